This design comes from an exercise in tuning for small area on the open sky130 flow, not from production work.
At most, simulation tests tie the RTL to the original design; equivalence was not proved.
The runs stand in the order in which they began. Some may have run side by side, so a run need not build on the results above it, and the first need not be the original design.
Not every run is shown, and edits may drop behaviour that the tests do not exercise.
Only the layout flow was run in runs 2 to 4, 6 and 10; the RTL was not checked for function there.
No driver is modelled on the clock port, so clocking that relies on it looks cheaper here than on a real chip.

<file path="design/flow/design.v">
module clock_divider (
    input  wire clk,         
    input  wire rst,         
    output reg  en_1hz,      
    output reg  en_mux,      
    output reg  en_debounce  
);
    localparam CNT_1HZ_MAX     = 100_000 - 1;
    localparam CNT_MUX_MAX     = 200 - 1;
    localparam CNT_DEBOUNCE_MAX = 100 - 1;
    reg [16:0] cnt_1hz;
    reg [7:0]  cnt_mux;
    reg [6:0]  cnt_debounce;
    always @(posedge clk) begin
        if (rst) begin
            cnt_1hz <= 0;
            en_1hz  <= 0;
        end else if (cnt_1hz == CNT_1HZ_MAX) begin
            cnt_1hz <= 0;
            en_1hz  <= 1;
        end else begin
            cnt_1hz <= cnt_1hz + 1;
            en_1hz  <= 0;
        end
    end
    always @(posedge clk) begin
        if (rst) begin
            cnt_mux <= 0;
            en_mux  <= 0;
        end else if (cnt_mux == CNT_MUX_MAX) begin
            cnt_mux <= 0;
            en_mux  <= 1;
        end else begin
            cnt_mux <= cnt_mux + 1;
            en_mux  <= 0;
        end
    end
    always @(posedge clk) begin
        if (rst) begin
            cnt_debounce <= 0;
            en_debounce  <= 0;
        end else if (cnt_debounce == CNT_DEBOUNCE_MAX) begin
            cnt_debounce <= 0;
            en_debounce  <= 1;
        end else begin
            cnt_debounce <= cnt_debounce + 1;
            en_debounce  <= 0;
        end
    end
endmodule
module debouncer (
    input  wire clk,
    input  wire rst,
    input  wire en_sample,    
    input  wire raw_in,       
    output wire db_level,     
    output wire db_pulse      
);
    reg sync_0, sync_1;
    always @(posedge clk) begin
        if (rst) begin
            sync_0 <= 0;
            sync_1 <= 0;
        end else begin
            sync_0 <= raw_in;
            sync_1 <= sync_0;
        end
    end
    reg [3:0] count;
    reg       db_reg;
    always @(posedge clk) begin
        if (rst) begin
            count  <= 0;
            db_reg <= 0;
        end else if (en_sample) begin
            if (sync_1 != db_reg) begin
                count <= count + 1;
                if (count == 4'd10) begin
                    db_reg <= sync_1;
                    count  <= 0;
                end
            end else begin
                count <= 0;
            end
        end
    end
    assign db_level = db_reg;
    reg db_prev;
    always @(posedge clk) begin
        if (rst)
            db_prev <= 0;
        else
            db_prev <= db_reg;
    end
    assign db_pulse = db_reg & ~db_prev;
endmodule
module fsm_controller (
    input  wire       clk,
    input  wire       rst,
    input  wire       en_1hz,
    input  wire       btn_confirm,
    input  wire       btn_nickel,
    input  wire       btn_dime,
    input  wire       btn_quarter,
    input  wire [1:0] sw_item,
    input  wire       sw_restock,
    output reg  [3:0] digit3,
    output reg  [3:0] digit2,
    output reg  [3:0] digit1,
    output reg  [3:0] digit0,
    output reg  [3:0] item_leds
);
    localparam S_IDLE       = 3'd0;
    localparam S_SOLD_OUT   = 3'd1;
    localparam S_SHOW_PRICE = 3'd2;
    localparam S_INSERT     = 3'd3;
    localparam S_DISPENSE   = 3'd4;
    localparam S_SHOW_CHG   = 3'd5;
    reg [2:0] state, next_state;
    function [6:0] get_price;
        input [1:0] item;
        case (item)
            2'd0: get_price = 7'd25;
            2'd1: get_price = 7'd50;
            2'd2: get_price = 7'd75;
            2'd3: get_price = 7'd95;
        endcase
    endfunction
    reg [6:0] balance;
    reg [6:0] price;
    reg [1:0] sel_item;
    reg [6:0] change;
    reg [2:0] timer;
    reg [2:0] stock_0, stock_1, stock_2, stock_3;
    reg [2:0] cur_stock;
    always @(*) begin
        case (sw_item)
            2'd0: cur_stock = stock_0;
            2'd1: cur_stock = stock_1;
            2'd2: cur_stock = stock_2;
            2'd3: cur_stock = stock_3;
        endcase
    end
    reg [2:0] sel_stock;
    always @(*) begin
        case (sel_item)
            2'd0: sel_stock = stock_0;
            2'd1: sel_stock = stock_1;
            2'd2: sel_stock = stock_2;
            2'd3: sel_stock = stock_3;
        endcase
    end
    function [7:0] to_bcd;
        input [6:0] val;
        begin
            to_bcd[7:4] = val / 10;
            to_bcd[3:0] = val % 10;
        end
    endfunction
    always @(posedge clk) begin
        if (rst)
            state <= S_IDLE;
        else
            state <= next_state;
    end
    always @(*) begin
        next_state = state;
        case (state)
            S_IDLE: begin
                if (!sw_restock && btn_confirm) begin
                    if (cur_stock == 0)
                        next_state = S_SOLD_OUT;
                    else
                        next_state = S_SHOW_PRICE;
                end
            end
            S_SOLD_OUT: begin
                if (timer == 0)
                    next_state = S_IDLE;
            end
            S_SHOW_PRICE: begin
                if (timer == 0)
                    next_state = S_INSERT;
            end
            S_INSERT: begin
                if (balance >= price)
                    next_state = S_DISPENSE;
            end
            S_DISPENSE: begin
                if (timer == 0) begin
                    if (change > 0)
                        next_state = S_SHOW_CHG;
                    else
                        next_state = S_IDLE;
                end
            end
            S_SHOW_CHG: begin
                if (timer == 0)
                    next_state = S_IDLE;
            end
            default: next_state = S_IDLE;
        endcase
    end
    always @(posedge clk) begin
        if (rst) begin
            balance   <= 0;
            price     <= 0;
            sel_item  <= 0;
            change    <= 0;
            timer     <= 0;
            item_leds <= 4'b0000;
            stock_0   <= 3'd5;
            stock_1   <= 3'd5;
            stock_2   <= 3'd5;
            stock_3   <= 3'd5;
        end else begin
            case (state)
                S_IDLE: begin
                    balance   <= 0;
                    change    <= 0;
                    item_leds <= 4'b0000;
                    if (sw_restock) begin
                        if (btn_confirm && cur_stock < 3'd5) begin
                            case (sw_item)
                                2'd0: stock_0 <= stock_0 + 1;
                                2'd1: stock_1 <= stock_1 + 1;
                                2'd2: stock_2 <= stock_2 + 1;
                                2'd3: stock_3 <= stock_3 + 1;
                            endcase
                        end
                    end else if (btn_confirm) begin
                        sel_item <= sw_item;
                        price    <= get_price(sw_item);
                        timer    <= 3'd1;
                    end
                end
                S_SOLD_OUT: begin
                    if (en_1hz && timer > 0)
                        timer <= timer - 1;
                end
                S_SHOW_PRICE: begin
                    if (en_1hz && timer > 0)
                        timer <= timer - 1;
                end
                S_INSERT: begin
                    if (btn_nickel && balance <= 7'd94)
                        balance <= balance + 7'd5;
                    else if (btn_dime && balance <= 7'd89)
                        balance <= balance + 7'd10;
                    else if (btn_quarter && balance <= 7'd74)
                        balance <= balance + 7'd25;
                end
                S_DISPENSE: begin
                    item_leds <= (4'b0001 << sel_item);
                    if (en_1hz && timer > 0)
                        timer <= timer - 1;
                end
                S_SHOW_CHG: begin
                    item_leds <= 4'b0000;
                    if (en_1hz && timer > 0)
                        timer <= timer - 1;
                end
                default: ;
            endcase
            if (state == S_INSERT && next_state == S_DISPENSE) begin
                timer  <= 3'd2;
                change <= balance - price;
                case (sel_item)
                    2'd0: stock_0 <= stock_0 - 1;
                    2'd1: stock_1 <= stock_1 - 1;
                    2'd2: stock_2 <= stock_2 - 1;
                    2'd3: stock_3 <= stock_3 - 1;
                endcase
            end
            if (state == S_DISPENSE && next_state == S_SHOW_CHG)
                timer <= 3'd2;
        end
    end
    wire [7:0] bcd_balance = to_bcd(balance);
    wire [7:0] bcd_price   = to_bcd(price);
    wire [7:0] bcd_change  = to_bcd(change);
    wire [7:0] bcd_stock   = to_bcd({4'b0, cur_stock});
    always @(*) begin
        case (state)
            S_IDLE: begin
                if (sw_restock) begin
                    case (sw_item)
                        2'd0: digit3 = 4'hA;
                        2'd1: digit3 = 4'h8;
                        2'd2: digit3 = 4'hC;
                        2'd3: digit3 = 4'hD;
                    endcase
                    digit2 = 4'hE;
                    digit1 = 4'hF;
                    digit0 = bcd_stock[3:0];
                end else begin
                    digit3 = 4'h0;
                    digit2 = 4'h0;
                    digit1 = 4'h0;
                    digit0 = 4'h0;
                end
            end
            S_SOLD_OUT: begin
                digit3 = 4'hA;
                digit2 = 4'hB;
                digit1 = 4'hE;
                digit0 = 4'hE;
            end
            S_SHOW_PRICE: begin
                digit3 = 4'hF;
                digit2 = 4'hF;
                digit1 = bcd_price[7:4];
                digit0 = bcd_price[3:0];
            end
            S_INSERT: begin
                digit3 = 4'hF;
                digit2 = 4'hF;
                digit1 = bcd_balance[7:4];
                digit0 = bcd_balance[3:0];
            end
            S_DISPENSE: begin
                digit3 = 4'hE;
                digit2 = 4'hE;
                digit1 = 4'hE;
                digit0 = 4'hE;
            end
            S_SHOW_CHG: begin
                digit3 = 4'hC;
                digit2 = 4'hD;
                digit1 = bcd_change[7:4];
                digit0 = bcd_change[3:0];
            end
            default: begin
                digit3 = 4'hF;
                digit2 = 4'hF;
                digit1 = 4'hF;
                digit0 = 4'hF;
            end
        endcase
    end
endmodule
module seg_display (
    input  wire       clk,
    input  wire       rst,
    input  wire       en_mux,       
    input  wire [3:0] digit3,       
    input  wire [3:0] digit2,
    input  wire [3:0] digit1,
    input  wire [3:0] digit0,       
    input  wire       dp_en,        
    output reg  [6:0] seg,          
    output reg        dp,           
    output reg  [3:0] an            
);
    reg [1:0] sel;   
    always @(posedge clk) begin
        if (rst)
            sel <= 0;
        else if (en_mux)
            sel <= sel + 1;
    end
    reg [3:0] cur_digit;
    always @(*) begin
        case (sel)
            2'd0: begin cur_digit = digit0; an = 4'b1110; end
            2'd1: begin cur_digit = digit1; an = 4'b1101; end
            2'd2: begin cur_digit = digit2; an = 4'b1011; end
            2'd3: begin cur_digit = digit3; an = 4'b0111; end
            default: begin cur_digit = 4'hF; an = 4'b1111; end
        endcase
    end
    always @(*) begin
        if (dp_en && sel == 2'd2)
            dp = 1'b0;   
        else
            dp = 1'b1;
    end
    always @(*) begin
        case (cur_digit)
            4'h0: seg = 7'b1000000;  
            4'h1: seg = 7'b1111001;  
            4'h2: seg = 7'b0100100;  
            4'h3: seg = 7'b0110000;  
            4'h4: seg = 7'b0011001;  
            4'h5: seg = 7'b0010010;  
            4'h6: seg = 7'b0000010;  
            4'h7: seg = 7'b1111000;  
            4'h8: seg = 7'b0000000;  
            4'h9: seg = 7'b0010000;  
            4'hA: seg = 7'b0010010;  
            4'hB: seg = 7'b1000000;  
            4'hC: seg = 7'b1000110;  
            4'hD: seg = 7'b0001011;  
            4'hE: seg = 7'b0111111;  
            4'hF: seg = 7'b1111111;  
            default: seg = 7'b1111111;
        endcase
    end
endmodule
module vending_top (
    input  wire       clk,           
    input  wire       sys_rst,       
    input  wire       btn_reset,     
    input  wire       btn_confirm,   
    input  wire       btn_nickel,    
    input  wire       btn_dime,      
    input  wire       btn_quarter,   
    input  wire       sw_sel0,       
    input  wire       sw_sel1,       
    input  wire       sw_restock,    
    output wire [6:0] seg,           
    output wire       dp,            
    output wire [3:0] an,            
    output wire [3:0] led            
);
    wire en_1hz, en_mux, en_debounce;
    wire rst;
    wire db_confirm, db_nickel, db_dime, db_quarter;
    wire db_sel0, db_sel1, db_restock;
    wire pulse_confirm, pulse_nickel, pulse_dime, pulse_quarter;
    wire [3:0] digit3, digit2, digit1, digit0;
    wire rst_pulse;
    clock_divider u_clkdiv (
        .clk        (clk),
        .rst        (rst),
        .en_1hz     (en_1hz),
        .en_mux     (en_mux),
        .en_debounce(en_debounce)
    );
    debouncer u_db_reset (
        .clk(clk), .rst(sys_rst), .en_sample(en_debounce),
        .raw_in(btn_reset), .db_level(), .db_pulse(rst_pulse)
    );
    assign rst = rst_pulse | sys_rst;
    debouncer u_db_confirm (
        .clk(clk), .rst(rst), .en_sample(en_debounce),
        .raw_in(btn_confirm), .db_level(db_confirm), .db_pulse(pulse_confirm)
    );
    debouncer u_db_nickel (
        .clk(clk), .rst(rst), .en_sample(en_debounce),
        .raw_in(btn_nickel), .db_level(db_nickel), .db_pulse(pulse_nickel)
    );
    debouncer u_db_dime (
        .clk(clk), .rst(rst), .en_sample(en_debounce),
        .raw_in(btn_dime), .db_level(db_dime), .db_pulse(pulse_dime)
    );
    debouncer u_db_quarter (
        .clk(clk), .rst(rst), .en_sample(en_debounce),
        .raw_in(btn_quarter), .db_level(db_quarter), .db_pulse(pulse_quarter)
    );
    debouncer u_db_sel0 (
        .clk(clk), .rst(rst), .en_sample(en_debounce),
        .raw_in(sw_sel0), .db_level(db_sel0), .db_pulse()
    );
    debouncer u_db_sel1 (
        .clk(clk), .rst(rst), .en_sample(en_debounce),
        .raw_in(sw_sel1), .db_level(db_sel1), .db_pulse()
    );
    debouncer u_db_restock (
        .clk(clk), .rst(rst), .en_sample(en_debounce),
        .raw_in(sw_restock), .db_level(db_restock), .db_pulse()
    );
    fsm_controller u_fsm (
        .clk        (clk),
        .rst        (rst),
        .en_1hz     (en_1hz),
        .btn_confirm(pulse_confirm),
        .btn_nickel (pulse_nickel),
        .btn_dime   (pulse_dime),
        .btn_quarter(pulse_quarter),
        .sw_item    ({db_sel1, db_sel0}),
        .sw_restock (db_restock),
        .digit3     (digit3),
        .digit2     (digit2),
        .digit1     (digit1),
        .digit0     (digit0),
        .item_leds  (led)
    );
    seg_display u_seg (
        .clk    (clk),
        .rst    (rst),
        .en_mux (en_mux),
        .digit3 (digit3),
        .digit2 (digit2),
        .digit1 (digit1),
        .digit0 (digit0),
        .dp_en  (1'b0),
        .seg    (seg),
        .dp     (dp),
        .an     (an)
    );
endmodule
</file>
<file path="design/flow/run.sh">
#!/bin/bash
# synth_recipe.tcl (not shown) runs the flow's synth.tcl, then flattens the netlist and writes it again
# the make line also repeats each setting of config.mk as NAME=value (left out here)
make -C /OpenROAD-flow-scripts/flow DESIGN_CONFIG=/design/flow/config.mk WORK_HOME=/design/flow/orfs CLKGATE_MAP_FILE= SYNTH_SCRIPT=/design/flow/synth_recipe.tcl finish
</file>
<file path="design/flow/config.mk">
export PLATFORM = sky130hd
export DESIGN_NAME = vending_top
export DESIGN_NICKNAME = vending_top
export VERILOG_FILES = /design/flow/design.v
export SDC_FILE = /design/flow/constraint.sdc
export NUM_CORES = 4
export LEC_CHECK = 0
export CAP_MARGIN = 20
export CORE_MARGIN = 2
export CORE_UTILIZATION = 40
export SLEW_MARGIN = 20
</file>
<file path="design/flow/constraint.sdc">
create_clock -name core_clock -period 10.0 [get_ports {clk}]
set_input_delay 2.0000 -clock core_clock [delete_from_list [all_inputs] [get_ports {clk}]]
set_output_delay 2.0000 -clock core_clock [all_outputs]
set_load 0.01 [all_outputs]
</file>
==> results.txt, run 1 <==
fillers 1963; Final Hold Viols 0; start point of the worst min-delay path u_db_confirm.sync_0; flip-flop and latch area 0.00284 mm^2; antenna diode instance count 0; area inside the core boundary 0.0201 mm^2; critical path's slowest cell sky130_fd_sc_hd__o221ai_1; Reg clk slew, reported paths roughly 0.06 ns; largest registers u_clkdiv.cnt_1hz: 17 flops, u_clkdiv.cnt_mux: 8 flops; Synth area leader sky130_fd_sc_hd__dfxtp_1; via count of the first global-routing pass 6118; Top FF cell, synth sky130_fd_sc_hd__dfxtp_1; simple-gate share of the synthesized area 0.228; growth of design area from synthesis to finish 12.5%; instance count along the most critical hold path 1; maximum clock path buffer count 2; worst-skew pair later-pin latency 0.43 ns; number of top-level pins 26; post-CTS setup buffers 0; number of distinct library cells after synthesis 81; leading cell types by count after synthesis sky130_fd_sc_hd__dfxtp_1, sky130_fd_sc_hd__nor2_1, sky130_fd_sc_hd__nand2_1, sky130_fd_sc_hd__a21oi_1, sky130_fd_sc_hd__inv_1; Mapped Nets 1063; vias per cell 5.28; routed len/inst roughly 14 um; num rows 52; Total Routed Length roughly 18000 um; Worst Reg2Reg Path Length in Cells 13; Critical Path End Type output port; largest family of logic cells by synthesized area simple AND/OR/NAND/NOR gates; number of violations of the max-capacitance limit 0; number of storage elements in the synthesis netlist 142; Non-Filler Cell Area, Final about 0.0092 mm^2; x dimension of the die 147 um; number of flops mapped to enable cells by yosys 0; kind of critical path flop to output port; worst hold slack 0.425 ns; unrepaired setup endpoints after global routing no; Clock Root Buffer sky130_fd_sc_hd__clkbuf_16; most numerous cell in the Yosys netlist sky130_fd_sc_hd__dfxtp_1; final max-slew violation count 0; area share of the largest cell type after synthesis 0.349; Max FO, Critical Path 17; XOR/XNOR share of the synthesized area 0.0611; final count of negative-setup-slack endpoints 0; compound-gate portion of the synthesized area 0.191; proportion of synthesized area in mux cells 0.0252; slew at the pin closest to its max-slew limit 1.01 ns; type of origin of the critical path flop; HPWL after detailed placement about 12000 um; sequential area share after synthesis 0.349; routability cong. 0.891; grt ovf 0; final period demand of the worst path 8.47 ns; count of TritonRoute iterations in the first routing pass 5; remaining antenna violation count 0; total via count in the routed design 6761; CP required around 8 ns; global routing usage summed across all routing layers 0.165; antenna violations before repair 0; worst endpoint data arrival time 6.47 ns; Hold Path Sink u_db_confirm.sync_1; max_slew headroom 0.324; slack of the worst reg-to-reg path roughly 6.8 ns; post-route DRC violation count 0; count of warnings emitted by yosys 4; DRT iter0 DRCs between 400 and 500; wire length of the first global-routing pass 29400 um; delay of the slowest cell on the worst path 0.81 ns; classification of the worst-slack hold path flop to flop; Placement Cell Area 0.00856 mm^2; pin count of the biggest net entering global routing 64; largest register by flop count u_clkdiv.cnt_1hz; count of buffers inserted at the top-level ports 24; adder-cell area share of the yosys netlist 0.0897; layout cell share with drive strength beyond 1 0.0644; TritonCTS clock tree yes; CP cell instances nand2_1 > or2_1 > o221ai_1 > nand2_1 > xnor2_1 > a221oi_1 > ha_1 > inv_1 > a2111oi_4 > a21oi_1 > a221o_1 > o21ba_1 > o31ai_2 > and2_1 > nor3_2 > a221oi_2 > clkdlybuf4s50_1; synthesized instance count 996; multi-input gate area in the final layout slightly below 0.005 mm^2; Clock H-tree levels 4; post-route setup TNS 0 ns; max reg flops 17; launch point of the worst reg-to-reg path u_fsm.balance[1]; CP dominant cell by count sky130_fd_sc_hd__nand2_1; sink count of the clock tree 142; share of the cycle needed by the critical path after routing 0.847; peak clock frequency supported by timing 118 MHz; cell area after synthesis 0.00815 mm^2; dominant cells by area after synthesis sky130_fd_sc_hd__dfxtp_1, sky130_fd_sc_hd__ha_1, sky130_fd_sc_hd__nor2_1; die height 147 um; Net count, final 1064; outcome finished clean; worst clock skew 0.0103 ns; capture instance of the worst register-to-register path u_fsm.stock_3[2]; CTS Hold Buffers Added 0; proportion of register bits with asynchronous set or reset after synthesis 0; Avg Cell Area, Syn 8.18 um^2; clock buffer count from CTS 17; number of resized instances in the post-cts repair step 0; Die Area 0.0215 mm^2; initial core utilization 0.405
==> area by class of cell <==
cell class,instances,share of cell area
multi-input cells,746,0.531
flip-flops and latches,142,0.310
clock buffers,20,0.0498
well taps,270,0.0369
repair buffers,30,0.0311
inverters,60,0.0246
clock inverters,12,0.0160
==> how the worst max path moves through the flow <==
stage / from / end
after floorplan: u_fsm.state[2] / seg[4]
after global placement: u_fsm.state[0] / seg[6]
after detailed placement: u_fsm.state[2] / seg[6]
after CTS: u_fsm.state[2] / seg[6]
after global routing: u_fsm.state[2] / seg[6]
final: u_fsm.state[0] / seg[6]
==> cells in the final DEF (no fill, tap or decap), drive strengths merged, types with 9 or more instances in the layout <==
cell type / count
clkdlybuf4s50: 24
nor3b: 10
mux2i: 16
a21oi: 73
o211ai: 17
inv: 67
xnor2: 20
clkbuf: 20
a211oi: 14
a22oi: 9
nand3: 36
nand2: 77
o21ai: 45
and2: 24
nor3: 19
nor2: 140
dfxtp: 142
xor2: 36
and3: 18
nand2b: 9
ha: 56
==> through the flow <==
stage	setup slack, ns	instances	utilization
detailed placement	2.01	1248	0.426
finish	1.53	1280	0.456
CTS	1.57	1280	0.456
global route	1.04	1280	0.456
floorplan	3.61	996	-
global placement	2.10	1248	0.426
==> critical path, delay by kind of cell, from the launching register on <==
family / cells / cell delay (ns)
buffers and inverters: 2 / 0.68
adder cells (fa/ha/maj): 1 / 0.37
AO/OA/AOI/OAI: 8 / 3.02
XOR/XNOR: 1 / 0.20
AND/OR/NAND/NOR: 5 / 1.12
flip-flops: 1 / 0.65
==> routing by layer <==
layer | part of all wire | global-route usage | vias up
li1 | - | - | 3484
met1 | 0.50 | 0.222 | 3120
met2 | 0.44 | 0.258 | 123
met3 | 0.033 | 0.0304 | 34
met4 | 0.030 | 0.0762 | 0
met5 | 0 | 0 | -
==> kinds of logic after synthesis <==
kind of cell             Yosys count
AND/OR/NAND/NOR                  383
buffers and inverters            108
XOR/XNOR                          56
adder cells (fa/ha/maj)           58
multiplexers                      18
AO/OA/AOI/OAI                    230
other                              1
flip-flops                       142
Power of run 1 is not shown: the default activity estimate is doubtful for this run.
==> run 2, diff against run 1 <==
==> design/flow/design.v (replaced) <==
module clock_divider (
    input  wire       clk,
    input  wire       rst,
    output wire       en_1hz,
    output wire       en_mux,
    output wire       en_debounce,
    output wire       en_capture,   
    output wire       en_after,     
    output wire [1:0] mux_sel
);
    reg [6:0] c;
    reg [9:0] k;
    wire c_top = &c;
    always @(posedge clk) begin
        if (rst) begin
            c <= 7'd27;
            k <= 10'd24;
        end else begin
            c <= c_top ? 7'd28 : c + 7'd1;
            if (c_top)
                k <= (&k) ? 10'd24 : k + 10'd1;
        end
    end
    assign en_debounce = c_top;
    assign en_mux      = c_top & k[0];
    assign en_1hz      = c_top & (&k);
    assign en_capture  = (c == 7'd125);
    assign en_after    = (c == 7'd28);
    assign mux_sel     = k[2:1];
endmodule
module debouncer #(parameter PULSE = 1) (
    input  wire clk,
    input  wire rst,          
    input  wire rst_level,    
    input  wire en_capture,
    input  wire en_sample,
    input  wire en_after,
    input  wire raw_in,
    output wire db_level,
    output wire db_pulse
);
    localparam ROSE = 4'd15;
    reg samp;
    always @(posedge clk)
        if (en_capture)
            samp <= raw_in;
    reg [3:0] count;
    reg       db_reg;
    always @(posedge clk) begin
        if (rst)
            count <= 4'd0;
        else if (en_sample) begin
            if (samp != db_reg) begin
                if (count == 4'd10)
                    count <= (PULSE && samp) ? ROSE : 4'd0;
                else if (PULSE && count == ROSE)
                    count <= 4'd1;
                else
                    count <= count + 4'd1;
            end else
                count <= 4'd0;
        end
    end
    always @(posedge clk) begin
        if (rst_level)
            db_reg <= 1'b0;
        else if (en_sample && samp != db_reg && count == 4'd10)
            db_reg <= samp;
    end
    assign db_level = db_reg;
    assign db_pulse = PULSE ? (en_after & (count == ROSE)) : 1'b0;
endmodule
module fsm_controller (
    input  wire       clk,
    input  wire       rst,
    input  wire       en_1hz,
    input  wire       btn_confirm,
    input  wire       btn_nickel,
    input  wire       btn_dime,
    input  wire       btn_quarter,
    input  wire [1:0] sw_item,
    input  wire       sw_restock,
    output reg  [3:0] digit3,
    output reg  [3:0] digit2,
    output reg  [3:0] digit1,
    output reg  [3:0] digit0,
    output wire [3:0] item_leds
);
    localparam S_IDLE   = 4'd0;
    localparam S_IDLE_L = 4'd1;
    localparam S_SO1    = 4'd2;
    localparam S_SO0    = 4'd3;
    localparam S_SP1    = 4'd4;
    localparam S_SP0    = 4'd5;
    localparam S_INS    = 4'd6;
    localparam S_D2A    = 4'd7;
    localparam S_D2     = 4'd8;
    localparam S_D1     = 4'd9;
    localparam S_D0     = 4'd10;
    localparam S_C2L    = 4'd11;
    localparam S_C2     = 4'd12;
    localparam S_C1     = 4'd13;
    localparam S_C0     = 4'd14;
    reg [3:0] state;
    reg [1:0] sel_item;
    reg [4:0] val;
    reg [2:0] stock_0, stock_1, stock_2, stock_3;
    wire idle = (state == S_IDLE) || (state == S_IDLE_L);
    reg [2:0] cur_stock;
    always @(*) begin
        case (sw_item)
            2'd0: cur_stock = stock_0;
            2'd1: cur_stock = stock_1;
            2'd2: cur_stock = stock_2;
            default: cur_stock = stock_3;
        endcase
    end
    reg [4:0] price5;
    always @(*) begin
        case (sel_item)
            2'd0: price5 = 5'd5;
            2'd1: price5 = 5'd10;
            2'd2: price5 = 5'd15;
            default: price5 = 5'd19;
        endcase
    end
    wire paid = (val >= price5);
    wire restock_inc = idle && sw_restock && btn_confirm && (cur_stock != 3'b100);
    wire sale        = (state == S_INS) && paid;
    always @(posedge clk) begin
        if (rst) begin
            state    <= S_IDLE;
            sel_item <= 2'd0;
            val      <= 5'd0;
            stock_0  <= 3'b100;
            stock_1  <= 3'b100;
            stock_2  <= 3'b100;
            stock_3  <= 3'b100;
        end else begin
            case (state)
                S_IDLE, S_IDLE_L: begin
                    val   <= 5'd0;
                    state <= S_IDLE;
                    if (!sw_restock && btn_confirm) begin
                        sel_item <= sw_item;
                        state    <= (cur_stock == 3'b000) ? S_SO1 : S_SP1;
                    end
                end
                S_SO1: if (en_1hz) state <= S_SO0;
                S_SO0: state <= S_IDLE;
                S_SP1: if (en_1hz) state <= S_SP0;
                S_SP0: state <= S_INS;
                S_INS: begin
                    if (paid) begin
                        state <= S_D2A;
                        val   <= val - price5;
                    end else if (btn_nickel && val <= 5'd18)
                        val <= val + 5'd1;
                    else if (btn_dime && val <= 5'd17)
                        val <= val + 5'd2;
                    else if (btn_quarter && val <= 5'd14)
                        val <= val + 5'd5;
                end
                S_D2A: state <= en_1hz ? S_D1 : S_D2;
                S_D2:  if (en_1hz) state <= S_D1;
                S_D1:  if (en_1hz) state <= S_D0;
                S_D0:  state <= (val != 5'd0) ? S_C2L : S_IDLE_L;
                S_C2L: state <= en_1hz ? S_C1 : S_C2;
                S_C2:  if (en_1hz) state <= S_C1;
                S_C1:  if (en_1hz) state <= S_C0;
                S_C0:  state <= S_IDLE;
                default: state <= S_IDLE;
            endcase
            if (restock_inc) begin
                case (sw_item)
                    2'd0: stock_0 <= {stock_0[1:0], ~stock_0[2]};
                    2'd1: stock_1 <= {stock_1[1:0], ~stock_1[2]};
                    2'd2: stock_2 <= {stock_2[1:0], ~stock_2[2]};
                    2'd3: stock_3 <= {stock_3[1:0], ~stock_3[2]};
                endcase
            end
            if (sale) begin
                case (sel_item)
                    2'd0: stock_0 <= {~stock_0[0], stock_0[2:1]};
                    2'd1: stock_1 <= {~stock_1[0], stock_1[2:1]};
                    2'd2: stock_2 <= {~stock_2[0], stock_2[2:1]};
                    2'd3: stock_3 <= {~stock_3[0], stock_3[2:1]};
                endcase
            end
        end
    end
    wire led_on = (state == S_D2) || (state == S_D1) || (state == S_D0) ||
                  (state == S_C2L) || (state == S_IDLE_L);
    assign item_leds = led_on ? (4'b0001 << sel_item) : 4'b0000;
    reg [3:0] stock_digit;
    always @(*) begin
        case (cur_stock)
            3'b000: stock_digit = 4'd0;
            3'b001: stock_digit = 4'd1;
            3'b011: stock_digit = 4'd2;
            3'b111: stock_digit = 4'd3;
            3'b110: stock_digit = 4'd4;
            default: stock_digit = 4'd5;
        endcase
    end
    reg [3:0] price_tens;
    always @(*) begin
        case (sel_item)
            2'd0: price_tens = 4'd2;
            2'd1: price_tens = 4'd5;
            2'd2: price_tens = 4'd7;
            default: price_tens = 4'd9;
        endcase
    end
    wire [3:0] price_units = (sel_item == 2'd1) ? 4'd0 : 4'd5;
    wire [3:0] val_tens  = val[4:1];
    wire [3:0] val_units = val[0] ? 4'd5 : 4'd0;
    always @(*) begin
        digit3 = 4'hF;
        digit2 = 4'hF;
        digit1 = 4'hF;
        digit0 = 4'hF;
        case (state)
            S_IDLE, S_IDLE_L: begin
                if (sw_restock) begin
                    case (sw_item)
                        2'd0: digit3 = 4'hA;
                        2'd1: digit3 = 4'h8;
                        2'd2: digit3 = 4'hC;
                        default: digit3 = 4'hD;
                    endcase
                    digit2 = 4'hE;
                    digit1 = 4'hF;
                    digit0 = stock_digit;
                end else begin
                    digit3 = 4'h0;
                    digit2 = 4'h0;
                    digit1 = 4'h0;
                    digit0 = 4'h0;
                end
            end
            S_SO1, S_SO0: begin
                digit3 = 4'hA;
                digit2 = 4'hB;
                digit1 = 4'hE;
                digit0 = 4'hE;
            end
            S_SP1, S_SP0: begin
                digit1 = price_tens;
                digit0 = price_units;
            end
            S_INS: begin
                digit1 = val_tens;
                digit0 = val_units;
            end
            S_D2A, S_D2, S_D1, S_D0: begin
                digit3 = 4'hE;
                digit2 = 4'hE;
                digit1 = 4'hE;
                digit0 = 4'hE;
            end
            S_C2L, S_C2, S_C1, S_C0: begin
                digit3 = 4'hC;
                digit2 = 4'hD;
                digit1 = val_tens;
                digit0 = val_units;
            end
            default: ;
        endcase
    end
endmodule
module seg_display (
    input  wire [1:0] sel,
    input  wire [3:0] digit3,
    input  wire [3:0] digit2,
    input  wire [3:0] digit1,
    input  wire [3:0] digit0,
    output reg  [6:0] seg,
    output wire       dp,
    output reg  [3:0] an
);
    reg [3:0] cur_digit;
    always @(*) begin
        case (sel)
            2'd0: begin cur_digit = digit0; an = 4'b1110; end
            2'd1: begin cur_digit = digit1; an = 4'b1101; end
            2'd2: begin cur_digit = digit2; an = 4'b1011; end
            default: begin cur_digit = digit3; an = 4'b0111; end
        endcase
    end
    assign dp = 1'b1;
    always @(*) begin
        case (cur_digit)
            4'h0: seg = 7'b1000000;
            4'h1: seg = 7'b1111001;
            4'h2: seg = 7'b0100100;
            4'h3: seg = 7'b0110000;
            4'h4: seg = 7'b0011001;
            4'h5: seg = 7'b0010010;
            4'h6: seg = 7'b0000010;
            4'h7: seg = 7'b1111000;
            4'h8: seg = 7'b0000000;
            4'h9: seg = 7'b0010000;
            4'hA: seg = 7'b0010010;
            4'hB: seg = 7'b1000000;
            4'hC: seg = 7'b1000110;
            4'hD: seg = 7'b0001011;
            4'hE: seg = 7'b0111111;
            default: seg = 7'b1111111;
        endcase
    end
endmodule
module vending_top (
    input  wire       clk,
    input  wire       sys_rst,
    input  wire       btn_reset,
    input  wire       btn_confirm,
    input  wire       btn_nickel,
    input  wire       btn_dime,
    input  wire       btn_quarter,
    input  wire       sw_sel0,
    input  wire       sw_sel1,
    input  wire       sw_restock,
    output wire [6:0] seg,
    output wire       dp,
    output wire [3:0] an,
    output wire [3:0] led
);
    wire en_1hz, en_mux, en_debounce, en_capture, en_after;
    wire [1:0] mux_sel;
    wire rst, rst_pulse;
    wire db_sel0, db_sel1, db_restock;
    wire pulse_confirm, pulse_nickel, pulse_dime, pulse_quarter;
    wire [3:0] digit3, digit2, digit1, digit0;
    assign rst = rst_pulse | sys_rst;
    clock_divider u_clkdiv (
        .clk(clk), .rst(rst),
        .en_1hz(en_1hz), .en_mux(en_mux), .en_debounce(en_debounce),
        .en_capture(en_capture), .en_after(en_after), .mux_sel(mux_sel)
    );
    debouncer #(.PULSE(1)) u_db_reset (
        .clk(clk), .rst(rst), .rst_level(sys_rst),
        .en_capture(en_capture), .en_sample(en_debounce), .en_after(en_after),
        .raw_in(btn_reset), .db_level(), .db_pulse(rst_pulse)
    );
    debouncer #(.PULSE(1)) u_db_confirm (
        .clk(clk), .rst(rst), .rst_level(rst),
        .en_capture(en_capture), .en_sample(en_debounce), .en_after(en_after),
        .raw_in(btn_confirm), .db_level(), .db_pulse(pulse_confirm)
    );
    debouncer #(.PULSE(1)) u_db_nickel (
        .clk(clk), .rst(rst), .rst_level(rst),
        .en_capture(en_capture), .en_sample(en_debounce), .en_after(en_after),
        .raw_in(btn_nickel), .db_level(), .db_pulse(pulse_nickel)
    );
    debouncer #(.PULSE(1)) u_db_dime (
        .clk(clk), .rst(rst), .rst_level(rst),
        .en_capture(en_capture), .en_sample(en_debounce), .en_after(en_after),
        .raw_in(btn_dime), .db_level(), .db_pulse(pulse_dime)
    );
    debouncer #(.PULSE(1)) u_db_quarter (
        .clk(clk), .rst(rst), .rst_level(rst),
        .en_capture(en_capture), .en_sample(en_debounce), .en_after(en_after),
        .raw_in(btn_quarter), .db_level(), .db_pulse(pulse_quarter)
    );
    debouncer #(.PULSE(0)) u_db_sel0 (
        .clk(clk), .rst(rst), .rst_level(rst),
        .en_capture(en_capture), .en_sample(en_debounce), .en_after(en_after),
        .raw_in(sw_sel0), .db_level(db_sel0), .db_pulse()
    );
    debouncer #(.PULSE(0)) u_db_sel1 (
        .clk(clk), .rst(rst), .rst_level(rst),
        .en_capture(en_capture), .en_sample(en_debounce), .en_after(en_after),
        .raw_in(sw_sel1), .db_level(db_sel1), .db_pulse()
    );
    debouncer #(.PULSE(0)) u_db_restock (
        .clk(clk), .rst(rst), .rst_level(rst),
        .en_capture(en_capture), .en_sample(en_debounce), .en_after(en_after),
        .raw_in(sw_restock), .db_level(db_restock), .db_pulse()
    );
    fsm_controller u_fsm (
        .clk(clk), .rst(rst), .en_1hz(en_1hz),
        .btn_confirm(pulse_confirm), .btn_nickel(pulse_nickel),
        .btn_dime(pulse_dime), .btn_quarter(pulse_quarter),
        .sw_item({db_sel1, db_sel0}), .sw_restock(db_restock),
        .digit3(digit3), .digit2(digit2), .digit1(digit1), .digit0(digit0),
        .item_leds(led)
    );
    seg_display u_seg (
        .sel(mux_sel),
        .digit3(digit3), .digit2(digit2), .digit1(digit1), .digit0(digit0),
        .seg(seg), .dp(dp), .an(an)
    );
endmodule
--- a/design/flow/config.mk
+++ b/design/flow/config.mk
@@ -6,4 +6,5 @@
 export NUM_CORES = 4
 export LEC_CHECK = 0
+export ABC_AREA = 1
 export CAP_MARGIN = 20
 export CORE_MARGIN = 2
==> run 2 against run 1 <==
Still clean on timing, DRC and antenna. Sequential cell count decreased by 54. Register-to-register slack improved by 0.25 ns. Via count fell by 21%. Core utilization increased by 0.080 points. Count of clock-buffer cells in the layout down 7. Die area is 26% lower. Worst setup slack better by 3.3 ns. Clock skew is 0.0012 ns lower. Synthesized cell count fell by 15%. First-iteration DRC count fell by 22%. Wire length decreased by 23%. Sequential share of layout area is 3.3 points lower. Critical endpoint is now seg[4]. Largest cell class unchanged.
==> results.txt, run 2 <==
routability cong. 0.896 (was 0.891); via count of the first global-routing pass 4788 (was 6118); Max FO, Critical Path 9 (was 17); CP required 8.00 ns (about the same); largest register by flop count u_clkdiv.k (was u_clkdiv.cnt_1hz); wire length of the first global-routing pass 22900 um (was 29400 um); slew at the pin closest to its max-slew limit 1.08 ns (was 1.01 ns); max reg flops 10 (was 17); Mapped Nets 893 (was 1063); antenna diode instance count 0 (unchanged); worst clock skew 0.00916 ns (was 0.0103 ns); die height 126 um (was 147 um); area inside the core boundary 0.0145 mm^2 (was 0.0201 mm^2); worst-skew pair later-pin latency 0.35 ns (was 0.43 ns); leading cell types by count after synthesis sky130_fd_sc_hd__nand2_1, sky130_fd_sc_hd__inv_1, sky130_fd_sc_hd__nor2_1, sky130_fd_sc_hd__dfxtp_1, sky130_fd_sc_hd__o21ai_0 (was sky130_fd_sc_hd__dfxtp_1, sky130_fd_sc_hd__nor2_1, sky130_fd_sc_hd__nand2_1, sky130_fd_sc_hd__a21oi_1, sky130_fd_sc_hd__inv_1); most numerous cell in the Yosys netlist sky130_fd_sc_hd__nand2_1 (was sky130_fd_sc_hd__dfxtp_1); count of buffers inserted at the top-level ports 24 (unchanged); vias per cell 5.06 (was 5.28); CP dominant cell by count sky130_fd_sc_hd__nand2_1 (unchanged); area share of the largest cell type after synthesis 0.269 (was 0.349); peak clock frequency supported by timing 194 MHz (was 118 MHz); count of TritonRoute iterations in the first routing pass 5 (unchanged); initial core utilization 0.410 (was 0.405); Final Hold Viols 0 (unchanged); x dimension of the die 126 um (was 147 um); Total Routed Length 13500 um (was 17500 um); classification of the worst-slack hold path flop to flop (unchanged); share of the cycle needed by the critical path after routing 0.515 (was 0.847); Synth area leader sky130_fd_sc_hd__dfxtp_1 (unchanged); fillers 1487 (was 1963); number of storage elements in the synthesis netlist 88 (was 142); type of origin of the critical path flop (unchanged); remaining antenna violation count 0 (unchanged); worst hold slack 0.486 ns (was 0.425 ns); max_slew headroom 0.279 (was 0.324); largest registers u_clkdiv.k: 10 flops, u_clkdiv.c: 7 flops, u_fsm.val: 5 flops (was u_clkdiv.cnt_1hz: 17 flops, u_clkdiv.cnt_mux: 8 flops); number of distinct library cells after synthesis 59 (was 81); final max-slew violation count 0 (unchanged); Non-Filler Cell Area, Final 0.00664 mm^2 (was 0.00916 mm^2); synthesized instance count 844 (was 996); number of top-level pins 26 (unchanged); unrepaired setup endpoints after global routing no (unchanged); HPWL after detailed placement 9860 um (was 12300 um); growth of design area from synthesis to finish 11.5% (was 12.5%); layout cell share with drive strength beyond 1 0.0936 (was 0.0644); post-CTS setup buffers 0 (unchanged); number of violations of the max-capacitance limit 0 (unchanged); global routing usage summed across all routing layers 0.173 (was 0.165); number of resized instances in the post-cts repair step 0 (unchanged); num rows 44 (was 52); Clock H-tree levels 3 (was 4); total via count in the routed design 5313 (was 6761); critical path's slowest cell sky130_fd_sc_hd__dfxtp_1 (was sky130_fd_sc_hd__o221ai_1); routed len/inst 12.9 um (was 13.7 um); proportion of register bits with asynchronous set or reset after synthesis 0 (unchanged); Net count, final 909 (was 1064); sequential area share after synthesis 0.309 (was 0.349); Avg Cell Area, Syn 7.06 um^2 (was 8.18 um^2); final period demand of the worst path 5.15 ns (was 8.47 ns); grt ovf 0 (unchanged); DRT iter0 DRCs 321 (was 412); clock buffer count from CTS 9 (was 17); post-route DRC violation count 0 (unchanged); delay of the slowest cell on the worst path 0.59 ns (was 0.81 ns); antenna violations before repair 0 (unchanged); final count of negative-setup-slack endpoints 0 (unchanged); Clock Root Buffer sky130_fd_sc_hd__clkbuf_16 (unchanged); worst endpoint data arrival time 3.15 ns (was 6.47 ns); dominant cells by area after synthesis sky130_fd_sc_hd__dfxtp_1, sky130_fd_sc_hd__nand2_1, sky130_fd_sc_hd__ha_1 (was sky130_fd_sc_hd__dfxtp_1, sky130_fd_sc_hd__ha_1, sky130_fd_sc_hd__nor2_1); flip-flop and latch area 0.00184 mm^2 (was 0.00284 mm^2); outcome finished clean (unchanged); Die Area 0.0159 mm^2 (was 0.0215 mm^2); maximum clock path buffer count 2 (unchanged); Top FF cell, synth sky130_fd_sc_hd__dfxtp_1 (unchanged); CTS Hold Buffers Added 0 (unchanged); multi-input gate area in the final layout 0.00352 mm^2 (was 0.00487 mm^2); number of flops mapped to enable cells by yosys 8 (was 0); Reg clk slew, reported paths 0.06 ns (about the same); cell area after synthesis 0.00595 mm^2 (was 0.00815 mm^2); commonest non-fill, non-tap cells in the layout sky130_fd_sc_hd__nand2_1, sky130_fd_sc_hd__inv_1, sky130_fd_sc_hd__nor2_1 (was sky130_fd_sc_hd__dfxtp_1, sky130_fd_sc_hd__nor2_1, sky130_fd_sc_hd__nand2_1); count of warnings emitted by yosys 5 (was 4); TritonCTS clock tree yes (unchanged); Critical Path End Type output port (unchanged); CP cell instances inv_2 > nor2_1 > nand2_1 > nand4_4 > inv_2 > nand2_1 > nand3_1 > nand2_1 > nand2_1 > nand2_1 > nand3_2 > ha_1 > nand3b_1 > a21oi_1 > nor2_1 > clkdlybuf4s50_1 (was nand2_1 > or2_1 > o221ai_1 > nand2_1 > xnor2_1 > a221oi_1 > ha_1 > inv_1 > a2111oi_4 > a21oi_1 > a221o_1 > o21ba_1 > o31ai_2 > and2_1 > nor3_2 > a221oi_2 > clkdlybuf4s50_1); most frequent standard cell in the layout excluding fill and tap cells sky130_fd_sc_hd__nand2_1 (was sky130_fd_sc_hd__dfxtp_1); pin count of the biggest net entering global routing 35 (was 64); sink count of the clock tree 88 (was 142); Placement Cell Area 0.00632 mm^2 (was 0.00856 mm^2); post-route setup TNS 0 ns (unchanged); kind of critical path flop to output port (unchanged)
==> run 2: cell count changes after synthesis, moves of 16 or more <==
cell and change:
sky130_fd_sc_hd__nand2_1 +73, sky130_fd_sc_hd__dfxtp_1 -62, sky130_fd_sc_hd__nor2_1 -54, sky130_fd_sc_hd__inv_1 +47, sky130_fd_sc_hd__and2_1 -23, sky130_fd_sc_hd__a21oi_1 -20
sky130_fd_sc_hd__clkbuf_1 -20, sky130_fd_sc_hd__xor2_1 -20, sky130_fd_sc_hd__ha_1 -18, sky130_fd_sc_hd__nand3_1 +18, sky130_fd_sc_hd__and3_1 -17, sky130_fd_sc_hd__mux2i_1 -16
sky130_fd_sc_hd__o21ai_0 +16
==> run 2: per-layer routing <==
metal  wire length (um)  track usage
met5                  0            0
met4                251       0.0588
met3                494       0.0246
met2               5740        0.269
met1               7010        0.245
==> run 2: final cells by class <==
cell class / count / share of cell area
repair buffers: 26 / 0.0385
clock buffers: 13 / 0.0441
inverters: 126 / 0.0718
flip-flops and latches: 88 / 0.278
clock inverters: 3 / 0.00283
multi-input cells: 609 / 0.531
well taps: 184 / 0.0347
==> run 2: cell families after synthesis <==
family	after synthesis	synth area share
AOI/OAI and AO/OA	158	0.150
xor gates and xnor gates	27	0.0397
adders and majority gates	39	0.0832
buffers and inverters	147	0.0994
DFF	88	0.309
other	1	0.000630
and+or+nand+nor	384	0.317
==> run 2: critical path: cells and delay by family, from the launching register on <==
family | cells | cell delay, ns
compound gates | 1 | 0.15
buf+inv | 3 | 0.64
flops | 1 | 0.59
fa+ha+maj | 1 | 0.34
simple gates | 11 | 1.09
==> run 2: worst paths after layout <==
| check | from | end | slack, ns | cells past startpoint |
|---|---|---|---|---|
| worst max-delay path | u_db_sel1.db_reg | seg[4] | 4.85 | 16 |
| worst min-delay path | u_clkdiv.k[9] | u_clkdiv.k[9] | 0.49 | 1 |
| worst max register to register | u_clkdiv.c[0] | u_db_reset.count[1] | 7.02 | 9 |
| worst min register to register | u_clkdiv.k[9] | u_clkdiv.k[9] | 0.49 | 1 |
==> run 2: through the flow <==
step                      cells  setup WS [ns]  utilization
after global routing       1049           4.61        0.457
after CTS                  1049           4.84        0.457
final                      1049           4.85        0.457
after floorplan             844           5.91            -
after detailed placement   1033           5.22        0.435
after global placement     1033           5.28        0.435
Power of run 2 is not shown: the default activity estimate is doubtful for this run.
==> run 3, diff against run 2 <==
--- a/design/flow/design.v
+++ b/design/flow/design.v
@@ -9,25 +9,38 @@
     output wire [1:0] mux_sel
 );
+    localparam [6:0] C_PRE = 7'd78;
+    localparam [6:0] C_S0  = 7'd28;
+    localparam [6:0] C_S97 = 7'd99;
+    localparam [6:0] C_S99 = 7'd14;    
+    localparam [6:0] H_S0   = 7'd0;
+    localparam [6:0] H_S124 = 7'd80;   
     reg [6:0] c;
-    reg [9:0] k;
-    wire c_top = &c;
+    reg [2:0] lo;
+    reg [6:0] hi;
+    wire c_top  = (c == C_S99);
+    wire lo_top = (lo == 3'd7);
+    wire hi_top = (hi == H_S124);
     always @(posedge clk) begin
         if (rst) begin
-            c <= 7'd27;
-            k <= 10'd24;
+            c  <= C_PRE;
+            lo <= 3'd0;
+            hi <= H_S0;
         end else begin
-            c <= c_top ? 7'd28 : c + 7'd1;
-            if (c_top)
-                k <= (&k) ? 10'd24 : k + 10'd1;
+            c <= {c[5:0], ~(c[6] ^ c[5]) & ~c_top};
+            if (c_top) begin
+                lo <= lo + 3'd1;
+                if (lo_top)
+                    hi <= {hi[5], hi[4] & ~hi_top, hi[3:0], ~(hi[6] ^ hi[5])};
+            end
         end
     end
     assign en_debounce = c_top;
-    assign en_mux      = c_top & k[0];
-    assign en_1hz      = c_top & (&k);
-    assign en_capture  = (c == 7'd125);
-    assign en_after    = (c == 7'd28);
-    assign mux_sel     = k[2:1];
+    assign en_mux      = c_top & lo[0];
+    assign en_1hz      = c_top & lo_top & hi_top;
+    assign en_capture  = (c == C_S97);
+    assign en_after    = (c == C_S0);
+    assign mux_sel     = lo[2:1];
 endmodule
-module debouncer #(parameter PULSE = 1) (
+module debouncer #(parameter LEVEL = 1) (
     input  wire clk,
     input  wire rst,          
@@ -40,34 +53,25 @@
     output wire db_pulse
 );
-    localparam ROSE = 4'd15;
-    reg samp;
-    always @(posedge clk)
-        if (en_capture)
-            samp <= raw_in;
+    localparam [3:0] PEND = 4'd5;
     reg [3:0] count;
     reg       db_reg;
+    wire pend  = (count == PEND);
+    wire apply = pend & (LEVEL ? en_sample : en_after);
     always @(posedge clk) begin
         if (rst)
             count <= 4'd0;
-        else if (en_sample) begin
-            if (samp != db_reg) begin
-                if (count == 4'd10)
-                    count <= (PULSE && samp) ? ROSE : 4'd0;
-                else if (PULSE && count == ROSE)
-                    count <= 4'd1;
-                else
-                    count <= count + 4'd1;
-            end else
-                count <= 4'd0;
-        end
+        else if (en_capture)
+            count <= (raw_in != db_reg) ? {count[2:0], ~(count[3] ^ count[2])} : 4'd0;
+        else if (apply)
+            count <= 4'd0;
     end
     always @(posedge clk) begin
         if (rst_level)
             db_reg <= 1'b0;
-        else if (en_sample && samp != db_reg && count == 4'd10)
-            db_reg <= samp;
+        else if (apply)
+            db_reg <= ~db_reg;
     end
     assign db_level = db_reg;
-    assign db_pulse = PULSE ? (en_after & (count == ROSE)) : 1'b0;
+    assign db_pulse = en_after & pend & ~db_reg;
 endmodule
 module fsm_controller (
@@ -339,40 +343,40 @@
         .en_capture(en_capture), .en_after(en_after), .mux_sel(mux_sel)
     );
-    debouncer #(.PULSE(1)) u_db_reset (
+    debouncer #(.LEVEL(0)) u_db_reset (
         .clk(clk), .rst(rst), .rst_level(sys_rst),
         .en_capture(en_capture), .en_sample(en_debounce), .en_after(en_after),
         .raw_in(btn_reset), .db_level(), .db_pulse(rst_pulse)
     );
-    debouncer #(.PULSE(1)) u_db_confirm (
+    debouncer #(.LEVEL(0)) u_db_confirm (
         .clk(clk), .rst(rst), .rst_level(rst),
         .en_capture(en_capture), .en_sample(en_debounce), .en_after(en_after),
         .raw_in(btn_confirm), .db_level(), .db_pulse(pulse_confirm)
     );
-    debouncer #(.PULSE(1)) u_db_nickel (
+    debouncer #(.LEVEL(0)) u_db_nickel (
         .clk(clk), .rst(rst), .rst_level(rst),
         .en_capture(en_capture), .en_sample(en_debounce), .en_after(en_after),
         .raw_in(btn_nickel), .db_level(), .db_pulse(pulse_nickel)
     );
-    debouncer #(.PULSE(1)) u_db_dime (
+    debouncer #(.LEVEL(0)) u_db_dime (
         .clk(clk), .rst(rst), .rst_level(rst),
         .en_capture(en_capture), .en_sample(en_debounce), .en_after(en_after),
         .raw_in(btn_dime), .db_level(), .db_pulse(pulse_dime)
     );
-    debouncer #(.PULSE(1)) u_db_quarter (
+    debouncer #(.LEVEL(0)) u_db_quarter (
         .clk(clk), .rst(rst), .rst_level(rst),
         .en_capture(en_capture), .en_sample(en_debounce), .en_after(en_after),
         .raw_in(btn_quarter), .db_level(), .db_pulse(pulse_quarter)
     );
-    debouncer #(.PULSE(0)) u_db_sel0 (
+    debouncer #(.LEVEL(1)) u_db_sel0 (
         .clk(clk), .rst(rst), .rst_level(rst),
         .en_capture(en_capture), .en_sample(en_debounce), .en_after(en_after),
         .raw_in(sw_sel0), .db_level(db_sel0), .db_pulse()
     );
-    debouncer #(.PULSE(0)) u_db_sel1 (
+    debouncer #(.LEVEL(1)) u_db_sel1 (
         .clk(clk), .rst(rst), .rst_level(rst),
         .en_capture(en_capture), .en_sample(en_debounce), .en_after(en_after),
         .raw_in(sw_sel1), .db_level(db_sel1), .db_pulse()
     );
-    debouncer #(.PULSE(0)) u_db_restock (
+    debouncer #(.LEVEL(1)) u_db_restock (
         .clk(clk), .rst(rst), .rst_level(rst),
         .en_capture(en_capture), .en_sample(en_debounce), .en_after(en_after),
--- a/design/flow/config.mk
+++ b/design/flow/config.mk
@@ -10,3 +10,4 @@
 export CORE_MARGIN = 2
 export CORE_UTILIZATION = 40
+export CTS_BUF_LIST = sky130_fd_sc_hd__clkbuf_2 sky130_fd_sc_hd__clkbuf_4 sky130_fd_sc_hd__clkbuf_8
 export SLEW_MARGIN = 20
==> run 3 against run 2 <==
Cell count shrank 3.5%. Sequential share of layout area hardly changed. Fmax shrank 4.0%. Clock skew up 0.0058 ns. Highest routed layer unchanged. Cell area fell by 13%. Still clean on timing, DRC and antenna. Synthesized area is 12% lower. Critical path depth is 3 higher. Sequential cell count down 8.
==> results.txt, run 3 <==
outcome finished clean (unchanged); commonest non-fill, non-tap cells in the layout sky130_fd_sc_hd__nand2_1, sky130_fd_sc_hd__inv_1, sky130_fd_sc_hd__dfxtp_1 (was sky130_fd_sc_hd__nand2_1, sky130_fd_sc_hd__inv_1, sky130_fd_sc_hd__nor2_1); vias per cell 4.96 (was 5.06); number of violations of the max-capacitance limit 0 (unchanged); multi-input gate area in the final layout 0.00308 mm^2 (was 0.00352 mm^2); leading cell types by count after synthesis sky130_fd_sc_hd__nand2_1, sky130_fd_sc_hd__inv_1, sky130_fd_sc_hd__dfxtp_1, sky130_fd_sc_hd__nor2_1, sky130_fd_sc_hd__a21oi_1 (was sky130_fd_sc_hd__nand2_1, sky130_fd_sc_hd__inv_1, sky130_fd_sc_hd__nor2_1, sky130_fd_sc_hd__dfxtp_1, sky130_fd_sc_hd__o21ai_0); most numerous cell in the Yosys netlist sky130_fd_sc_hd__nand2_1 (unchanged); max_slew headroom 0.548 (was 0.279); Worst Reg2Reg Path Length in Cells 10 (was 9); kind of critical path flop to output port (unchanged); worst endpoint data arrival time 3.36 ns (was 3.15 ns); Mapped Nets 860 (was 893); classification of the worst-slack hold path flop to flop (unchanged); Layout Cells excl Fill 1012 (was 1049); cell area after synthesis 0.00523 mm^2 (was 0.00595 mm^2); area inside the core boundary 0.0127 mm^2 (was 0.0145 mm^2); largest registers u_clkdiv.c: 7 flops, u_clkdiv.hi: 7 flops, u_fsm.val: 5 flops (was u_clkdiv.k: 10 flops, u_clkdiv.c: 7 flops, u_fsm.val: 5 flops); launch point of the worst reg-to-reg path u_clkdiv.c[5] (was u_clkdiv.c[0]); routed len/inst 12.7 um (was 12.9 um); die height 118 um (was 126 um); number of top-level pins 26 (unchanged); antenna diode instance count 0 (unchanged); Total Routed Length 12900 um (was 13500 um); count of TritonRoute iterations in the first routing pass 5 (unchanged); num rows 41 (was 44); antenna violations before repair 0 (unchanged); DRT iter0 DRCs 317 (was 321); final max-slew violation count 0 (unchanged); start point of the worst min-delay path u_db_reset.count[3] (was u_clkdiv.k[9]); Clock Root Buffer sky130_fd_sc_hd__clkbuf_8 (was sky130_fd_sc_hd__clkbuf_16); post-route setup TNS 0 ns (unchanged); unrepaired setup endpoints after global routing no (unchanged); number of resized instances in the post-cts repair step 0 (unchanged); critical path's slowest cell sky130_fd_sc_hd__dfxtp_1 (unchanged); Avg Cell Area, Syn 6.40 um^2 (was 7.06 um^2); clock buffer count from CTS 9 (unchanged); initial core utilization 0.413 (was 0.410); Cells after DPL 996 (was 1033); count of warnings emitted by yosys 5 (unchanged); instance count along the most critical hold path 2 (was 1); count of buffers inserted at the top-level ports 24 (unchanged); sink count of the clock tree 80 (was 88); growth of design area from synthesis to finish 10.3% (was 11.5%); number of distinct library cells after synthesis 45 (was 59); fillers 1325 (was 1487); Synth area leader sky130_fd_sc_hd__dfxtp_1 (unchanged); buffers and inverters on the worst path 6 (was 3); HPWL after detailed placement 9690 um (was 9860 um); dominant cells by area after synthesis sky130_fd_sc_hd__dfxtp_1, sky130_fd_sc_hd__nand2_1, sky130_fd_sc_hd__inv_1 (was sky130_fd_sc_hd__dfxtp_1, sky130_fd_sc_hd__nand2_1, sky130_fd_sc_hd__ha_1); maximum clock path buffer count 2 (unchanged); Net count, final 878 (was 909); x dimension of the die 118 um (was 126 um); family with the most delay on the worst path buffers and inverters (was simple AND/OR/NAND/NOR gates); sequential area share after synthesis 0.306 (was 0.309); worst-skew pair later-pin latency 0.38 ns (was 0.35 ns); proportion of register bits with asynchronous set or reset after synthesis 0 (unchanged); TritonCTS clock tree yes (unchanged); most frequent standard cell in the layout excluding fill and tap cells sky130_fd_sc_hd__nand2_1 (unchanged); Top FF cell, synth sky130_fd_sc_hd__dfxtp_1 (unchanged); Hold Path Sink u_db_reset.count[3] (was u_clkdiv.k[9]); flip-flop and latch area 0.00160 mm^2 (was 0.00184 mm^2); delay of the slowest cell on the worst path 0.56 ns (was 0.59 ns); type of origin of the critical path flop (unchanged); capture instance of the worst register-to-register path u_fsm.stock_2[0] (was u_db_reset.count[1]); Critical Path End Type output port (unchanged); pin count of the biggest net entering global routing 63 (was 35); number of storage elements in the synthesis netlist 80 (was 88); wire length of the first global-routing pass 21800 um (was 22900 um); synthesized instance count 817 (was 844); post-CTS setup buffers 0 (unchanged); Die Area 0.0140 mm^2 (was 0.0159 mm^2); global routing usage summed across all routing layers 0.191 (was 0.173); post-route DRC violation count 0 (unchanged); layout cell share with drive strength beyond 1 0.0607 (was 0.0936); Clock H-tree levels 3 (unchanged); final count of negative-setup-slack endpoints 0 (unchanged); peak clock frequency supported by timing 187 MHz (was 194 MHz); slack of the worst reg-to-reg path 7.22 ns (was 7.02 ns); Reg clk slew, reported paths 0.09 ns (was 0.06 ns); worst clock skew 0.0150 ns (was 0.00916 ns); CTS Hold Buffers Added 0 (unchanged); total via count in the routed design 5024 (was 5313); CP required 8.00 ns (about the same); final period demand of the worst path 5.36 ns (was 5.15 ns); share of the cycle needed by the critical path after routing 0.536 (was 0.515); Final Hold Viols 0 (unchanged); CP cell instances inv_1 > nand3_1 > nand2_1 > inv_1 > nand2_1 > nand2_1 > nand3_1 > nand2_1 > inv_1 > nand2_1 > nand2_1 > nand2_1 > nand3_1 > inv_1 > ha_1 > inv_1 > nand2_1 > a21oi_1 > clkdlybuf4s50_1 (was inv_2 > nor2_1 > nand2_1 > nand4_4 > inv_2 > nand2_1 > nand3_1 > nand2_1 > nand2_1 > nand2_1 > nand3_2 > ha_1 > nand3b_1 > a21oi_1 > nor2_1 > clkdlybuf4s50_1); number of flops mapped to enable cells by yosys 0 (was 8); CP dominant cell by count sky130_fd_sc_hd__nand2_1 (unchanged); via count of the first global-routing pass 4784 (was 4788); grt ovf 0 (unchanged); routability cong. 0.889 (was 0.896); area share of the largest cell type after synthesis 0.306 (was 0.269); Max FO, Critical Path 11 (was 9); slew at the pin closest to its max-slew limit 0.677 ns (was 1.08 ns); remaining antenna violation count 0 (unchanged)
run 3: cell types whose count changed after synthesis, sizes merged, moves of 5 or more:
| cell | delta |
|---|---|
| nand4 | -10 |
| o32ai | -6 |
| nor2 | -13 |
| and2 | +5 |
| clkbuf | -7 |
| nor3 | -20 |
| xnor2 | -9 |
| nand2 | +77 |
| o21ai | -32 |
| edfxtp | -8 |
| nand3 | -12 |
| ha | -6 |
| a21oi | +20 |
run 3: cells by family (layout without fill, tap and decap cells):
group | Yosys count | count (layout) | synth area share
xor+xnor | 15 | 15 | 0.0251
fa+ha+maj | 33 | 33 | 0.0804
flops | 80 | 80 | 0.306
compound gates | 131 | 131 | 0.135
simple gates | 417 | 417 | 0.347
other cells | 1 | 1 | 0.000717
buf+inv | 140 | 163 | 0.106
run 3: worst min-delay path, delay by kind of cell, from the launching register on:
| family | cells | cell delay [ns] |
|---|---|---|
| flops | 1 | 0.31 |
| simple gates | 1 | 0.06 |
| compound gates | 1 | 0.05 |
run 3: worst max-delay path by stage:
stage	start	endpoint	slack, ns	cells past startpoint
finish	u_db_sel1.db_reg	seg[1]	4.64	19
global route	u_db_sel0.db_reg	seg[1]	4.34	16
CTS	u_db_sel1.db_reg	seg[1]	4.64	19
detailed placement	u_db_sel1.db_reg	seg[1]	5.09	19
global placement	u_db_sel0.db_reg	seg[1]	5.14	18
floorplan	u_db_sel1.db_reg	seg[1]	5.94	19
run 3: layout make-up:
cell class,instances,area share
sequential,80,0.278
clock inverter,7,0.00781
inverter,123,0.0805
multi-input combinational,597,0.534
clock buffer,9,0.0215
timing repair buffer,24,0.0417
tap,172,0.0373
run 3: per-layer routing:
metal  GRT usage  up-vias  part of all wire
li1            -     2637                 -
met1       0.243     2272              0.50
met2       0.317       88              0.45
met3      0.0319       27             0.029
met4      0.0821        0             0.025
met5           0        -                 0
run 3: through the flow:
stage | instance area, um^2 | hold WS [ns] | util | setup slack, ns
2_1_floorplan | 5230 | 0.423 | - | 5.94
3_3_place_gp | 5600 | 0.447 | 0.442 | 5.14
3_5_place_dp | 5600 | 0.451 | 0.442 | 5.09
4_1_cts | 5770 | 0.464 | 0.455 | 4.64
5_1_grt | 5770 | 0.482 | 0.455 | 4.34
6_report | 5770 | 0.462 | 0.455 | 4.64
Power of run 3 is not shown: the default activity estimate is doubtful for this run.
==> run 4, diff against run 3 <==
--- a/design/flow/config.mk
+++ b/design/flow/config.mk
@@ -9,5 +9,7 @@
 export CAP_MARGIN = 20
 export CORE_MARGIN = 2
-export CORE_UTILIZATION = 40
+export CORE_UTILIZATION = 60
 export CTS_BUF_LIST = sky130_fd_sc_hd__clkbuf_2 sky130_fd_sc_hd__clkbuf_4 sky130_fd_sc_hd__clkbuf_8
+export CTS_CLUSTER_DIAMETER = 200
+export CTS_CLUSTER_SIZE = 40
 export SLEW_MARGIN = 20
==> run 4 against run 3 <==
Still clean. Register-to-register slack got worse by 0.05 ns. First-iteration DRC count fell by 0.32%. Sequential share of layout area grew 0.18 points. Non-clock buffer count did not move. Sequential cell count is the same. Cell count shrank 6.3%. Cell area fell by 0.65%. Critical path depth unchanged. Worst hold slack worse by 0.0012 ns. Synthesized cell count did not move. Highest routed layer unchanged.
==> results.txt, run 4 <==
Die Area 0.00948 mm^2 (was 0.0140 mm^2); start point of the worst min-delay path u_clkdiv.hi[5] (was u_db_reset.count[3]); Max FO, Critical Path 11 (unchanged); Final Hold Viols 0 (unchanged); share of the cycle needed by the critical path after routing 0.534 (was 0.536); TritonCTS clock tree yes (unchanged); peak clock frequency supported by timing 187 MHz (about the same); total via count in the routed design 5125 (was 5024); final max-slew violation count 0 (unchanged); Layout Cells excl Fill 948 (was 1012); via count of the first global-routing pass 4937 (was 4784); Clock H-tree levels 3 (unchanged); worst clock skew 0.0135 ns (was 0.0150 ns); buffers and inverters on the worst path 6 (unchanged); sequential area share after synthesis 0.306 (unchanged); Avg Cell Area, Syn 6.40 um^2 (unchanged); CP dominant cell by count sky130_fd_sc_hd__nand2_1 (unchanged); max_slew headroom 0.558 (was 0.548); area share of the largest cell type after synthesis 0.306 (unchanged); growth of design area from synthesis to finish 9.55% (was 10.3%); count of TritonRoute iterations in the first routing pass 4 (was 5); delay of the slowest cell on the worst path 0.57 ns (was 0.56 ns); number of resized instances in the post-cts repair step 0 (unchanged); Total Routed Length 12200 um (was 12900 um); routed len/inst 12.9 um (was 12.7 um); post-CTS setup buffers 0 (unchanged); pin count of the biggest net entering global routing 63 (unchanged); classification of the worst-slack hold path flop to flop (unchanged); antenna violations before repair 0 (unchanged); multi-input gate area in the final layout 0.00308 mm^2 (unchanged); met2 layer wire length in the routed design 5950 um (was 5800 um); Clock Root Buffer sky130_fd_sc_hd__clkbuf_8 (unchanged); most frequent standard cell in the layout excluding fill and tap cells sky130_fd_sc_hd__nand2_1 (unchanged); slew at the pin closest to its max-slew limit 0.663 ns (was 0.677 ns); die height 97.4 um (was 118 um); final period demand of the worst path 5.34 ns (was 5.36 ns); Cells after DPL 932 (was 996); type of origin of the critical path flop (unchanged); maximum clock path buffer count 2 (unchanged); x dimension of the die 97.4 um (was 118 um); count of warnings emitted by yosys 5 (unchanged); proportion of register bits with asynchronous set or reset after synthesis 0 (unchanged); worst endpoint data arrival time 3.34 ns (was 3.36 ns); family with the most delay on the worst path buffers and inverters (unchanged); Top FF cell, synth sky130_fd_sc_hd__dfxtp_1 (unchanged); initial core utilization 0.609 (was 0.413); commonest non-fill, non-tap cells in the layout sky130_fd_sc_hd__nand2_1, sky130_fd_sc_hd__inv_1, sky130_fd_sc_hd__dfxtp_1 (unchanged); Reg clk slew, reported paths 0.10 ns (was 0.09 ns); critical path's slowest cell sky130_fd_sc_hd__dfxtp_1 (unchanged); largest registers u_clkdiv.c: 7 flops, u_clkdiv.hi: 7 flops, u_fsm.val: 5 flops (unchanged); core occupancy in the finished layout 0.667 (was 0.455); number of violations of the max-capacitance limit 0 (unchanged); post-route setup TNS 0 ns (unchanged); Net count, final 878 (unchanged); HPWL after detailed placement 9270 um (was 9690 um); CP cell instances inv_1 > nand3_1 > nand2_1 > inv_1 > nand2_1 > nand2_1 > nand3_1 > nand2_1 > inv_1 > nand2_1 > nand2_1 > nand2_1 > nand3_1 > inv_1 > ha_1 > inv_1 > nand2_1 > a21oi_1 > clkdlybuf4s50_1 (unchanged); number of storage elements in the synthesis netlist 80 (unchanged); grt ovf 0 (unchanged); kind of critical path flop to output port (unchanged); layout cell share with drive strength beyond 1 0.0607 (unchanged); CTS Hold Buffers Added 0 (unchanged); dominant cells by area after synthesis sky130_fd_sc_hd__dfxtp_1, sky130_fd_sc_hd__nand2_1, sky130_fd_sc_hd__inv_1 (unchanged); number of flops mapped to enable cells by yosys 0 (unchanged); Mapped Nets 860 (unchanged); fillers 794 (was 1325); count of buffers inserted at the top-level ports 24 (unchanged); highest metal layer used by the detailed router met4 (unchanged); wire length of the first global-routing pass 21300 um (was 21800 um); sink count of the clock tree 80 (unchanged); cell area after synthesis 0.00523 mm^2 (unchanged); antenna diode instance count 0 (unchanged); num rows 34 (was 41); outcome finished clean (unchanged); Critical Path End Type output port (unchanged); post-route DRC violation count 0 (unchanged); worst-skew pair later-pin latency 0.35 ns (was 0.38 ns); global routing usage summed across all routing layers 0.267 (was 0.191); wire length on met1 5420 um (was 6390 um); routability cong. 0.932 (was 0.889); number of distinct library cells after synthesis 45 (unchanged); number of top-level pins 26 (unchanged); Synth area leader sky130_fd_sc_hd__dfxtp_1 (unchanged); DRT iter0 DRCs 316 (was 317); synthesized instance count 817 (unchanged); CP required 8.00 ns (about the same); unrepaired setup endpoints after global routing no (unchanged); most numerous cell in the Yosys netlist sky130_fd_sc_hd__nand2_1 (unchanged); final count of negative-setup-slack endpoints 0 (unchanged); launch point of the worst reg-to-reg path u_fsm.sel_item[0] (was u_clkdiv.c[5]); leading cell types by count after synthesis sky130_fd_sc_hd__nand2_1, sky130_fd_sc_hd__inv_1, sky130_fd_sc_hd__dfxtp_1, sky130_fd_sc_hd__nor2_1, sky130_fd_sc_hd__a21oi_1 (unchanged); detailed route wirelength on metal3 510 um (was 378 um); vias per cell 5.41 (was 4.96); area inside the core boundary 0.00859 mm^2 (was 0.0127 mm^2); launching element of the worst setup path u_db_sel1.db_reg (unchanged); remaining antenna violation count 0 (unchanged); flip-flop and latch area 0.00160 mm^2 (unchanged); clock buffer count from CTS 9 (unchanged)
-- run 4: final timing paths --
path,cells after the start,endpoint,slack (ns)
worst max register to register,14,u_fsm.stock_1[0],7.17
worst max-delay path,19,seg[1],4.66
worst min-delay path,2,u_clkdiv.hi[6],0.46
worst min register to register,2,u_clkdiv.hi[6],0.46
-- run 4: per-stage QoR --
stage | setup slack [ns] | hold slack (ns) | instance area, um^2
after detailed placement | 5.10 | 0.452 | 5520
after global placement | 5.18 | 0.446 | 5520
final | 4.66 | 0.461 | 5730
after floorplan | 5.94 | 0.423 | 5230
after global routing | 4.34 | 0.483 | 5730
after CTS | 4.70 | 0.463 | 5730
-- run 4: kinds of logic (layout without fill, tap and decap cells) --
group	Yosys count	after routing	synth area share
simple gates	417	417	0.347
buf+inv	140	163	0.106
compound gates	131	131	0.135
flops	80	80	0.306
fa+ha+maj	33	33	0.0804
xor+xnor	15	15	0.0251
other cells	1	1	0.000717
-- run 4: routing by layer --
layer  up-vias  GRT usage
met5         -          0
met4         0     0.0897
met3        29     0.0432
met2       109      0.479
met1      2358      0.326
li1       2629          -
-- run 4: tightest hold or removal path, stage by stage, from the launching register on --
cell and delay [ns]:
sky130_fd_sc_hd__dfxtp_1 0.32, sky130_fd_sc_hd__nand2_1 0.06, sky130_fd_sc_hd__a21oi_1 0.05
-- run 4: cell type report --
cell class | instances | share of cell area
clock inverter | 6 | 0.0129
inverter | 123 | 0.0810
timing repair buffer | 24 | 0.0419
tap | 108 | 0.0236
sequential | 80 | 0.280
clock buffer | 10 | 0.0240
multi-input combinational | 597 | 0.537
Power of run 4 is not shown: the default activity estimate is doubtful for this run.
==> run 5, diff against run 4 <==
--- a/design/flow/design.v
+++ b/design/flow/design.v
@@ -91,36 +91,41 @@
     output wire [3:0] item_leds
 );
-    localparam S_IDLE   = 4'd0;
-    localparam S_IDLE_L = 4'd1;
-    localparam S_SO1    = 4'd2;
-    localparam S_SO0    = 4'd3;
-    localparam S_SP1    = 4'd4;
-    localparam S_SP0    = 4'd5;
-    localparam S_INS    = 4'd6;
-    localparam S_D2A    = 4'd7;
-    localparam S_D2     = 4'd8;
-    localparam S_D1     = 4'd9;
-    localparam S_D0     = 4'd10;
-    localparam S_C2L    = 4'd11;
-    localparam S_C2     = 4'd12;
-    localparam S_C1     = 4'd13;
-    localparam S_C0     = 4'd14;
+    localparam [3:0] S_IDLE = 4'b0010;
+    localparam [3:0] S_SO1  = 4'b0001;
+    localparam [3:0] S_SO0  = 4'b0000;
+    localparam [3:0] S_SP1  = 4'b0101;
+    localparam [3:0] S_SP0  = 4'b0100;
+    localparam [3:0] S_INS  = 4'b0110;
+    localparam [3:0] S_D2   = 4'b1010;
+    localparam [3:0] S_D1   = 4'b1001;
+    localparam [3:0] S_D0   = 4'b1000;
+    localparam [3:0] S_C2   = 4'b1110;
+    localparam [3:0] S_C1   = 4'b1101;
+    localparam [3:0] S_C0   = 4'b1100;
     reg [3:0] state;
+    reg       led_on;
     reg [1:0] sel_item;
     reg [4:0] val;
-    reg [2:0] stock_0, stock_1, stock_2, stock_3;
-    wire idle = (state == S_IDLE) || (state == S_IDLE_L);
-    reg [2:0] cur_stock;
+    reg [2:0] sold_0, sold_1, sold_2, sold_3;
+    wire idle  = (state[3:2] == 2'b00) &  state[1];
+    wire g_so  = (state[3:2] == 2'b00) & ~state[1];
+    wire g_sp  = (state[3:2] == 2'b01) & ~state[1];
+    wire g_ins = (state[3:2] == 2'b01) &  state[1];
+    wire g_d   = (state[3:2] == 2'b10);
+    wire g_c   = (state[3:2] == 2'b11);
+    wire t0    = (state[1:0] == 2'b00);
+    wire [1:0] idx = idle ? sw_item : sel_item;
+    reg [2:0] cur_sold;
     always @(*) begin
-        case (sw_item)
-            2'd0: cur_stock = stock_0;
-            2'd1: cur_stock = stock_1;
-            2'd2: cur_stock = stock_2;
-            default: cur_stock = stock_3;
+        case (idx)
+            2'd0: cur_sold = sold_0;
+            2'd1: cur_sold = sold_1;
+            2'd2: cur_sold = sold_2;
+            default: cur_sold = sold_3;
         endcase
     end
-    reg [4:0] price5;
-    always @(*) begin
-        case (sel_item)
+    function [4:0] price5;
+        input [1:0] item;
+        case (item)
             2'd0: price5 = 5'd5;
             2'd1: price5 = 5'd10;
@@ -128,8 +133,32 @@
             default: price5 = 5'd19;
         endcase
+    endfunction
+    wire [4:0] price = price5(sel_item);
+    wire paid = (val >= price);
+    wire restock_inc = idle && sw_restock && btn_confirm && (cur_sold != 3'b000);
+    wire sale        = g_ins && paid;
+    wire sold_we     = restock_inc | sale;
+    wire [2:0] sold_new = sale ? {cur_sold[1:0], ~cur_sold[2]} : {~cur_sold[0], cur_sold[2:1]};
+    always @(posedge clk) begin
+        if (rst) begin
+            sold_0 <= 3'b000;
+            sold_1 <= 3'b000;
+            sold_2 <= 3'b000;
+            sold_3 <= 3'b000;
+        end else if (sold_we) begin
+            case (idx)
+                2'd0: sold_0 <= sold_new;
+                2'd1: sold_1 <= sold_new;
+                2'd2: sold_2 <= sold_new;
+                default: sold_3 <= sold_new;
+            endcase
+        end
+    end
+    always @(posedge clk) begin
+        if (rst)
+            led_on <= 1'b0;
+        else
+            led_on <= g_d;
     end
-    wire paid = (val >= price5);
-    wire restock_inc = idle && sw_restock && btn_confirm && (cur_stock != 3'b100);
-    wire sale        = (state == S_INS) && paid;
     always @(posedge clk) begin
         if (rst) begin
@@ -137,85 +166,47 @@
             sel_item <= 2'd0;
             val      <= 5'd0;
-            stock_0  <= 3'b100;
-            stock_1  <= 3'b100;
-            stock_2  <= 3'b100;
-            stock_3  <= 3'b100;
         end else begin
-            case (state)
-                S_IDLE, S_IDLE_L: begin
+            if (idle) begin
+                val <= price5(sw_item);
+                if (!sw_restock && btn_confirm) begin
+                    sel_item <= sw_item;
+                    state    <= (cur_sold == 3'b100) ? S_SO1 : S_SP1;
+                end
+            end else if (g_ins) begin
+                if (paid) begin
+                    state <= S_D2;
+                    val   <= val - price;
+                end else if (btn_nickel && val <= 5'd18)
+                    val <= val + 5'd1;
+                else if (btn_dime && val <= 5'd17)
+                    val <= val + 5'd2;
+                else if (btn_quarter && val <= 5'd14)
+                    val <= val + 5'd5;
+            end else if (t0) begin
+                if (g_so)
+                    state <= S_IDLE;
+                else if (g_sp) begin
+                    state <= S_INS;
                     val   <= 5'd0;
+                end else if (g_d)
+                    state <= (val != 5'd0) ? S_C2 : S_IDLE;
+                else
                     state <= S_IDLE;
-                    if (!sw_restock && btn_confirm) begin
-                        sel_item <= sw_item;
-                        state    <= (cur_stock == 3'b000) ? S_SO1 : S_SP1;
-                    end
-                end
-                S_SO1: if (en_1hz) state <= S_SO0;
-                S_SO0: state <= S_IDLE;
-                S_SP1: if (en_1hz) state <= S_SP0;
-                S_SP0: state <= S_INS;
-                S_INS: begin
-                    if (paid) begin
-                        state <= S_D2A;
-                        val   <= val - price5;
-                    end else if (btn_nickel && val <= 5'd18)
-                        val <= val + 5'd1;
-                    else if (btn_dime && val <= 5'd17)
-                        val <= val + 5'd2;
-                    else if (btn_quarter && val <= 5'd14)
-                        val <= val + 5'd5;
-                end
-                S_D2A: state <= en_1hz ? S_D1 : S_D2;
-                S_D2:  if (en_1hz) state <= S_D1;
-                S_D1:  if (en_1hz) state <= S_D0;
-                S_D0:  state <= (val != 5'd0) ? S_C2L : S_IDLE_L;
-                S_C2L: state <= en_1hz ? S_C1 : S_C2;
-                S_C2:  if (en_1hz) state <= S_C1;
-                S_C1:  if (en_1hz) state <= S_C0;
-                S_C0:  state <= S_IDLE;
-                default: state <= S_IDLE;
-            endcase
-            if (restock_inc) begin
-                case (sw_item)
-                    2'd0: stock_0 <= {stock_0[1:0], ~stock_0[2]};
-                    2'd1: stock_1 <= {stock_1[1:0], ~stock_1[2]};
-                    2'd2: stock_2 <= {stock_2[1:0], ~stock_2[2]};
-                    2'd3: stock_3 <= {stock_3[1:0], ~stock_3[2]};
-                endcase
-            end
-            if (sale) begin
-                case (sel_item)
-                    2'd0: stock_0 <= {~stock_0[0], stock_0[2:1]};
-                    2'd1: stock_1 <= {~stock_1[0], stock_1[2:1]};
-                    2'd2: stock_2 <= {~stock_2[0], stock_2[2:1]};
-                    2'd3: stock_3 <= {~stock_3[0], stock_3[2:1]};
-                endcase
-            end
+            end else if (en_1hz)
+                state <= state - 4'd1;
         end
     end
-    wire led_on = (state == S_D2) || (state == S_D1) || (state == S_D0) ||
-                  (state == S_C2L) || (state == S_IDLE_L);
     assign item_leds = led_on ? (4'b0001 << sel_item) : 4'b0000;
     reg [3:0] stock_digit;
     always @(*) begin
-        case (cur_stock)
-            3'b000: stock_digit = 4'd0;
-            3'b001: stock_digit = 4'd1;
-            3'b011: stock_digit = 4'd2;
-            3'b111: stock_digit = 4'd3;
-            3'b110: stock_digit = 4'd4;
-            default: stock_digit = 4'd5;
-        endcase
-    end
-    reg [3:0] price_tens;
-    always @(*) begin
-        case (sel_item)
-            2'd0: price_tens = 4'd2;
-            2'd1: price_tens = 4'd5;
-            2'd2: price_tens = 4'd7;
-            default: price_tens = 4'd9;
+        case (cur_sold)
+            3'b000: stock_digit = 4'd5;
+            3'b001: stock_digit = 4'd4;
+            3'b011: stock_digit = 4'd3;
+            3'b111: stock_digit = 4'd2;
+            3'b110: stock_digit = 4'd1;
+            default: stock_digit = 4'd0;
         endcase
     end
-    wire [3:0] price_units = (sel_item == 2'd1) ? 4'd0 : 4'd5;
     wire [3:0] val_tens  = val[4:1];
     wire [3:0] val_units = val[0] ? 4'd5 : 4'd0;
@@ -223,53 +214,37 @@
         digit3 = 4'hF;
         digit2 = 4'hF;
-        digit1 = 4'hF;
-        digit0 = 4'hF;
-        case (state)
-            S_IDLE, S_IDLE_L: begin
-                if (sw_restock) begin
-                    case (sw_item)
-                        2'd0: digit3 = 4'hA;
-                        2'd1: digit3 = 4'h8;
-                        2'd2: digit3 = 4'hC;
-                        default: digit3 = 4'hD;
-                    endcase
-                    digit2 = 4'hE;
-                    digit1 = 4'hF;
-                    digit0 = stock_digit;
-                end else begin
-                    digit3 = 4'h0;
-                    digit2 = 4'h0;
-                    digit1 = 4'h0;
-                    digit0 = 4'h0;
-                end
-            end
-            S_SO1, S_SO0: begin
-                digit3 = 4'hA;
-                digit2 = 4'hB;
-                digit1 = 4'hE;
-                digit0 = 4'hE;
-            end
-            S_SP1, S_SP0: begin
-                digit1 = price_tens;
-                digit0 = price_units;
-            end
-            S_INS: begin
-                digit1 = val_tens;
-                digit0 = val_units;
-            end
-            S_D2A, S_D2, S_D1, S_D0: begin
-                digit3 = 4'hE;
+        digit1 = val_tens;
+        digit0 = val_units;
+        if (idle) begin
+            if (sw_restock) begin
+                case (sw_item)
+                    2'd0: digit3 = 4'hA;
+                    2'd1: digit3 = 4'h8;
+                    2'd2: digit3 = 4'hC;
+                    default: digit3 = 4'hD;
+                endcase
                 digit2 = 4'hE;
-                digit1 = 4'hE;
-                digit0 = 4'hE;
-            end
-            S_C2L, S_C2, S_C1, S_C0: begin
-                digit3 = 4'hC;
-                digit2 = 4'hD;
-                digit1 = val_tens;
-                digit0 = val_units;
-            end
-            default: ;
-        endcase
+                digit1 = 4'hF;
+                digit0 = stock_digit;
+            end else begin
+                digit3 = 4'h0;
+                digit2 = 4'h0;
+                digit1 = 4'h0;
+                digit0 = 4'h0;
+            end
+        end else if (g_so) begin
+            digit3 = 4'hA;
+            digit2 = 4'hB;
+            digit1 = 4'hE;
+            digit0 = 4'hE;
+        end else if (g_d) begin
+            digit3 = 4'hE;
+            digit2 = 4'hE;
+            digit1 = 4'hE;
+            digit0 = 4'hE;
+        end else if (g_c) begin
+            digit3 = 4'hC;
+            digit2 = 4'hD;
+        end
     end
 endmodule
--- a/design/flow/config.mk
+++ b/design/flow/config.mk
@@ -9,7 +9,5 @@
 export CAP_MARGIN = 20
 export CORE_MARGIN = 2
-export CORE_UTILIZATION = 60
+export CORE_UTILIZATION = 40
 export CTS_BUF_LIST = sky130_fd_sc_hd__clkbuf_2 sky130_fd_sc_hd__clkbuf_4 sky130_fd_sc_hd__clkbuf_8
-export CTS_CLUSTER_DIAMETER = 200
-export CTS_CLUSTER_SIZE = 40
 export SLEW_MARGIN = 20
==> run 5 against run 4 <==
Count of clock-buffer cells in the layout grew 1. Sequential cell count grew 1. Core utilization shrank 21 points. Synthesized cell count shrank 9.9%. Critical path type unchanged. Largest cell class unchanged. Still clean on timing, DRC and antenna. Cell area shrank 2.0%. Fmax shrank 7.0%.
==> results.txt, run 5 <==
Layout Cells excl Fill 927 (was 948); initial core utilization 0.414 (was 0.609); post-CTS setup buffers 0 (unchanged); Reg clk slew, reported paths 0.08 ns (was 0.10 ns); sequential area share after synthesis 0.322 (was 0.306); slew at the pin closest to its max-slew limit 0.725 ns (was 0.663 ns); most numerous cell in the Yosys netlist sky130_fd_sc_hd__nand2_1 (unchanged); Max FO, Critical Path 12 (was 11); growth of design area from synthesis to finish 11.6% (was 9.55%); final period demand of the worst path 5.74 ns (was 5.34 ns); wire length of the first global-routing pass 19300 um (was 21300 um); antenna violations before repair 0 (unchanged); Top FF cell, synth sky130_fd_sc_hd__dfxtp_1 (unchanged); unrepaired setup endpoints after global routing no (unchanged); total via count in the routed design 4612 (was 5125); Critical Path End Type output port (unchanged); max_slew headroom 0.516 (was 0.558); Avg Cell Area, Syn 6.83 um^2 (was 6.40 um^2); cell area after synthesis 0.00503 mm^2 (was 0.00523 mm^2); number of resized instances in the post-cts repair step 0 (unchanged); count of buffers inserted at the top-level ports 24 (unchanged); instance count along the most critical hold path 2 (unchanged); clock buffer count from CTS 9 (unchanged); most frequent standard cell in the layout excluding fill and tap cells sky130_fd_sc_hd__nand2_1 (unchanged); HPWL after detailed placement 8450 um (was 9270 um); peak clock frequency supported by timing 174 MHz (was 187 MHz); final max-slew violation count 0 (unchanged); area share of the largest cell type after synthesis 0.322 (was 0.306); area inside the core boundary 0.0122 mm^2 (was 0.00859 mm^2); worst clock skew 0.00876 ns (was 0.0135 ns); Die Area 0.0135 mm^2 (was 0.00948 mm^2); antenna diode instance count 0 (unchanged); dominant cells by area after synthesis sky130_fd_sc_hd__dfxtp_1, sky130_fd_sc_hd__nand2_1, sky130_fd_sc_hd__ha_1 (was sky130_fd_sc_hd__dfxtp_1, sky130_fd_sc_hd__nand2_1, sky130_fd_sc_hd__inv_1); sink count of the clock tree 81 (was 80); TritonCTS clock tree yes (unchanged); Cells after DPL 911 (was 932); layout cell share with drive strength beyond 1 0.0738 (was 0.0607); Net count, final 802 (was 878); Mapped Nets 784 (was 860); maximum clock path buffer count 2 (unchanged); number of top-level pins 26 (unchanged); launch point of the worst reg-to-reg path u_fsm.sel_item[1] (was u_fsm.sel_item[0]); final count of negative-setup-slack endpoints 0 (unchanged); CTS Hold Buffers Added 0 (unchanged); Total Routed Length 11400 um (was 12200 um); classification of the worst-slack hold path flop to flop (unchanged); launching element of the worst setup path u_fsm.state[2] (was u_db_sel1.db_reg); global routing usage summed across all routing layers 0.181 (was 0.267); fillers 1248 (was 794); type of origin of the critical path flop (unchanged); number of violations of the max-capacitance limit 0 (unchanged); routed len/inst 12.3 um (was 12.9 um); Clock H-tree levels 3 (unchanged); Synth area leader sky130_fd_sc_hd__dfxtp_1 (unchanged); remaining antenna violation count 0 (unchanged); DRT iter0 DRCs 219 (was 316); worst-skew pair later-pin latency 0.38 ns (was 0.35 ns); post-route setup TNS 0 ns (unchanged); synthesized instance count 736 (was 817); count of TritonRoute iterations in the first routing pass 4 (unchanged); CP required 8.00 ns (about the same); number of distinct library cells after synthesis 45 (unchanged); die height 116 um (was 97.4 um); via count of the first global-routing pass 4251 (was 4937); Final Hold Viols 0 (unchanged); Worst Reg2Reg Path Length in Cells 15 (was 14); worst endpoint data arrival time 3.74 ns (was 3.34 ns); start point of the worst min-delay path u_db_sel0.count[3] (was u_clkdiv.hi[5]); largest registers u_clkdiv.c: 7 flops, u_clkdiv.hi: 7 flops, u_fsm.val: 5 flops (unchanged); num rows 40 (was 34); vias per cell 4.98 (was 5.41); worst hold slack 0.463 ns (was 0.461 ns); outcome finished clean (unchanged); kind of critical path flop to output port (unchanged); grt ovf 0 (unchanged); slack of the worst reg-to-reg path 6.71 ns (was 7.17 ns); Clock Root Buffer sky130_fd_sc_hd__clkbuf_8 (unchanged); leading cell types by count after synthesis sky130_fd_sc_hd__nand2_1, sky130_fd_sc_hd__inv_1, sky130_fd_sc_hd__dfxtp_1, sky130_fd_sc_hd__a21oi_1, sky130_fd_sc_hd__nor2_1 (was sky130_fd_sc_hd__nand2_1, sky130_fd_sc_hd__inv_1, sky130_fd_sc_hd__dfxtp_1, sky130_fd_sc_hd__nor2_1, sky130_fd_sc_hd__a21oi_1); number of storage elements in the synthesis netlist 81 (was 80); post-route DRC violation count 0 (unchanged); share of the cycle needed by the critical path after routing 0.574 (was 0.534); commonest non-fill, non-tap cells in the layout sky130_fd_sc_hd__nand2_1, sky130_fd_sc_hd__inv_1, sky130_fd_sc_hd__dfxtp_1 (unchanged); x dimension of the die 116 um (was 97.4 um); routability cong. 0.913 (was 0.932); number of flops mapped to enable cells by yosys 0 (unchanged); count of warnings emitted by yosys 5 (unchanged); proportion of register bits with asynchronous set or reset after synthesis 0 (unchanged); pin count of the biggest net entering global routing 57 (was 63)
==> run 5: layer usage <==
layer  vias up  GRT usage  part of all wire
met2        82      0.303              0.48
met1      2095      0.229              0.47
li1       2420          -                 -
met3        15     0.0405             0.040
met5         -          0                 0
met4         0     0.0683             0.017
==> run 5: worst paths after layout <==
kind / to
min reg2reg: u_db_sel0.count[3]
min: u_db_sel0.count[3]
max reg2reg: u_fsm.sold_3[2]
max: seg[6]
==> run 5: cell type report <==
type	count	area (um^2)	area share
clock buffers	11	145	0.0259
multi-input cells	541	2960	0.528
inverters	96	360	0.0642
flip-flops and latches	81	1620	0.289
clock inverters	5	65.1	0.0116
repair buffers	25	248	0.0441
well taps	168	210	0.0374
==> run 5: worst max-delay path, stage by stage (launching register included) <==
cell and delay, ns:
sky130_fd_sc_hd__dfxtp_1 0.44, sky130_fd_sc_hd__nor2_4 0.23, sky130_fd_sc_hd__nand2_2 0.19, sky130_fd_sc_hd__nand2_1 0.13, sky130_fd_sc_hd__nand2_2 0.13, sky130_fd_sc_hd__nor2_4 0.19
sky130_fd_sc_hd__nand2_1 0.10, sky130_fd_sc_hd__nand3_1 0.08, sky130_fd_sc_hd__nand2_1 0.11, sky130_fd_sc_hd__nand2_1 0.08, sky130_fd_sc_hd__nand3_1 0.06, sky130_fd_sc_hd__nand2_1 0.06
sky130_fd_sc_hd__nand2_1 0.04, sky130_fd_sc_hd__nand2_1 0.05, sky130_fd_sc_hd__nand2_1 0.04, sky130_fd_sc_hd__nand2_1 0.06, sky130_fd_sc_hd__nand2_2 0.08, sky130_fd_sc_hd__inv_1 0.09
sky130_fd_sc_hd__ha_1 0.22, sky130_fd_sc_hd__or2_1 0.25, sky130_fd_sc_hd__o21ai_1 0.08, sky130_fd_sc_hd__nand2_1 0.06, sky130_fd_sc_hd__nand2_1 0.06, sky130_fd_sc_hd__clkdlybuf4s50_1 0.52
==> run 5: cell families (layout without fill, tap and decap cells) <==
| kind of cell | Yosys count | count (layout) | share of synthesized area |
|---|---|---|---|
| adder cells (fa/ha/maj) | 38 | 38 | 0.0960 |
| flip-flops | 81 | 81 | 0.322 |
| buffers and inverters | 114 | 137 | 0.0883 |
| AND/OR/NAND/NOR | 337 | 337 | 0.303 |
| XOR/XNOR | 20 | 20 | 0.0348 |
| AO/OA/AOI/OAI | 145 | 145 | 0.155 |
| other | 1 | 1 | 0.000746 |
==> run 5: metrics by stage <==
step           instance area [um^2]  utilization  setup WS (ns)
5_1_grt                        5610        0.462           3.86
3_3_place_gp                   5400        0.444           4.78
4_1_cts                        5610        0.462           4.25
6_report                       5610        0.462           4.26
3_5_place_dp                   5400        0.444           4.67
2_1_floorplan                  5030            -           5.63
Power of run 5 is not shown: the default activity estimate is doubtful for this run.
==> run 6, diff against run 5 <==
--- a/design/flow/design.v
+++ b/design/flow/design.v
@@ -85,8 +85,6 @@
     input  wire [1:0] sw_item,
     input  wire       sw_restock,
-    output reg  [3:0] digit3,
-    output reg  [3:0] digit2,
-    output reg  [3:0] digit1,
-    output reg  [3:0] digit0,
+    input  wire [1:0] sel,
+    output reg  [3:0] digit,
     output wire [3:0] item_leds
 );
@@ -176,8 +174,8 @@
                 if (paid) begin
                     state <= S_D2;
-                    val   <= val - price;
-                end else if (btn_nickel && val <= 5'd18)
+                    val   <= {2'b00, val[2:0] - price[2:0]};
+                end else if (btn_nickel)
                     val <= val + 5'd1;
-                else if (btn_dime && val <= 5'd17)
+                else if (btn_dime && val != 5'd18)
                     val <= val + 5'd2;
                 else if (btn_quarter && val <= 5'd14)
@@ -190,5 +188,5 @@
                     val   <= 5'd0;
                 end else if (g_d)
-                    state <= (val != 5'd0) ? S_C2 : S_IDLE;
+                    state <= (val[2:0] != 3'd0) ? S_C2 : S_IDLE;
                 else
                     state <= S_IDLE;
@@ -211,39 +209,38 @@
     wire [3:0] val_tens  = val[4:1];
     wire [3:0] val_units = val[0] ? 4'd5 : 4'd0;
+    reg [3:0] letter;
+    always @(*) begin
+        case (sw_item)
+            2'd0: letter = 4'hA;
+            2'd1: letter = 4'h8;
+            2'd2: letter = 4'hC;
+            default: letter = 4'hD;
+        endcase
+    end
     always @(*) begin
-        digit3 = 4'hF;
-        digit2 = 4'hF;
-        digit1 = val_tens;
-        digit0 = val_units;
         if (idle) begin
-            if (sw_restock) begin
-                case (sw_item)
-                    2'd0: digit3 = 4'hA;
-                    2'd1: digit3 = 4'h8;
-                    2'd2: digit3 = 4'hC;
-                    default: digit3 = 4'hD;
-                endcase
-                digit2 = 4'hE;
-                digit1 = 4'hF;
-                digit0 = stock_digit;
-            end else begin
-                digit3 = 4'h0;
-                digit2 = 4'h0;
-                digit1 = 4'h0;
-                digit0 = 4'h0;
-            end
-        end else if (g_so) begin
-            digit3 = 4'hA;
-            digit2 = 4'hB;
-            digit1 = 4'hE;
-            digit0 = 4'hE;
-        end else if (g_d) begin
-            digit3 = 4'hE;
-            digit2 = 4'hE;
-            digit1 = 4'hE;
-            digit0 = 4'hE;
-        end else if (g_c) begin
-            digit3 = 4'hC;
-            digit2 = 4'hD;
+            if (!sw_restock)
+                digit = 4'h0;
+            else case (sel)
+                2'd0: digit = stock_digit;
+                2'd1: digit = 4'hF;
+                2'd2: digit = 4'hE;
+                default: digit = letter;
+            endcase
+        end else if (g_d)
+            digit = 4'hE;
+        else if (g_so) begin
+            case (sel)
+                2'd0, 2'd1: digit = 4'hE;
+                2'd2: digit = 4'hB;
+                default: digit = 4'hA;
+            endcase
+        end else begin
+            case (sel)
+                2'd0: digit = val_units;
+                2'd1: digit = val_tens;
+                2'd2: digit = g_c ? 4'hD : 4'hF;
+                default: digit = g_c ? 4'hC : 4'hF;
+            endcase
         end
     end
@@ -251,19 +248,15 @@
 module seg_display (
     input  wire [1:0] sel,
-    input  wire [3:0] digit3,
-    input  wire [3:0] digit2,
-    input  wire [3:0] digit1,
-    input  wire [3:0] digit0,
+    input  wire [3:0] cur_digit,    
     output reg  [6:0] seg,
     output wire       dp,
     output reg  [3:0] an
 );
-    reg [3:0] cur_digit;
     always @(*) begin
         case (sel)
-            2'd0: begin cur_digit = digit0; an = 4'b1110; end
-            2'd1: begin cur_digit = digit1; an = 4'b1101; end
-            2'd2: begin cur_digit = digit2; an = 4'b1011; end
-            default: begin cur_digit = digit3; an = 4'b0111; end
+            2'd0: an = 4'b1110;
+            2'd1: an = 4'b1101;
+            2'd2: an = 4'b1011;
+            default: an = 4'b0111;
         endcase
     end
@@ -311,5 +304,5 @@
     wire db_sel0, db_sel1, db_restock;
     wire pulse_confirm, pulse_nickel, pulse_dime, pulse_quarter;
-    wire [3:0] digit3, digit2, digit1, digit0;
+    wire [3:0] digit;
     assign rst = rst_pulse | sys_rst;
     clock_divider u_clkdiv (
@@ -363,10 +356,10 @@
         .btn_dime(pulse_dime), .btn_quarter(pulse_quarter),
         .sw_item({db_sel1, db_sel0}), .sw_restock(db_restock),
-        .digit3(digit3), .digit2(digit2), .digit1(digit1), .digit0(digit0),
+        .sel(mux_sel), .digit(digit),
         .item_leds(led)
     );
     seg_display u_seg (
         .sel(mux_sel),
-        .digit3(digit3), .digit2(digit2), .digit1(digit1), .digit0(digit0),
+        .cur_digit(digit),
         .seg(seg), .dp(dp), .an(an)
     );
==> design/flow/flow/run.sh (new file) <==
#!/bin/bash
# Own layout flow: ORFS's standard flow (standard.sh) with three changes:
#  - synthesis maps logic with an area-oriented ABC script (flow/abc_area.script,
#    used through a copy of ORFS's scripts folder) and without extracting
#    half/full adder cells; registers are mapped as in the standard synthesis;
#  - input/output port buffers are the smallest buffer (buf_1);
#  - clock tree synthesis uses small clock buffers and no dummy loads.
# Each make run's full output goes to a log file in this folder.
set -euo pipefail
W=$(pwd)
rm -rf "$W/scripts_mod"
cp -r "$FLOW_HOME/scripts" "$W/scripts_mod"
cp "$W/flow/abc_area.script" "$W/scripts_mod/abc_area.script"

bash standard.sh SCRIPTS_DIR="$W/scripts_mod" ADDER_MAP_FILE= synth > "$W/synth.log" 2>&1

bash standard.sh \
  BUFFER_PORTS_ARGS="-buffer_cell sky130_fd_sc_hd__buf_1" \
  CTS_ARGS="-sink_clustering_enable -repair_clock_nets -dont_use_dummy_load -buf_list {sky130_fd_sc_hd__clkbuf_4 sky130_fd_sc_hd__clkbuf_8} -root_buf sky130_fd_sc_hd__clkbuf_8 -sink_clustering_size 30 -sink_clustering_max_diameter 150" \
  finish > "$W/pnr.log" 2>&1
==> design/flow/flow/abc_area.script (new file) <==
strash
&get -n
&st
&dch
&nf -R 1000
&st
&dch
&nf -R 1000
&put
==> design/flow/standard.sh (new file) <==
#!/bin/bash
# synth_recipe.tcl (not shown) runs the flow's synth.tcl, then flattens the netlist and writes it again
# the make line also repeats each setting of config.mk as NAME=value (left out here)
make -C /OpenROAD-flow-scripts/flow DESIGN_CONFIG=/design/flow/config.mk WORK_HOME=/design/flow/orfs CLKGATE_MAP_FILE= SYNTH_SCRIPT=/design/flow/synth_recipe.tcl "${@:-finish}"
--- a/design/flow/config.mk
+++ b/design/flow/config.mk
@@ -10,4 +10,3 @@
 export CORE_MARGIN = 2
 export CORE_UTILIZATION = 40
-export CTS_BUF_LIST = sky130_fd_sc_hd__clkbuf_2 sky130_fd_sc_hd__clkbuf_4 sky130_fd_sc_hd__clkbuf_8
 export SLEW_MARGIN = 20
removed: design/flow/run.sh
==> run 6 against run 5 <==
Clock skew increased by 0.0075 ns. Critical path depth decreased by 8. Core utilization decreased by 1.2 points. Worst setup slack got worse by 0.68 ns. Critical path type unchanged. Still clean on timing, DRC and antenna. Wire length decreased by 23%. Cell area decreased by 22%. Sequential share of layout area increased by 8.3 points. First-iteration DRC count increased by 6.8%. Synthesized area decreased by 21%. Non-clock buffer count increased by 1. Synthesized cell count decreased by 32%. Sequential cell count unchanged.
==> results.txt, run 6 <==
antenna violations before repair 0 (unchanged); outcome finished clean (unchanged); pin count of the biggest net entering global routing 40 (was 57); Mapped Nets 507 (was 784); worst-skew pair later-pin latency 0.35 ns (was 0.38 ns); launching element of the worst setup path u_fsm.state[1] (was u_fsm.state[2]); wire length of the first global-routing pass 15300 um (was 19300 um); number of distinct library cells after synthesis 42 (was 45); final count of negative-setup-slack endpoints 0 (unchanged); launch point of the worst reg-to-reg path u_fsm.state[1] (was u_fsm.sel_item[1]); TritonCTS clock tree yes (unchanged); slew at the pin closest to its max-slew limit 0.815 ns (was 0.725 ns); Final Hold Viols 0 (unchanged); cell area after synthesis 0.00397 mm^2 (was 0.00503 mm^2); global routing usage summed across all routing layers 0.173 (was 0.181); dominant cells by area after synthesis sky130_fd_sc_hd__dfxtp_1, sky130_fd_sc_hd__nor2_1, sky130_fd_sc_hd__a22oi_1 (was sky130_fd_sc_hd__dfxtp_1, sky130_fd_sc_hd__nand2_1, sky130_fd_sc_hd__ha_1); worst endpoint data arrival time 4.42 ns (was 3.74 ns); detailed route wirelength on metal3 395 um (was 462 um); number of violations of the max-capacitance limit 0 (unchanged); growth of design area from synthesis to finish 9.81% (was 11.6%); number of storage elements in the synthesis netlist 81 (unchanged); DRT iter0 DRCs 234 (was 219); kind of critical path flop to output port (unchanged); total via count in the routed design 3605 (was 4612); count of warnings emitted by yosys 5 (unchanged); post-CTS setup buffers 0 (unchanged); Reg clk slew, reported paths 0.08 ns (about the same); clock buffer count from CTS 9 (unchanged); max_slew headroom 0.452 (was 0.516); Top FF cell, synth sky130_fd_sc_hd__dfxtp_1 (unchanged); Net count, final 543 (was 802); Avg Cell Area, Syn 7.98 um^2 (was 6.83 um^2); number of flops mapped to enable cells by yosys 0 (unchanged); met2 layer wire length in the routed design 3840 um (was 5450 um); Die Area 0.0107 mm^2 (was 0.0135 mm^2); post-route DRC violation count 0 (unchanged); CTS Hold Buffers Added 0 (unchanged); Critical Path End Type output port (unchanged); final max-slew violation count 0 (unchanged); type of origin of the critical path flop (unchanged); Clock Root Buffer sky130_fd_sc_hd__clkbuf_8 (unchanged); remaining antenna violation count 0 (unchanged); final period demand of the worst path 6.42 ns (was 5.74 ns); area inside the core boundary 0.00968 mm^2 (was 0.0122 mm^2); CP required 8.00 ns (about the same); count of TritonRoute iterations in the first routing pass 4 (unchanged); Clock H-tree levels 3 (unchanged); wire length on met1 4390 um (was 5330 um); area share of the largest cell type after synthesis 0.409 (was 0.322); layout cell share with drive strength beyond 1 0.0245 (was 0.0738); proportion of register bits with asynchronous set or reset after synthesis 0 (unchanged); Total Routed Length 8840 um (was 11400 um); maximum clock path buffer count 2 (unchanged); sink count of the clock tree 81 (unchanged); highest metal layer used by the detailed router met4 (unchanged); worst clock skew 0.0162 ns (was 0.00876 ns); HPWL after detailed placement 6280 um (was 8450 um); routed len/inst 13.3 um (was 12.3 um); count of buffers inserted at the top-level ports 24 (unchanged); commonest non-fill, non-tap cells in the layout sky130_fd_sc_hd__nor2_1, sky130_fd_sc_hd__dfxtp_1, sky130_fd_sc_hd__nand2_1 (was sky130_fd_sc_hd__nand2_1, sky130_fd_sc_hd__inv_1, sky130_fd_sc_hd__dfxtp_1); Max FO, Critical Path 10 (was 12); grt ovf 0 (unchanged); synthesized instance count 497 (was 736); leading cell types by count after synthesis sky130_fd_sc_hd__nor2_1, sky130_fd_sc_hd__dfxtp_1, sky130_fd_sc_hd__nand2_1, sky130_fd_sc_hd__a22oi_1, sky130_fd_sc_hd__o21ai_0 (was sky130_fd_sc_hd__nand2_1, sky130_fd_sc_hd__inv_1, sky130_fd_sc_hd__dfxtp_1, sky130_fd_sc_hd__a21oi_1, sky130_fd_sc_hd__nor2_1); num rows 36 (was 40); Synth area leader sky130_fd_sc_hd__dfxtp_1 (unchanged); peak clock frequency supported by timing 156 MHz (was 174 MHz); most numerous cell in the Yosys netlist sky130_fd_sc_hd__nor2_1 (was sky130_fd_sc_hd__nand2_1); via count of the first global-routing pass 3258 (was 4251); antenna diode instance count 0 (unchanged); sequential area share after synthesis 0.409 (was 0.322); share of the cycle needed by the critical path after routing 0.642 (was 0.574); initial core utilization 0.410 (was 0.414); largest registers u_clkdiv.c: 7 flops, u_clkdiv.hi: 7 flops, u_fsm.val: 5 flops (unchanged); routability cong. 0.901 (was 0.913); post-route setup TNS 0 ns (unchanged); unrepaired setup endpoints after global routing no (unchanged); die height 104 um (was 116 um); most frequent standard cell in the layout excluding fill and tap cells sky130_fd_sc_hd__nor2_1 (was sky130_fd_sc_hd__nand2_1); start point of the worst min-delay path u_clkdiv.c[2] (was u_db_sel0.count[3]); number of resized instances in the post-cts repair step 0 (unchanged); x dimension of the die 104 um (was 116 um); vias per cell 5.43 (was 4.98); number of top-level pins 26 (unchanged); classification of the worst-slack hold path flop to flop (unchanged)
-- run 6: layer usage --
| layer | up-vias | global-route usage |
|---|---|---|
| met4 | 0 | 0.0656 |
| met5 | - | 0 |
| met3 | 18 | 0.0434 |
| li1 | 1870 | - |
| met2 | 77 | 0.263 |
| met1 | 1640 | 0.235 |
-- run 6: worst paths after layout --
kind / depth (start not counted) / endpoint / slack [ns]
min: 1 / u_clkdiv.c[3] / 0.48
max: 15 / seg[4] / 3.58
max reg2reg: 11 / u_fsm.sold_1[2] / 6.00
min reg2reg: 1 / u_clkdiv.c[3] / 0.48
-- run 6: logic make-up (layout without fill, tap and decap cells) --
kind of cell              after synthesis  in the layout  synth area share
buffers and inverters                   9             43           0.00946
and+or+nand+nor                       248            248             0.295
AOI/OAI and AO/OA                     128            128             0.219
muxes                                   2              2           0.00505
other                                   1              1          0.000945
DFF                                    81             81             0.409
xor gates and xnor gates               28             28            0.0618
-- run 6: critical path, cell delays in order (launching register included) --
cell and delay [ns]:
sky130_fd_sc_hd__dfxtp_1 0.46, sky130_fd_sc_hd__nor2b_1 0.30, sky130_fd_sc_hd__nor2b_1 0.60, sky130_fd_sc_hd__nor2_1 0.12
sky130_fd_sc_hd__nor2_1 0.41, sky130_fd_sc_hd__o21ai_0 0.18, sky130_fd_sc_hd__a31oi_1 0.52, sky130_fd_sc_hd__nor2_1 0.13
sky130_fd_sc_hd__nor2_1 0.13, sky130_fd_sc_hd__a221oi_1 0.09, sky130_fd_sc_hd__o211ai_1 0.23, sky130_fd_sc_hd__o221ai_1 0.27
sky130_fd_sc_hd__nor2_1 0.25, sky130_fd_sc_hd__nor2_1 0.08, sky130_fd_sc_hd__xnor2_1 0.16, sky130_fd_sc_hd__buf_1 0.16
-- run 6: through the flow --
step	instance area, um^2	worst slack (ns)	hold WS (ns)	cells	util
global route	4360	3.05	0.512	664	0.450
global placement	4230	4.24	0.460	655	0.437
CTS	4350	3.62	0.490	664	0.450
detailed placement	4230	4.03	0.467	655	0.437
floorplan	3970	4.72	0.434	497	-
finish	4360	3.58	0.482	664	0.450
-- run 6: layout make-up --
cell class | count | area, um^2
multi-input cells | 407 | 2310
fillers | 988 | 5330
flip-flops and latches | 81 | 1620
inverters | 8 | 30.0
clock buffers | 9 | 124
well taps | 133 | 166
repair buffers | 26 | 105
Power of run 6 is not shown: the default activity estimate is doubtful for this run.
==> run 7, diff against run 6 <==
==> design/flow/design.v: back to that of run 5 <==
==> run 7 against run 6 <==
Critical path depth is the same. Via count grew 2.4%. Sequential share of layout area shrank 0.22 points. Global-route usage grew 1.3 points. Critical path type unchanged.
==> results.txt, run 7 <==
outcome finished clean (unchanged); most numerous cell in the Yosys netlist sky130_fd_sc_hd__nor2_1 (unchanged); type of origin of the critical path flop (unchanged); Synth area leader sky130_fd_sc_hd__dfxtp_1 (unchanged); dominant cells by area after synthesis sky130_fd_sc_hd__dfxtp_1, sky130_fd_sc_hd__nor2_1, sky130_fd_sc_hd__a22oi_1 (unchanged); number of flops mapped to enable cells by yosys 0 (unchanged); unrepaired setup endpoints after global routing no (unchanged); compound-gate portion of the synthesized area 0.221 (was 0.219); most frequent standard cell in the layout excluding fill and tap cells sky130_fd_sc_hd__nor2_1 (unchanged); sequential area share after synthesis 0.406 (was 0.409); commonest non-fill, non-tap cells in the layout sky130_fd_sc_hd__nor2_1, sky130_fd_sc_hd__dfxtp_1, sky130_fd_sc_hd__nand2_1 (unchanged); area share of the largest cell type after synthesis 0.406 (was 0.409); share of the cycle needed by the critical path after routing 0.627 (was 0.642); cell area after synthesis 0.00399 mm^2 (was 0.00397 mm^2); synthesized instance count 514 (was 497); remaining antenna violation count 0 (unchanged); routed len/inst 14.0 um (was 13.3 um); Mapped Nets 524 (was 507); layout cell share with drive strength beyond 1 0.0219 (was 0.0245); x dimension of the die 104 um (about the same); pin count of the biggest net entering global routing 67 (was 40); sink count of the clock tree 81 (unchanged); number of violations of the max-capacitance limit 0 (unchanged); global routing usage summed across all routing layers 0.186 (was 0.173); clock buffer count from CTS 9 (unchanged); Net count, final 560 (was 543); Clock H-tree levels 3 (unchanged); kind of critical path flop to output port (unchanged); CP required 8.00 ns (about the same); XOR/XNOR share of the synthesized area 0.0746 (was 0.0618); via count of the first global-routing pass 3555 (was 3258); num rows 36 (unchanged); proportion of register bits with asynchronous set or reset after synthesis 0 (unchanged); worst setup path endpoint seg[0] (was seg[4]); CTS Hold Buffers Added 0 (unchanged); number of resized instances in the post-cts repair step 0 (unchanged); fillers 1024 (was 988); worst endpoint data arrival time 4.27 ns (was 4.42 ns); post-route DRC violation count 0 (unchanged); growth of design area from synthesis to finish 9.71% (was 9.81%); launching element of the worst setup path u_fsm.state[1] (unchanged); grt ovf 0 (unchanged); launch point of the worst reg-to-reg path u_fsm.sel_item[0] (was u_fsm.state[1]); largest registers u_clkdiv.c: 7 flops, u_clkdiv.hi: 7 flops, u_fsm.val: 5 flops (unchanged); Clock Root Buffer sky130_fd_sc_hd__clkbuf_8 (unchanged); number of storage elements in the synthesis netlist 81 (unchanged); worst-skew pair later-pin latency 0.36 ns (was 0.35 ns); total via count in the routed design 3691 (was 3605); routability cong. 0.948 (was 0.901); count of warnings emitted by yosys 5 (unchanged); worst hold slack 0.476 ns (was 0.482 ns); Critical Path End Type output port (unchanged); Avg Cell Area, Syn 7.77 um^2 (was 7.98 um^2); final period demand of the worst path 6.27 ns (was 6.42 ns); vias per cell 5.42 (was 5.43); antenna violations before repair 0 (unchanged); final count of negative-setup-slack endpoints 0 (unchanged); antenna diode instance count 0 (unchanged); area inside the core boundary 0.00973 mm^2 (was 0.00968 mm^2); capture instance of the worst register-to-register path u_fsm.sold_1[1] (was u_fsm.sold_1[2]); slew at the pin closest to its max-slew limit 0.840 ns (was 0.815 ns); worst clock skew 0.0167 ns (was 0.0162 ns); Final Hold Viols 0 (unchanged); Max FO, Critical Path 8 (was 10); classification of the worst-slack hold path flop to flop (unchanged); initial core utilization 0.410 (about the same); simple-gate share of the synthesized area 0.284 (was 0.295); peak clock frequency supported by timing 160 MHz (was 156 MHz); adder-cell area share of the yosys netlist 0.00251 (was 0); max_slew headroom 0.440 (was 0.452); Reg clk slew, reported paths 0.08 ns (about the same); count of TritonRoute iterations in the first routing pass 5 (was 4); largest family of logic cells by synthesized area simple AND/OR/NAND/NOR gates (unchanged); proportion of synthesized area in mux cells 0.00251 (was 0.00505); TritonCTS clock tree yes (unchanged); post-CTS setup buffers 0 (unchanged); Worst Reg2Reg Path Length in Cells 13 (was 11); HPWL after detailed placement 6810 um (was 6280 um); maximum clock path buffer count 2 (unchanged); number of top-level pins 26 (unchanged); slack of the worst reg-to-reg path 6.18 ns (was 6.00 ns); die height 104 um (about the same); Top FF cell, synth sky130_fd_sc_hd__dfxtp_1 (unchanged); wire length of the first global-routing pass 16700 um (was 15300 um); leading cell types by count after synthesis sky130_fd_sc_hd__nor2_1, sky130_fd_sc_hd__dfxtp_1, sky130_fd_sc_hd__nand2_1, sky130_fd_sc_hd__a22oi_1, sky130_fd_sc_hd__a21oi_1 (was sky130_fd_sc_hd__nor2_1, sky130_fd_sc_hd__dfxtp_1, sky130_fd_sc_hd__nand2_1, sky130_fd_sc_hd__a22oi_1, sky130_fd_sc_hd__o21ai_0); final max-slew violation count 0 (unchanged); post-route setup TNS 0 ns (unchanged); Total Routed Length 9510 um (was 8840 um); number of distinct library cells after synthesis 42 (unchanged); count of buffers inserted at the top-level ports 24 (unchanged); Die Area 0.0108 mm^2 (was 0.0107 mm^2); DRT iter0 DRCs 227 (was 234)
[run 7: cell families (layout without fill, tap and decap cells)]
kind of cell | Yosys count | in the layout
compound gates | 136 | 136
xor+xnor | 34 | 34
fa+ha+maj | 1 | 1
buf+inv | 8 | 42
flops | 81 | 81
mux | 1 | 1
other cells | 1 | 1
simple gates | 252 | 252
[run 7: cell type report]
| cell class | count | area, um^2 | area share |
|---|---|---|---|
| tap | 133 | 166 | 0.0380 |
| multi-input combinational | 425 | 2340 | 0.534 |
| clock buffer | 9 | 124 | 0.0283 |
| sequential | 81 | 1620 | 0.370 |
| timing repair buffer | 26 | 105 | 0.0240 |
| inverter | 7 | 26.3 | 0.00600 |
[run 7: worst max-delay path, stage by stage, from the launching register on]
cell                       delay (ns)
sky130_fd_sc_hd__dfxtp_1         0.44
sky130_fd_sc_hd__nor2b_1         0.30
sky130_fd_sc_hd__nand2b_1        0.24
sky130_fd_sc_hd__nor2_1          0.27
sky130_fd_sc_hd__nor2_1          0.17
sky130_fd_sc_hd__nor2_1          0.20
sky130_fd_sc_hd__a22oi_1         0.13
sky130_fd_sc_hd__a21oi_1         0.38
sky130_fd_sc_hd__clkinv_1        0.16
sky130_fd_sc_hd__nand3b_1        0.11
sky130_fd_sc_hd__a221oi_1        0.08
sky130_fd_sc_hd__a311oi_1        0.71
sky130_fd_sc_hd__nand2b_1        0.19
sky130_fd_sc_hd__a21o_1          0.22
sky130_fd_sc_hd__o21ai_0         0.16
sky130_fd_sc_hd__buf_1           0.17
[run 7: worst min path at each step]
stage	startpoint	end	slack, ns	depth (start not counted)
6_report	u_clkdiv.lo[0]	u_clkdiv.lo[0]	0.48	1
5_1_grt	u_clkdiv.lo[0]	u_clkdiv.lo[0]	0.50	1
4_1_cts	u_clkdiv.lo[0]	u_clkdiv.lo[0]	0.47	1
3_5_place_dp	u_clkdiv.lo[0]	u_clkdiv.lo[0]	0.46	1
3_3_place_gp	u_clkdiv.lo[0]	u_clkdiv.lo[0]	0.45	1
2_1_floorplan	u_clkdiv.lo[0]	u_clkdiv.lo[0]	0.44	1
[run 7: metal layers]
| layer | track usage | part of all wire | vias up |
|---|---|---|---|
| met5 | 0 | 0 | - |
| met4 | 0.0705 | 0.018 | 0 |
| met3 | 0.0370 | 0.041 | 14 |
| met2 | 0.297 | 0.45 | 65 |
| met1 | 0.247 | 0.49 | 1706 |
| li1 | - | - | 1906 |
[run 7: per-stage QoR]
step / area [um^2] / setup slack (ns) / utilization / instances
4_1_cts: 4380 / 3.76 / 0.450 / 681
6_report: 4380 / 3.73 / 0.450 / 681
3_5_place_dp: 4260 / 4.17 / 0.438 / 672
2_1_floorplan: 3990 / 4.81 / - / 514
5_1_grt: 4380 / 3.16 / 0.450 / 681
3_3_place_gp: 4260 / 4.39 / 0.438 / 672
Power of run 7 is not shown: the default activity estimate is doubtful for this run.
==> run 8, diff against run 7 <==
--- a/design/flow/design.v
+++ b/design/flow/design.v
@@ -7,5 +7,5 @@
     output wire       en_capture,   
     output wire       en_after,     
-    output wire [1:0] mux_sel
+    output wire [1:0] mux_sel       
 );
     localparam [6:0] C_PRE = 7'd78;
@@ -16,18 +16,22 @@
     localparam [6:0] H_S124 = 7'd80;   
     reg [6:0] c;
-    reg [2:0] lo;
+    reg       p;
+    reg [1:0] sj;
     reg [6:0] hi;
     wire c_top  = (c == C_S99);
-    wire lo_top = (lo == 3'd7);
+    wire lo_top = p & (sj == 2'b10);
     wire hi_top = (hi == H_S124);
     always @(posedge clk) begin
         if (rst) begin
             c  <= C_PRE;
-            lo <= 3'd0;
+            p  <= 1'b0;
+            sj <= 2'b00;
             hi <= H_S0;
         end else begin
             c <= {c[5:0], ~(c[6] ^ c[5]) & ~c_top};
             if (c_top) begin
-                lo <= lo + 3'd1;
+                p <= ~p;
+                if (p)
+                    sj <= {sj[0], ~sj[1]};
                 if (lo_top)
                     hi <= {hi[5], hi[4] & ~hi_top, hi[3:0], ~(hi[6] ^ hi[5])};
@@ -36,9 +40,9 @@
     end
     assign en_debounce = c_top;
-    assign en_mux      = c_top & lo[0];
+    assign en_mux      = c_top & p;
     assign en_1hz      = c_top & lo_top & hi_top;
     assign en_capture  = (c == C_S97);
     assign en_after    = (c == C_S0);
-    assign mux_sel     = lo[2:1];
+    assign mux_sel     = sj;
 endmodule
 module debouncer #(parameter LEVEL = 1) (
@@ -53,7 +57,14 @@
     output wire db_pulse
 );
-    localparam [3:0] PEND = 4'd5;
+    localparam [3:0] PEND = 4'd8;
     reg [3:0] count;
     reg       db_reg;
+    reg g;
+    always @(*) begin
+        case (count)
+            4'd0, 4'd1, 4'd2, 4'd3, 4'd8, 4'd12: g = 1'b1;
+            default: g = 1'b0;
+        endcase
+    end
     wire pend  = (count == PEND);
     wire apply = pend & (LEVEL ? en_sample : en_after);
@@ -62,7 +73,5 @@
             count <= 4'd0;
         else if (en_capture)
-            count <= (raw_in != db_reg) ? {count[2:0], ~(count[3] ^ count[2])} : 4'd0;
-        else if (apply)
-            count <= 4'd0;
+            count <= (raw_in != db_reg) ? {count[2:0], g} : 4'd0;
     end
     always @(posedge clk) begin
@@ -85,8 +94,6 @@
     input  wire [1:0] sw_item,
     input  wire       sw_restock,
-    output reg  [3:0] digit3,
-    output reg  [3:0] digit2,
-    output reg  [3:0] digit1,
-    output reg  [3:0] digit0,
+    input  wire [1:0] sel,
+    output reg  [3:0] digit,
     output wire [3:0] item_leds
 );
@@ -162,39 +169,37 @@
     end
     always @(posedge clk) begin
-        if (rst) begin
-            state    <= S_IDLE;
-            sel_item <= 2'd0;
+        if (idle) begin
+            sel_item <= sw_item;
             val      <= 5'd0;
-        end else begin
-            if (idle) begin
-                val <= price5(sw_item);
-                if (!sw_restock && btn_confirm) begin
-                    sel_item <= sw_item;
-                    state    <= (cur_sold == 3'b100) ? S_SO1 : S_SP1;
-                end
-            end else if (g_ins) begin
-                if (paid) begin
-                    state <= S_D2;
-                    val   <= val - price;
-                end else if (btn_nickel && val <= 5'd18)
-                    val <= val + 5'd1;
-                else if (btn_dime && val <= 5'd17)
-                    val <= val + 5'd2;
-                else if (btn_quarter && val <= 5'd14)
-                    val <= val + 5'd5;
-            end else if (t0) begin
-                if (g_so)
-                    state <= S_IDLE;
-                else if (g_sp) begin
-                    state <= S_INS;
-                    val   <= 5'd0;
-                end else if (g_d)
-                    state <= (val != 5'd0) ? S_C2 : S_IDLE;
-                else
-                    state <= S_IDLE;
-            end else if (en_1hz)
-                state <= state - 4'd1;
+        end else if (g_ins) begin
+            if (paid)
+                val <= {2'b00, val[2:0] - price[2:0]};
+            else if (btn_nickel)
+                val <= val + 5'd1;
+            else if (btn_dime && val != 5'd18)
+                val <= val + 5'd2;
+            else if (btn_quarter && val <= 5'd14)
+                val <= val + 5'd5;
         end
     end
+    always @(posedge clk) begin
+        if (rst)
+            state <= S_IDLE;
+        else if (idle) begin
+            if (!sw_restock && btn_confirm)
+                state <= (cur_sold == 3'b100) ? S_SO1 : S_SP1;
+        end else if (g_ins) begin
+            if (paid)
+                state <= S_D2;
+        end else if (t0) begin
+            if (g_sp)
+                state <= S_INS;
+            else if (g_d && val[2:0] != 3'd0)
+                state <= S_C2;
+            else
+                state <= S_IDLE;
+        end else if (en_1hz)
+            state <= state - 4'd1;
+    end
     assign item_leds = led_on ? (4'b0001 << sel_item) : 4'b0000;
     reg [3:0] stock_digit;
@@ -211,39 +216,38 @@
     wire [3:0] val_tens  = val[4:1];
     wire [3:0] val_units = val[0] ? 4'd5 : 4'd0;
+    reg [3:0] letter;
+    always @(*) begin
+        case (sw_item)
+            2'd0: letter = 4'hA;
+            2'd1: letter = 4'h8;
+            2'd2: letter = 4'hC;
+            default: letter = 4'hD;
+        endcase
+    end
     always @(*) begin
-        digit3 = 4'hF;
-        digit2 = 4'hF;
-        digit1 = val_tens;
-        digit0 = val_units;
         if (idle) begin
-            if (sw_restock) begin
-                case (sw_item)
-                    2'd0: digit3 = 4'hA;
-                    2'd1: digit3 = 4'h8;
-                    2'd2: digit3 = 4'hC;
-                    default: digit3 = 4'hD;
-                endcase
-                digit2 = 4'hE;
-                digit1 = 4'hF;
-                digit0 = stock_digit;
-            end else begin
-                digit3 = 4'h0;
-                digit2 = 4'h0;
-                digit1 = 4'h0;
-                digit0 = 4'h0;
-            end
-        end else if (g_so) begin
-            digit3 = 4'hA;
-            digit2 = 4'hB;
-            digit1 = 4'hE;
-            digit0 = 4'hE;
-        end else if (g_d) begin
-            digit3 = 4'hE;
-            digit2 = 4'hE;
-            digit1 = 4'hE;
-            digit0 = 4'hE;
-        end else if (g_c) begin
-            digit3 = 4'hC;
-            digit2 = 4'hD;
+            if (!sw_restock)
+                digit = 4'h0;
+            else case (sel)
+                2'b00: digit = stock_digit;
+                2'b01: digit = 4'hF;
+                2'b11: digit = 4'hE;
+                default: digit = letter;
+            endcase
+        end else if (g_d)
+            digit = 4'hE;
+        else if (g_so) begin
+            case (sel)
+                2'b00, 2'b01: digit = 4'hE;
+                2'b11: digit = 4'hB;
+                default: digit = 4'hA;
+            endcase
+        end else begin
+            case (sel)
+                2'b00: digit = g_sp ? ((sel_item == 2'd1) ? 4'd0 : 4'd5) : val_units;
+                2'b01: digit = g_sp ? ((sel_item == 2'd0) ? 4'd2 : (sel_item == 2'd1) ? 4'd5 : (sel_item == 2'd2) ? 4'd7 : 4'd9) : val_tens;
+                2'b11: digit = g_c ? 4'hD : 4'hF;
+                default: digit = g_c ? 4'hC : 4'hF;
+            endcase
         end
     end
@@ -251,19 +255,15 @@
 module seg_display (
     input  wire [1:0] sel,
-    input  wire [3:0] digit3,
-    input  wire [3:0] digit2,
-    input  wire [3:0] digit1,
-    input  wire [3:0] digit0,
+    input  wire [3:0] cur_digit,    
     output reg  [6:0] seg,
     output wire       dp,
     output reg  [3:0] an
 );
-    reg [3:0] cur_digit;
     always @(*) begin
         case (sel)
-            2'd0: begin cur_digit = digit0; an = 4'b1110; end
-            2'd1: begin cur_digit = digit1; an = 4'b1101; end
-            2'd2: begin cur_digit = digit2; an = 4'b1011; end
-            default: begin cur_digit = digit3; an = 4'b0111; end
+            2'b00: an = 4'b1110;
+            2'b01: an = 4'b1101;
+            2'b11: an = 4'b1011;
+            default: an = 4'b0111;
         endcase
     end
@@ -311,5 +311,5 @@
     wire db_sel0, db_sel1, db_restock;
     wire pulse_confirm, pulse_nickel, pulse_dime, pulse_quarter;
-    wire [3:0] digit3, digit2, digit1, digit0;
+    wire [3:0] digit;
     assign rst = rst_pulse | sys_rst;
     clock_divider u_clkdiv (
@@ -363,10 +363,10 @@
         .btn_dime(pulse_dime), .btn_quarter(pulse_quarter),
         .sw_item({db_sel1, db_sel0}), .sw_restock(db_restock),
-        .digit3(digit3), .digit2(digit2), .digit1(digit1), .digit0(digit0),
+        .sel(mux_sel), .digit(digit),
         .item_leds(led)
     );
     seg_display u_seg (
         .sel(mux_sel),
-        .digit3(digit3), .digit2(digit2), .digit1(digit1), .digit0(digit0),
+        .cur_digit(digit),
         .seg(seg), .dp(dp), .an(an)
     );
==> design/flow/flow/abc_area.script (replaced) <==
strash
&get -n
&st
&deepsyn -T 60
&dch
&nf -R 1000
&st
&dch
&nf -R 1000
&put
==> run 8 against run 7 <==
Highest routed layer unchanged. Global-route usage fell by 1.5 points. Via count decreased by 18%. Critical endpoint is now seg[1]. Cell area down 9.5%. Die area is 9.3% lower. Core utilization up 0.43 points. Wire length fell by 17%. Synthesized area decreased by 9.7%. Non-clock buffer count unchanged.
==> results.txt, run 8 <==
outcome finished clean (unchanged); Max FO, Critical Path 9 (was 8); adder-cell area share of the yosys netlist 0 (was 0.00251); wire length of the first global-routing pass 13700 um (was 16700 um); most frequent standard cell in the layout excluding fill and tap cells sky130_fd_sc_hd__dfxtp_1 (was sky130_fd_sc_hd__nor2_1); final max-slew violation count 0 (unchanged); number of storage elements in the synthesis netlist 81 (unchanged); DRT iter0 DRCs 128 (was 227); classification of the worst-slack hold path flop to flop (unchanged); Reg clk slew, reported paths 0.06 ns (was 0.08 ns); vias per cell 5.42 (about the same); antenna violations before repair 0 (unchanged); largest registers u_clkdiv.c: 7 flops, u_clkdiv.hi: 7 flops, u_fsm.val: 5 flops (unchanged); die height 98.9 um (was 104 um); num rows 34 (was 36); maximum clock path buffer count 2 (unchanged); Synth area leader sky130_fd_sc_hd__dfxtp_1 (unchanged); number of violations of the max-capacitance limit 0 (unchanged); final count of negative-setup-slack endpoints 0 (unchanged); HPWL after detailed placement 5690 um (was 6810 um); post-CTS setup buffers 0 (unchanged); peak clock frequency supported by timing 141 MHz (was 160 MHz); grt ovf 0 (unchanged); max_slew headroom 0.435 (was 0.440); commonest non-fill, non-tap cells in the layout sky130_fd_sc_hd__dfxtp_1, sky130_fd_sc_hd__nor2_1, sky130_fd_sc_hd__nand2_1 (was sky130_fd_sc_hd__nor2_1, sky130_fd_sc_hd__dfxtp_1, sky130_fd_sc_hd__nand2_1); worst clock skew 0.0267 ns (was 0.0167 ns); synthesized instance count 416 (was 514); area inside the core boundary 0.00872 mm^2 (was 0.00973 mm^2); post-route setup TNS 0 ns (unchanged); x dimension of the die 98.9 um (was 104 um); unrepaired setup endpoints after global routing no (unchanged); growth of design area from synthesis to finish 9.96% (was 9.71%); global routing usage summed across all routing layers 0.171 (was 0.186); proportion of synthesized area in mux cells 0.0271 (was 0.00251); number of top-level pins 26 (unchanged); kind of critical path flop to output port (unchanged); routability cong. 0.876 (was 0.948); Final Hold Viols 0 (unchanged); number of flops mapped to enable cells by yosys 0 (unchanged); remaining antenna violation count 0 (unchanged); worst hold slack 0.459 ns (was 0.476 ns); antenna diode instance count 0 (unchanged); Mapped Nets 426 (was 524); CTS Hold Buffers Added 0 (unchanged); Net count, final 462 (was 560); Die Area 0.00979 mm^2 (was 0.0108 mm^2); total via count in the routed design 3023 (was 3691); count of TritonRoute iterations in the first routing pass 4 (was 5); simple-gate share of the synthesized area 0.231 (was 0.284); fillers 857 (was 1024); area share of the largest cell type after synthesis 0.450 (was 0.406); XOR/XNOR share of the synthesized area 0.0510 (was 0.0746); TritonCTS clock tree yes (unchanged); Non-Filler Cell Area, Final 0.00397 mm^2 (was 0.00438 mm^2); CP required 8.00 ns (about the same); Total Routed Length 7860 um (was 9510 um); dominant cells by area after synthesis sky130_fd_sc_hd__dfxtp_1, sky130_fd_sc_hd__a22o_1, sky130_fd_sc_hd__nor2_1 (was sky130_fd_sc_hd__dfxtp_1, sky130_fd_sc_hd__nor2_1, sky130_fd_sc_hd__a22oi_1); worst endpoint data arrival time 5.09 ns (was 4.27 ns); Critical Path End Type output port (unchanged); Placement Cell Area 0.00384 mm^2 (was 0.00426 mm^2); via count of the first global-routing pass 2929 (was 3555); slew at the pin closest to its max-slew limit 0.840 ns (about the same); worst-skew pair later-pin latency 0.35 ns (was 0.36 ns); number of resized instances in the post-cts repair step 0 (unchanged); sequential area share after synthesis 0.450 (was 0.406); Clock H-tree levels 3 (unchanged); proportion of register bits with asynchronous set or reset after synthesis 0 (unchanged); leading cell types by count after synthesis sky130_fd_sc_hd__dfxtp_1, sky130_fd_sc_hd__nor2_1, sky130_fd_sc_hd__nand2_1, sky130_fd_sc_hd__a22o_1, sky130_fd_sc_hd__o21ai_0 (was sky130_fd_sc_hd__nor2_1, sky130_fd_sc_hd__dfxtp_1, sky130_fd_sc_hd__nand2_1, sky130_fd_sc_hd__a22oi_1, sky130_fd_sc_hd__a21oi_1); sink count of the clock tree 81 (unchanged); Top FF cell, synth sky130_fd_sc_hd__dfxtp_1 (unchanged); number of distinct library cells after synthesis 45 (was 42); Avg Cell Area, Syn 8.67 um^2 (was 7.77 um^2); cell area after synthesis 0.00361 mm^2 (was 0.00399 mm^2); post-route DRC violation count 0 (unchanged); count of warnings emitted by yosys 5 (unchanged); final period demand of the worst path 7.09 ns (was 6.27 ns); clock buffer count from CTS 9 (unchanged); pin count of the biggest net entering global routing 33 (was 67); share of the cycle needed by the critical path after routing 0.709 (was 0.627); largest family of logic cells by synthesized area simple AND/OR/NAND/NOR gates (unchanged); type of origin of the critical path flop (unchanged); layout cell share with drive strength beyond 1 0.0333 (was 0.0219); routed len/inst 14.1 um (was 14.0 um); most numerous cell in the Yosys netlist sky130_fd_sc_hd__dfxtp_1 (was sky130_fd_sc_hd__nor2_1); initial core utilization 0.413 (was 0.410); count of buffers inserted at the top-level ports 24 (unchanged); Clock Root Buffer sky130_fd_sc_hd__clkbuf_8 (unchanged); compound-gate portion of the synthesized area 0.228 (was 0.221)
## run 8: worst max-delay path, stage by stage, from the launching register on
cell and delay [ns]:
sky130_fd_sc_hd__dfxtp_1 0.45, sky130_fd_sc_hd__nor2b_1 0.46, sky130_fd_sc_hd__nand2_1 0.27, sky130_fd_sc_hd__mux2i_1 0.40, sky130_fd_sc_hd__clkinv_1 0.30, sky130_fd_sc_hd__mux4_2 0.57
sky130_fd_sc_hd__nand2_1 0.11, sky130_fd_sc_hd__o21ai_0 0.08, sky130_fd_sc_hd__or3_1 0.31, sky130_fd_sc_hd__a41oi_1 0.29, sky130_fd_sc_hd__a21oi_1 0.15, sky130_fd_sc_hd__a31oi_1 0.23
sky130_fd_sc_hd__o21ai_0 0.11, sky130_fd_sc_hd__o31ai_1 0.11, sky130_fd_sc_hd__o21ai_0 0.20, sky130_fd_sc_hd__o2bb2ai_1 0.18, sky130_fd_sc_hd__nor2_1 0.13, sky130_fd_sc_hd__nand2_1 0.07
sky130_fd_sc_hd__a21boi_0 0.16, sky130_fd_sc_hd__buf_1 0.17
## run 8: per-layer routing
| layer | share of wire | global-route usage | vias to the layer above | wire (um) |
|---|---|---|---|---|
| li1 | - | - | 1575 | - |
| met1 | 0.50 | 0.222 | 1396 | 3890 |
| met2 | 0.47 | 0.282 | 48 | 3660 |
| met3 | 0.032 | 0.0411 | 4 | 253 |
| met4 | 0.0067 | 0.0495 | 0 | 53 |
| met5 | 0 | 0 | - | 0 |
## run 8: area by class of cell
class                           count  area, um^2  share of cell area
Clock buffer                        9         124              0.0312
Inverter                           10        37.5             0.00947
Multi-Input combinational cell    324        1940               0.490
Sequential cell                    81        1620               0.409
Timing Repair Buffer               26         105              0.0265
Tap cell                          108         135              0.0341
## run 8: logic make-up after synthesis
kind of cell / count (synthesis)
and+or+nand+nor: 178
AOI/OAI and AO/OA: 118
DFF: 81
xor gates and xnor gates: 21
buffers and inverters: 11
muxes: 6
other: 1
## run 8: path summary, 6_finish.rpt
path | to | startpoint | cells after the start | slack, ns
worst max-delay path | seg[1] | u_fsm.state[1] | 19 | 2.91
worst min register to register | u_fsm.sold_2[0] | u_fsm.sold_2[0] | 2 | 0.46
worst min-delay path | u_fsm.sold_2[0] | u_fsm.sold_2[0] | 2 | 0.46
worst max register to register | u_fsm.sold_0[1] | u_fsm.state[1] | 10 | 6.11
## run 8: per-stage QoR
stage	setup WS [ns]	instances	utilization
3_3_place_gp	3.61	549	0.440
5_1_grt	2.21	558	0.455
4_1_cts	2.89	558	0.455
6_report	2.91	558	0.455
2_1_floorplan	3.82	416	-
3_5_place_dp	3.28	549	0.440
Power of run 8 is not shown: the default activity estimate is doubtful for this run.
==> run 9, diff against run 8 <==
--- a/design/flow/flow/run.sh
+++ b/design/flow/flow/run.sh
@@ -1,7 +1,8 @@
 #!/bin/bash
 # Own layout flow: ORFS's standard flow (standard.sh) with three changes:
-#  - synthesis maps logic with an area-oriented ABC script (flow/abc_area.script,
-#    used through a copy of ORFS's scripts folder) and without extracting
-#    half/full adder cells; registers are mapped as in the standard synthesis;
+#  - synthesis maps logic with an area-oriented ABC script (flow/abc_area.script:
+#    AIG resynthesis with &deepsyn, then area mapping with &nf), used through a
+#    copy of ORFS's scripts folder, and without extracting half/full adder
+#    cells; registers are mapped as in the standard synthesis;
 #  - input/output port buffers are the smallest buffer (buf_1);
 #  - clock tree synthesis uses small clock buffers and no dummy loads.
@@ -14,4 +15,5 @@
 
 bash standard.sh SCRIPTS_DIR="$W/scripts_mod" ADDER_MAP_FILE= synth > "$W/synth.log" 2>&1
+rm -rf "$W/scripts_mod"
 
 bash standard.sh \
==> design/flow/flow/abc_area.script (replaced) <==
strash
&get -n
&st
&deepsyn -T 60
&nf -R 1000
&put
==> run 9 against run 8 <==
Sequential share of layout area rose by 0.47 points. Global-route usage fell by 0.15 points. Cell area down 1.1%. Largest cell class unchanged.
==> results.txt, run 9 <==
max_slew headroom 0.401 (was 0.435); synthesized instance count 402 (was 416); Max FO, Critical Path 7 (was 9); largest registers u_clkdiv.c: 7 flops, u_clkdiv.hi: 7 flops, u_fsm.val: 5 flops (unchanged); die height 98.4 um (was 98.9 um); unrepaired setup endpoints after global routing no (unchanged); pin count of the biggest net entering global routing 33 (unchanged); final period demand of the worst path 7.10 ns (was 7.09 ns); number of violations of the max-capacitance limit 0 (unchanged); final count of negative-setup-slack endpoints 0 (unchanged); post-route setup TNS 0 ns (unchanged); type of origin of the critical path flop (unchanged); number of flops mapped to enable cells by yosys 0 (unchanged); worst setup margin 2.90 ns (was 2.91 ns); simple-gate share of the synthesized area 0.224 (was 0.231); outcome finished clean (unchanged); XOR/XNOR share of the synthesized area 0.0492 (was 0.0510); Total Routed Length 7760 um (was 7860 um); post-route DRC violation count 0 (unchanged); dominant cells by area after synthesis sky130_fd_sc_hd__dfxtp_1, sky130_fd_sc_hd__a22o_1, sky130_fd_sc_hd__nor2_1 (unchanged); adder-cell area share of the yosys netlist 0 (unchanged); number of resized instances in the post-cts repair step 0 (unchanged); most numerous cell in the Yosys netlist sky130_fd_sc_hd__dfxtp_1 (unchanged); count of warnings emitted by yosys 5 (unchanged); compound-gate portion of the synthesized area 0.231 (was 0.228); vias per cell 5.70 (was 5.42); largest family of logic cells by synthesized area compound AO/OA/AOI/OAI gates (was simple AND/OR/NAND/NOR gates); minimum setup slack after placement 3.32 ns (was 3.28 ns); via count of the first global-routing pass 2847 (was 2929); initial core utilization 0.410 (was 0.413); wire length of the first global-routing pass 13400 um (was 13700 um); post-CTS setup buffers 0 (unchanged); antenna violations before repair 0 (unchanged); count of TritonRoute iterations in the first routing pass 5 (was 4); Clock H-tree levels 3 (unchanged); Mapped Nets 412 (was 426); sequential area share after synthesis 0.455 (was 0.450); x dimension of the die 98.4 um (was 98.9 um); final max-slew violation count 0 (unchanged); slack of the worst reg-to-reg path 6.56 ns (was 6.11 ns); CTS Hold Buffers Added 0 (unchanged); Clock Root Buffer sky130_fd_sc_hd__clkbuf_8 (unchanged); antenna diode instance count 0 (unchanged); number of storage elements in the synthesis netlist 81 (unchanged); Final Hold Viols 0 (unchanged); launch point of the worst reg-to-reg path u_fsm.state[1] (unchanged); clock buffer count from CTS 9 (unchanged); layout cell share with drive strength beyond 1 0.0344 (was 0.0333); maximum clock path buffer count 2 (unchanged); Critical Path End Type output port (unchanged); remaining antenna violation count 0 (unchanged); proportion of synthesized area in mux cells 0.0246 (was 0.0271); Worst Reg2Reg Path Length in Cells 9 (was 10); growth of design area from synthesis to finish 10.1% (was 9.96%); global routing usage summed across all routing layers 0.169 (was 0.171); Reg clk slew, reported paths 0.07 ns (was 0.06 ns); commonest non-fill, non-tap cells in the layout sky130_fd_sc_hd__dfxtp_1, sky130_fd_sc_hd__nor2_1, sky130_fd_sc_hd__a22o_1 (was sky130_fd_sc_hd__dfxtp_1, sky130_fd_sc_hd__nor2_1, sky130_fd_sc_hd__nand2_1); number of distinct library cells after synthesis 41 (was 45); num rows 34 (unchanged); total via count in the routed design 3102 (was 3023); number of top-level pins 26 (unchanged); capture instance of the worst register-to-register path u_fsm.sold_1[1] (was u_fsm.sold_0[1]); Placement Cell Area 0.00380 mm^2 (was 0.00384 mm^2); count of buffers inserted at the top-level ports 24 (unchanged); routed len/inst 14.3 um (was 14.1 um); Net count, final 448 (was 462); HPWL after detailed placement 5560 um (was 5690 um); area inside the core boundary 0.00868 mm^2 (was 0.00872 mm^2); Die Area 0.00967 mm^2 (was 0.00979 mm^2); DRT iter0 DRCs 143 (was 128); TritonCTS clock tree yes (unchanged); launching element of the worst setup path u_fsm.state[1] (unchanged); worst-skew pair later-pin latency 0.34 ns (was 0.35 ns); most frequent standard cell in the layout excluding fill and tap cells sky130_fd_sc_hd__dfxtp_1 (unchanged); Avg Cell Area, Syn 8.86 um^2 (was 8.67 um^2); routability cong. 0.938 (was 0.876); leading cell types by count after synthesis sky130_fd_sc_hd__dfxtp_1, sky130_fd_sc_hd__nor2_1, sky130_fd_sc_hd__a22o_1, sky130_fd_sc_hd__nand2_1, sky130_fd_sc_hd__nor3_1 (was sky130_fd_sc_hd__dfxtp_1, sky130_fd_sc_hd__nor2_1, sky130_fd_sc_hd__nand2_1, sky130_fd_sc_hd__a22o_1, sky130_fd_sc_hd__o21ai_0); CP required 8.00 ns (about the same); share of the cycle needed by the critical path after routing 0.710 (was 0.709); area share of the largest cell type after synthesis 0.455 (was 0.450); sink count of the clock tree 81 (unchanged); fillers 879 (was 857); peak clock frequency supported by timing 141 MHz (about the same); worst endpoint data arrival time 5.10 ns (was 5.09 ns); worst setup path endpoint seg[1] (unchanged); kind of critical path flop to output port (unchanged); Synth area leader sky130_fd_sc_hd__dfxtp_1 (unchanged); proportion of register bits with asynchronous set or reset after synthesis 0 (unchanged); slew at the pin closest to its max-slew limit 0.899 ns (was 0.840 ns); Top FF cell, synth sky130_fd_sc_hd__dfxtp_1 (unchanged); cell area after synthesis 0.00356 mm^2 (was 0.00361 mm^2); grt ovf 0 (unchanged); classification of the worst-slack hold path flop to flop (unchanged); worst clock skew 0.0229 ns (was 0.0267 ns); Non-Filler Cell Area, Final 0.00392 mm^2 (was 0.00397 mm^2)
[run 9: changes by cell type in the layout (fill, tap and decap cells not counted), moves of 4 or more]
cell | previous run | this run
sky130_fd_sc_hd__and3_1 | 4 | 9
sky130_fd_sc_hd__xor2_1 | 5 | 1
sky130_fd_sc_hd__nor3_1 | 14 | 23
sky130_fd_sc_hd__o21ai_0 | 33 | 21
sky130_fd_sc_hd__a22o_1 | 43 | 50
sky130_fd_sc_hd__nand2_1 | 48 | 32
[run 9: logic make-up after synthesis]
| group | after synthesis |
|---|---|
| and+or+nand+nor | 168 |
| AOI/OAI and AO/OA | 114 |
| DFF | 81 |
| xor gates and xnor gates | 20 |
| buffers and inverters | 13 |
| muxes | 5 |
| other | 1 |
[run 9: worst min path at each step]
stage	startpoint	endpoint	slack, ns	cells past startpoint
after CTS	u_clkdiv.c[0]	u_clkdiv.c[1]	0.47	1
after global routing	u_clkdiv.c[0]	u_clkdiv.c[1]	0.48	1
final	u_clkdiv.c[0]	u_clkdiv.c[1]	0.46	1
after global placement	u_clkdiv.c[1]	u_clkdiv.c[2]	0.45	1
after floorplan	u_clkdiv.c[0]	u_clkdiv.c[1]	0.42	1
after detailed placement	u_clkdiv.c[1]	u_clkdiv.c[2]	0.45	1
[run 9: layout make-up]
class	instances	area, um^2	area share
Clock buffer	9	124	0.0316
Sequential cell	81	1620	0.414
Timing Repair Buffer	26	105	0.0268
Multi-Input combinational cell	308	1890	0.482
Tap cell	108	135	0.0345
Inverter	12	45.0	0.0115
[run 9: routing by layer]
metal / up-vias / share of wire / track usage / routed length (um)
li1: 1551 / - / - / -
met1: 1444 / 0.49 / 0.234 / 3840
met2: 92 / 0.43 / 0.255 / 3340
met3: 15 / 0.057 / 0.0322 / 439
met4: 0 / 0.018 / 0.0790 / 142
met5: - / 0 / 0 / 0
[run 9: worst max-delay path: stages, from the launching register on]
cell and delay, ns:
sky130_fd_sc_hd__dfxtp_1 0.41, sky130_fd_sc_hd__nor2b_1 0.39, sky130_fd_sc_hd__nand2_1 0.27, sky130_fd_sc_hd__mux2i_1 0.55, sky130_fd_sc_hd__mux4_2 0.63, sky130_fd_sc_hd__clkinv_1 0.12, sky130_fd_sc_hd__nor3_1 0.06, sky130_fd_sc_hd__o41ai_1 0.34
sky130_fd_sc_hd__o211ai_1 0.22, sky130_fd_sc_hd__nor2_1 0.29, sky130_fd_sc_hd__o21ai_0 0.16, sky130_fd_sc_hd__and2_0 0.25, sky130_fd_sc_hd__nor3_1 0.20, sky130_fd_sc_hd__o22ai_1 0.15, sky130_fd_sc_hd__o2bb2ai_1 0.18, sky130_fd_sc_hd__nor2_1 0.14
sky130_fd_sc_hd__a21oi_1 0.09, sky130_fd_sc_hd__a21oi_1 0.14, sky130_fd_sc_hd__buf_1 0.16
[run 9: per-stage QoR]
stage                     hold WS (ns)  utilization  instances
after floorplan                  0.421            -        402
after detailed placement         0.453        0.437        535
after global routing             0.482        0.452        544
final                            0.459        0.452        544
after CTS                        0.468        0.452        544
after global placement           0.453        0.437        535
Power of run 9 is not shown: the default activity estimate is doubtful for this run.
==> run 10, diff against run 9 <==
--- a/design/flow/design.v
+++ b/design/flow/design.v
@@ -98,28 +98,19 @@
     output wire [3:0] item_leds
 );
-    localparam [3:0] S_IDLE = 4'b0010;
-    localparam [3:0] S_SO1  = 4'b0001;
-    localparam [3:0] S_SO0  = 4'b0000;
-    localparam [3:0] S_SP1  = 4'b0101;
-    localparam [3:0] S_SP0  = 4'b0100;
-    localparam [3:0] S_INS  = 4'b0110;
-    localparam [3:0] S_D2   = 4'b1010;
-    localparam [3:0] S_D1   = 4'b1001;
-    localparam [3:0] S_D0   = 4'b1000;
-    localparam [3:0] S_C2   = 4'b1110;
-    localparam [3:0] S_C1   = 4'b1101;
-    localparam [3:0] S_C0   = 4'b1100;
-    reg [3:0] state;
+    reg [6:0] ctl;
     reg       led_on;
     reg [1:0] sel_item;
-    reg [4:0] val;
     reg [2:0] sold_0, sold_1, sold_2, sold_3;
-    wire idle  = (state[3:2] == 2'b00) &  state[1];
-    wire g_so  = (state[3:2] == 2'b00) & ~state[1];
-    wire g_sp  = (state[3:2] == 2'b01) & ~state[1];
-    wire g_ins = (state[3:2] == 2'b01) &  state[1];
-    wire g_d   = (state[3:2] == 2'b10);
-    wire g_c   = (state[3:2] == 2'b11);
-    wire t0    = (state[1:0] == 2'b00);
+    wire [1:0] grp   = ctl[6:5];
+    wire [4:0] data  = ctl[4:0];
+    wire [1:0] timer = ctl[4:3];
+    wire       g_msg = (grp == 2'b00);
+    wire       idle  = g_msg & (ctl[1:0] == 2'b00);
+    wire       g_so  = g_msg & ctl[0];
+    wire       g_sp  = g_msg & ctl[1];
+    wire       g_ins = (grp == 2'b01);
+    wire       g_d   = (grp == 2'b10);
+    wire       g_c   = (grp == 2'b11);
+    wire       t0    = (timer == 2'b00);
     wire [1:0] idx = idle ? sw_item : sel_item;
     reg [2:0] cur_sold;
@@ -142,5 +133,5 @@
     endfunction
     wire [4:0] price = price5(sel_item);
-    wire paid = (val >= price);
+    wire paid = (data >= price);
     wire restock_inc = idle && sw_restock && btn_confirm && (cur_sold != 3'b000);
     wire sale        = g_ins && paid;
@@ -168,37 +159,31 @@
             led_on <= g_d;
     end
-    always @(posedge clk) begin
-        if (idle) begin
+    always @(posedge clk)
+        if (idle)
             sel_item <= sw_item;
-            val      <= 5'd0;
-        end else if (g_ins) begin
-            if (paid)
-                val <= {2'b00, val[2:0] - price[2:0]};
-            else if (btn_nickel)
-                val <= val + 5'd1;
-            else if (btn_dime && val != 5'd18)
-                val <= val + 5'd2;
-            else if (btn_quarter && val <= 5'd14)
-                val <= val + 5'd5;
-        end
-    end
     always @(posedge clk) begin
         if (rst)
-            state <= S_IDLE;
+            ctl <= 7'd0;
         else if (idle) begin
             if (!sw_restock && btn_confirm)
-                state <= (cur_sold == 3'b100) ? S_SO1 : S_SP1;
+                ctl <= {2'b00, 2'd1, 1'b0, (cur_sold == 3'b100) ? 2'b01 : 2'b10};
         end else if (g_ins) begin
             if (paid)
-                state <= S_D2;
+                ctl <= {2'b10, 2'd2, data[2:0] - price[2:0]};
+            else if (btn_nickel)
+                ctl[4:0] <= data + 5'd1;
+            else if (btn_dime && data != 5'd18)
+                ctl[4:0] <= data + 5'd2;
+            else if (btn_quarter && data <= 5'd14)
+                ctl[4:0] <= data + 5'd5;
         end else if (t0) begin
             if (g_sp)
-                state <= S_INS;
-            else if (g_d && val[2:0] != 3'd0)
-                state <= S_C2;
+                ctl <= {2'b01, 5'd0};
+            else if (g_d && data[2:0] != 3'd0)
+                ctl <= {2'b11, 2'd2, data[2:0]};
             else
-                state <= S_IDLE;
+                ctl <= 7'd0;
         end else if (en_1hz)
-            state <= state - 4'd1;
+            ctl[4:3] <= timer - 2'd1;
     end
     assign item_leds = led_on ? (4'b0001 << sel_item) : 4'b0000;
@@ -214,6 +199,6 @@
         endcase
     end
-    wire [3:0] val_tens  = val[4:1];
-    wire [3:0] val_units = val[0] ? 4'd5 : 4'd0;
+    wire [3:0] val_tens  = {data[4:3] & {2{g_ins}}, data[2:1]};
+    wire [3:0] val_units = data[0] ? 4'd5 : 4'd0;
     reg [3:0] letter;
     always @(*) begin
--- a/design/flow/flow/run.sh
+++ b/design/flow/flow/run.sh
@@ -6,5 +6,8 @@
 #    cells; registers are mapped as in the standard synthesis;
 #  - input/output port buffers are the smallest buffer (buf_1);
-#  - clock tree synthesis uses small clock buffers and no dummy loads.
+#  - clock tree synthesis uses clkbuf_8 buffers and no dummy loads; after it,
+#    flow/clk_downsize.tcl (run as ORFS's POST_CTS_TCL hook) turns each clock
+#    buffer into a clkbuf_4 where the estimated flip-flop clock-pin slew stays
+#    within 100 ps.
 # Each make run's full output goes to a log file in this folder.
 set -euo pipefail
@@ -19,4 +22,5 @@
 bash standard.sh \
   BUFFER_PORTS_ARGS="-buffer_cell sky130_fd_sc_hd__buf_1" \
-  CTS_ARGS="-sink_clustering_enable -repair_clock_nets -dont_use_dummy_load -buf_list {sky130_fd_sc_hd__clkbuf_4 sky130_fd_sc_hd__clkbuf_8} -root_buf sky130_fd_sc_hd__clkbuf_8 -sink_clustering_size 30 -sink_clustering_max_diameter 150" \
+  CTS_ARGS="-sink_clustering_enable -repair_clock_nets -dont_use_dummy_load -buf_list {sky130_fd_sc_hd__clkbuf_8} -root_buf sky130_fd_sc_hd__clkbuf_8" \
+  POST_CTS_TCL="$W/flow/clk_downsize.tcl" \
   finish > "$W/pnr.log" 2>&1
==> design/flow/flow/clk_downsize.tcl (new file) <==
proc clk_pin_worst_slew {} {
  set worst 0
  foreach pin [all_registers -clock_pins -edge_triggered] {
    foreach e {rise fall} {
      set s [sta::time_ui_sta [get_property $pin slew_max_$e]]
      set worst [expr {max($worst, $s * 1e12)}]
    }
  }
  return $worst
}
set limit 100
set small [[ord::get_db] findMaster sky130_fd_sc_hd__clkbuf_4]
estimate_parasitics -placement
puts "clock downsize: start worst slew [clk_pin_worst_slew] ps"
foreach inst [[ord::get_db_block] getInsts] {
  set m [$inst getMaster]
  if {[$m getName] ne "sky130_fd_sc_hd__clkbuf_8"} continue
  if {![string match "clkbuf_*" [$inst getName]]} continue
  $inst swapMaster $small
  estimate_parasitics -placement
  set w [clk_pin_worst_slew]
  if {$w > $limit} {
    $inst swapMaster $m
    estimate_parasitics -placement
    puts "clock downsize: keep [$inst getName] ($w ps)"
  } else {
    puts "clock downsize: [$inst getName] to clkbuf_4 ($w ps)"
  }
}
puts "clock downsize: end worst slew [clk_pin_worst_slew] ps"
==> run 10 against run 9 <==
Cell area increased by 1.0%. Count of clock-buffer cells in the layout unchanged. Synthesized cell count increased by 4.7%. Critical endpoint is now seg[2]. Critical path depth decreased by 3. Sequential cell count decreased by 2. Clock skew increased by 0.0051 ns. Synthesized area increased by 1.7%. Via count increased by 4.7%. Non-clock buffer count increased by 1. Register-to-register slack got worse by 0.55 ns. Critical path type unchanged. Sequential share of layout area decreased by 1.4 points.
==> results.txt, run 10 <==
leading cell types by count after synthesis sky130_fd_sc_hd__dfxtp_1, sky130_fd_sc_hd__nor2_1, sky130_fd_sc_hd__a22o_1, sky130_fd_sc_hd__nand2_1, sky130_fd_sc_hd__o21ai_0 (was sky130_fd_sc_hd__dfxtp_1, sky130_fd_sc_hd__nor2_1, sky130_fd_sc_hd__a22o_1, sky130_fd_sc_hd__nand2_1, sky130_fd_sc_hd__nor3_1); worst-skew pair later-pin latency 0.43 ns (was 0.34 ns); vias per cell 5.76 (was 5.70); number of flops mapped to enable cells by yosys 0 (unchanged); Reg clk slew, reported paths 0.09 ns (was 0.07 ns); area inside the core boundary 0.00876 mm^2 (was 0.00868 mm^2); worst clock skew 0.0280 ns (was 0.0229 ns); Total Routed Length 8660 um (was 7760 um); worst setup margin 3.65 ns (was 2.90 ns); die height 99.1 um (was 98.4 um); synthesized instance count 421 (was 402); outcome finished clean (unchanged); share of the cycle needed by the critical path after routing 0.635 (was 0.710); Net count, final 468 (was 448); number of top-level pins 26 (unchanged); instance count along the most critical hold path 1 (unchanged); Worst Reg2Reg Path Length in Cells 14 (was 9); commonest non-fill, non-tap cells in the layout sky130_fd_sc_hd__dfxtp_1, sky130_fd_sc_hd__nor2_1, sky130_fd_sc_hd__nand2_1, sky130_fd_sc_hd__a22o_1, sky130_fd_sc_hd__o21ai_0 (was sky130_fd_sc_hd__dfxtp_1, sky130_fd_sc_hd__nor2_1, sky130_fd_sc_hd__a22o_1); dominant cells by area after synthesis sky130_fd_sc_hd__dfxtp_1, sky130_fd_sc_hd__a22o_1, sky130_fd_sc_hd__nor2_1 (unchanged); grt ovf 0 (unchanged); count of TritonRoute iterations in the first routing pass 5 (unchanged); count of buffers inserted at the top-level ports 24 (unchanged); pin count of the biggest net entering global routing 26 (was 33); max_slew headroom 0.407 (was 0.401); sequential area share after synthesis 0.437 (was 0.455); most frequent standard cell in the layout excluding fill and tap cells sky130_fd_sc_hd__dfxtp_1 (unchanged); area share of the largest cell type after synthesis 0.437 (was 0.455); launch point of the worst reg-to-reg path u_fsm.ctl[0] (was u_fsm.state[1]); antenna diode instance count 0 (unchanged); unrepaired setup endpoints after global routing no (unchanged); Final Hold Viols 0 (unchanged); wire length of the first global-routing pass 14200 um (was 13400 um); remaining antenna violation count 0 (unchanged); post-route DRC violation count 0 (unchanged); proportion of register bits with asynchronous set or reset after synthesis 0 (unchanged); classification of the worst-slack hold path flop to flop (unchanged); worst setup path endpoint seg[2] (was seg[1]); peak clock frequency supported by timing 158 MHz (was 141 MHz); growth of design area from synthesis to finish 9.36% (was 10.1%); slack of the worst reg-to-reg path 6.01 ns (was 6.56 ns); CP required 8.00 ns (about the same); worst endpoint data arrival time 4.35 ns (was 5.10 ns); DRT iter0 DRCs 201 (was 143); capture instance of the worst register-to-register path u_fsm.ctl[0] (was u_fsm.sold_1[1]); HPWL after detailed placement 6210 um (was 5560 um); number of violations of the max-capacitance limit 0 (unchanged); initial core utilization 0.413 (was 0.410); count of warnings emitted by yosys 5 (unchanged); Max FO, Critical Path 15 (was 7); type of origin of the critical path flop (unchanged); num rows 34 (unchanged); final max-slew violation count 0 (unchanged); minimum setup slack after placement 4.14 ns (was 3.32 ns); most numerous cell in the Yosys netlist sky130_fd_sc_hd__dfxtp_1 (unchanged); total via count in the routed design 3248 (was 3102); worst hold slack 0.468 ns (was 0.459 ns); kind of critical path flop to output port (unchanged); Synth area leader sky130_fd_sc_hd__dfxtp_1 (unchanged); global routing usage summed across all routing layers 0.181 (was 0.169); number of storage elements in the synthesis netlist 79 (was 81); launching element of the worst setup path u_fsm.ctl[0] (was u_fsm.state[1]); Avg Cell Area, Syn 8.60 um^2 (was 8.86 um^2); via count of the first global-routing pass 2931 (was 2847); antenna violations before repair 0 (unchanged); post-route setup TNS 0 ns (unchanged); cell area after synthesis 0.00362 mm^2 (was 0.00356 mm^2); final period demand of the worst path 6.35 ns (was 7.10 ns); layout cell share with drive strength beyond 1 0.0307 (was 0.0344); fillers 889 (was 879); Top FF cell, synth sky130_fd_sc_hd__dfxtp_1 (unchanged); largest registers u_clkdiv.c: 7 flops, u_clkdiv.hi: 7 flops, u_fsm.ctl: 7 flops (was u_clkdiv.c: 7 flops, u_clkdiv.hi: 7 flops, u_fsm.val: 5 flops); sink count of the clock tree 79 (was 81); slew at the pin closest to its max-slew limit 0.882 ns (was 0.899 ns); number of distinct library cells after synthesis 48 (was 41); routed len/inst 15.4 um (was 14.3 um); x dimension of the die 99.1 um (was 98.4 um); routability cong. 0.885 (was 0.938); Die Area 0.00983 mm^2 (was 0.00967 mm^2); Critical Path End Type output port (unchanged); final count of negative-setup-slack endpoints 0 (unchanged); Mapped Nets 431 (was 412); TritonCTS clock tree yes (unchanged)
==> run 10: cell type report <==
cell class | count | area (um^2) | share of cell area
Multi-Input combinational cell | 332 | 2000 | 0.505
Sequential cell | 79 | 1580 | 0.399
Tap cell | 108 | 135 | 0.0341
Timing Repair Buffer | 27 | 116 | 0.0294
Clock buffer | 9 | 92.6 | 0.0234
Inverter | 9 | 33.8 | 0.00853
==> run 10: routing by layer <==
layer  track usage  share of wire
met3        0.0492          0.056
met5             0              0
met4        0.0748          0.026
met2         0.272           0.44
met1         0.248           0.48
==> run 10: worst max-delay path, stage by stage (launching register included) <==
cell	delay, ns
sky130_fd_sc_hd__dfxtp_1	0.45
sky130_fd_sc_hd__nor4_1	0.31
sky130_fd_sc_hd__buf_4	0.20
sky130_fd_sc_hd__mux2i_1	0.55
sky130_fd_sc_hd__mux4_2	0.66
sky130_fd_sc_hd__nor2_1	0.13
sky130_fd_sc_hd__o22ai_1	0.09
sky130_fd_sc_hd__a22oi_1	0.22
sky130_fd_sc_hd__o21a_1	0.27
sky130_fd_sc_hd__nand2_1	0.09
sky130_fd_sc_hd__or2_0	0.24
sky130_fd_sc_hd__and2_0	0.18
sky130_fd_sc_hd__o21ai_0	0.22
sky130_fd_sc_hd__nand2_1	0.08
sky130_fd_sc_hd__nand2_1	0.07
sky130_fd_sc_hd__buf_1	0.15
==> run 10: logic make-up (layout without fill, tap and decap cells) <==
family,after synthesis,after routing,synth area share
other cells,1,1,0.00104
mux,7,7,0.0232
flops,79,79,0.437
buf+inv,10,45,0.0114
compound gates,136,136,0.260
simple gates,169,169,0.222
xor+xnor,19,19,0.0460
==> run 10: stage by stage <==
| step | utilization | cells | instance area [um^2] |
|---|---|---|---|
| 2_1_floorplan | - | 421 | 3620 |
| 5_1_grt | 0.452 | 564 | 3960 |
| 3_3_place_gp | 0.440 | 554 | 3860 |
| 6_report | 0.452 | 564 | 3960 |
| 3_5_place_dp | 0.441 | 555 | 3870 |
==> run 10: worst min-delay path by stage <==
stage	startpoint	to	slack (ns)
floorplan	u_fsm.sold_0[0]	u_fsm.sold_0[0]	0.42
global placement	u_fsm.sold_0[0]	u_fsm.sold_0[0]	0.45
detailed placement	u_fsm.sold_0[2]	u_fsm.sold_0[2]	0.46
global route	u_fsm.sold_1[2]	u_fsm.sold_1[2]	0.51
finish	u_clkdiv.c[0]	u_clkdiv.c[1]	0.47
Power of run 10 is not shown: the default activity estimate is doubtful for this run.
==> run 11, diff against run 10 <==
==> design/flow/design.v: back to that of run 8 <==
--- a/design/flow/config.mk
+++ b/design/flow/config.mk
@@ -7,6 +7,7 @@
 export LEC_CHECK = 0
 export ABC_AREA = 1
-export CAP_MARGIN = 20
+export CAP_MARGIN = 0
 export CORE_MARGIN = 2
-export CORE_UTILIZATION = 40
-export SLEW_MARGIN = 20
+export CORE_UTILIZATION = 60
+export GPL_TIMING_DRIVEN = 0
+export SLEW_MARGIN = 0
==> run 11 against run 10 <==
Count of clock-buffer cells in the layout unchanged. Via count is 5.2% lower. Cell area decreased by 2.0%. Core utilization grew 22 points. Non-clock buffer count is 1 lower.
==> results.txt, run 11 <==
largest family of logic cells by synthesized area compound AO/OA/AOI/OAI gates (unchanged); initial core utilization 0.612 (was 0.413); classification of the worst-slack hold path flop to flop (unchanged); wire length of the first global-routing pass 12500 um (was 14200 um); sequential area share after synthesis 0.455 (was 0.437); Die Area 0.00657 mm^2 (was 0.00983 mm^2); compound-gate portion of the synthesized area 0.231 (was 0.260); growth of design area from synthesis to finish 8.96% (was 9.36%); post-route DRC violation count 0 (unchanged); Top FF cell, synth sky130_fd_sc_hd__dfxtp_1 (unchanged); most numerous cell in the Yosys netlist sky130_fd_sc_hd__dfxtp_1 (unchanged); Critical Path End Type output port (unchanged); pin count of the biggest net entering global routing 25 (was 26); routed len/inst 14.9 um (was 15.4 um); worst-skew pair later-pin latency 0.42 ns (was 0.43 ns); number of distinct library cells after synthesis 41 (was 48); CP required 8.00 ns (about the same); outcome finished clean (unchanged); Net count, final 448 (was 468); number of top-level pins 26 (unchanged); layout cell share with drive strength beyond 1 0.0344 (was 0.0307); slew at the pin closest to its max-slew limit 1.27 ns (was 0.882 ns); most frequent standard cell in the layout excluding fill and tap cells sky130_fd_sc_hd__dfxtp_1 (unchanged); max_slew headroom 0.154 (was 0.407); type of origin of the critical path flop (unchanged); area inside the core boundary 0.00582 mm^2 (was 0.00876 mm^2); Synth area leader sky130_fd_sc_hd__dfxtp_1 (unchanged); final count of negative-setup-slack endpoints 0 (unchanged); num rows 28 (was 34); Reg clk slew, reported paths 0.08 ns (was 0.09 ns); die height 81.0 um (was 99.1 um); remaining antenna violation count 0 (unchanged); unrepaired setup endpoints after global routing no (unchanged); simple-gate share of the synthesized area 0.224 (was 0.222); kind of critical path flop to output port (unchanged); area share of the largest cell type after synthesis 0.455 (was 0.437); synthesized instance count 402 (was 421); leading cell types by count after synthesis sky130_fd_sc_hd__dfxtp_1, sky130_fd_sc_hd__nor2_1, sky130_fd_sc_hd__a22o_1, sky130_fd_sc_hd__nand2_1, sky130_fd_sc_hd__nor3_1 (was sky130_fd_sc_hd__dfxtp_1, sky130_fd_sc_hd__nor2_1, sky130_fd_sc_hd__a22o_1, sky130_fd_sc_hd__nand2_1, sky130_fd_sc_hd__o21ai_0); number of violations of the max-capacitance limit 0 (unchanged); final max-slew violation count 0 (unchanged); cell area after synthesis 0.00356 mm^2 (was 0.00362 mm^2); count of TritonRoute iterations in the first routing pass 5 (unchanged); XOR/XNOR share of the synthesized area 0.0492 (was 0.0460); worst clock skew 0.0249 ns (was 0.0280 ns); count of warnings emitted by yosys 5 (unchanged); number of flops mapped to enable cells by yosys 0 (unchanged); Max FO, Critical Path 7 (was 15); count of buffers inserted at the top-level ports 24 (unchanged); global routing usage summed across all routing layers 0.248 (was 0.181); TritonCTS clock tree yes (unchanged); proportion of synthesized area in mux cells 0.0246 (was 0.0232); sink count of the clock tree 81 (was 79); routability cong. 0.897 (was 0.885); number of storage elements in the synthesis netlist 81 (was 79); peak clock frequency supported by timing 137 MHz (was 158 MHz); grt ovf 0 (unchanged); final period demand of the worst path 7.29 ns (was 6.35 ns); via count of the first global-routing pass 2715 (was 2931); dominant cells by area after synthesis sky130_fd_sc_hd__dfxtp_1, sky130_fd_sc_hd__a22o_1, sky130_fd_sc_hd__nor2_1 (unchanged); Final Hold Viols 0 (unchanged); antenna diode instance count 0 (unchanged); antenna violations before repair 0 (unchanged); DRT iter0 DRCs 254 (was 201); largest registers u_clkdiv.c: 7 flops, u_clkdiv.hi: 7 flops, u_fsm.val: 5 flops (was u_clkdiv.c: 7 flops, u_clkdiv.hi: 7 flops, u_fsm.ctl: 7 flops); slack of the worst reg-to-reg path 6.23 ns (was 6.01 ns); Mapped Nets 412 (was 431); fillers 506 (was 889); x dimension of the die 81.0 um (was 99.1 um); Total Routed Length 7590 um (was 8660 um); vias per cell 6.03 (was 5.76); proportion of register bits with asynchronous set or reset after synthesis 0 (unchanged); HPWL after detailed placement 5320 um (was 6210 um); post-route setup TNS 0 ns (unchanged); adder-cell area share of the yosys netlist 0 (unchanged); Avg Cell Area, Syn 8.86 um^2 (was 8.60 um^2); commonest non-fill, non-tap cells in the layout sky130_fd_sc_hd__dfxtp_1, sky130_fd_sc_hd__nor2_1, sky130_fd_sc_hd__a22o_1 (was sky130_fd_sc_hd__dfxtp_1, sky130_fd_sc_hd__nor2_1, sky130_fd_sc_hd__nand2_1, sky130_fd_sc_hd__a22o_1, sky130_fd_sc_hd__o21ai_0); worst endpoint data arrival time 5.29 ns (was 4.35 ns); total via count in the routed design 3080 (was 3248); share of the cycle needed by the critical path after routing 0.729 (was 0.635)
==> run 11: cell type report <==
class | instances | area, um^2 | area share
timing repair buffer | 25 | 118 | 0.0303
buffer | 1 | 7.51 | 0.00193
inverter | 12 | 45.0 | 0.0116
sequential | 81 | 1620 | 0.418
clock buffer | 9 | 105 | 0.0271
multi-input combinational | 308 | 1890 | 0.487
tap | 75 | 93.8 | 0.0242
==> run 11: layer usage <==
metal | up-vias | track usage | part of all wire | wire (um)
met5 | - | 0 | 0 | 0
met4 | 0 | 0.100 | 0.010 | 79
met3 | 6 | 0.0422 | 0.041 | 310
met2 | 72 | 0.386 | 0.46 | 3530
met1 | 1444 | 0.344 | 0.48 | 3670
li1 | 1558 | - | - | -
==> run 11: kinds of logic (layout without fill, tap and decap cells) <==
family | Yosys count | count (layout)
XOR/XNOR | 20 | 20
multiplexers | 5 | 5
buffers and inverters | 13 | 47
AO/OA/AOI/OAI | 114 | 114
AND/OR/NAND/NOR | 168 | 168
other | 1 | 1
flip-flops | 81 | 81
==> run 11: path summary, 6_finish.rpt <==
kind	startpoint	end	cells past startpoint
worst min register to register	u_fsm.sold_1[2]	u_fsm.sold_1[2]	1
worst max-delay path	u_fsm.state[1]	seg[1]	18
worst min-delay path	u_fsm.sold_1[2]	u_fsm.sold_1[2]	1
worst max register to register	u_clkdiv.c[0]	u_db_restock.count[2]	8
==> run 11: critical path, stage by stage (launching register included) <==
cell and delay, ns:
sky130_fd_sc_hd__dfxtp_1 0.43, sky130_fd_sc_hd__nor2b_1 0.39, sky130_fd_sc_hd__nand2_1 0.30, sky130_fd_sc_hd__mux2i_1 0.58, sky130_fd_sc_hd__mux4_2 0.64, sky130_fd_sc_hd__clkinv_1 0.13, sky130_fd_sc_hd__nor3_1 0.07, sky130_fd_sc_hd__o41ai_1 0.38
sky130_fd_sc_hd__o211ai_1 0.23, sky130_fd_sc_hd__nor2_1 0.31, sky130_fd_sc_hd__o21ai_0 0.14, sky130_fd_sc_hd__and2_0 0.21, sky130_fd_sc_hd__nor3_1 0.20, sky130_fd_sc_hd__o22ai_1 0.15, sky130_fd_sc_hd__o2bb2ai_1 0.19, sky130_fd_sc_hd__nor2_1 0.15
sky130_fd_sc_hd__a21oi_1 0.10, sky130_fd_sc_hd__a21oi_1 0.14, sky130_fd_sc_hd__buf_1 0.16
==> run 11: per-stage QoR <==
step           hold slack [ns]  std cells  area (um^2)   util  setup WS (ns)
5_1_grt                  0.503        511         3880  0.667           2.23
2_1_floorplan            0.421        402         3560      -           3.81
6_report                 0.481        511         3880  0.667           2.71
3_5_place_dp             0.456        502         3770  0.649           3.21
3_3_place_gp             0.457        501         3740  0.644           3.32
Power of run 11 is not shown: the default activity estimate is doubtful for this run.
==> run 12, diff against run 11 <==
--- a/design/flow/config.mk
+++ b/design/flow/config.mk
@@ -9,5 +9,5 @@
 export CAP_MARGIN = 0
 export CORE_MARGIN = 2
-export CORE_UTILIZATION = 60
+export CORE_UTILIZATION = 40
 export GPL_TIMING_DRIVEN = 0
 export SLEW_MARGIN = 0
==> run 12 against run 11 <==
Clock skew is 0.0041 ns lower. Register-to-register slack worse by 0.05 ns. Count of clock-buffer cells in the layout stayed put. Synthesized area stayed put. Worst hold slack worse by 0.0074 ns. Core utilization is 22 points lower. Largest cell class unchanged. Sequential cell count stayed put. Via count is 2.3% lower. Fmax is 0.34% lower. Non-clock buffer count stayed put. Still clean on timing, DRC and antenna. First-iteration DRC count is 55% lower.
==> results.txt, run 12 <==
count of buffers inserted at the top-level ports 24 (unchanged); proportion of synthesized area in mux cells 0.0246 (unchanged); DRT iter0 DRCs 115 (was 254); most frequent standard cell in the layout excluding fill and tap cells sky130_fd_sc_hd__dfxtp_1 (unchanged); adder-cell area share of the yosys netlist 0 (unchanged); sink count of the clock tree 81 (unchanged); commonest non-fill, non-tap cells in the layout sky130_fd_sc_hd__dfxtp_1, sky130_fd_sc_hd__nor2_1, sky130_fd_sc_hd__a22o_1 (unchanged); simple-gate share of the synthesized area 0.224 (unchanged); Synth area leader sky130_fd_sc_hd__dfxtp_1 (unchanged); antenna violations before repair 0 (unchanged); number of violations of the max-capacitance limit 0 (unchanged); num rows 34 (was 28); share of the cycle needed by the critical path after routing 0.731 (was 0.729); vias per cell 5.53 (was 6.03); leading cell types by count after synthesis sky130_fd_sc_hd__dfxtp_1, sky130_fd_sc_hd__nor2_1, sky130_fd_sc_hd__a22o_1, sky130_fd_sc_hd__nand2_1, sky130_fd_sc_hd__nor3_1 (unchanged); total via count in the routed design 3008 (was 3080); compound-gate portion of the synthesized area 0.231 (unchanged); Mapped Nets 412 (unchanged); synthesized instance count 402 (unchanged); largest registers u_clkdiv.c: 7 flops, u_clkdiv.hi: 7 flops, u_fsm.val: 5 flops (unchanged); final count of negative-setup-slack endpoints 0 (unchanged); post-route setup TNS 0 ns (unchanged); area inside the core boundary 0.00868 mm^2 (was 0.00582 mm^2); Reg clk slew, reported paths 0.09 ns (was 0.08 ns); number of flops mapped to enable cells by yosys 0 (unchanged); most numerous cell in the Yosys netlist sky130_fd_sc_hd__dfxtp_1 (unchanged); kind of critical path flop to output port (unchanged); post-route DRC violation count 0 (unchanged); HPWL after detailed placement 5550 um (was 5320 um); outcome finished clean (unchanged); worst hold slack 0.473 ns (was 0.481 ns); worst-skew pair later-pin latency 0.41 ns (was 0.42 ns); slew at the pin closest to its max-slew limit 1.24 ns (was 1.27 ns); classification of the worst-slack hold path flop to flop (unchanged); Critical Path End Type output port (unchanged); routability cong. 0.815 (was 0.897); x dimension of the die 98.4 um (was 81.0 um); initial core utilization 0.410 (was 0.612); max_slew headroom 0.173 (was 0.154); fillers 884 (was 506); Net count, final 448 (unchanged); TritonCTS clock tree yes (unchanged); Top FF cell, synth sky130_fd_sc_hd__dfxtp_1 (unchanged); final period demand of the worst path 7.31 ns (was 7.29 ns); die height 98.4 um (was 81.0 um); dominant cells by area after synthesis sky130_fd_sc_hd__dfxtp_1, sky130_fd_sc_hd__a22o_1, sky130_fd_sc_hd__nor2_1 (unchanged); CP required 8.00 ns (about the same); Total Routed Length 7680 um (was 7590 um); XOR/XNOR share of the synthesized area 0.0492 (unchanged); number of storage elements in the synthesis netlist 81 (unchanged); growth of design area from synthesis to finish 9.42% (was 8.96%); Avg Cell Area, Syn 8.86 um^2 (unchanged); area share of the largest cell type after synthesis 0.455 (unchanged); via count of the first global-routing pass 2805 (was 2715); count of warnings emitted by yosys 5 (unchanged); worst endpoint data arrival time 5.31 ns (was 5.29 ns); final max-slew violation count 0 (unchanged); pin count of the biggest net entering global routing 21 (was 25); largest family of logic cells by synthesized area compound AO/OA/AOI/OAI gates (unchanged); number of top-level pins 26 (unchanged); routed len/inst 14.1 um (was 14.9 um); global routing usage summed across all routing layers 0.166 (was 0.248); number of distinct library cells after synthesis 41 (unchanged); unrepaired setup endpoints after global routing no (unchanged); wire length of the first global-routing pass 13100 um (was 12500 um); grt ovf 0 (unchanged); type of origin of the critical path flop (unchanged); Die Area 0.00967 mm^2 (was 0.00657 mm^2); worst clock skew 0.0208 ns (was 0.0249 ns); layout cell share with drive strength beyond 1 0.0344 (unchanged); Final Hold Viols 0 (unchanged); remaining antenna violation count 0 (unchanged); cell area after synthesis 0.00356 mm^2 (unchanged); count of TritonRoute iterations in the first routing pass 4 (was 5); antenna diode instance count 0 (unchanged); sequential area share after synthesis 0.455 (unchanged); proportion of register bits with asynchronous set or reset after synthesis 0 (unchanged); peak clock frequency supported by timing 137 MHz (about the same); Max FO, Critical Path 7 (unchanged)
run 12: cell types whose count changed in the layout (fill, tap and decap cells not counted):
cell | previous run | this run
sky130_fd_sc_hd__buf_16 | 1 | 0
sky130_fd_sc_hd__buf_8 | 0 | 1
sky130_fd_sc_hd__clkbuf_8 | 6 | 4
sky130_fd_sc_hd__clkbuf_4 | 3 | 5
run 12: worst paths after layout:
check / cells past startpoint / from / slack [ns] / endpoint
min: 1 / u_clkdiv.c[1] / 0.47 / u_clkdiv.c[2]
min reg2reg: 1 / u_clkdiv.c[1] / 0.47 / u_clkdiv.c[2]
max: 18 / u_fsm.state[1] / 2.69 / seg[1]
max reg2reg: 8 / u_clkdiv.c[0] / 6.18 / u_db_nickel.count[0]
run 12: layout make-up:
class / count / area [um^2] / area share
sequential: 81 / 1620 / 0.416
inverter: 12 / 45.0 / 0.0116
multi-input combinational: 308 / 1890 / 0.485
tap: 108 / 135 / 0.0347
timing repair buffer: 25 / 105 / 0.0270
clock buffer: 9 / 92.6 / 0.0238
buffer: 1 / 7.51 / 0.00193
run 12: routing by layer:
| metal | GRT usage | part of all wire |
|---|---|---|
| met2 | 0.248 | 0.43 |
| met4 | 0.0727 | 0.021 |
| met3 | 0.0387 | 0.042 |
| met1 | 0.228 | 0.51 |
| met5 | 0 | 0 |
run 12: logic make-up (layout without fill, tap and decap cells):
logic type / Yosys count / in the layout
buf+inv: 13 / 47
other cells: 1 / 1
simple gates: 168 / 168
compound gates: 114 / 114
flops: 81 / 81
xor+xnor: 20 / 20
mux: 5 / 5
run 12: critical path: stages (launching register included):
cell                        delay [ns]
sky130_fd_sc_hd__dfxtp_1          0.42
sky130_fd_sc_hd__nor2b_1          0.40
sky130_fd_sc_hd__nand2_1          0.32
sky130_fd_sc_hd__mux2i_1          0.57
sky130_fd_sc_hd__mux4_2           0.64
sky130_fd_sc_hd__clkinv_1         0.12
sky130_fd_sc_hd__nor3_1           0.07
sky130_fd_sc_hd__o41ai_1          0.40
sky130_fd_sc_hd__o211ai_1         0.25
sky130_fd_sc_hd__nor2_1           0.31
sky130_fd_sc_hd__o21ai_0          0.14
sky130_fd_sc_hd__and2_0           0.22
sky130_fd_sc_hd__nor3_1           0.19
sky130_fd_sc_hd__o22ai_1          0.15
sky130_fd_sc_hd__o2bb2ai_1        0.18
sky130_fd_sc_hd__nor2_1           0.13
sky130_fd_sc_hd__a21oi_1          0.08
sky130_fd_sc_hd__a21oi_1          0.14
sky130_fd_sc_hd__buf_1            0.17
run 12: through the flow:
step	utilization	cells	instance area (um^2)	worst slack (ns)
2_1_floorplan	-	402	3560	3.81
3_3_place_gp	0.436	534	3790	3.24
3_5_place_dp	0.438	535	3800	3.22
5_1_grt	0.449	544	3900	2.14
6_report	0.449	544	3900	2.69
Power of run 12 is not shown: the default activity estimate is doubtful for this run.
==> run 13, diff against run 12 <==
==> design/flow/flow/run.sh (replaced) <==
#!/bin/bash
set -euo pipefail
W=$(pwd)
rm -rf "$W/scripts_mod"
cp -r "$FLOW_HOME/scripts" "$W/scripts_mod"
cp "$W/flow/abc_area.script" "$W/scripts_mod/abc_area.script"

bash standard.sh SCRIPTS_DIR="$W/scripts_mod" ADDER_MAP_FILE= synth > "$W/synth.log" 2>&1
rm -rf "$W/scripts_mod"

bash standard.sh \
  BUFFER_PORTS_ARGS="-buffer_cell sky130_fd_sc_hd__buf_1" \
  CTS_ARGS="-sink_clustering_enable -repair_clock_nets -dont_use_dummy_load -buf_list {sky130_fd_sc_hd__clkbuf_8} -root_buf sky130_fd_sc_hd__clkbuf_8" \
  POST_CTS_TCL="$W/flow/clk_downsize.tcl" \
  finish > "$W/pnr.log" 2>&1
==> design/flow/flow/clk_downsize.tcl (replaced) <==
proc clk_pin_worst_slew {} {
  set worst 0
  foreach pin [all_registers -clock_pins -edge_triggered] {
    foreach e {rise fall} {
      set s [sta::time_ui_sta [get_property $pin slew_max_$e]]
      set worst [expr {max($worst, $s * 1e12)}]
    }
  }
  return $worst
}
set limit 108
set db [ord::get_db]
set sizes {}
foreach n {sky130_fd_sc_hd__clkbuf_1 sky130_fd_sc_hd__clkbuf_2 sky130_fd_sc_hd__clkbuf_4} { lappend sizes [$db findMaster $n] }
estimate_parasitics -placement
puts "clock downsize: start worst slew [clk_pin_worst_slew] ps"
# leaves first, then the buffers that drive them
set bufs {}
foreach inst [[ord::get_db_block] getInsts] {
  if {[string match "clkbuf_*" [$inst getName]]} { lappend bufs [list [string match "clkbuf_0_*" [$inst getName]] $inst] }
}
foreach e [lsort -integer -index 0 $bufs] {
  set inst [lindex $e 1]
  set m [$inst getMaster]
  if {![string match "sky130_fd_sc_hd__clkbuf_*" [$m getName]]} continue
  if {![string match "clkbuf_*" [$inst getName]]} continue
  set done 0
  foreach s $sizes {
    if {$done} break
    $inst swapMaster $s
    estimate_parasitics -placement
    set w [clk_pin_worst_slew]
    if {$w <= $limit} {
      puts "clock downsize: [$inst getName] to [$s getName] ($w ps)"
      set done 1
    }
  }
  if {!$done} {
    $inst swapMaster $m
    estimate_parasitics -placement
    puts "clock downsize: keep [$inst getName] [$m getName]"
  }
}
puts "clock downsize: end worst slew [clk_pin_worst_slew] ps"
==> run 13 against run 12 <==
Worst hold slack hardly changed. Sequential cell count stayed put. Fmax is 1.2% lower. Wire length hardly changed. Cell count stayed put. Die area stayed put. Count of clock-buffer cells in the layout stayed put. Core utilization hardly changed. Largest cell class unchanged. Synthesized area stayed put. Highest routed layer unchanged. First-iteration DRC count stayed put. Synthesized cell count stayed put.
==> results.txt, run 13 <==
worst-skew pair later-pin latency 0.50 ns (was 0.41 ns); post-route setup TNS 0 ns (unchanged); Max FO, Critical Path 7 (unchanged); Top FF cell, synth sky130_fd_sc_hd__dfxtp_1 (unchanged); buffers and inverters on the worst path 2 (unchanged); proportion of register bits with asynchronous set or reset after synthesis 0 (unchanged); Mapped Nets 412 (unchanged); commonest non-fill, non-tap cells in the layout sky130_fd_sc_hd__dfxtp_1, sky130_fd_sc_hd__nor2_1, sky130_fd_sc_hd__a22o_1 (unchanged); CP cell instances nor2b_1 > nand2_1 > mux2i_1 > mux4_2 > clkinv_1 > nor3_1 > o41ai_1 > o211ai_1 > nor2_1 > o21ai_0 > and2_0 > nor3_1 > o22ai_1 > o2bb2ai_1 > nor2_1 > a21oi_1 > a21oi_1 > buf_1 (unchanged); post-route DRC violation count 0 (unchanged); area inside the core boundary 0.00868 mm^2 (unchanged); Reg clk slew, reported paths 0.09 ns (about the same); number of distinct library cells after synthesis 41 (unchanged); dominant cells by area after synthesis sky130_fd_sc_hd__dfxtp_1, sky130_fd_sc_hd__a22o_1, sky130_fd_sc_hd__nor2_1 (unchanged); initial core utilization 0.410 (unchanged); worst clock skew 0.0231 ns (was 0.0208 ns); vias per cell 5.53 (about the same); leading cell types by count after synthesis sky130_fd_sc_hd__dfxtp_1, sky130_fd_sc_hd__nor2_1, sky130_fd_sc_hd__a22o_1, sky130_fd_sc_hd__nand2_1, sky130_fd_sc_hd__nor3_1 (unchanged); x dimension of the die 98.4 um (unchanged); pin count of the biggest net entering global routing 21 (unchanged); critical path's slowest cell sky130_fd_sc_hd__mux4_2 (unchanged); instance count along the most critical hold path 1 (unchanged); Final Hold Viols 0 (unchanged); num rows 34 (unchanged); count of buffers inserted at the top-level ports 24 (unchanged); area share of the largest cell type after synthesis 0.455 (unchanged); most frequent standard cell in the layout excluding fill and tap cells sky130_fd_sc_hd__dfxtp_1 (unchanged); worst endpoint data arrival time 5.40 ns (was 5.31 ns); start point of the worst min-delay path u_clkdiv.c[1] (unchanged); classification of the worst-slack hold path flop to flop (unchanged); largest registers u_clkdiv.c: 7 flops, u_clkdiv.hi: 7 flops, u_fsm.val: 5 flops (unchanged); total via count in the routed design 3010 (was 3008); final count of negative-setup-slack endpoints 0 (unchanged); family with the most delay on the worst path simple AND/OR/NAND/NOR gates (unchanged); unrepaired setup endpoints after global routing no (unchanged); Total Routed Length 7680 um (about the same); outcome finished clean (unchanged); grt ovf 0 (unchanged); layout cell share with drive strength beyond 1 0.0344 (unchanged); sequential area share after synthesis 0.455 (unchanged); final period demand of the worst path 7.40 ns (was 7.31 ns); die height 98.4 um (unchanged); HPWL after detailed placement 5550 um (unchanged); synthesized instance count 402 (unchanged); antenna diode instance count 0 (unchanged); remaining antenna violation count 0 (unchanged); sink count of the clock tree 81 (unchanged); delay of the slowest cell on the worst path 0.64 ns (about the same); CP required 8.00 ns (about the same); fillers 885 (was 884); number of top-level pins 26 (unchanged); Net count, final 448 (unchanged); count of TritonRoute iterations in the first routing pass 4 (unchanged); share of the cycle needed by the critical path after routing 0.740 (was 0.731); DRT iter0 DRCs 115 (unchanged); routed len/inst 14.1 um (about the same); count of warnings emitted by yosys 5 (unchanged); slack of the worst reg-to-reg path 6.17 ns (was 6.18 ns); type of origin of the critical path flop (unchanged); peak clock frequency supported by timing 135 MHz (was 137 MHz); growth of design area from synthesis to finish 9.35% (was 9.42%); number of flops mapped to enable cells by yosys 0 (unchanged); antenna violations before repair 0 (unchanged); Die Area 0.00967 mm^2 (unchanged); Critical Path End Type output port (unchanged); Hold Path Sink u_clkdiv.c[2] (unchanged); via count of the first global-routing pass 2805 (unchanged); global routing usage summed across all routing layers 0.166 (unchanged); final max-slew violation count 0 (unchanged); Synth area leader sky130_fd_sc_hd__dfxtp_1 (unchanged); cell area after synthesis 0.00356 mm^2 (unchanged); max_slew headroom 0.173 (unchanged); most numerous cell in the Yosys netlist sky130_fd_sc_hd__dfxtp_1 (unchanged); capture instance of the worst register-to-register path u_db_nickel.count[0] (unchanged); TritonCTS clock tree yes (unchanged); kind of critical path flop to output port (unchanged); slew at the pin closest to its max-slew limit 1.24 ns (unchanged); wire length of the first global-routing pass 13100 um (unchanged); launch point of the worst reg-to-reg path u_clkdiv.c[0] (unchanged); routability cong. 0.815 (unchanged); Worst Reg2Reg Path Length in Cells 8 (unchanged); Avg Cell Area, Syn 8.86 um^2 (unchanged); number of violations of the max-capacitance limit 0 (unchanged); number of storage elements in the synthesis netlist 81 (unchanged)
run 13: final cells by class:
| class | instances | area (um^2) | area share |
|---|---|---|---|
| flip-flops and latches | 81 | 1620 | 0.416 |
| multi-input cells | 308 | 1890 | 0.485 |
| plain buffers | 1 | 7.51 | 0.00193 |
| repair buffers | 25 | 105 | 0.0270 |
| inverters | 12 | 45.0 | 0.0116 |
| well taps | 108 | 135 | 0.0347 |
| clock buffers | 9 | 90.1 | 0.0231 |
run 13: cells by family after synthesis:
group,Yosys count,share of synthesized area
flops,81,0.455
simple gates,168,0.224
xor+xnor,20,0.0492
other cells,1,0.00105
compound gates,114,0.231
buf+inv,13,0.0148
mux,5,0.0246
run 13: through the flow:
step           utilization  setup WS, ns  cells  hold WS [ns]  area [um^2]
6_report             0.449          2.60    544         0.474         3890
3_5_place_dp         0.438          3.22    535         0.453         3800
5_1_grt              0.449          2.04    544         0.492         3890
3_3_place_gp         0.436          3.24    534         0.453         3790
2_1_floorplan            -          3.81    402         0.421         3560
run 13: how the worst max path moves through the flow:
stage	from	end	cells past startpoint
6_report	u_fsm.state[1]	seg[1]	18
5_1_grt	u_fsm.state[1]	seg[1]	18
3_5_place_dp	u_fsm.state[1]	seg[1]	18
3_3_place_gp	u_fsm.state[1]	seg[1]	18
2_1_floorplan	u_fsm.state[1]	seg[1]	17
run 13: per-layer routing:
layer,up-vias,GRT usage,share of wire
li1,1539,-,-
met2,69,0.248,0.43
met5,-,0,0
met1,1387,0.228,0.51
met4,0,0.0727,0.021
met3,15,0.0387,0.042
run 13: worst register-to-register path: stages (launching register included):
cell                       delay [ns]
sky130_fd_sc_hd__dfxtp_1         0.33
sky130_fd_sc_hd__nand3b_1        0.16
sky130_fd_sc_hd__nor3_1          0.30
sky130_fd_sc_hd__nand3b_1        0.33
sky130_fd_sc_hd__nor4_1          0.71
sky130_fd_sc_hd__or2_0           1.01
sky130_fd_sc_hd__nor2_2          0.35
sky130_fd_sc_hd__buf_8           0.27
sky130_fd_sc_hd__a22o_1          0.24
Power of run 13 is not shown: the default activity estimate is doubtful for this run.

re-timing with driven ports:
No port has a modelled driver above. Below, the same layouts with a new extraction and two added sets of constraints. Step 1 sets driving cells, clkbuf_16 on the clock port and buf_2 on the other inputs (assumed; they add their load-dependent delay and slew). Step 2 moves the port delays by t, midway between the first and last clock arrival at a register: inputs arrive t later, outputs are due t later. That takes back most of the time a late clock gives input paths. Three values: no drivers, after step 1, after step 2; two values: the first two.
run | t (ns) | setup slack, ns | worst setup path after step 2
run 1 | 0.462 | 1.530 / 1.490 / 1.951 | register to output
run 2 | 0.378 | 4.852 / 4.815 / 5.193 | register to output
run 3 | 0.406 | 4.639 / 4.603 / 5.010 | register to output
run 4 | 0.374 | 4.663 / 4.629 / 5.003 | register to output
run 5 | 0.405 | 4.258 / 4.223 / 4.629 | register to output
run 6 | 0.367 | 3.578 / 3.549 / 3.917 | register to output
run 7 | 0.386 | 3.735 / 3.702 / 4.088 | register to output
run 8 | 0.364 | 2.915 / 2.884 / 3.248 | register to output
run 9 | 0.362 | 2.898 / 2.868 / 3.231 | register to output
run 10 | 0.441 | 3.655 / 3.625 / 4.066 | register to output
run 11 | 0.434 | 2.710 / 2.683 / 3.117 | register to output
run 12 | 0.432 | 2.685 / 2.657 / 3.089 | register to output
run 13 | 0.518 | 2.598 / 2.570 / 3.087 | register to output
After both steps every run listed still meets setup and hold.
